Background: an optimization exercise with open tools, aiming at small area, a short achievable clock period and few clock cycles. Do not read the settings as production practice.
Only simulation tests tie the RTL to the original design; equivalence was not proved.
Runs are listed by start time; runs that overlapped did not see each other's results, and the first one shown may already differ from the original design.
Not every run is shown, and edits may drop behaviour that the tests do not exercise.
Power figures rest on the tool's default switching activity, not on a simulated workload.

==> run.sh <==
#!/bin/bash
# synth_recipe.tcl (not shown) runs the flow's synth.tcl, then flattens the netlist and writes it again
# the make line also repeats each setting of config.mk as NAME=value (left out here)
make -C /OpenROAD-flow-scripts/flow DESIGN_CONFIG=/design/flow/config.mk WORK_HOME=/design/flow/orfs CLKGATE_MAP_FILE= SYNTH_SCRIPT=/design/flow/synth_recipe.tcl finish
==> config.mk <==
export PLATFORM = sky130hd
export DESIGN_NAME = JAM
export DESIGN_NICKNAME = JAM
export VERILOG_FILES = /design/flow/design.v
export SDC_FILE = /design/flow/constraint.sdc
export NUM_CORES = 4
export LEC_CHECK = 0
export CAP_MARGIN = 20
export CORE_MARGIN = 2
export CORE_UTILIZATION = 40
export SLEW_MARGIN = 20
==> constraint.sdc <==
create_clock -name core_clock -period 7.0 [get_ports {CLK}]
set_input_delay 1.4000 -clock core_clock [delete_from_list [all_inputs] [get_ports {CLK}]]
set_output_delay 1.4000 -clock core_clock [all_outputs]
set_load 0.01 [all_outputs]
==> design.v <==
module JAM (
input CLK,
input RST,
output reg [2:0] W,
output reg [2:0] J,
input [6:0] Cost,
output reg [3:0] MatchCount,
output reg [9:0] MinCost,
output reg Valid );
reg [ 2:0] ns, cs;
reg [ 2:0] i;			 
reg [ 2:0] w_j [0:7];
reg [15:0] cnt;			 
reg [ 9:0] acc;			 
reg        cost_done, next_done, change1_done, change2_done;
reg        acc_en;
reg [ 2:0] compare;
reg [ 2:0] n, m, index;            
parameter IDLE   = 3'b000;
parameter COST   = 3'b001;
parameter COMP   = 3'b010;
parameter NEXT   = 3'b011;
parameter CHANGE1 = 3'b100;
parameter CHANGE2 = 3'b101;
parameter DONE   = 3'b110;
always@(posedge CLK)begin
	if(RST)
		cs <= IDLE;
	else
		cs <= ns;
end
always@(*)begin
		case(cs)
			IDLE:begin
			         ns = COST;
			     end
			COST:begin
			     	if (cost_done) ns = COMP;
				    else ns = COST;
			     end
			COMP:begin
			         if(cnt == 16'd40319)
			             ns = DONE;
			         else
			             ns = NEXT;
			     end
			NEXT:begin
			     	if (next_done) ns = CHANGE1;
				    else ns = NEXT;
			     end
			CHANGE1:begin
			     	if (change1_done) ns = CHANGE2;
				    else ns = CHANGE1;
			       end			     
			CHANGE2:begin
			     	if (change2_done)begin 
			     	       ns = IDLE;
			     	end
				    else ns = CHANGE2;
			       end
			DONE:begin
			         ns = DONE;
			     end
			default: ns = IDLE;
		endcase
end
always@(*)begin
	if(RST)
		W = 3'd0;
	else if(cs == COST)
		W = i;
	else
		W = 3'd0;
end
always@(*)begin
	if(RST) 
		J = 3'd0;
	else if(cs == COST)
		J = w_j[i];
	else
		J = 3'd0;
end
always@(posedge CLK)begin
	if(RST)
		i <= 3'd0;
	else if(cs == COST)
		i <= i + 3'd1;
	else
		i <= 3'd0;
end
always@(posedge CLK)begin
	if(RST)
		acc <= 10'd0;
	else if(cs == COST && acc_en)
		acc <= Cost + acc;
	else if(ns == NEXT || cs == CHANGE1)
		acc <= acc;
	else 
		acc <= 10'd0;
end
always@(posedge CLK)begin
    if(RST)
        cost_done <= 0;
    else if(i == 3'd7)
        cost_done <= 1;
    else
        cost_done <= 0;
end     
always@(posedge CLK)begin
    if(RST)
        acc_en <= 0;
    else if(cs == COST)begin
        if(ns == COMP)
            acc_en <= 0;
        else
            acc_en <= 1;
    end
    else
        acc_en <= 0;
end       
always@(posedge CLK)begin
	if(RST)
		MinCost <= 10'd0;
	else if(cs == COMP)begin
	    if(cnt == 0)
	        MinCost <= acc;
	    else
		    if(MinCost > acc)
                MinCost <= acc;
		    else
		        MinCost <= MinCost;
	end
	else
	    MinCost <= MinCost;	
end
always@(posedge CLK)begin
	if(RST)
		MatchCount <= 4'd0;
	else if(cs == COMP)begin
		if(cnt == 0)
			MatchCount <= 4'd1;
		else if(MinCost == acc)
			MatchCount <= MatchCount + 4'd1;
		else if(MinCost > acc)
			MatchCount <= 4'd1;
	   else
	        MatchCount <= MatchCount;
	end
	else
		MatchCount <= MatchCount;
end
always@(posedge CLK)begin
	if(RST)
		cnt <= 16'd0;
	else if(cs == CHANGE2 && ns == IDLE)
		if(cnt < 16'd40320)
			cnt <= cnt + 16'd1;
		else
			cnt <= 16'd0;
	else
		cnt <= cnt;
end
always@(posedge CLK)begin
    if(RST)
        n <= 3'd0;
    else if(cs == NEXT)begin
        if(w_j[n-1] < w_j[n])
            n <= n;
        else
            n <= n - 3'd1;    
    end
    else if(cs == CHANGE1 || cs == CHANGE2)
        n <= n;
    else
        n <= 3'd7;    
end
always@(posedge CLK)begin
    if(RST)
        next_done <= 0;
    else if(cs == NEXT)
        if(w_j[n-1] < w_j[n])
            next_done <= 1;
        else
            next_done <= 0;
    else
        next_done <= 0;    
end
always@(posedge CLK)begin
    if(RST)
        m <= 3'd0;
    else if(cs == CHANGE1)begin
        if((m + n) == 7)
            m <= m;
        else
            m <= m + 3'd1;
    end
    else
        m <= 3'd0;
end
always@(posedge CLK)begin
    if(RST)
        compare <= 3'd0;
    else if(cs == CHANGE1)begin
        if((w_j[n+m] - w_j[n-1]) > 0)
            if((w_j[n+m] - w_j[n-1]) > compare)
                if(compare == 3'd0)
                    compare <= (w_j[n+m] - w_j[n-1]);
                else
                    compare <= compare;
            else
                compare <= (w_j[n+m] - w_j[n-1]);
        else
            compare <= compare;               
    end
    else
        compare <= 3'd0;        
end
always@(posedge CLK)begin
    if(RST)
        index <= 3'd0;
    else if(cs == CHANGE1)begin
        if((w_j[n+m] - w_j[n-1]) > compare)
            index <= index;
        else
            index <= m;
    end
    else if(cs == CHANGE2)begin
        index <= index;
    end
    else
        index <= 3'd0;   
end
always@(posedge CLK)begin
    if(RST)
        change1_done <= 0;
    else if(cs == CHANGE1)begin
        if((m+n)==7)
            change1_done <= 1;
        else     
            change1_done <= 0;  
    end
    else
        change1_done <= 0; 
end
reg [ 2:0] c_last, c;
always@(posedge CLK)begin
    if(RST)
        c_last <= 3'd0;
    else if(cs == CHANGE1 && ns == CHANGE2) begin
       case(n)
        3'd0: c_last <= 3'd4;
        3'd1: c_last <= 3'd4;
        3'd2: c_last <= 3'd3;
        3'd3: c_last <= 3'd3;
        3'd4: c_last <= 3'd2;
        3'd5: c_last <= 3'd2;
        3'd6: c_last <= 3'd0;
        3'd7: c_last <= 3'd0;
        default: c_last <= 3'd0;
       endcase 
    end
    else
        c_last <= c_last;
end
always@(posedge CLK)begin
    if(RST)
        c <= 3'd0;
    else if(cs == CHANGE2)
        if(c < c_last)
            c <= c + 3'd1;
        else
            c <= 3'd0;
    else
        c <= 3'd0;
end
always@(*)begin
    if(RST)
        change2_done = 0;
    else if(cs == CHANGE2)begin
        if(c_last == 0)
            change2_done = 1;
        else begin
            if(c == c_last -1)
                change2_done = 1;
            else
                change2_done = 0;
        end
    end
    else
        change2_done = 0;
end
always@(posedge CLK)begin
	if(RST)begin
		w_j[0] <= 3'd0;
		w_j[1] <= 3'd1;
		w_j[2] <= 3'd2;
		w_j[3] <= 3'd3;
		w_j[4] <= 3'd4;
		w_j[5] <= 3'd5;
		w_j[6] <= 3'd6;
		w_j[7] <= 3'd7;
	end
	else if(cs == CHANGE1 && ns == CHANGE2)begin
        w_j[n-1] <= w_j[n+index];
        w_j[n+index] <= w_j[n-1];
	end
	else if(cs == CHANGE2 )begin
	    w_j[n+c] <= w_j[7-c];
	    w_j[7-c] <= w_j[n+c];
	end
	else begin
		w_j[0] <= w_j[0];
		w_j[1] <= w_j[1];
		w_j[2] <= w_j[2];
		w_j[3] <= w_j[3];
		w_j[4] <= w_j[4];
		w_j[5] <= w_j[5];
		w_j[6] <= w_j[6];
		w_j[7] <= w_j[7];	
	end
end
always@(posedge CLK)begin
    if(RST)
        Valid <= 0;
    else if(cs == DONE)
        Valid <= 1;
    else
        Valid <= 0;
end
endmodule
==> results of run 1 <==
==> per-layer routing <==
| metal | vias to the layer above | GRT usage [%] | share of wire (%) |
|---|---|---|---|
| met1 | 2672 | 25.6 | 42 |
| li1 | 2608 | - | - |
| met5 | - | 0 | 0 |
| met3 | 38 | 2.99 | 6.8 |
| met2 | 214 | 32.5 | 48 |
| met4 | 0 | 7.99 | 2.6 |
==> where the power goes <==
group | switching [mW] | internal, mW
clock network | 0.225 | 0.314
logic | 0.0947 | 0.0738
registers | 0.0161 | 0.573
total | 0.336 | 0.961
==> logic make-up after synthesis <==
group	Yosys count	share of synthesized area, %
flops	96	31.4
simple gates	235	17.6
compound gates	130	13.6
buf+inv	76	4.60
mux	77	19.1
fa+ha+maj	50	9.64
xor+xnor	29	4.09
==> worst max path at each step <==
stage / depth (start not counted) / endpoint / from / slack [ns]
after floorplan: 16 / compare[2] / n[0] / 3.15
after global placement: 6 / J[2] / RST / 2.16
after detailed placement: 6 / J[2] / RST / 2.05
after CTS: 6 / J[2] / RST / 2.05
after global routing: 6 / J[2] / RST / 1.94
final: 6 / J[2] / RST / 2.03
==> worst max-delay path, cell delays in order <==
cell	delay (ns)
buf_2	0.10
buf_4	0.25
inv_1	0.69
nand2_1	0.31
nor2_1	0.20
clkdlybuf4s50_1	0.57
==> flip-flops by register name (all words and copies together) (netlist names), 3 cells and up, named ones only <==
register / cells
MatchCount: 4
MinCost: 10
acc: 10
c: 3
c_last: 3
cnt: 16
compare: 3
cs: 3
i: 3
index: 3
m: 3
n: 3
w_j: 24
==> area by class of cell <==
cell class              instances  share of cell area [%]
clock buffers                  11                    3.06
well taps                     220                    3.62
flip-flops and latches         96                    28.4
repair buffers                 31                    3.95
multi-input cells             521                    57.9
clock inverters                 5                    1.05
inverters                      40                    1.97
==> cells in the final DEF, fill, tap and decap left out, drive strengths merged, types with 11 or more instances in the layout <==
cell type / synthesis / routed
clkbuf: 23 / 11
dfxtp: 72 / 72
a21oi: 35 / 35
nand2: 53 / 53
edfxtp: 24 / 24
clkdlybuf4s50: 0 / 28
nor2: 68 / 68
nand3: 15 / 15
mux2i: 25 / 25
inv: 40 / 41
mux4: 42 / 42
nor3: 20 / 20
ha: 45 / 45
o21ai: 19 / 19
xnor2: 18 / 18
o211ai: 15 / 15
==> summary.txt, run 1 <==
core area 0.0167 mm²; antenna cell count 0; Finished Layout Cells between 900 and 1000; Total GRT Usage 19.6%; Hold EP MinCost[0]; Slew Limit Fails 0; gate count of the mapped netlist 693; reg-to-reg startpoint n[0]; CTS root buffer clkbuf_16; Post-synth EDFFs 24; vias 5532; leading post-synthesis cells by cell area dfxtp_1 (21%), mux4_2 (13%), edfxtp_1 (10%), ha_1 (8.2%), nor2_1 (3.7%); sequential fraction of the synthesis area 31.4%; CP max FO 39; Starting Density 41.2%; worst setup margin 2.03 ns; Port Buffer Count 29; WHS 0.487 ns; r2r endpoint compare[2]; synth warn 1; Max-Cap Viols 0; Die X-Extent 135 µm; fmax 201 MHz; pin count of the biggest net entering global routing 40; measured slew at the worst slew-check pin ~1.1 ns; DR pass1 iterations 5; top-area cell type share of the netlist area approximately a fifth; Synthesized Nets 752; FFs w/ async S/R, synth 0%; peak supply drop approximately 0.088 mV; Layout Skew about 0.0084 ns; status timing/DRC/antenna clean; I/O pin count 30; Setup crit end kind output pin; CTS max path bufs 2; Row Count 47; FF+latch area around 0.0022 mm²; pwr/cell area 170 mW/mm²; wire length of the first global-routing pass ~28 mm; top-count cell post-synth dfxtp_1; vias in the first global route 5463; worst setup path category input port to output pin; period utilization between 70 and 80%; final setup TNS 0 ns; Nets 758; CP Launch Type input port; Worst-path clk slew 0.06 ns; critical path required time 5.60 ns; minimum clock period 4.97 ns; post-synthesis sequential element count 96; Reg2Reg Depth 15; Num CTS Buffers 9; dpl ws 2.05 ns; Die ar. approximately 0.018 mm²; final instance area 0.00761 mm²; fin util 45.6%; fillcell total between 1500 and 2000; layout cells sized above 1 12.4%; top cells by count, synth dfxtp_1 (72), nor2_1 (67), nand2_1 (53), ha_1 (45), mux4_2 (41); Hold WC Path Type register to register; postcts setup bufs 0; total power 1.30 mW; final setup violation count 0; Synth Cell Area 0.00688 mm²; area grow syn2layout 10.6%; Post-CTS Resized 0; vias per cell between 5 and 6; H-tree levels 3; wire length per cell 18.9 µm; Final Routed Wirelength 17.4 mm; Worst Hold Path Cells 2; clk sink count 96; unrepaired setup endpoints after global routing no; Hold Vio Cnt, Final 0; Multi-input gate area 0.00441 mm²; Main synth FF type dfxtp_1; Die Height roughly 140 µm; Reg2Reg Setup Slack between 2 and 2.5 ns; number of antenna violations at the first check in global routing 0; max_slew headroom roughly 29%; count of cell types in the netlist 68; CTS tree yes; dpl hpwl 12.9 mm; Residual DRC 0; Skew-Pair Late Insertion Delay between 0.3 and 0.4 ns; RePlAce Congestion 0.930; area post-placement 0.00730 mm²; Synth area leader dfxtp_1; grt total ovfl 0; Crit path arrival time ~3.6 ns; Initial DRC Count 385; hold path startpoint MinCost[0]; Inst Count DP 908; Synth Area per Inst 9.93 µm²; Lkg Pwr 2.72 nW; Post-DRT Antenna Nets 0; hold buffers post-CTS 0
Testbench counts, summed over its fixed seeds: cycles 12,781,548.
==> run 2, diff against run 1 <==
==> design.v (replaced) <==
module JAM (
input CLK,
input RST,
output reg [2:0] W,
output reg [2:0] J,
input [6:0] Cost,
output reg [3:0] MatchCount,
output reg [9:0] MinCost,
output reg Valid );
localparam ST_HUNG  = 3'd0;
localparam ST_TIGHT = 3'd1;
localparam ST_RED   = 3'd2;
localparam ST_RYS   = 3'd3;
localparam ST_DONE  = 3'd4;
localparam [8:0] INF = 9'h1ff;
reg [2:0]  st;
reg [2:0]  row;           
reg        root;          
reg [2:0]  j0;            
reg [63:0] nvf;           
reg [71:0] mvf;           
reg [23:0] wayf;          
reg [7:0]  wset;          
reg [23:0] pf;            
reg [7:0]  matched, used, pend;
reg [6:0]  Dprev;         
reg [8:0]  best;          
reg [2:0]  j1;
reg [7:0]  K;             
reg        decide;
reg        isact;
reg [2:0]  iss;
reg [5:0]  tcnt;          
reg        vA, kA, lA; reg [2:0] cA;
reg        vB, kB, lB; reg [2:0] cB;
reg        vC, kC, lC; reg [2:0] cC; reg [6:0] Cr;
reg        vD, lD;     reg [2:0] cD; reg [8:0] keyD;
reg        vE, lE;     reg [2:0] cE; reg [8:0] nmE;
reg        aact;
reg [2:0]  jj;
reg [2:0]  arow;
reg [63:0] T;
reg [8:0]  tm;
reg [7:0]  tmask;
reg [2:0]  trow;
reg [7:0]  Rr, Rc;
reg [7:0]  S;
reg        vF, lF, sF; reg [31:0] F;
reg        vP, lP, sP; reg [3:0] P;
integer k;
function [3:0] pc8;
  input [7:0] x;
  pc8 = x[0] + x[1] + x[2] + x[3] + x[4] + x[5] + x[6] + x[7];
endfunction
function [3:0] mul4;
  input [3:0] a, b;
  mul4 = a * b;
endfunction
function oneh;
  input [7:0] x;
  oneh = (x != 8'd0) && ((x & (x - 8'd1)) == 8'd0);
endfunction
wire        hiss   = (st == ST_HUNG) && isact;
wire [2:0]  hcol   = (root ? 3'd0 : j0) + iss;
wire        tiss   = (st == ST_TIGHT) && isact;
wire        dec_cont = decide && matched[j1];
wire        dec_end  = decide && !matched[j1];
reg         issue_now;
reg  [2:0]  icol;
reg  [2:0]  irow;
reg         ifirstk;      
reg         ilast;
always @(*) begin
  issue_now = 1'b0; icol = 3'd0; irow = row; ifirstk = 1'b0; ilast = 1'b0;
  if (dec_cont) begin
    issue_now = 1'b1; icol = j1; irow = pf[j1*3 +: 3]; ifirstk = 1'b1;
  end else if (dec_end) begin
    issue_now = 1'b1; icol = 3'd0; irow = (row == 3'd7) ? 3'd0 : row + 3'd1;
  end else if (hiss) begin
    issue_now = 1'b1; icol = hcol; irow = root ? row : pf[j0*3 +: 3]; ilast = (iss == 3'd7);
  end else if (tiss) begin
    issue_now = 1'b1; icol = tcnt[2:0]; irow = tcnt[5:3]; ilast = (tcnt == 6'd63);
  end
end
wire [7:0] pend_e = dec_end ? used : pend;
wire [6:0] Dp_e   = dec_end ? best[6:0] : Dprev;
wire [7:0] nv_i   = nvf[icol*8 +: 8];
wire [7:0] nv_iadd = ifirstk ? -{1'b0, best[6:0]} : {1'b0, Dp_e};
wire [7:0] nv_inew = nv_i + nv_iadd;
wire       nv_iwe  = issue_now && (ifirstk || pend_e[icol]);
wire [7:0] nv_c   = nvf[cC*8 +: 8];
wire [9:0] keyC   = {3'd0, Cr} + {{2{nv_c[7]}}, nv_c} + {{2{K[7]}}, K};
wire [7:0] Kc     = -({1'b0, Cr} + nv_c);
wire [8:0] mv_d   = mvf[cD*9 +: 9];
wire       lt_d   = keyD < mv_d;
wire       upd_d  = vD && (st == ST_HUNG) && !used[cD];
wire       take_d = root || lt_d;
wire [8:0] nm_d   = take_d ? keyD : mv_d;
wire [7:0] oh_d   = 8'd1 << cD;
reg  [7:0] tmask_n;
always @(*) begin
  if (cD == 3'd0 || keyD < tm) tmask_n = oh_d;
  else if (keyD == tm)         tmask_n = tmask | oh_d;
  else                         tmask_n = tmask;
end
reg [7:0] fr, fc, rsel, csel, colm;
reg [7:0] mr;
integer r, c;
always @(*) begin
  fr = 8'd0; fc = 8'd0; rsel = 8'd0; csel = 8'd0;
  for (r = 0; r < 8; r = r + 1) begin
    mr = T[r*8 +: 8] & Rc;
    if (Rr[r] && oneh(mr)) begin
      fr[r] = 1'b1;
      csel = csel | mr;
    end
  end
  for (c = 0; c < 8; c = c + 1) begin
    for (r = 0; r < 8; r = r + 1) colm[r] = T[r*8 + c];
    colm = colm & Rr;
    if (Rc[c] && oneh(colm)) begin
      fc[c] = 1'b1;
      rsel = rsel | colm;
    end
  end
end
wire red_done = (fr == 8'd0) && (fc == 8'd0);
wire [7:0] S_next = ((S | ~Rc) + 8'd1) & Rc;
reg  [31:0] fac;
always @(*) begin
  for (r = 0; r < 8; r = r + 1)
    fac[r*4 +: 4] = Rr[r] ? pc8(T[r*8 +: 8] & S) : 4'd1;
end
wire [3:0] p01 = mul4(F[3:0],   F[7:4]);
wire [3:0] p23 = mul4(F[11:8],  F[15:12]);
wire [3:0] p45 = mul4(F[19:16], F[23:20]);
wire [3:0] p67 = mul4(F[27:24], F[31:28]);
wire [3:0] prod = mul4(mul4(p01, p23), mul4(p45, p67));
always @(posedge CLK) begin
  if (RST) begin
    st <= ST_HUNG;
    row <= 3'd0; root <= 1'b1; j0 <= 3'd0;
    nvf <= 64'd0; wset <= 8'd0; matched <= 8'd0; used <= 8'd0; pend <= 8'd0;
    Dprev <= 7'd0; best <= INF; K <= 8'd0; decide <= 1'b0;
    W <= 3'd0; J <= 3'd0;
    vA <= 1'b1; kA <= 1'b0; lA <= 1'b0; cA <= 3'd0;
    isact <= 1'b1; iss <= 3'd1;
    vB <= 1'b0; vC <= 1'b0; vD <= 1'b0; vE <= 1'b0;
    lB <= 1'b0; lC <= 1'b0; lD <= 1'b0; lE <= 1'b0;
    aact <= 1'b0;
    vF <= 1'b0; vP <= 1'b0;
    MinCost <= 10'd0; MatchCount <= 4'd0; Valid <= 1'b0;
  end else begin
    vA <= issue_now; kA <= ifirstk; lA <= ilast; cA <= icol;
    if (issue_now) begin
      W <= irow; J <= icol;
    end
    if (nv_iwe) nvf[icol*8 +: 8] <= nv_inew;
    if (issue_now && !ifirstk) pend[icol] <= 1'b0;
    if (hiss) begin
      iss <= iss + 3'd1;
      if (iss == 3'd7) isact <= 1'b0;
    end
    if (tiss) begin
      tcnt <= tcnt + 6'd1;
      if (tcnt == 6'd63) isact <= 1'b0;
    end
    vB <= vA; kB <= kA; lB <= lA; cB <= cA;
    vC <= vB; kC <= kB; lC <= lB; cC <= cB; Cr <= Cost;
    vD <= vC && !kC; lD <= lC; cD <= cC; keyD <= keyC[8:0];
    if (vC && kC) K <= Kc;
    vE <= upd_d; lE <= lD && (st == ST_HUNG); cE <= cD; nmE <= nm_d;
    if (upd_d && take_d) begin
      mvf[cD*9 +: 9] <= keyD;
      if (!root) begin
        wayf[cD*3 +: 3] <= j0;
        wset[cD] <= 1'b1;
      end
    end
    if (vE && nmE < best) begin
      best <= nmE; j1 <= cE;
    end
    decide <= lE;
    if (dec_cont) begin
      j0 <= j1; root <= 1'b0; used[j1] <= 1'b1;
      iss <= 3'd1; isact <= 1'b1; best <= INF;
      if (root) wset <= 8'd0;
    end
    if (dec_end) begin
      MinCost <= MinCost + {3'd0, best[6:0]};
      pend <= used; pend[0] <= 1'b0;
      Dprev <= best[6:0]; used <= 8'd0;
      if (root) wset <= 8'd0;
      best <= INF; K <= 8'd0; root <= 1'b1;
      iss <= 3'd1; isact <= 1'b1;
      if (row == 3'd7) begin
        st <= ST_TIGHT; tcnt <= 6'd1; trow <= 3'd0;
      end else begin
        row <= row + 3'd1;
        aact <= 1'b1; jj <= j1; arow <= row;
      end
    end
    if (aact) begin
      matched[jj] <= 1'b1;
      if (wset[jj]) begin
        pf[jj*3 +: 3] <= pf[wayf[jj*3 +: 3]*3 +: 3];
        jj <= wayf[jj*3 +: 3];
      end else begin
        pf[jj*3 +: 3] <= arow;
        aact <= 1'b0;
      end
    end
    if (st == ST_TIGHT && vD) begin
      tm <= (cD == 3'd0 || keyD < tm) ? keyD : tm;
      tmask <= tmask_n;
      if (cD == 3'd7) begin
        T[trow*8 +: 8] <= tmask_n;
        trow <= trow + 3'd1;
        if (trow == 3'd7) begin
          st <= ST_RED; Rr <= 8'hff; Rc <= 8'hff;
        end
      end
    end
    if (st == ST_RED) begin
      Rr <= Rr & ~fr & ~rsel;
      Rc <= Rc & ~fc & ~csel;
      if (red_done) begin
        st <= ST_RYS; S <= 8'd0; MatchCount <= 4'd0;
      end
    end
    vF <= 1'b0;
    if (st == ST_RYS) begin
      vF <= 1'b1; F <= fac; sF <= (^S) ^ (^Rc); lF <= (S_next == 8'd0);
      S <= S_next;
      if (S_next == 8'd0) st <= ST_DONE;
    end
    vP <= vF; lP <= lF; sP <= sF; P <= prod;
    if (vP) begin
      MatchCount <= sP ? MatchCount - P : MatchCount + P;
      if (lP) Valid <= 1'b1;
    end
  end
end
endmodule
==> run 2 against run 1 <==
Net effect: count of clock-buffer cells in the layout rose by 71; non-clock buffer count rose by 49; fmax fell by 2.5%; register-to-register slack got worse by 0.48 ns; still clean; critical endpoint is now nvf[15].
==> summary.txt, run 2 <==
post-synthesis sequential element count 495 (+420%); CTS max path bufs 3 (+1); Post-CTS Resized 0 (unchanged); vias 24100 (+340%); Top reg by flops mvf; max_slew headroom 28.4% (-0.23 points); area grow syn2layout 10.7%; Die Height 279 µm (+110%); synth warn 1 (unchanged); flip-flop count of the largest register after layout 72 (+200%); Num CTS Buffers 56 (+47); fillcell total 7039 (+340%); postcts setup bufs 0 (unchanged); Seq pwr share 45.4% (about the same); Hold WC Path Type register to register; final setup violation count 0 (unchanged); CP max FO 36 (-7.7%); Reg2Reg Setup Slack 1.91 ns (-0.48 ns); Synth Cell Area 0.0302 mm² (+340%); Internal 5.27 mW (+450%); CP Launch Type register; Residual DRC 0 (unchanged); minimum clock period 5.09 ns (+0.127 ns); Reg2Reg Depth 22 (+7); Row Count 100 (+110%); Skew-Pair Late Insertion Delay 0.64 ns (+0.28 ns); top-area cell type share of the netlist area 32.1% (+11 points); Synth Area per Inst 9.87 µm² (-0.57%); core area 0.0746 mm² (+350%); Main synth FF type edfxtp_1; most common cell after layout, fill and taps aside nand2_1; count of cell types in the netlist 90 (+32%); dpl hpwl 64.5 mm (+400%); Sw Share 26.2% (+0.34 points); number of antenna violations at the first check in global routing 0 (unchanged); Setup crit end kind register; Post-DRT Antenna Nets 0 (unchanged); vias in the first global route 23500 (+330%); pin count of the biggest net entering global routing 68 (+70%); I/O pin count 30 (unchanged); Starting Density 40.4% (-0.77 points); Die X-Extent 279 µm (+110%); Clock power frac 43.7% (+2.2 points); Max-Cap Viols 0 (unchanged); most frequent cells in the layout nand2_1 (547), edfxtp_1 (322), dfxtp_1 (173), o21ai_0 (166), ha_1 (155); layout cells sized above 1 8.97% (-3.4 points); unrepaired setup endpoints after global routing no; Worst-path clk slew 0.06 ns (about the same); grt total ovfl 0 (unchanged); period utilization 72.8% (+1.8 points); sequential fraction of the synthesis area 43.6% (+12 points); Final Routed Wirelength 93.0 mm (+430%); clk sink count 495 (+420%); Hold EP cB[0]; leading post-synthesis cells by cell area edfxtp_1 (32%), dfxtp_1 (11%), nand2_1 (6.8%), ha_1 (6.4%), mux4_2 (4.2%); combinational power share 10.9% (-2.1 points); Post-synth EDFFs 322 (+1200%); critical path required time 7.50 ns (+1.90 ns); Worst Hold Path Cells 0 (-2); antenna cell count 0 (unchanged); top cells by count, synth nand2_1 (547), edfxtp_1 (322), dfxtp_1 (173), o21ai_0 (167), ha_1 (155); measured slew at the worst slew-check pin 1.06 ns (-0.00291 ns); CTS tree yes; Hold Vio Cnt, Final 0 (unchanged); H-tree levels 2 (-1); gate count of the mapped netlist 3054 (+340%); vias per cell 5.96 (-0.44%); peak supply drop 0.209 mV (+140%); fmax 196 MHz (-2.5%); RePlAce Congestion 0.989 (+6.3%); r2r endpoint nvf[15]; Lkg Pwr 12.8 nW (+370%); DR pass1 iterations 7 (+2); wire length of the first global-routing pass 141 mm (+410%); Total GRT Usage 23.4% (+3.8 points); CTS root buffer clkbuf_16; status timing/DRC/antenna clean; FFs w/ async S/R, synth 0% (unchanged); Die ar. 0.0776 mm² (+320%); final setup TNS 0 ns (unchanged); Initial DRC Count 2644 (+590%); biggest regs mvf: 72 flops, T: 64 flops, nvf: 64 flops; Sw Pwr 1.87 mW (+460%); Layout Skew 0.0328 ns (+0.0244 ns); Synth area leader edfxtp_1; hold buffers post-CTS 0 (unchanged); Port Buffer Count 29 (unchanged); reg-to-reg startpoint root; wire length per cell 23.0 µm (+22%); hold path startpoint cA[0]; Slew Limit Fails 0 (unchanged); Crit path arrival time 5.59 ns (+2.02 ns); top-count cell post-synth nand2_1; pwr/cell area 214 mW/mm² (+26%); Synthesized Nets 3263 (+330%); worst setup path category register to register; Nets 3238 (+330%); WHS 0.403 ns (-0.0846 ns)
run 2: power groups by stage:
stage / sequential [mW] / clock, mW / combinational [mW]
after floorplan: 3.25 / 0 / 0.548
after CTS: 3.25 / 3.18 / 0.769
after global routing: 3.25 / 3.29 / 0.853
after global placement: 3.30 / 0 / 0.750
final: 3.25 / 3.12 / 0.779
after detailed placement: 3.31 / 0 / 0.766
run 2: final cells by class:
class                           instances  area [µm²]  share of cell area [%]
Multi-Input combinational cell       2241       15900                    47.5
Sequential cell                       495       13100                    39.3
Clock buffer                           82        1620                    4.86
Tap cell                              969        1210                    3.63
Timing Repair Buffer                   80         671                    2.01
Inverter                              155         582                    1.74
Clock inverter                         24         315                   0.944
run 2: cells by family after synthesis:
logic type,count (synthesis),synth area share [%]
AO/OA/AOI/OAI,684,15.1
multiplexers,152,7.56
adder cells (fa/ha/maj),204,9.55
buffers and inverters,318,4.05
XOR/XNOR,140,4.11
flip-flops,495,43.6
AND/OR/NAND/NOR,1061,16.1
run 2: per-layer routing:
metal | track usage [%] | vias up | routed length (µm)
li1 | - | 11000 | -
met1 | 31.2 | 11800 | 38900
met2 | 38.7 | 1099 | 43700
met3 | 3.64 | 217 | 7420
met4 | 8.29 | 0 | 3040
met5 | 0 | - | 0
run 2: stage by stage:
step                      instance area, µm²  power [mW]  std cells  setup WS (ns)  utilization (%)
after floorplan                        30200        3.80       3054          0.930                -
after global placement                 31400        4.05       3935           1.96             42.1
after detailed placement               31400        4.07       3936           1.92             42.1
after CTS                              33400        7.19       4042           1.92             44.7
after global routing                   33400        7.40       4046           1.47             44.8
final                                  33400        7.14       4046           1.91             44.8
run 2: worst max-delay path by stage:
stage           from  cells after the start  slack (ns)       to
6_report        root                     22        1.91  nvf[15]
5_1_grt         root                     22        1.47  nvf[15]
4_1_cts         root                     22        1.92  nvf[15]
3_5_place_dp    root                     22        1.92  nvf[15]
3_3_place_gp   j0[0]                     23        1.96  nvf[15]
2_1_floorplan    RST                      4        0.93   mvf[0]
run 2: worst max-delay path: stages, from the launching register on:
cell and delay [ns]:
dfxtp_1 0.57, nor2b_1 0.10, ha_1 0.20, fa_1 0.49
mux2i_1 0.10, or3_1 0.41, o21a_1 0.15, inv_2 0.49
nand2_1 0.11, nand3_1 0.09, o21ai_0 0.10, o21a_1 0.23
inv_1 0.06, ha_1 0.22, a21oi_1 0.16, inv_1 0.07
nand2_1 0.06, a21oi_1 0.08, o41ai_1 0.33, xor2_1 0.14
and3_1 0.19, o21ai_1 0.41, o21ai_0 0.17
Testbench counts for the RTL of run 2, summed over its fixed seeds: cycles 5,746.
==> run 3, diff against run 2 <==
==> design.v (replaced) <==
module JAM (
input CLK,
input RST,
output reg [2:0] W,
output reg [2:0] J,
input [6:0] Cost,
output reg [3:0] MatchCount,
output reg [9:0] MinCost,
output reg Valid );
localparam ST_HUNG  = 3'd0;
localparam ST_TIGHT = 3'd1;
localparam ST_RED   = 3'd2;
localparam ST_RYS   = 3'd3;
localparam ST_DONE  = 3'd4;
localparam [8:0] INF = 9'h1ff;
reg [2:0]  st;
reg [2:0]  row;           
reg        root;          
reg [2:0]  j0;            
reg [63:0] nvf;           
reg [71:0] mvf;           
reg [23:0] wayf;          
reg [7:0]  wset;          
reg [23:0] pf;            
reg [7:0]  matched, used, pend;
reg [6:0]  Dprev;         
reg [6:0]  D;             
reg [8:0]  best;          
reg [2:0]  j1;
reg [7:0]  Kr;            
reg        decide;
reg        isact;
reg [2:0]  iss;
reg [5:0]  tcnt;          
reg        vA, kA, lA; reg [2:0] cA;
reg        vB, kB, lB; reg [2:0] cB;
reg        vC, kC, lC; reg [2:0] cC; reg [6:0] Cr; reg [7:0] nvC; reg pC;
reg        vD, lD;     reg [2:0] cD; reg [8:0] keyD; reg [8:0] mvD;
reg        aact;
reg [2:0]  jj;
reg [2:0]  arow;
reg [7:0]  tmask;
reg [2:0]  trow;
reg [7:0]  Rr, Rc;
reg [7:0]  S;
reg        vP, lP, sP; reg [15:0] P;
function [3:0] pc8;
  input [7:0] x;
  pc8 = x[0] + x[1] + x[2] + x[3] + x[4] + x[5] + x[6] + x[7];
endfunction
function [3:0] mul4;
  input [3:0] a, b;
  mul4 = a * b;
endfunction
function oneh;
  input [7:0] x;
  oneh = (x != 8'd0) && ((x & (x - 8'd1)) == 8'd0);
endfunction
wire [63:0] T = {mvf[70:63], mvf[61:54], mvf[52:45], mvf[43:36],
                 mvf[34:27], mvf[25:18], mvf[16:9],  mvf[7:0]};
wire        hung     = (st == ST_HUNG);
wire        tight    = (st == ST_TIGHT);
wire        dec_cont = decide && matched[j1];
wire        dec_end  = decide && !matched[j1];
wire        hiss     = hung && isact;
wire        tiss     = tight && isact;
reg         issue_now;
reg  [2:0]  icol, irow;
reg         ik, il;
always @(*) begin
  issue_now = 1'b0; icol = 3'd0; irow = row; ik = 1'b0; il = 1'b0;
  if (dec_cont) begin
    issue_now = 1'b1; icol = j1; irow = pf[j1*3 +: 3]; ik = 1'b1;
  end else if (dec_end) begin
    issue_now = 1'b1; icol = 3'd0; irow = (row == 3'd7) ? 3'd0 : row + 3'd1;
  end else if (hiss) begin
    issue_now = 1'b1; icol = (root ? 3'd0 : j0) + iss;
    irow = root ? row : pf[j0*3 +: 3]; il = (iss == 3'd7);
  end else if (tiss) begin
    issue_now = 1'b1; icol = tcnt[2:0]; irow = tcnt[5:3]; il = (tcnt == 6'd63);
  end
end
wire       padd   = (root || tight) && pC;      
wire [7:0] pval   = padd ? {1'b0, Dprev} : 8'd0;
wire       ksub   = !root && !tight;            
wire [7:0] Z      = kC ? {1'b0, D} : (ksub ? Kr : pval);
wire [7:0] Zx     = ksub ? ~Z : Z;
wire [9:0] keyC   = {3'd0, Cr} + {{2{nvC[7]}}, nvC} + {{2{Zx[7]}}, Zx} + {9'd0, ksub};
wire [7:0] nvwb   = nvC + (kC ? -{1'b0, D} : pval);
wire       nvwe   = vC && (kC || padd);
wire       lt_km  = keyD < mvD;
wire       take   = root || lt_km;
wire [8:0] nm     = take ? keyD : mvD;
wire       upd    = vD && hung && !used[cD];
wire       nlt    = nm < best;
wire [7:0] oh_d   = 8'd1 << cD;
wire       tfirst = (cD == 3'd0) || (keyD < best);
wire [7:0] tmask_n = tfirst ? oh_d : ((keyD == best) ? (tmask | oh_d) : tmask);
reg [7:0] fr, fc, rsel, csel, colm, mr;
integer r, c;
always @(*) begin
  fr = 8'd0; fc = 8'd0; rsel = 8'd0; csel = 8'd0;
  for (r = 0; r < 8; r = r + 1) begin
    mr = T[r*8 +: 8] & Rc;
    if (Rr[r] && oneh(mr)) begin
      fr[r] = 1'b1;
      csel = csel | mr;
    end
  end
  for (c = 0; c < 8; c = c + 1) begin
    for (r = 0; r < 8; r = r + 1) colm[r] = T[r*8 + c];
    colm = colm & Rr;
    if (Rc[c] && oneh(colm)) begin
      fc[c] = 1'b1;
      rsel = rsel | colm;
    end
  end
end
wire red_done = (fr == 8'd0) && (fc == 8'd0);
wire [7:0] S_next = ((S | ~Rc) + 8'd1) & Rc;
reg  [31:0] fac;
always @(*) begin
  for (r = 0; r < 8; r = r + 1)
    fac[r*4 +: 4] = Rr[r] ? pc8(T[r*8 +: 8] & S) : 4'd1;
end
wire [15:0] fp = {mul4(fac[31:28], fac[27:24]), mul4(fac[23:20], fac[19:16]),
                  mul4(fac[15:12], fac[11:8]),  mul4(fac[7:4],   fac[3:0])};
wire [3:0]  prod = mul4(mul4(P[15:12], P[11:8]), mul4(P[7:4], P[3:0]));
always @(posedge CLK) begin
  if (RST) begin
    st <= ST_HUNG;
    row <= 3'd0; root <= 1'b1; j0 <= 3'd0;
    nvf <= 64'd0; wset <= 8'd0; matched <= 8'd0; used <= 8'd0; pend <= 8'd0;
    Dprev <= 7'd0; D <= 7'd0; best <= INF; decide <= 1'b0;
    W <= 3'd0; J <= 3'd0;
    vA <= 1'b1; kA <= 1'b0; lA <= 1'b0; cA <= 3'd0;
    isact <= 1'b1; iss <= 3'd1;
    vB <= 1'b0; vC <= 1'b0; vD <= 1'b0;
    lB <= 1'b0; lC <= 1'b0; lD <= 1'b0;
    aact <= 1'b0;
    vP <= 1'b0;
    MinCost <= 10'd0; MatchCount <= 4'd0; Valid <= 1'b0;
  end else begin
    vA <= issue_now; kA <= ik; lA <= il; cA <= icol;
    if (issue_now) begin
      W <= irow; J <= icol;
    end
    if (hiss) begin
      iss <= iss + 3'd1;
      if (iss == 3'd7) isact <= 1'b0;
    end
    if (tiss) begin
      tcnt <= tcnt + 6'd1;
      if (tcnt == 6'd63) isact <= 1'b0;
    end
    vB <= vA; kB <= kA; lB <= lA; cB <= cA;
    vC <= vB; kC <= kB; lC <= lB; cC <= cB;
    Cr <= Cost; nvC <= nvf[cB*8 +: 8]; pC <= pend[cB];
    vD <= vC && !kC; lD <= lC; cD <= cC; keyD <= keyC[8:0];
    mvD <= mvf[cC*9 +: 9];
    if (vC && kC) Kr <= keyC[7:0];
    if (nvwe) nvf[cC*8 +: 8] <= nvwb;
    if (vC && padd) pend[cC] <= 1'b0;
    if (upd) begin
      if (take) mvf[cD*9 +: 9] <= keyD;
      if (take && !root) begin
        wayf[cD*3 +: 3] <= j0;
        wset[cD] <= 1'b1;
      end
      if (nlt) begin
        best <= nm; j1 <= cD;
      end
    end
    decide <= lD && hung;
    if (dec_cont) begin
      j0 <= j1; root <= 1'b0; used[j1] <= 1'b1; D <= best[6:0];
      iss <= 3'd1; isact <= 1'b1; best <= INF;
      if (root) wset <= 8'd0;
    end
    if (dec_end) begin
      MinCost <= MinCost + {3'd0, best[6:0]};
      pend <= used; Dprev <= best[6:0]; used <= 8'd0; D <= 7'd0;
      if (root) wset <= 8'd0;
      best <= INF; root <= 1'b1;
      iss <= 3'd1; isact <= 1'b1;
      if (row == 3'd7) begin
        st <= ST_TIGHT; tcnt <= 6'd1; trow <= 3'd0;
      end else begin
        row <= row + 3'd1;
        aact <= 1'b1; jj <= j1; arow <= row;
      end
    end
    if (aact) begin
      matched[jj] <= 1'b1;
      if (wset[jj]) begin
        pf[jj*3 +: 3] <= pf[wayf[jj*3 +: 3]*3 +: 3];
        jj <= wayf[jj*3 +: 3];
      end else begin
        pf[jj*3 +: 3] <= arow;
        aact <= 1'b0;
      end
    end
    if (tight && vD) begin
      if (tfirst) best <= keyD;
      tmask <= tmask_n;
      if (cD == 3'd7) begin
        mvf[trow*9 +: 9] <= {1'b0, tmask_n};
        trow <= trow + 3'd1;
        if (trow == 3'd7) begin
          st <= ST_RED; Rr <= 8'hff; Rc <= 8'hff;
        end
      end
    end
    if (st == ST_RED) begin
      Rr <= Rr & ~fr & ~rsel;
      Rc <= Rc & ~fc & ~csel;
      if (red_done) begin
        st <= ST_RYS; S <= 8'd0; MatchCount <= 4'd0;
      end
    end
    vP <= 1'b0;
    if (st == ST_RYS) begin
      vP <= 1'b1; P <= fp; sP <= (^S) ^ (^Rc); lP <= (S_next == 8'd0);
      S <= S_next;
      if (S_next == 8'd0) st <= ST_DONE;
    end
    if (vP) begin
      MatchCount <= sP ? MatchCount - prod : MatchCount + prod;
      if (lP) Valid <= 1'b1;
    end
  end
end
endmodule
==> run 3 against run 2 <==
Net effect: still clean on timing, DRC and antenna; synthesized cell count is 7.6% lower; critical path depth down 6; power fell by 9.3%; register-to-register slack worse by 0.08 ns; flip-flop and latch count is 85 lower; first-iteration DRC count down 14%; clock skew grew 0.022 ns; worst hold slack about the same; critical path type unchanged; largest power group unchanged; highest routed layer is now met5.
==> summary.txt, run 3 <==
wire length of the first global-routing pass 135 mm (-4.3%); slowest stage delay, CP 0.75 ns (+0.18 ns); CP max FO 12 (-67%); Initial DRC Count 2283 (-14%); vias in the first global route 22300 (-4.9%); area grow syn2layout 10.2%; Crit path max-delay family simple AND/OR/NAND/NOR gates; Crit path arrival time 5.70 ns (+0.11 ns); Buf+Inv Stages, Crit Path 2 (-1); hold buffers post-CTS 0 (unchanged); CTS tree yes; gate count of the mapped netlist 2823 (-7.6%); H-tree levels 2 (unchanged); pin count of the biggest net entering global routing 98 (+44%); DR pass1 iterations 8 (+1); antenna cell count 0 (unchanged); minimum clock period 5.18 ns (+0.0828 ns); Layout Skew 0.0550 ns (+0.0223 ns); most frequent cells in the layout nand2_1 (399), edfxtp_1 (241), nor2_1 (202), dfxtp_1 (169), inv_1 (146); leading post-synthesis cells by cell area edfxtp_1 (27%), dfxtp_1 (13%), ha_1 (6.3%), nand2_1 (5.5%), mux4_2 (4.9%); Die X-Extent 264 µm (-5.2%); period utilization 73.9% (+1.2 points); Post-synth EDFFs 241 (-25%); Residual DRC 0 (unchanged); Hold Vio Cnt, Final 0 (unchanged); top-count cell post-synth nand2_1; critical-path cell list or3b_2, nand2_1, inv_1, nor3_1, a22o_1, ha_1, inv_1, fa_1, nor2b_1, o21ai_0, a21boi_0, o21ai_0, nor3b_1, nor3_1, a32oi_1, nor2_1; most common cell after layout, fill and taps aside nand2_1; measured slew at the worst slew-check pin 1.27 ns (+0.208 ns); Slew Limit Fails 0 (unchanged); fmax 193 MHz (-1.6%); unrepaired setup endpoints after global routing no; Max-Cap Viols 0 (unchanged); vias 22700 (-6.0%); top cells by count, synth nand2_1 (399), edfxtp_1 (241), nor2_1 (202), dfxtp_1 (169), clkbuf_1 (163); Die Height 264 µm (-5.2%); number of antenna violations at the first check in global routing 1 (+1); fillcell total 6372 (-9.5%); Top reg by flops mvf; peak supply drop 0.197 mV (-6.0%); Reg2Reg Setup Slack 1.82 ns (-0.08 ns); dpl hpwl 62.3 mm (-3.5%); top-area cell type share of the netlist area 26.8% (-5.3 points); clk sink count 410 (-17%); postcts setup bufs 0 (unchanged); vias per cell 6.16 (+3.4%); Post-CTS Resized 0 (unchanged); Lkg Pwr 11.7 nW (-9.1%); Nets 2956 (-8.7%); Worst-path clk slew 0.06 ns (about the same); Synth Cell Area 0.0270 mm² (-10%); count of cell types in the netlist 79 (-12%); RePlAce Congestion 0.955 (-3.4%); Synth area leader edfxtp_1; critical path required time 7.53 ns (+0.03 ns); Final Routed Wirelength 89.3 mm (-4.0%); pwr/cell area 218 mW/mm² (+1.7%); post-synthesis sequential element count 410 (-17%); wire length per cell 24.3 µm (+5.6%); Starting Density 40.3% (-0.10 points); Setup crit end kind register; Main synth FF type edfxtp_1; I/O pin count 30 (unchanged); core area 0.0670 mm² (-10%); WHS 0.403 ns (+0.000129 ns); FFs w/ async S/R, synth 0% (unchanged); Hold WC Path Type register to register; Total GRT Usage 25.0% (+1.6 points); sequential fraction of the synthesis area 39.3% (-4.3 points); Synthesized Nets 3012 (-7.7%); worst setup path category register to register; Row Count 95 (-5.0%); Die ar. 0.0697 mm² (-10%); final setup TNS 0 ns (unchanged); max_slew headroom 15.2% (-13 points); flip-flop count of the largest register after layout 72 (unchanged); Port Buffer Count 29 (unchanged); grt total ovfl 0 (unchanged); total power 6.48 mW (-9.3%); synth warn 1 (unchanged); Skew-Pair Late Insertion Delay 0.62 ns (-0.02 ns); status timing/DRC/antenna clean; slowest stage cell on the critical path nor3_1; biggest regs mvf: 72 flops, nvf: 64 flops; final setup violation count 0 (unchanged); Synth Area per Inst 9.58 µm² (-3.0%); Post-DRT Antenna Nets 0 (unchanged); layout cells sized above 1 8.48% (-0.48 points); CP Launch Type register; CTS root buffer clkbuf_16; CTS max path bufs 3 (unchanged); Num CTS Buffers 48 (-14%)
## run 3: cell families (layout without fill, tap and decap cells)
group	Yosys count	after routing	synth area share, %
AND/OR/NAND/NOR	947	947	16.2
multiplexers	203	203	10.4
flip-flops	410	410	39.3
XOR/XNOR	123	123	3.98
AO/OA/AOI/OAI	617	617	15.7
adder cells (fa/ha/maj)	182	182	9.63
buffers and inverters	341	323	4.87
## run 3: final timing paths
kind,endpoint,startpoint,depth (start not counted)
setup reg to reg,nvf[30],st[0],16
hold reg to reg,cB[0],cA[0],0
hold / removal,cB[0],cA[0],0
setup / recovery,nvf[30],st[0],16
## run 3: area by class of cell
| cell class | instances | area [µm²] | share of cell area [%] |
|---|---|---|---|
| clock inverters | 29 | 407 | 1.36 |
| flip-flops and latches | 410 | 10600 | 35.6 |
| inverters | 149 | 564 | 1.89 |
| repair buffers | 86 | 711 | 2.39 |
| clock buffers | 59 | 1250 | 4.20 |
| well taps | 873 | 1090 | 3.67 |
| multi-input cells | 2072 | 15100 | 50.8 |
## run 3: metal layers
metal | part of all wire, % | wire length, µm | track usage, %
met1 | 42 | 37200 | 32.4
met2 | 46 | 41400 | 40.9
met3 | 7.7 | 6850 | 4.25
met4 | 4.3 | 3870 | 11.3
met5 | 0.018 | 16 | 0
## run 3: report_power, final
| group | internal [mW] | switching (mW) |
|---|---|---|
| combinational | 0.411 | 0.601 |
| clock | 1.58 | 1.09 |
| sequential | 2.65 | 0.147 |
| total | 4.64 | 1.84 |
## run 3: through the flow
step	cells	setup slack [ns]	utilization, %	instance area, µm²
after floorplan	2823	0.930	-	27000
after global placement	3586	1.93	41.9	28100
after detailed placement	3590	1.86	42.0	28100
after CTS	3678	1.84	44.4	29800
after global routing	3678	1.41	44.4	29800
final	3678	1.82	44.4	29800
Testbench counts for the RTL of run 3, summed over its fixed seeds: cycles 5,392.
==> run 4, diff against run 3 <==
==> design.v (replaced) <==
module JAM (
input CLK,
input RST,
output reg [2:0] W,
output reg [2:0] J,
input [6:0] Cost,
output reg [3:0] MatchCount,
output reg [9:0] MinCost,
output reg Valid );
localparam ST_HUNG  = 3'd0;
localparam ST_TIGHT = 3'd1;
localparam ST_RED   = 3'd2;
localparam ST_RYS   = 3'd3;
localparam ST_DONE  = 3'd4;
localparam [8:0] INF = 9'h1ff;
reg [2:0]  st;
reg [2:0]  row;           
reg        root;          
reg [2:0]  j0;            
reg [63:0] nvf;           
reg [71:0] mvf;           
reg [23:0] wayf;          
reg [7:0]  wset;          
reg [23:0] pf;            
reg [7:0]  matched, used, pend;
reg [6:0]  Dprev;         
reg [6:0]  D;             
reg [8:0]  best;          
reg [2:0]  j1;
reg [7:0]  Kr;            
reg        isact;
reg [2:0]  iss;
reg [5:0]  tcnt;          
reg        vA, kA, lA; reg [2:0] cA;
reg        vB, kB, lB; reg [2:0] cB;
reg        vC, kC, lC; reg [2:0] cC; reg [6:0] Cr; reg [7:0] YC;
reg        vD, lD;     reg [2:0] cD; reg [8:0] keyD; reg [8:0] mvD;
reg        aact;
reg [2:0]  jj;
reg [2:0]  arow;
reg [7:0]  tmask;
reg [2:0]  trow;
reg [7:0]  Rr, Rc;
reg [7:0]  S;
reg        vF, lF, sF; reg [31:0] F;
reg        vQ, lQ, sQ; reg [7:0]  Q;
function [3:0] pc8;
  input [7:0] x;
  pc8 = x[0] + x[1] + x[2] + x[3] + x[4] + x[5] + x[6] + x[7];
endfunction
function [3:0] mul4;
  input [3:0] a, b;
  mul4 = a * b;
endfunction
function any4;
  input [3:0] x;
  any4 = |x;
endfunction
function two4;
  input [3:0] x;
  two4 = (x[0] & x[1]) | (x[2] & x[3]) | ((x[0] | x[1]) & (x[2] | x[3]));
endfunction
function oneh;
  input [7:0] x;
  oneh = (any4(x[3:0]) ^ any4(x[7:4])) & ~two4(x[3:0]) & ~two4(x[7:4]);
endfunction
wire [63:0] T = {mvf[70:63], mvf[61:54], mvf[52:45], mvf[43:36],
                 mvf[34:27], mvf[25:18], mvf[16:9],  mvf[7:0]};
wire        hung  = (st == ST_HUNG);
wire        tight = (st == ST_TIGHT);
wire       lt_km  = keyD < mvD;
wire       lt_kb  = keyD < best;
wire       lt_mb  = mvD < best;
wire       take   = root || lt_km;
wire [8:0] nm     = take ? keyD : mvD;
wire       upd    = vD && hung && !used[cD];
wire       nlt    = upd && (take ? lt_kb : lt_mb);
wire       dec    = vD && lD && hung;
wire [8:0] bestf  = nlt ? nm : best;
wire [2:0] j1f    = nlt ? cD : j1;
wire       mf     = nlt ? matched[cD] : matched[j1];
wire [2:0] pj1f   = nlt ? pf[cD*3 +: 3] : pf[j1*3 +: 3];
wire       dec_cont = dec && mf;
wire       dec_end  = dec && !mf;
wire [7:0] oh_d   = 8'd1 << cD;
wire       tfirst = (cD == 3'd0) || lt_kb;
wire [7:0] tmask_n = tfirst ? oh_d : ((keyD == best) ? (tmask | oh_d) : tmask);
wire        hiss = hung && isact;
wire        tiss = tight && isact;
reg         issue_now;
reg  [2:0]  icol, irow;
reg         ik, il;
always @(*) begin
  issue_now = 1'b0; icol = 3'd0; irow = row; ik = 1'b0; il = 1'b0;
  if (dec_cont) begin
    issue_now = 1'b1; icol = j1f; irow = pj1f; ik = 1'b1;
  end else if (dec_end) begin
    issue_now = 1'b1; icol = 3'd0; irow = (row == 3'd7) ? 3'd0 : row + 3'd1;
  end else if (hiss) begin
    issue_now = root || (iss != 3'd0);
    icol = (root ? 3'd0 : j0) + iss;
    irow = root ? row : pf[j0*3 +: 3]; il = (iss == 3'd7);
  end else if (tiss) begin
    issue_now = 1'b1; icol = tcnt[2:0]; irow = tcnt[5:3]; il = (tcnt == 6'd63);
  end
end
wire [7:0] nvB    = nvf[cB*8 +: 8];
wire       padd   = (root || tight) && pend[cB];
wire       bsub   = kB || (!root && !tight);
wire [7:0] Zx     = kB ? ~{1'b0, D} : (bsub ? ~Kr : (padd ? {1'b0, Dprev} : 8'd0));
wire [7:0] Y      = nvB + Zx + {7'd0, bsub};
wire       nvwe   = vB && (kB || padd);
wire [9:0] keyC   = {3'd0, Cr} + {{2{YC[7]}}, YC};
reg [7:0] fr, fc, rsel, csel, colm, mr;
integer r, c;
always @(*) begin
  fr = 8'd0; fc = 8'd0; rsel = 8'd0; csel = 8'd0;
  for (r = 0; r < 8; r = r + 1) begin
    mr = T[r*8 +: 8] & Rc;
    if (Rr[r] && oneh(mr)) begin
      fr[r] = 1'b1;
      csel = csel | mr;
    end
  end
  for (c = 0; c < 8; c = c + 1) begin
    for (r = 0; r < 8; r = r + 1) colm[r] = T[r*8 + c];
    colm = colm & Rr;
    if (Rc[c] && oneh(colm)) begin
      fc[c] = 1'b1;
      rsel = rsel | colm;
    end
  end
end
wire red_done = (fr == 8'd0) && (fc == 8'd0);
wire [7:0] S_next = ((S | ~Rc) + 8'd1) & Rc;
reg  [31:0] fac;
always @(*) begin
  for (r = 0; r < 8; r = r + 1)
    fac[r*4 +: 4] = Rr[r] ? pc8(T[r*8 +: 8] & S) : 4'd1;
end
wire [3:0] q0 = mul4(mul4(F[3:0],   F[7:4]),   mul4(F[11:8],  F[15:12]));
wire [3:0] q1 = mul4(mul4(F[19:16], F[23:20]), mul4(F[27:24], F[31:28]));
wire [3:0] prod = mul4(Q[3:0], Q[7:4]);
always @(posedge CLK) begin
  if (RST) begin
    st <= ST_HUNG;
    row <= 3'd0; root <= 1'b1; j0 <= 3'd0;
    nvf <= 64'd0; wset <= 8'd0; matched <= 8'd0; used <= 8'd0; pend <= 8'd0;
    Dprev <= 7'd0; D <= 7'd0; best <= INF;
    W <= 3'd0; J <= 3'd0;
    vA <= 1'b1; kA <= 1'b0; lA <= 1'b0; cA <= 3'd0;
    isact <= 1'b1; iss <= 3'd1;
    vB <= 1'b0; vC <= 1'b0; vD <= 1'b0;
    lB <= 1'b0; lC <= 1'b0; lD <= 1'b0;
    aact <= 1'b0;
    vF <= 1'b0; vQ <= 1'b0;
    MinCost <= 10'd0; MatchCount <= 4'd0; Valid <= 1'b0;
  end else begin
    vA <= issue_now; kA <= ik; lA <= il; cA <= icol;
    if (issue_now) begin
      W <= irow; J <= icol;
    end
    if (hiss) begin
      iss <= iss + 3'd1;
      if (iss == 3'd7) isact <= 1'b0;
    end
    if (tiss) begin
      tcnt <= tcnt + 6'd1;
      if (tcnt == 6'd63) isact <= 1'b0;
    end
    vB <= vA; kB <= kA; lB <= lA; cB <= cA;
    vC <= vB; kC <= kB; lC <= lB; cC <= cB; Cr <= Cost; YC <= Y;
    if (nvwe) nvf[cB*8 +: 8] <= Y;
    if (vB && padd) pend[cB] <= 1'b0;
    vD <= vC && !kC; lD <= lC; cD <= cC; keyD <= keyC[8:0];
    mvD <= mvf[cC*9 +: 9];
    if (vC && kC) Kr <= keyC[7:0];
    if (upd) begin
      if (take) mvf[cD*9 +: 9] <= keyD;
      if (take && !root) begin
        wayf[cD*3 +: 3] <= j0;
        wset[cD] <= 1'b1;
      end
      if (nlt) begin
        best <= nm; j1 <= cD;
      end
    end
    if (dec_cont) begin
      j0 <= j1f; root <= 1'b0; used[j1f] <= 1'b1; D <= bestf[6:0];
      iss <= 3'd0; isact <= 1'b1; best <= INF;
      if (root) wset <= 8'd0;
    end
    if (dec_end) begin
      MinCost <= MinCost + {3'd0, bestf[6:0]};
      pend <= used; Dprev <= bestf[6:0]; used <= 8'd0; D <= 7'd0;
      if (root) wset <= 8'd0;
      best <= INF; root <= 1'b1;
      iss <= 3'd1; isact <= 1'b1;
      if (row == 3'd7) begin
        st <= ST_TIGHT; tcnt <= 6'd1; trow <= 3'd0;
      end else begin
        row <= row + 3'd1;
        aact <= 1'b1; jj <= j1f; arow <= row;
      end
    end
    if (aact) begin
      matched[jj] <= 1'b1;
      if (wset[jj]) begin
        pf[jj*3 +: 3] <= pf[wayf[jj*3 +: 3]*3 +: 3];
        jj <= wayf[jj*3 +: 3];
      end else begin
        pf[jj*3 +: 3] <= arow;
        aact <= 1'b0;
      end
    end
    if (tight && vD) begin
      if (tfirst) best <= keyD;
      tmask <= tmask_n;
      if (cD == 3'd7) begin
        mvf[trow*9 +: 9] <= {1'b0, tmask_n};
        trow <= trow + 3'd1;
        if (trow == 3'd7) begin
          st <= ST_RED; Rr <= 8'hff; Rc <= 8'hff;
        end
      end
    end
    if (st == ST_RED) begin
      Rr <= Rr & ~fr & ~rsel;
      Rc <= Rc & ~fc & ~csel;
      if (red_done) begin
        st <= ST_RYS; S <= 8'd0; MatchCount <= 4'd0;
      end
    end
    vF <= 1'b0;
    if (st == ST_RYS) begin
      vF <= 1'b1; F <= fac; sF <= (^S) ^ (^Rc); lF <= (S_next == 8'd0);
      S <= S_next;
      if (S_next == 8'd0) st <= ST_DONE;
    end
    vQ <= vF; lQ <= lF; sQ <= sF; Q <= {q1, q0};
    if (vQ) begin
      MatchCount <= sQ ? MatchCount - prod : MatchCount + prod;
      if (lQ) Valid <= 1'b1;
    end
  end
end
endmodule
==> run 4 against run 3 <==
Net effect: clock skew grew 0.0067 ns; global-route usage grew 0.92 points; final area grew 0.91%; clock power grew 4%; via count shrank 0.19%; flip-flop and latch count grew 25; critical path depth is the same.
==> summary.txt, run 4 <==
slowest stage delay, CP 0.91 ns (+0.16 ns); synth warn 1 (unchanged); Multi-input gate area 0.0149 mm² (-1.9%); combinational power share 11.1% (-4.5 points); Max-Cap Viols 0 (unchanged); unrepaired setup endpoints after global routing no; Port Buffer Count 29 (unchanged); flip-flop count of the largest register after layout 72 (unchanged); Post-synth EDFFs 266 (+10%); Post-DRT Antenna Nets 0 (unchanged); status timing/DRC/antenna clean; Seq pwr share 46.1% (+3.0 points); gate count of the mapped netlist 2793 (-1.1%); Hold Vio Cnt, Final 0 (unchanged); critical path required time 7.56 ns (+0.03 ns); Synthesized Nets 2974 (-1.3%); Residual DRC 0 (unchanged); hold buffers post-CTS 0 (unchanged); vias 22600 (-0.19%); CTS root buffer clkbuf_16; CTS tree yes; Synth Area in Adders 8.99% (-0.64 points); wire length on met3 8.78 mm (+28%); Lkg Pwr 11.5 nW (-1.5%); RePlAce Congestion 1.04 (+8.6%); top cells by count, synth nand2_1 (369), edfxtp_1 (266), nor2_1 (230), dfxtp_1 (169), a22oi_1 (158); slowest stage cell on the critical path nor3b_1; Die Height 265 µm (+0.54%); biggest regs mvf: 72 flops, nvf: 64 flops, F: 32 flops; post-synthesis sequential element count 435 (+6.1%); Synth Area per Inst 9.79 µm² (+2.2%); max_slew headroom 25.2% (+10 points); Layout Skew 0.0617 ns (+0.00666 ns); Crit path arrival time 5.98 ns (+0.28 ns); minimum clock period 5.42 ns (+0.244 ns); Sw Pwr 1.75 mW (-4.9%); main combinational cell family by area after synthesis compound AO/OA/AOI/OAI gates; fin util 44.6% (+0.17 points); Internal 4.73 mW (+1.8%); top-count cell post-synth nand2_1; fmax 184 MHz (-4.5%); FFs w/ async S/R, synth 0% (unchanged); period utilization 77.4% (+3.5 points); wire length per cell 25.3 µm (+4.3%); Synth area leader edfxtp_1; Setup crit end kind register; met1 WL 37.4 mm (+0.56%); WHS 0.405 ns (+0.00199 ns); fillcell total 6321 (-0.80%); Nets 2899 (-1.9%); pwr/cell area 215 mW/mm² (-0.97%); CTS max path bufs 3 (unchanged); highest routed layer met5; count of cell types in the netlist 82 (+3.8%); Total GRT Usage 25.9% (+0.92 points); DR pass1 iterations 7 (-1); critical-path cell list nor3b_1, nor2_1, a21oi_1, a211oi_1, a21oi_1, ha_1, nor2b_1, o21ai_0, a21boi_0, o21ai_0, a21boi_0, o21a_1, or3_1, a211oi_1, a22oi_1, nor2_1; Starting Density 40.6% (+0.23 points); Hold WC Path Type register to register; vias in the first global route 22500 (+0.60%); area grow syn2layout 9.99%; most common cell after layout, fill and taps aside nand2_1; Initial DRC Count 3142 (+38%); leading post-synthesis cells by cell area edfxtp_1 (29%), dfxtp_1 (12%), ha_1 (6.1%), nand2_1 (5.1%), a22oi_1 (4.3%); Main synth FF type edfxtp_1; Post-CTS Resized 0 (unchanged); pin count of the biggest net entering global routing 80 (-18%); Row Count 95 (unchanged); final setup TNS 0 ns (unchanged); clk sink count 435 (+6.1%); worst setup path category register to register; Die ar. 0.0704 mm² (+1.1%); grt total ovfl 0 (unchanged); FF+latch area 0.0114 mm² (+7.1%); core area 0.0674 mm² (+0.53%); Post-Synth XOR/XNOR Area 3.91% (-0.075 points); top-area cell type share of the netlist area 29.2% (+2.5 points); Met2 Wirelength 42.0 mm (+1.5%); wire length of the first global-routing pass 140 mm (+3.6%); mux contribution to synthesized area 9.25% (-1.2 points); Worst-path clk slew 0.06 ns (about the same); I/O pin count 30 (unchanged); Top reg by flops mvf; dpl hpwl 64.0 mm (+2.8%); Die X-Extent 265 µm (+0.54%); measured slew at the worst slew-check pin 1.12 ns (-0.151 ns); peak supply drop 0.222 mV (+13%); layout cells sized above 1 9.35% (+0.87 points); sequential fraction of the synthesis area 41.6% (+2.3 points); CP max FO 10 (-2); final setup violation count 0 (unchanged); Num CTS Buffers 50 (+4.2%); Synth Cell Area 0.0273 mm² (+1.1%); number of antenna violations at the first check in global routing 2 (+1); H-tree levels 2 (unchanged); Final Routed Wirelength 92.0 mm (+3.0%); Sw Share 27.0% (-1.4 points); Slew Limit Fails 0 (unchanged); most frequent cells in the layout nand2_1 (369), edfxtp_1 (266), nor2_1 (229), dfxtp_1 (169), a22oi_1 (158); Compound-Gate Fraction of Synth Area 16.2% (+0.52 points); vias per cell 6.23 (+1.1%); postcts setup bufs 0 (unchanged); CP Launch Type register; Skew-Pair Late Insertion Delay 0.62 ns (about the same); simple-gate share of the synthesized area 15.7% (-0.46 points); Clock power frac 42.8% (+1.5 points)
## run 4: cell count changes in the layout (fill, tap and decap cells not counted), sizes merged, moves of 21 or more
cell / before / now
nor2: 202 / 231
a211oi: 11 / 32
mux2: 24 / 58
a32oi: 36 / 6
mux2i: 119 / 70
o22ai: 18 / 70
inv: 152 / 129
a21oi: 120 / 149
a22oi: 118 / 158
buf: 58 / 32
nand2: 399 / 369
o21ai: 118 / 53
edfxtp: 241 / 266
## run 4: per-layer routing
layer | vias to the layer above | global-route usage, %
met5 | - | 0
met4 | 2 | 10.2
met3 | 278 | 4.77
met2 | 1275 | 41.7
met1 | 11000 | 34.6
li1 | 10000 | -
## run 4: cell families after synthesis
kind of cell	count (synthesis)
AND/OR/NAND/NOR	931
AO/OA/AOI/OAI	637
flip-flops	435
buffers and inverters	314
multiplexers	180
adder cells (fa/ha/maj)	174
XOR/XNOR	122
## run 4: final timing paths
path	start	end	slack, ns	cells after the start
min reg2reg	cA[2]	cB[2]	0.40	0
max	st[0]	nvf[31]	1.58	16
min	cA[2]	cB[2]	0.40	0
max reg2reg	st[0]	nvf[31]	1.58	16
## run 4: power by group through the flow
stage / Combinational, mW / Sequential, mW / Clock [mW]
3_5_place_dp: 0.705 / 3.03 / 0
3_3_place_gp: 0.693 / 3.03 / 0
4_1_cts: 0.710 / 2.97 / 2.82
2_1_floorplan: 0.570 / 2.90 / 0
5_1_grt: 0.795 / 2.98 / 2.92
6_report: 0.718 / 2.98 / 2.78
## run 4: final cells by class
cell class                      instances  share of cell area (%)
Tap cell                              873                    3.63
Clock inverter                         29                    1.17
Timing Repair Buffer                   60                    1.73
Antenna cell                            1                 0.00832
Inverter                              127                    1.61
Sequential cell                       435                    37.8
Multi-Input combinational cell       2044                    49.4
Clock buffer                           63                    4.59
## run 4: critical path: cells and delay by family (launching register included)
kind / cells / cell delay, ns
fa+ha+maj: 1 / 0.28
flops: 1 / 0.38
compound gates: 10 / 3.08
simple gates: 5 / 1.61
## run 4: metrics by stage
step / cell area (µm²) / setup slack [ns] / power, mW / cells
after global routing: 30100 / 1.10 / 6.70 / 3631
final: 30100 / 1.58 / 6.48 / 3632
after detailed placement: 28300 / 1.80 / 3.73 / 3539
after floorplan: 27300 / 0.798 / 3.47 / 2793
after global placement: 28300 / 1.91 / 3.72 / 3539
after CTS: 30000 / 1.76 / 6.51 / 3631
Testbench counts for the RTL of run 4, summed over its fixed seeds: cycles 5,266.
==> run 5, diff against run 4 <==
--- a/design.v
+++ b/design.v
@@ -12,20 +12,20 @@
 localparam ST_RED   = 3'd2;
 localparam ST_RYS   = 3'd3;
 localparam ST_DONE  = 3'd4;
-localparam [8:0] INF = 9'h1ff;
+localparam [7:0] INF = 8'hff;
 reg [2:0]  st;
 reg [2:0]  row;           
 reg        root;          
 reg [2:0]  j0;            
 reg [63:0] nvf;           
-reg [71:0] mvf;           
+reg [63:0] mvf;           
 reg [23:0] wayf;          
 reg [7:0]  wset;          
 reg [23:0] pf;            
 reg [7:0]  matched, used, pend;
 reg [6:0]  Dprev;         
 reg [6:0]  D;             
-reg [8:0]  best;          
+reg [7:0]  best;          
 reg [2:0]  j1;
 reg [7:0]  Kr;            
 reg        isact;
@@ -34,7 +34,7 @@
 reg        vA, kA, lA; reg [2:0] cA;
 reg        vB, kB, lB; reg [2:0] cB;
 reg        vC, kC, lC; reg [2:0] cC; reg [6:0] Cr; reg [7:0] YC;
-reg        vD, lD;     reg [2:0] cD; reg [8:0] keyD; reg [8:0] mvD;
+reg        vD, lD;     reg [2:0] cD; reg [7:0] keyD; reg [7:0] mvD;
 reg        aact;
 reg [2:0]  jj;
 reg [2:0]  arow;
@@ -64,19 +64,18 @@
   input [7:0] x;
   oneh = (any4(x[3:0]) ^ any4(x[7:4])) & ~two4(x[3:0]) & ~two4(x[7:4]);
 endfunction
-wire [63:0] T = {mvf[70:63], mvf[61:54], mvf[52:45], mvf[43:36],
-                 mvf[34:27], mvf[25:18], mvf[16:9],  mvf[7:0]};
+wire [63:0] T = mvf;
 wire        hung  = (st == ST_HUNG);
 wire        tight = (st == ST_TIGHT);
 wire       lt_km  = keyD < mvD;
 wire       lt_kb  = keyD < best;
 wire       lt_mb  = mvD < best;
 wire       take   = root || lt_km;
-wire [8:0] nm     = take ? keyD : mvD;
+wire [7:0] nm     = take ? keyD : mvD;
 wire       upd    = vD && hung && !used[cD];
 wire       nlt    = upd && (take ? lt_kb : lt_mb);
 wire       dec    = vD && lD && hung;
-wire [8:0] bestf  = nlt ? nm : best;
+wire [7:0] bestf  = nlt ? nm : best;
 wire [2:0] j1f    = nlt ? cD : j1;
 wire       mf     = nlt ? matched[cD] : matched[j1];
 wire [2:0] pj1f   = nlt ? pf[cD*3 +: 3] : pf[j1*3 +: 3];
@@ -172,11 +171,11 @@
     vC <= vB; kC <= kB; lC <= lB; cC <= cB; Cr <= Cost; YC <= Y;
     if (nvwe) nvf[cB*8 +: 8] <= Y;
     if (vB && padd) pend[cB] <= 1'b0;
-    vD <= vC && !kC; lD <= lC; cD <= cC; keyD <= keyC[8:0];
-    mvD <= mvf[cC*9 +: 9];
+    vD <= vC && !kC; lD <= lC; cD <= cC; keyD <= keyC[8] ? 8'hff : keyC[7:0];
+    mvD <= mvf[cC*8 +: 8];
     if (vC && kC) Kr <= keyC[7:0];
     if (upd) begin
-      if (take) mvf[cD*9 +: 9] <= keyD;
+      if (take) mvf[cD*8 +: 8] <= keyD;
       if (take && !root) begin
         wayf[cD*3 +: 3] <= j0;
         wset[cD] <= 1'b1;
@@ -217,7 +216,7 @@
       if (tfirst) best <= keyD;
       tmask <= tmask_n;
       if (cD == 3'd7) begin
-        mvf[trow*9 +: 9] <= {1'b0, tmask_n};
+        mvf[trow*8 +: 8] <= tmask_n;
         trow <= trow + 3'd1;
         if (trow == 3'd7) begin
           st <= ST_RED; Rr <= 8'hff; Rc <= 8'hff;
==> run 5 against run 4 <==
Net effect: global-route usage fell by 0.21 points; clock skew decreased by 0.0060 ns; largest power group unchanged; die area fell by 1.2%; via count up 0.53%; combinational power increased by 6.7%; critical path depth is 5 lower; setup slack better by 0.015 ns; flip-flop and latch count decreased by 11; clock power decreased by 7.2%; synthesized area shrank 1.2%; core utilization shrank 0.31 points; sequential power shrank 3%.
==> summary.txt, run 5 <==
status timing/DRC/antenna clean; vias in the first global route 22800 (+1.3%); final instance area 0.0297 mm² (-1.2%); critical-path cell list mux4_2, nand2_1, nand4_1, a221o_1, nor2_1, inv_1, o211ai_2, a211o_1, buf_4, o221ai_1, a21oi_1; FF+latch area 0.0111 mm² (-2.8%); I/O pin count 30 (unchanged); Hold WC Path Type register to register; Multi-input gate area 0.0147 mm² (-1.0%); Hold Vio Cnt, Final 0 (unchanged); vias per cell 6.23 (about the same); vias 22700 (+0.53%); CTS max path bufs 3 (unchanged); grt total ovfl 0 (unchanged); main combinational cell family by area after synthesis compound AO/OA/AOI/OAI gates; Post-Synth XOR/XNOR Area 3.79% (-0.12 points); Die X-Extent 264 µm (-0.58%); slowest stage cell on the critical path nor2_1; CP Launch Type register; Inst Count DP 3555 (+0.45%); Port Buffer Count 29 (unchanged); max_slew headroom 25.7% (+0.48 points); mux contribution to synthesized area 7.53% (-1.7 points); most frequent cells in the layout nand2_1 (334), edfxtp_1 (256), nor2_1 (186), a22oi_1 (181), dfxtp_1 (168); final setup TNS 0 ns (unchanged); dpl ws 1.77 ns (-0.0272 ns); postcts setup bufs 0 (unchanged); Final Routed Wirelength 91.3 mm (-0.71%); leading post-synthesis cells by cell area edfxtp_1 (28%), dfxtp_1 (12%), ha_1 (6.3%), a22oi_1 (5.0%), nand2_1 (4.6%); Synth Area per Inst 9.64 µm² (-1.5%); period utilization 77.2% (-0.22 points); Row Count 95 (unchanged); Slew Limit Fails 0 (unchanged); Post-CTS Resized 0 (unchanged); slowest stage delay, CP 0.77 ns (-0.14 ns); fillcell total 6362 (+0.65%); Synth Area in Adders 9.35% (+0.36 points); worst setup margin 1.60 ns (+0.0154 ns); top cells by count, synth nand2_1 (334), edfxtp_1 (256), nor2_1 (187), a22oi_1 (181), clkbuf_1 (173); CTS root buffer clkbuf_16; Post-synth EDFFs 256 (-3.8%); count of cell types in the netlist 78 (-4.9%); Post-DRT Antenna Nets 0 (unchanged); CTS tree yes; measured slew at the worst slew-check pin 1.10 ns (-0.0174 ns); worst setup path category register to register; Nets 2919 (+0.69%); biggest regs mvf: 64 flops, nvf: 64 flops, F: 32 flops; top-area cell type share of the netlist area 28.5% (-0.77 points); Worst-path clk slew 0.06 ns (about the same); Num CTS Buffers 48 (-4.0%); core area 0.0670 mm² (-0.53%); DR pass1 iterations 8 (+1); layout cells sized above 1 8.61% (-0.74 points); pin count of the biggest net entering global routing 85 (+6.3%); dpl hpwl 64.3 mm (+0.42%); Starting Density 40.3% (-0.26 points); clk sink count 424 (-2.5%); number of antenna violations at the first check in global routing 2 (unchanged); wire length per cell 25.0 µm (-1.2%); CP max FO 17 (+7); sequential fraction of the synthesis area 40.9% (-0.69 points); Die Height 264 µm (-0.58%); Synthesized Nets 2986 (+0.40%); simple-gate share of the synthesized area 16.2% (+0.45 points); fmax 185 MHz (+0.29%); Main synth FF type edfxtp_1; peak supply drop 0.227 mV (+2.2%); Residual DRC 0 (unchanged); area grow syn2layout 9.93% (about the same); most common cell after layout, fill and taps aside nand2_1; Skew-Pair Late Insertion Delay 0.62 ns (about the same); final setup violation count 0 (unchanged); Finished Layout Cells 3650 (+0.50%); Die ar. 0.0696 mm² (-1.2%); Synth Cell Area 0.0270 mm² (-1.2%); FFs w/ async S/R, synth 0% (unchanged); Layout Skew 0.0557 ns (-0.00603 ns); top-count cell post-synth nand2_1; H-tree levels 2 (unchanged); Lkg Pwr 11.2 nW (-2.5%); synth warn 1 (unchanged); pwr/cell area 210 mW/mm² (-2.6%); Crit path arrival time 5.95 ns (-0.03 ns); wire length of the first global-routing pass 139 mm (-1.1%); Setup crit end kind register; Compound-Gate Fraction of Synth Area 17.5% (+1.3 points); Total GRT Usage 25.7% (-0.21 points); critical path required time 7.54 ns (-0.02 ns); gate count of the mapped netlist 2802 (+0.32%); hold buffers post-CTS 0 (unchanged); area post-placement 0.0280 mm² (-0.93%); Initial DRC Count 2827 (-10%); RePlAce Congestion 0.990 (-4.5%); unrepaired setup endpoints after global routing no; Max-Cap Viols 0 (unchanged); Synth area leader edfxtp_1; minimum clock period 5.40 ns (-0.0154 ns); post-synthesis sequential element count 424 (-2.5%)
-- run 5: cell count changes after synthesis, moves of 11 or more --
| cell | previous run | this run |
|---|---|---|
| nor2b_1 | 25 | 36 |
| o21ai_0 | 45 | 64 |
| a21oi_1 | 147 | 136 |
| clkbuf_1 | 156 | 173 |
| nor2_1 | 230 | 187 |
| mux2i_1 | 69 | 58 |
| mux2_2 | 58 | 29 |
| a22oi_1 | 158 | 181 |
| nand3_1 | 52 | 90 |
| nor3_1 | 22 | 43 |
| nand2_1 | 369 | 334 |
| nor3b_1 | 16 | 5 |
| inv_1 | 123 | 145 |
-- run 5: worst max-delay path, delay by kind of cell (launching register included) --
| kind | cells | cell delay, ns |
|---|---|---|
| AND/OR/NAND/NOR | 3 | 1.28 |
| AO/OA/AOI/OAI | 5 | 1.94 |
| flip-flops | 1 | 0.70 |
| buffers and inverters | 2 | 0.83 |
| multiplexers | 1 | 0.58 |
-- run 5: area by class of cell --
cell class | count | share of cell area (%)
tap | 873 | 3.68
sequential | 424 | 37.2
inverter | 148 | 1.89
multi-input combinational | 2034 | 49.5
timing repair buffer | 79 | 2.22
clock inverter | 14 | 0.598
antenna | 2 | 0.0169
clock buffer | 76 | 4.85
-- run 5: stage by stage --
step | power (mW) | utilization (%) | hold WS [ns]
after floorplan | 3.40 | - | 0.386
after global placement | 3.66 | 41.8 | 0.388
after detailed placement | 3.68 | 41.8 | 0.391
after CTS | 6.26 | 44.3 | 0.394
after global routing | 6.45 | 44.3 | 0.408
final | 6.23 | 44.3 | 0.397
-- run 5: logic make-up after synthesis --
family | Yosys count
and+or+nand+nor | 922
AOI/OAI and AO/OA | 678
DFF | 424
buffers and inverters | 344
adders and majority gates | 180
muxes | 137
xor gates and xnor gates | 117
-- run 5: final timing paths --
kind,from,endpoint,slack [ns],cells after the start
hold / removal,kA,kB,0.40,0
setup / recovery,cD[0],pend[4],1.60,11
hold reg to reg,kA,kB,0.40,0
setup reg to reg,cD[0],pend[4],1.60,11
-- run 5: layer usage --
layer	up-vias	part of all wire, %	track usage [%]
li1	10200	-	-
met1	11200	39	31.6
met2	1102	47	43.0
met3	300	8.4	5.07
met4	2	5.4	12.9
met5	-	0.021	0
-- run 5: report_power, final --
group          leakage, nW  total [mW]  internal, mW  switching, mW
Sequential            3.76        2.89          2.73          0.161
Clock                0.790        2.58          1.50           1.08
Combinational         6.65       0.766         0.298          0.468
Total                 11.2        6.23          4.52           1.71
Testbench counts for the RTL of run 5, summed over its fixed seeds: cycles 5,266.
==> run 6, diff against run 5 <==
--- a/config.mk
+++ b/config.mk
@@ -5,7 +5,9 @@
 export SDC_FILE = /design/flow/constraint.sdc
 export NUM_CORES = 4
 export LEC_CHECK = 0
+export ABC_CLOCK_PERIOD_IN_PS = 3000
 export CAP_MARGIN = 20
 export CORE_MARGIN = 2
 export CORE_UTILIZATION = 40
+export SETUP_SLACK_MARGIN = 4.0
 export SLEW_MARGIN = 20
==> run 6 against run 5 <==
Net effect: non-clock buffer count grew 340; sequential share of layout area shrank 6.2 points; largest cell class unchanged; worst hold slack better by 0.0054 ns; still clean on timing, DRC and antenna; core utilization grew 9.0 points.
==> summary.txt, run 6 <==
grt total ovfl 0 (unchanged); Reg2Reg Depth 17 (+6); Slew Limit Fails 0 (unchanged); DR pass1 iterations 8 (unchanged); Die ar. 0.0696 mm² (unchanged); H-tree levels 2 (unchanged); mux contribution to synthesized area 7.53% (unchanged); Nets 3261 (+12%); total power 6.91 mW (+11%); clk sink count 424 (unchanged); Residual DRC 0 (unchanged); CTS root buffer clkbuf_16; simple-gate share of the synthesized area 16.2% (unchanged); worst setup margin 3.10 ns (+1.51 ns); wire length per cell 26.4 µm (+5.4%); Die X-Extent 264 µm (unchanged); Max-Cap Viols 0 (unchanged); dpl hpwl 64.8 mm (+0.71%); gate count of the mapped netlist 2802 (unchanged); Crit path arrival time 4.42 ns (-1.53 ns); vias in the first global route 24400 (+7.4%); main combinational cell family by area after synthesis compound AO/OA/AOI/OAI gates; CP max FO 7 (-10); core area 0.0670 mm² (unchanged); FFs w/ async S/R, synth 0% (unchanged); RePlAce Congestion 0.957 (-3.4%); vias 24900 (+9.7%); Synthesized Nets 2986 (unchanged); CP Launch Type register; Final Routed Wirelength 105 mm (+15%); top-area cell type share of the netlist area 28.5% (unchanged); Setup crit end kind register; Total GRT Usage 28.7% (+3.0 points); CTS max path bufs 3 (unchanged); Hold Vio Cnt, Final 0 (unchanged); Post-synth EDFFs 256 (unchanged); Lkg Pwr 13.6 nW (+21%); hold buffers post-CTS 0 (unchanged); critical path required time 7.52 ns (-0.02 ns); fmax 256 MHz (+39%); final setup violation count 0 (unchanged); Skew-Pair Late Insertion Delay 0.61 ns (about the same); Hold WC Path Type register to register; count of cell types in the netlist 78 (unchanged); pwr/cell area 193 mW/mm² (-7.8%); Layout Skew 0.0180 ns (-0.0377 ns); Port Buffer Count 29 (unchanged); final instance area 0.0357 mm² (+20%); vias per cell 6.25 (+0.29%); synth warn 1 (unchanged); top cells by count, synth nand2_1 (334), edfxtp_1 (256), nor2_1 (187), a22oi_1 (181), clkbuf_1 (173); Compound-Gate Fraction of Synth Area 17.5% (unchanged); peak supply drop 0.173 mV (-24%); Initial DRC Count 3127 (+11%); dpl ws 2.05 ns (+0.280 ns); measured slew at the worst slew-check pin 1.05 ns (-0.0582 ns); top-count cell post-synth nand2_1; Synth area leader edfxtp_1; I/O pin count 30 (unchanged); layout cells sized above 1 32.1% (+23 points); most common cell after layout, fill and taps aside nand2_1; Synth Area per Inst 9.64 µm² (unchanged); worst setup path category register to register; Worst Hold Path Cells 0 (unchanged); number of antenna violations at the first check in global routing 3 (+1); Row Count 95 (unchanged); max_slew headroom 30.3% (+4.6 points); period utilization 55.7% (-22 points); final setup TNS 0 ns (unchanged); unrepaired setup endpoints after global routing yes; Synth Area in Adders 9.35% (unchanged); pin count of the biggest net entering global routing 102 (+20%); Main synth FF type edfxtp_1; Post-Synth XOR/XNOR Area 3.79% (unchanged); status timing/DRC/antenna clean; area grow syn2layout 32.2%; Die Height 264 µm (unchanged); area post-placement 0.0283 mm² (+0.90%); CTS tree yes; Synth Cell Area 0.0270 mm² (unchanged); sequential fraction of the synthesis area 40.9% (unchanged); fin util 53.3% (+9.0 points); post-synthesis sequential element count 424 (unchanged); minimum clock period 3.90 ns (-1.51 ns); Worst-path clk slew 0.06 ns (about the same); wire length of the first global-routing pass 153 mm (+10%); biggest regs mvf: 64 flops, nvf: 64 flops, F: 32 flops; most frequent cells in the layout nand2_1 (307), buf_4 (286), edfxtp_1 (256), dfxtp_1 (162), nor2_1 (154); leading post-synthesis cells by cell area edfxtp_1 (28%), dfxtp_1 (12%), ha_1 (6.3%), a22oi_1 (5.0%), nand2_1 (4.6%); Num CTS Buffers 48 (unchanged); Starting Density 40.3% (unchanged); Post-DRT Antenna Nets 0 (unchanged)
## run 6: layout make-up
type,instances,area [µm²]
antenna,3,7.51
clock buffer,67,1430
clock inverter,23,388
fill,5835,31300
inverter,148,594
multi-input combinational,2036,17100
sequential,424,11100
tap,873,1090
timing repair buffer,419,3980
## run 6: worst max-delay path, cell delays in order (launching register included)
cell	delay (ns)
edfxtp_1	0.43
buf_12	0.16
mux4_2	0.34
nand2_2	0.07
a21oi_4	0.32
a211oi_2	0.12
a21oi_2	0.23
ha_1	0.28
nor2b_1	0.16
o21ai_2	0.19
a21boi_2	0.10
o21ai_2	0.21
a21boi_2	0.09
o21a_1	0.20
or3_4	0.36
a21boi_4	0.29
o21ai_1	0.12
a21oi_1	0.15
## run 6: timing repair
action                     CTS  global route
resized for setup          293           268
gates cloned                 7             6
setup endpoints to repair  351           334
setup buffers              256            86
pin swaps                   87           140
## run 6: per-layer routing
metal / vias up / routed length, µm / GRT usage [%] / part of all wire [%]
met5: - / 16 / 0 / 0.015
met4: 2 / 6190 / 14.1 / 5.9
met3: 399 / 10100 / 6.98 / 9.6
met2: 1363 / 49700 / 47.0 / 47
met1: 12300 / 39400 / 35.4 / 37
li1: 10900 / - / - / -
## run 6: path summary, 6_finish.rpt
kind / startpoint / endpoint / slack (ns)
hold reg to reg: cA[1] / cB[1] / 0.40
setup / recovery: cB[0] / nvf[63] / 3.10
hold / removal: cA[1] / cB[1] / 0.40
setup reg to reg: cB[0] / nvf[63] / 3.10
## run 6: cells by family after synthesis
family	count (synthesis)
and+or+nand+nor	922
AOI/OAI and AO/OA	678
DFF	424
buffers and inverters	344
adders and majority gates	180
muxes	137
xor gates and xnor gates	117
## run 6: power breakdown
part	switching [mW]	total, mW	internal, mW
combinational	0.682	1.18	0.499
sequential	0.101	2.83	2.73
clock	1.13	2.90	1.77
## run 6: per-stage QoR
| stage | std cells | hold slack (ns) |
|---|---|---|
| after global placement | 3543 | 0.394 |
| after floorplan | 2802 | 0.386 |
| after CTS | 3898 | 0.404 |
| after global routing | 3990 | 0.412 |
| after detailed placement | 3545 | 0.389 |
| final | 3993 | 0.403 |
==> run 7, diff against run 6 <==
--- a/design.v
+++ b/design.v
@@ -22,17 +22,21 @@
 reg [23:0] wayf;          
 reg [7:0]  wset;          
 reg [23:0] pf;            
-reg [7:0]  matched, used, pend;
+reg [7:0]  matched;
+reg [7:0]  used;          
 reg [6:0]  Dprev;         
 reg [6:0]  D;             
 reg [7:0]  best;          
 reg [2:0]  j1;
 reg [7:0]  Kr;            
+reg        post, mfr;
+reg [2:0]  j1r;
+reg [6:0]  bestr;
 reg        isact;
 reg [2:0]  iss;
 reg [5:0]  tcnt;          
-reg        vA, kA, lA; reg [2:0] cA;
-reg        vB, kB, lB; reg [2:0] cB;
+reg        vA, kA, lA, mA; reg [2:0] cA;
+reg        vB, kB, lB, mB, pB; reg [2:0] cB; reg [7:0] nvB;
 reg        vC, kC, lC; reg [2:0] cC; reg [6:0] Cr; reg [7:0] YC;
 reg        vD, lD;     reg [2:0] cD; reg [7:0] keyD; reg [7:0] mvD;
 reg        aact;
@@ -81,32 +85,34 @@
 wire [2:0] pj1f   = nlt ? pf[cD*3 +: 3] : pf[j1*3 +: 3];
 wire       dec_cont = dec && mf;
 wire       dec_end  = dec && !mf;
+wire       nrow7  = (row == 3'd7);
 wire [7:0] oh_d   = 8'd1 << cD;
 wire       tfirst = (cD == 3'd0) || lt_kb;
 wire [7:0] tmask_n = tfirst ? oh_d : ((keyD == best) ? (tmask | oh_d) : tmask);
-wire        hiss = hung && isact;
+wire        hiss = hung && isact && !post;
 wire        tiss = tight && isact;
 reg         issue_now;
 reg  [2:0]  icol, irow;
-reg         ik, il;
+reg         ik, il, im;
 always @(*) begin
-  issue_now = 1'b0; icol = 3'd0; irow = row; ik = 1'b0; il = 1'b0;
+  issue_now = 1'b0; icol = 3'd0; irow = row; ik = 1'b0; il = 1'b0; im = 1'b1;
   if (dec_cont) begin
-    issue_now = 1'b1; icol = j1f; irow = pj1f; ik = 1'b1;
+    issue_now = 1'b1; icol = j1f; irow = pj1f; ik = 1'b1; im = 1'b0;
   end else if (dec_end) begin
-    issue_now = 1'b1; icol = 3'd0; irow = (row == 3'd7) ? 3'd0 : row + 3'd1;
+    issue_now = 1'b1; icol = 3'd0; irow = nrow7 ? 3'd0 : row + 3'd1;
+  end else if (post) begin
+    issue_now = !mfr; icol = 3'd1; irow = nrow7 ? 3'd0 : row + 3'd1;
   end else if (hiss) begin
-    issue_now = root || (iss != 3'd0);
+    issue_now = 1'b1;
     icol = (root ? 3'd0 : j0) + iss;
-    irow = root ? row : pf[j0*3 +: 3]; il = (iss == 3'd7);
+    irow = root ? row : pf[j0*3 +: 3]; il = (iss == 3'd7); im = root;
   end else if (tiss) begin
     issue_now = 1'b1; icol = tcnt[2:0]; irow = tcnt[5:3]; il = (tcnt == 6'd63);
   end
 end
-wire [7:0] nvB    = nvf[cB*8 +: 8];
-wire       padd   = (root || tight) && pend[cB];
-wire       bsub   = kB || (!root && !tight);
-wire [7:0] Zx     = kB ? ~{1'b0, D} : (bsub ? ~Kr : (padd ? {1'b0, Dprev} : 8'd0));
+wire       padd   = mB && pB;
+wire       bsub   = !mB;
+wire [7:0] Zx     = kB ? ~{1'b0, D} : (bsub ? ~Kr : (pB ? {1'b0, Dprev} : 8'd0));
 wire [7:0] Y      = nvB + Zx + {7'd0, bsub};
 wire       nvwe   = vB && (kB || padd);
 wire [9:0] keyC   = {3'd0, Cr} + {{2{YC[7]}}, YC};
@@ -144,10 +150,11 @@
   if (RST) begin
     st <= ST_HUNG;
     row <= 3'd0; root <= 1'b1; j0 <= 3'd0;
-    nvf <= 64'd0; wset <= 8'd0; matched <= 8'd0; used <= 8'd0; pend <= 8'd0;
+    nvf <= 64'd0; wset <= 8'd0; matched <= 8'd0; used <= 8'd0;
     Dprev <= 7'd0; D <= 7'd0; best <= INF;
+    post <= 1'b0;
     W <= 3'd0; J <= 3'd0;
-    vA <= 1'b1; kA <= 1'b0; lA <= 1'b0; cA <= 3'd0;
+    vA <= 1'b1; kA <= 1'b0; lA <= 1'b0; cA <= 3'd0; mA <= 1'b1;
     isact <= 1'b1; iss <= 3'd1;
     vB <= 1'b0; vC <= 1'b0; vD <= 1'b0;
     lB <= 1'b0; lC <= 1'b0; lD <= 1'b0;
@@ -155,7 +162,7 @@
     vF <= 1'b0; vQ <= 1'b0;
     MinCost <= 10'd0; MatchCount <= 4'd0; Valid <= 1'b0;
   end else begin
-    vA <= issue_now; kA <= ik; lA <= il; cA <= icol;
+    vA <= issue_now; kA <= ik; lA <= il; cA <= icol; mA <= im;
     if (issue_now) begin
       W <= irow; J <= icol;
     end
@@ -167,10 +174,11 @@
       tcnt <= tcnt + 6'd1;
       if (tcnt == 6'd63) isact <= 1'b0;
     end
-    vB <= vA; kB <= kA; lB <= lA; cB <= cA;
+    vB <= vA; kB <= kA; lB <= lA; cB <= cA; mB <= mA;
+    nvB <= nvf[cA*8 +: 8]; pB <= used[cA];
     vC <= vB; kC <= kB; lC <= lB; cC <= cB; Cr <= Cost; YC <= Y;
     if (nvwe) nvf[cB*8 +: 8] <= Y;
-    if (vB && padd) pend[cB] <= 1'b0;
+    if (vB && padd) used[cB] <= 1'b0;
     vD <= vC && !kC; lD <= lC; cD <= cC; keyD <= keyC[8] ? 8'hff : keyC[7:0];
     mvD <= mvf[cC*8 +: 8];
     if (vC && kC) Kr <= keyC[7:0];
@@ -184,22 +192,28 @@
         best <= nm; j1 <= cD;
       end
     end
-    if (dec_cont) begin
-      j0 <= j1f; root <= 1'b0; used[j1f] <= 1'b1; D <= bestf[6:0];
-      iss <= 3'd0; isact <= 1'b1; best <= INF;
+    post <= dec;
+    if (dec) begin
+      mfr <= mf; j1r <= j1f; bestr <= bestf[6:0];
+      isact <= 1'b0;
+    end
+    if (post) begin
+      best <= INF;
       if (root) wset <= 8'd0;
-    end
-    if (dec_end) begin
-      MinCost <= MinCost + {3'd0, bestf[6:0]};
-      pend <= used; Dprev <= bestf[6:0]; used <= 8'd0; D <= 7'd0;
-      if (root) wset <= 8'd0;
-      best <= INF; root <= 1'b1;
-      iss <= 3'd1; isact <= 1'b1;
-      if (row == 3'd7) begin
-        st <= ST_TIGHT; tcnt <= 6'd1; trow <= 3'd0;
+      isact <= 1'b1;
+      if (mfr) begin
+        j0 <= j1r; root <= 1'b0; used[j1r] <= 1'b1; D <= bestr;
+        iss <= 3'd1;
       end else begin
-        row <= row + 3'd1;
-        aact <= 1'b1; jj <= j1f; arow <= row;
+        MinCost <= MinCost + {3'd0, bestr};
+        Dprev <= bestr; D <= 7'd0; root <= 1'b1;
+        iss <= 3'd2;
+        if (nrow7) begin
+          st <= ST_TIGHT; tcnt <= 6'd2; trow <= 3'd0;
+        end else begin
+          row <= row + 3'd1;
+          aact <= 1'b1; jj <= j1r; arow <= row;
+        end
       end
     end
     if (aact) begin
--- a/config.mk
+++ b/config.mk
@@ -5,7 +5,6 @@
 export SDC_FILE = /design/flow/constraint.sdc
 export NUM_CORES = 4
 export LEC_CHECK = 0
-export ABC_CLOCK_PERIOD_IN_PS = 3000
 export CAP_MARGIN = 20
 export CORE_MARGIN = 2
 export CORE_UTILIZATION = 40
==> run 7 against run 6 <==
Net effect: still clean; synthesized area up 1.1%; fmax up 9.9%; setup slack better by 0.35 ns; register-to-register slack better by 0.35 ns; flip-flop and latch count up 15; sequential share of layout area up 2.4 points; wire length down 3.9%; worst hold slack better by 0.015 ns; critical path type unchanged; largest cell class unchanged.
==> summary.txt, run 7 <==
status timing/DRC/antenna clean; area grow syn2layout 26.8%; slowest stage cell on the critical path mux4_2; area post-placement 0.0283 mm² (+0.17%); gate count of the mapped netlist 2773 (-1.0%); Synth area leader edfxtp_1; most frequent cells in the layout nand2_1 (324), edfxtp_1 (277), buf_4 (276), nor2_1 (192), dfxtp_1 (161); vias per cell 6.32 (+1.2%); critical path required time 7.55 ns (+0.03 ns); sequential fraction of the synthesis area 42.3% (+1.4 points); Hold Vio Cnt, Final 0 (unchanged); Crit path arrival time 4.10 ns (-0.32 ns); Die ar. 0.0704 mm² (+1.1%); period utilization 50.7% (-5.0 points); CTS max path bufs 3 (unchanged); minimum clock period 3.55 ns (-0.351 ns); Residual DRC 0 (unchanged); fmax 282 MHz (+9.9%); leading post-synthesis cells by cell area edfxtp_1 (30%), dfxtp_1 (12%), ha_1 (6.1%), a22oi_1 (4.7%), nand2_1 (4.6%); top-count cell post-synth nand2_1; Total GRT Usage 27.6% (-1.1 points); H-tree levels 2 (unchanged); Hold WC Path Type register to register; Buf+Inv Stages, Crit Path 3 (+2); reg-to-reg startpoint keyD[2]; RePlAce Congestion 1.02 (+6.5%); synth warn 1 (unchanged); pwr/cell area 196 mW/mm² (+1.4%); wire length of the first global-routing pass 149 mm (-2.7%); Setup crit end kind register; peak supply drop 0.217 mV (+25%); max_slew headroom 27.2% (-3.1 points); Synth Area per Inst 9.85 µm² (+2.2%); measured slew at the worst slew-check pin 1.09 ns (+0.0464 ns); most common cell after layout, fill and taps aside nand2_1; core area 0.0674 mm² (+0.53%); FFs w/ async S/R, synth 0% (unchanged); clk sink count 439 (+3.5%); Skew-Pair Late Insertion Delay 0.63 ns (+0.02 ns); Row Count 95 (unchanged); slowest stage delay, CP 0.49 ns (+0.06 ns); number of antenna violations at the first check in global routing 5 (+2); Max-Cap Viols 0 (unchanged); dpl hpwl 62.2 mm (-3.9%); biggest regs mvf: 64 flops, nvf: 64 flops, F: 32 flops; hold path startpoint lF; critical-path cell list buf_4, buf_4, ha_1, o211ai_1, a21oi_2, or3_4, a21oi_4, mux2i_4, clkinv_4, mux2i_1, mux4_2, mux2i_1, o21a_1; fillcell total 5924 (+1.5%); I/O pin count 30 (unchanged); CTS root buffer clkbuf_16; CP Launch Type register; Main synth FF type edfxtp_1; Crit path max-delay family multiplexers; wire length per cell 25.8 µm (-2.3%); Starting Density 40.5% (+0.23 points); CP max FO 11 (+4); Lkg Pwr 13.2 nW (-2.3%); Slew Limit Fails 0 (unchanged); Synth Cell Area 0.0273 mm² (+1.1%); Initial DRC Count 3044 (-2.7%); count of cell types in the netlist 83 (+6.4%); Die X-Extent 265 µm (+0.54%); final instance area 0.0346 mm² (-3.0%); Nets 3187 (-2.3%); final setup violation count 0 (unchanged); vias 24800 (-0.47%); worst setup path category register to register; Die Height 265 µm (+0.54%); layout cells sized above 1 28.9% (-3.2 points); unrepaired setup endpoints after global routing yes; final setup TNS 0 ns (unchanged); CP startpoint keyD[2]; grt total ovfl 0 (unchanged); Layout Skew 0.0445 ns (+0.0265 ns); Num CTS Buffers 51 (+6.3%); Port Buffer Count 29 (unchanged); pin count of the biggest net entering global routing 104 (+2.0%); top cells by count, synth nand2_1 (334), edfxtp_1 (277), nor2_1 (213), clkbuf_1 (178), a22oi_1 (172); top-area cell type share of the netlist area 30.5% (+2.0 points); Final Routed Wirelength 101 mm (-3.9%); Post-synth EDFFs 277 (+8.2%); CTS tree yes; Worst-path clk slew 0.06 ns (about the same); DR pass1 iterations 14 (+6); hold buffers post-CTS 0 (unchanged); post-synthesis sequential element count 439 (+3.5%); Post-DRT Antenna Nets 0 (unchanged); vias in the first global route 24100 (-1.5%); Synthesized Nets 2953 (-1.1%)
==> run 7: final cells by class <==
cell class              count  area (µm²)  area share [%]
multi-input cells        2019       16600            47.8
clock buffers              66        1390            4.02
repair inverters            1        16.3          0.0470
diodes                      3        7.51          0.0217
flip-flops and latches    439       11600            33.4
inverters                 126         495            1.43
clock inverters            30         294           0.849
well taps                 873        1090            3.15
repair buffers            369        3210            9.26
==> run 7: worst paths after layout <==
check	endpoint	slack, ns	cells past startpoint
worst max-delay path	W[1]	3.45	13
worst max register to register	W[1]	3.45	13
worst min register to register	lQ	0.42	0
worst min-delay path	lQ	0.42	0
==> run 7: metrics by stage <==
| stage | setup slack [ns] | hold WS [ns] | cells | power [mW] | util (%) |
|---|---|---|---|---|---|
| detailed placement | 2.56 | 0.407 | 3505 | 3.82 | 42.1 |
| CTS | 3.44 | 0.420 | 3813 | 6.67 | 48.4 |
| global placement | 2.68 | 0.411 | 3505 | 3.80 | 42.1 |
| global route | 3.36 | 0.438 | 3923 | 7.01 | 51.4 |
| finish | 3.45 | 0.418 | 3926 | 6.79 | 51.4 |
| floorplan | 3.78 | 0.386 | 2773 | 3.54 | - |
==> run 7: worst register-to-register path, stage by stage (launching register included) <==
cell and delay (ns):
edfxtp_1 0.44, buf_4 0.16, buf_4 0.20, ha_1 0.33
o211ai_1 0.15, a21oi_2 0.12, or3_4 0.42, a21oi_4 0.23
mux2i_4 0.36, clkinv_4 0.15, mux2i_1 0.16, mux4_2 0.49
mux2i_1 0.15, o21a_1 0.13
==> run 7: layer usage <==
| metal | GRT usage, % | vias to the layer above | part of all wire, % |
|---|---|---|---|
| li1 | - | 10700 | - |
| met1 | 34.2 | 12100 | 38 |
| met2 | 44.1 | 1559 | 45 |
| met3 | 7.48 | 467 | 11 |
| met4 | 14.7 | 4 | 6.2 |
| met5 | 0 | - | 0.030 |
==> run 7: cell families (layout without fill, tap and decap cells) <==
family | Yosys count | in the layout | synth area share (%)
muxes | 146 | 146 | 7.96
xor gates and xnor gates | 118 | 119 | 3.78
other | 0 | 3 | 0
and+or+nand+nor | 951 | 956 | 16.7
adders and majority gates | 173 | 173 | 8.95
AOI/OAI and AO/OA | 624 | 625 | 15.8
buffers and inverters | 322 | 592 | 4.48
DFF | 439 | 439 | 42.3
==> run 7: repair_timing <==
| item | in CTS | in global routing |
|---|---|---|
| resized for setup | 221 | 246 |
| endpoints found under the setup margin | 302 | 232 |
| setup buffers | 207 | 105 |
| pin swaps | 59 | 130 |
| gates cloned | 5 | 4 |
==> run 7: report_power, final <==
part | switching (mW) | leakage (nW) | internal [mW] | total, mW
logic | 0.668 | 8.51 | 0.480 | 1.15
clock network | 1.17 | 0.824 | 1.53 | 2.70
registers | 0.107 | 3.92 | 2.84 | 2.95
total | 1.95 | 13.2 | 4.85 | 6.79
Testbench counts for the RTL of run 7, summed over its fixed seeds: cycles 5,266.
==> run 8, diff against run 7 <==
--- a/config.mk
+++ b/config.mk
@@ -8,5 +8,5 @@
 export CAP_MARGIN = 20
 export CORE_MARGIN = 2
 export CORE_UTILIZATION = 40
-export SETUP_SLACK_MARGIN = 4.0
+export SETUP_SLACK_MARGIN = 3.3
 export SLEW_MARGIN = 20
==> run 8 against run 7 <==
Net effect: clock power is essentially flat; critical path depth shrank 3; wire length shrank 4.2%; power shrank 3.2%; final cell count shrank 4.6%; largest cell class unchanged; largest power group unchanged.
==> summary.txt, run 8 <==
dpl hpwl 63.7 mm (+2.3%); Total GRT Usage 26.7% (-0.95 points); Hold Vio Cnt, Final 0 (unchanged); biggest regs mvf: 64 flops, nvf: 64 flops, F: 32 flops; Synth Cell Area 0.0273 mm² (unchanged); minimum clock period 3.66 ns (+0.108 ns); Synthesized Nets 2953 (unchanged); Crit path arrival time 4.03 ns (-0.07 ns); vias per cell 6.35 (+0.34%); Max-Cap Viols 0 (unchanged); Synth Area per Inst 9.85 µm² (unchanged); most common cell after layout, fill and taps aside nand2_1; CTS max path bufs 3 (unchanged); Final Routed Wirelength 96.9 mm (-4.2%); Hold WC Path Type register to register; Die X-Extent 265 µm (unchanged); Residual DRC 0 (unchanged); post-synthesis sequential element count 439 (unchanged); final setup TNS 0 ns (unchanged); CTS root buffer clkbuf_16; wire length of the first global-routing pass 143 mm (-3.7%); Port Buffer Count 29 (unchanged); Inst Count DP 3511 (+0.17%); Finished Layout Cells 3747 (-4.6%); Die ar. 0.0704 mm² (unchanged); Post-DRT Antenna Nets 0 (unchanged); fillcell total 6197 (+4.6%); grt total ovfl 0 (unchanged); Multi-input gate area 0.0149 mm² (-9.9%); FF+latch area 0.0116 mm² (about the same); count of cell types in the netlist 83 (unchanged); pwr/cell area 209 mW/mm² (+6.7%); Worst-path clk slew 0.06 ns (about the same); DR pass1 iterations 14 (unchanged); measured slew at the worst slew-check pin 1.11 ns (+0.0178 ns); Main synth FF type edfxtp_1; I/O pin count 30 (unchanged); area grow syn2layout 15.0%; gate count of the mapped netlist 2773 (unchanged); Slew Limit Fails 0 (unchanged); pin count of the biggest net entering global routing 91 (-13%); top cells by count, synth nand2_1 (334), edfxtp_1 (277), nor2_1 (213), clkbuf_1 (178), a22oi_1 (172); Row Count 95 (unchanged); fmax 274 MHz (-3.0%); Synth area leader edfxtp_1; Initial DRC Count 3008 (-1.2%); number of antenna violations at the first check in global routing 3 (-2); CP Launch Type register; most frequent cells in the layout nand2_1 (334), edfxtp_1 (277), nor2_1 (208), a22oi_1 (166), dfxtp_1 (162); FFs w/ async S/R, synth 0% (unchanged); period utilization 52.2% (+1.5 points); Num CTS Buffers 50 (-2.0%); layout cells sized above 1 14.9% (-14 points); Nets 3012 (-5.5%); Lkg Pwr 12.0 nW (-9.8%); Skew-Pair Late Insertion Delay 0.64 ns (about the same); peak supply drop 0.237 mV (+9.2%); vias in the first global route 23000 (-4.3%); sequential fraction of the synthesis area 42.3% (unchanged); synth warn 1 (unchanged); Post-synth EDFFs 277 (unchanged); H-tree levels 2 (unchanged); core area 0.0674 mm² (unchanged); final setup violation count 0 (unchanged); top-count cell post-synth nand2_1; wire length per cell 25.9 µm (+0.34%); vias 23800 (-4.2%); worst setup path category register to register; CP max FO 5 (-6); Layout Skew 0.0512 ns (+0.00667 ns); leading post-synthesis cells by cell area edfxtp_1 (30%), dfxtp_1 (12%), ha_1 (6.1%), a22oi_1 (4.7%), nand2_1 (4.6%); CTS tree yes; antenna cell count 0 (-3); top-area cell type share of the netlist area 30.5% (unchanged); Starting Density 40.5% (unchanged); unrepaired setup endpoints after global routing yes; Setup crit end kind register; critical path required time 7.37 ns (-0.18 ns); status timing/DRC/antenna clean; Die Height 265 µm (unchanged); RePlAce Congestion 1.01 (-1.3%); max_slew headroom 25.9% (-1.3 points); clk sink count 439 (unchanged)
## run 8: kinds of logic (layout without fill, tap and decap cells)
| family | Yosys count | count (layout) | share of synthesized area, % |
|---|---|---|---|
| buffers and inverters | 322 | 422 | 4.48 |
| muxes | 146 | 146 | 7.96 |
| DFF | 439 | 439 | 42.3 |
| AOI/OAI and AO/OA | 624 | 625 | 15.8 |
| xor gates and xnor gates | 118 | 118 | 3.78 |
| and+or+nand+nor | 951 | 951 | 16.7 |
| adders and majority gates | 173 | 173 | 8.95 |
## run 8: final timing paths
path | cells after the start | slack [ns] | startpoint | end
worst max register to register | 10 | 3.34 | mvf[32] | F[18]
worst max-delay path | 10 | 3.34 | mvf[32] | F[18]
worst min register to register | 0 | 0.42 | kA | kB
worst min-delay path | 0 | 0.42 | kA | kB
## run 8: layout make-up
cell class	instances	share of cell area (%)
clock buffer	62	4.29
clock inverter	32	1.08
inverter	126	1.54
multi-input combinational	2013	47.5
sequential	439	36.8
tap	873	3.48
timing repair buffer	201	5.23
timing repair inverter	1	0.0279
## run 8: power breakdown
part | switching [mW] | internal, mW | total, mW
registers | 0.140 | 2.84 | 2.98
clock network | 1.18 | 1.51 | 2.69
logic | 0.545 | 0.364 | 0.909
total | 1.87 | 4.71 | 6.58
## run 8: what timing repair did
item / in CTS / in global routing
hold buffers: 0 / 0
setup endpoints to repair: 140 / 116
cloned: 1 / 1
pin swaps: 4 / 22
buffers inserted: 40 / 98
resized for setup: 29 / 34
## run 8: per-stage QoR
step	instance area [µm²]	util (%)	setup slack (ns)	power [mW]	hold slack, ns
after CTS	30400	45.1	3.21	6.53	0.415
after floorplan	27300	-	3.37	3.52	0.386
after global routing	31400	46.6	3.19	6.79	0.417
after detailed placement	28200	41.9	2.31	3.81	0.400
final	31400	46.6	3.34	6.58	0.419
after global placement	28200	41.9	2.44	3.80	0.400
## run 8: metal layers
layer | up-vias | wire (µm) | track usage [%]
met5 | - | 24 | 0
met4 | 4 | 5600 | 13.3
met3 | 379 | 9120 | 5.65
met2 | 1450 | 45000 | 44.1
met1 | 11600 | 37200 | 33.1
li1 | 10300 | - | -
## run 8: critical path, stage by stage (launching register included)
cell,delay [ns]
edfxtp_1,0.54
and2_1,0.26
fa_1,0.55
inv_1,0.06
fa_1,0.51
fa_1,0.55
inv_1,0.04
ha_1,0.21
fa_1,0.40
xor2_1,0.16
and2_1,0.17
==> run 9, diff against run 8 <==
--- a/design.v
+++ b/design.v
@@ -25,7 +25,6 @@
 reg [7:0]  matched;
 reg [7:0]  used;          
 reg [6:0]  Dprev;         
-reg [6:0]  D;             
 reg [7:0]  best;          
 reg [2:0]  j1;
 reg [7:0]  Kr;            
@@ -36,8 +35,7 @@
 reg [2:0]  iss;
 reg [5:0]  tcnt;          
 reg        vA, kA, lA, mA; reg [2:0] cA;
-reg        vB, kB, lB, mB, pB; reg [2:0] cB; reg [7:0] nvB;
-reg        vC, kC, lC; reg [2:0] cC; reg [6:0] Cr; reg [7:0] YC;
+reg        vB, kB, lB; reg [2:0] cB; reg [7:0] YB;
 reg        vD, lD;     reg [2:0] cD; reg [7:0] keyD; reg [7:0] mvD;
 reg        aact;
 reg [2:0]  jj;
@@ -110,12 +108,15 @@
     issue_now = 1'b1; icol = tcnt[2:0]; irow = tcnt[5:3]; il = (tcnt == 6'd63);
   end
 end
-wire       padd   = mB && pB;
-wire       bsub   = !mB;
-wire [7:0] Zx     = kB ? ~{1'b0, D} : (bsub ? ~Kr : (pB ? {1'b0, Dprev} : 8'd0));
-wire [7:0] Y      = nvB + Zx + {7'd0, bsub};
-wire       nvwe   = vB && (kB || padd);
-wire [9:0] keyC   = {3'd0, Cr} + {{2{YC[7]}}, YC};
+wire [7:0] nvA    = nvf[cA*8 +: 8];
+wire       pA     = used[cA];
+wire       padd   = mA && pA;
+wire       asub   = !mA;
+wire [6:0] Dp     = post ? bestr : Dprev;
+wire [7:0] Zx     = kA ? ~{1'b0, bestr} : (asub ? ~Kr : (pA ? {1'b0, Dp} : 8'd0));
+wire [7:0] Y      = nvA + Zx + {7'd0, asub};
+wire       nvwe   = vA && (kA || padd);
+wire [9:0] keyB   = {3'd0, Cost} + {{2{YB[7]}}, YB};
 reg [7:0] fr, fc, rsel, csel, colm, mr;
 integer r, c;
 always @(*) begin
@@ -151,13 +152,13 @@
     st <= ST_HUNG;
     row <= 3'd0; root <= 1'b1; j0 <= 3'd0;
     nvf <= 64'd0; wset <= 8'd0; matched <= 8'd0; used <= 8'd0;
-    Dprev <= 7'd0; D <= 7'd0; best <= INF;
+    Dprev <= 7'd0; best <= INF;
     post <= 1'b0;
     W <= 3'd0; J <= 3'd0;
     vA <= 1'b1; kA <= 1'b0; lA <= 1'b0; cA <= 3'd0; mA <= 1'b1;
     isact <= 1'b1; iss <= 3'd1;
-    vB <= 1'b0; vC <= 1'b0; vD <= 1'b0;
-    lB <= 1'b0; lC <= 1'b0; lD <= 1'b0;
+    vB <= 1'b0; vD <= 1'b0;
+    lB <= 1'b0; lD <= 1'b0;
     aact <= 1'b0;
     vF <= 1'b0; vQ <= 1'b0;
     MinCost <= 10'd0; MatchCount <= 4'd0; Valid <= 1'b0;
@@ -174,14 +175,12 @@
       tcnt <= tcnt + 6'd1;
       if (tcnt == 6'd63) isact <= 1'b0;
     end
-    vB <= vA; kB <= kA; lB <= lA; cB <= cA; mB <= mA;
-    nvB <= nvf[cA*8 +: 8]; pB <= used[cA];
-    vC <= vB; kC <= kB; lC <= lB; cC <= cB; Cr <= Cost; YC <= Y;
-    if (nvwe) nvf[cB*8 +: 8] <= Y;
-    if (vB && padd) used[cB] <= 1'b0;
-    vD <= vC && !kC; lD <= lC; cD <= cC; keyD <= keyC[8] ? 8'hff : keyC[7:0];
-    mvD <= mvf[cC*8 +: 8];
-    if (vC && kC) Kr <= keyC[7:0];
+    vB <= vA; kB <= kA; lB <= lA; cB <= cA; YB <= Y;
+    if (nvwe) nvf[cA*8 +: 8] <= Y;
+    if (vA && padd) used[cA] <= 1'b0;
+    vD <= vB && !kB; lD <= lB; cD <= cB; keyD <= keyB[8] ? 8'hff : keyB[7:0];
+    mvD <= mvf[cB*8 +: 8];
+    if (vB && kB) Kr <= keyB[7:0];
     if (upd) begin
       if (take) mvf[cD*8 +: 8] <= keyD;
       if (take && !root) begin
@@ -202,11 +201,11 @@
       if (root) wset <= 8'd0;
       isact <= 1'b1;
       if (mfr) begin
-        j0 <= j1r; root <= 1'b0; used[j1r] <= 1'b1; D <= bestr;
+        j0 <= j1r; root <= 1'b0; used[j1r] <= 1'b1;
         iss <= 3'd1;
       end else begin
         MinCost <= MinCost + {3'd0, bestr};
-        Dprev <= bestr; D <= 7'd0; root <= 1'b1;
+        Dprev <= bestr; root <= 1'b1;
         iss <= 3'd2;
         if (nrow7) begin
           st <= ST_TIGHT; tcnt <= 6'd2; trow <= 3'd0;
==> run 9 against run 8 <==
Net effect: core utilization grew 0.27 points; non-clock buffer count decreased by 4; final area decreased by 3.5%; first-iteration DRC count up 2.3%; critical endpoint is now W[2]; clock power is 7% lower; still clean; largest cell class unchanged; clock skew decreased by 0.012 ns; global-route usage increased by 0.53 points; synthesized cell count shrank 2.8%; via count fell by 3.3%.
==> summary.txt, run 9 <==
status timing/DRC/antenna clean; count of cell types in the netlist 74 (-11%); fmax 272 MHz (-0.50%); Finished Layout Cells 3662 (-2.3%); Num CTS Buffers 48 (-4.0%); hold buffers post-CTS 0 (unchanged); critical path required time 7.49 ns (+0.12 ns); pwr/cell area 203 mW/mm² (-3.1%); max_slew headroom 23.2% (-2.7 points); post-synthesis sequential element count 409 (-6.8%); Main synth FF type edfxtp_1; fillcell total 6037 (-2.6%); peak supply drop 0.225 mV (-5.2%); FFs w/ async S/R, synth 0% (unchanged); vias in the first global route 22500 (-2.1%); Synth Cell Area 0.0263 mm² (-3.9%); Post-DRT Antenna Nets 0 (unchanged); Synthesized Nets 2875 (-2.6%); Starting Density 40.6% (+0.047 points); Synth Area per Inst 9.74 µm² (-1.1%); gate count of the mapped netlist 2694 (-2.8%); vias 23000 (-3.3%); core area 0.0647 mm² (-4.0%); area grow syn2layout 15.5%; I/O pin count 30 (unchanged); sequential fraction of the synthesis area 41.0% (-1.4 points); biggest regs mvf: 64 flops, nvf: 64 flops, F: 32 flops; final setup TNS 0 ns (unchanged); measured slew at the worst slew-check pin 1.14 ns (+0.0312 ns); worst setup path category register to register; layout cells sized above 1 15.0% (+0.036 points); Inst Count DP 3451 (-1.7%); Crit path arrival time 4.17 ns (+0.14 ns); Slew Limit Fails 0 (unchanged); Hold WC Path Type register to register; dpl ws 2.29 ns (-0.0161 ns); pin count of the biggest net entering global routing 96 (+5.5%); worst setup margin 3.33 ns (-0.0185 ns); Setup crit end kind register; Initial DRC Count 3078 (+2.3%); minimum clock period 3.67 ns (+0.0185 ns); top-count cell post-synth nand2_1; Total GRT Usage 27.2% (+0.53 points); leading post-synthesis cells by cell area edfxtp_1 (29%), dfxtp_1 (12%), ha_1 (6.4%), nand2_1 (5.0%), a22oi_1 (4.7%); period utilization 52.5% (+0.26 points); Row Count 93 (-2.1%); final setup violation count 0 (unchanged); Nets 2951 (-2.0%); Layout Skew 0.0395 ns (-0.0117 ns); most common cell after layout, fill and taps aside nand2_1; Die Height 260 µm (-1.9%); Worst-path clk slew 0.07 ns (about the same); top-area cell type share of the netlist area 29.3% (-1.2 points); dpl hpwl 63.5 mm (-0.23%); antenna cell count 0 (unchanged); RePlAce Congestion 0.993 (-1.3%); Residual DRC 0 (unchanged); number of antenna violations at the first check in global routing 4 (+1); clk sink count 409 (-6.8%); Synth area leader edfxtp_1; wire length of the first global-routing pass 140 mm (-1.9%); unrepaired setup endpoints after global routing yes; vias per cell 6.28 (-1.0%); CP max FO 4 (-1); CTS tree yes; Post-synth EDFFs 256 (-7.6%); most frequent cells in the layout nand2_1 (346), edfxtp_1 (256), nor2_1 (210), buf_4 (156), a22oi_1 (152); Hold Vio Cnt, Final 0 (unchanged); CP Launch Type register; Die ar. 0.0677 mm² (-3.8%); Port Buffer Count 29 (unchanged); Max-Cap Viols 0 (unchanged); Skew-Pair Late Insertion Delay 0.61 ns (-0.03 ns); Final Routed Wirelength 94.1 mm (-2.9%); DR pass1 iterations 6 (-8); top cells by count, synth nand2_1 (350), edfxtp_1 (256), nor2_1 (213), a22oi_1 (163), dfxtp_1 (153); grt total ovfl 0 (unchanged); CTS root buffer clkbuf_16; H-tree levels 2 (unchanged); Die X-Extent 260 µm (-1.9%); CTS max path bufs 3 (unchanged); wire length per cell 25.7 µm (-0.68%); synth warn 1 (unchanged); Lkg Pwr 11.5 nW (-3.9%)
-- run 9: cell types whose count changed in the layout (fill, tap and decap cells not counted), sizes merged, moves of 10 or more --
cell,previous run,this run
o21ai,66,48
a32oi,13,31
nor3b,5,18
nand3,83,60
nand2,334,350
mux2,46,24
edfxtp,277,256
a21oi,127,109
nand2b,28,38
o22ai,66,83
and2,104,88
-- run 9: where the power goes --
group | switching [mW] | total (mW) | internal (mW)
Combinational | 0.526 | 0.885 | 0.360
Sequential | 0.135 | 2.77 | 2.63
Clock | 1.08 | 2.50 | 1.42
Total | 1.74 | 6.15 | 4.41
-- run 9: layout make-up --
cell class | instances | area [µm²] | share of cell area (%)
Clock buffer | 62 | 1370 | 4.51
Clock inverter | 25 | 185 | 0.611
Sequential cell | 409 | 10800 | 35.5
Inverter | 125 | 487 | 1.61
Timing Repair Buffer | 197 | 1670 | 5.51
Multi-Input combinational cell | 1989 | 14800 | 48.8
Tap cell | 855 | 1070 | 3.53
-- run 9: what timing repair did --
action / in CTS / in global routing
endpoints found under the setup margin: 159 / 121
buffers inserted: 54 / 69
gates resized for setup: 51 / 43
pin swaps: 8 / 23
cloned: 1 / 0
-- run 9: through the flow --
step	util, %	cell area (µm²)	power [mW]	hold slack [ns]
final	46.9	30300	6.15	0.421
after global routing	46.9	30300	6.35	0.442
after CTS	45.7	29600	6.11	0.424
after detailed placement	42.3	27400	3.58	0.414
after global placement	42.2	27300	3.56	0.418
after floorplan	-	26300	3.29	0.400
-- run 9: cells by family after synthesis --
family | share of synthesized area [%]
simple gates | 17.0
fa+ha+maj | 9.40
flops | 41.0
buf+inv | 4.26
compound gates | 16.7
xor+xnor | 3.94
mux | 7.75
-- run 9: metal layers --
layer / global-route usage (%) / vias to the layer above / wire length, µm
met1: 34.8 / 11200 / 36800
li1: - / 10100 / -
met4: 12.2 / 6 / 4870
met5: 0 / - / 35
met3: 5.73 / 334 / 9150
met2: 44.3 / 1344 / 43300
-- run 9: final timing paths --
path	from	end	slack, ns	depth (start not counted)
max	keyD[3]	W[2]	3.33	12
min	sF	sQ	0.42	0
max reg2reg	keyD[3]	W[2]	3.33	12
min reg2reg	sF	sQ	0.42	0
-- run 9: critical path: stages (launching register included) --
cell and delay [ns]:
edfxtp_1 0.53, ha_1 0.34, o21a_1 0.13, o21bai_1 0.08, o32ai_2 0.40, mux2_4 0.37, nor2_8 0.16, mux2i_4 0.31
buf_6 0.15, mux4_2 0.49, mux2_2 0.28, nor4_2 0.26, nor3_1 0.06
Testbench counts for the RTL of run 9, summed over its fixed seeds: cycles 4,912.
==> run 10, diff against run 9 <==
--- a/config.mk
+++ b/config.mk
@@ -8,5 +8,5 @@
 export CAP_MARGIN = 20
 export CORE_MARGIN = 2
 export CORE_UTILIZATION = 40
-export SETUP_SLACK_MARGIN = 3.3
+export SETUP_SLACK_MARGIN = 3.0
 export SLEW_MARGIN = 20
==> run 10 against run 9 <==
Net effect: still clean on timing, DRC and antenna; wire length decreased by 1.3%; synthesized area unchanged; clock skew increased by 0.0048 ns; sequential power about the same; final area decreased by 2.7%; largest cell class unchanged.
==> summary.txt, run 10 <==
Hold EP lQ; wire length of the first global-routing pass 139 mm (-1.2%); final setup violation count 0 (unchanged); Reg2Reg Depth 9 (-3); leading post-synthesis cells by cell area edfxtp_1 (29%), dfxtp_1 (12%), ha_1 (6.4%), nand2_1 (5.0%), a22oi_1 (4.7%); H-tree levels 2 (unchanged); CTS max path bufs 3 (unchanged); Port Buffer Count 29 (unchanged); CTS root buffer clkbuf_16; Synth area leader edfxtp_1; Slew Limit Fails 0 (unchanged); measured slew at the worst slew-check pin 1.08 ns (-0.0596 ns); most frequent cells in the layout nand2_1 (349), edfxtp_1 (256), nor2_1 (211), a22oi_1 (160), dfxtp_1 (152); top-count cell post-synth nand2_1; pwr/cell area 209 mW/mm² (+2.7%); top-area cell type share of the netlist area 29.3% (unchanged); CP Launch Type register; Initial DRC Count 2849 (-7.4%); number of antenna violations at the first check in global routing 0 (-4); FFs w/ async S/R, synth 0% (unchanged); Final Routed Wirelength 92.9 mm (-1.3%); max_slew headroom 27.3% (+4.1 points); slowest stage cell on the critical path edfxtp_1; Post-synth EDFFs 256 (unchanged); gate count of the mapped netlist 2694 (unchanged); CP most frequent cell o31ai_1; dpl hpwl 63.9 mm (+0.58%); Buf+Inv Stages, Crit Path 2 (+1); biggest regs mvf: 64 flops, nvf: 64 flops, F: 32 flops; pin count of the biggest net entering global routing 94 (-2.1%); count of cell types in the netlist 74 (unchanged); hold path startpoint lF; Lkg Pwr 11.1 nW (-3.8%); r2r endpoint mvf[5]; sequential fraction of the synthesis area 41.0% (unchanged); post-synthesis sequential element count 409 (unchanged); Worst Hold Path Cells 0 (unchanged); Nets 2868 (-2.8%); Synth Area per Inst 9.74 µm² (unchanged); CTS tree yes; unrepaired setup endpoints after global routing yes; wire length per cell 25.9 µm (+0.90%); CP max FO 12 (+8); grt total ovfl 0 (unchanged); Hold WC Path Type register to register; vias 22600 (-1.6%); hold buffers post-CTS 0 (unchanged); Die Height 260 µm (unchanged); Worst-path clk slew 0.06 ns (about the same); final setup TNS 0 ns (unchanged); clk sink count 409 (unchanged); Post-DRT Antenna Nets 0 (unchanged); Hold Vio Cnt, Final 0 (unchanged); Die ar. 0.0677 mm² (unchanged); peak supply drop 0.174 mV (-23%); Starting Density 40.6% (unchanged); Skew-Pair Late Insertion Delay 0.62 ns (about the same); Layout Skew 0.0442 ns (+0.00478 ns); Die X-Extent 260 µm (unchanged); worst setup path category register to register; core area 0.0647 mm² (unchanged); Total GRT Usage 26.9% (-0.35 points); layout cells sized above 1 11.0% (-3.9 points); status timing/DRC/antenna clean; Reg2Reg Setup Slack 3.07 ns (-0.25 ns); minimum clock period 3.93 ns (+0.252 ns); WHS 0.427 ns (+0.00600 ns); Crit path arrival time 4.24 ns (+0.07 ns); most common cell after layout, fill and taps aside nand2_1; Synthesized Nets 2875 (unchanged); Row Count 93 (unchanged); DR pass1 iterations 8 (+2); Num CTS Buffers 49 (+2.1%); reg-to-reg startpoint keyD[0]; slowest stage delay, CP 0.76 ns (+0.23 ns); period utilization 56.1% (+3.6 points); top cells by count, synth nand2_1 (350), edfxtp_1 (256), nor2_1 (213), a22oi_1 (163), dfxtp_1 (153); vias in the first global route 22400 (-0.69%); Main synth FF type edfxtp_1; Setup crit end kind register; RePlAce Congestion 1.01 (+2.1%); Max-Cap Viols 0 (unchanged); critical path required time 7.31 ns (-0.18 ns); antenna cell count 0 (unchanged); I/O pin count 30 (unchanged); vias per cell 6.32 (+0.62%); Crit path max-delay family compound AO/OA/AOI/OAI gates; area grow syn2layout 12.4%; fmax 255 MHz (-6.4%); synth warn 1 (unchanged); critical-path cell list inv_1, ha_1, o221a_2, o31ai_1, and2_1, o31ai_1, a32oi_1, buf_2, o22ai_1; Residual DRC 0 (unchanged); Synth Cell Area 0.0263 mm² (unchanged)
## run 10: cell counts after synthesis
Identical to the previous run, type by type.
## run 10: where the power goes
group          leakage (nW)  switching (mW)  internal (mW)
Sequential             3.64           0.159           2.63
Combinational          6.64           0.485          0.331
Clock                 0.775            1.08           1.46
## run 10: logic make-up (layout without fill, tap and decap cells)
family / count (synthesis) / in the layout / synth area share [%]
muxes: 132 / 132 / 7.75
xor gates and xnor gates: 118 / 118 / 3.94
buffers and inverters: 296 / 329 / 4.26
and+or+nand+nor: 945 / 945 / 17.0
adders and majority gates: 175 / 175 / 9.40
DFF: 409 / 409 / 41.0
AOI/OAI and AO/OA: 619 / 619 / 16.7
## run 10: area by class of cell
class	count	area (µm²)
clock buffer	69	1380
clock inverter	22	210
fill	6167	35200
inverter	125	482
multi-input combinational	1989	14600
sequential	409	10800
tap	855	1070
timing repair buffer	113	987
## run 10: timing repair
action,in CTS,in global routing
setup endpoints to repair,115,100
resized for setup,27,18
pin swaps,1,5
cloned,1,0
buffers inserted,24,22
## run 10: how the worst max path moves through the flow
stage / cells past startpoint / to / startpoint / slack [ns]
floorplan: 17 / nvf[15] / cA[0] / 3.03
global placement: 9 / mvf[33] / cD[0] / 2.50
detailed placement: 9 / mvf[34] / cD[0] / 2.37
CTS: 11 / mA / cD[0] / 3.00
global route: 9 / mvf[34] / cD[0] / 2.92
finish: 9 / mvf[5] / keyD[0] / 3.07
## run 10: metrics by stage
stage	instance area [µm²]	power (mW)	setup WS, ns	cells	utilization [%]
finish	29500	6.15	3.07	3582	45.6
global route	29500	6.34	2.92	3582	45.6
CTS	29200	6.14	3.00	3560	45.2
detailed placement	27300	3.57	2.37	3444	42.2
global placement	27300	3.56	2.50	3441	42.1
floorplan	26300	3.29	3.03	2694	-
## run 10: routing by layer
metal | track usage (%) | share of wire [%]
met5 | 0 | 0
met4 | 13.0 | 5.1
met1 | 33.7 | 39
met2 | 44.5 | 47
met3 | 5.13 | 8.6
==> run 11, diff against run 10 <==
--- a/design.v
+++ b/design.v
@@ -117,10 +117,10 @@
 wire [7:0] Y      = nvA + Zx + {7'd0, asub};
 wire       nvwe   = vA && (kA || padd);
 wire [9:0] keyB   = {3'd0, Cost} + {{2{YB[7]}}, YB};
-reg [7:0] fr, fc, rsel, csel, colm, mr;
-integer r, c;
+reg [7:0] fr, csel, mr;
+integer r;
 always @(*) begin
-  fr = 8'd0; fc = 8'd0; rsel = 8'd0; csel = 8'd0;
+  fr = 8'd0; csel = 8'd0;
   for (r = 0; r < 8; r = r + 1) begin
     mr = T[r*8 +: 8] & Rc;
     if (Rr[r] && oneh(mr)) begin
@@ -128,16 +128,8 @@
       csel = csel | mr;
     end
   end
-  for (c = 0; c < 8; c = c + 1) begin
-    for (r = 0; r < 8; r = r + 1) colm[r] = T[r*8 + c];
-    colm = colm & Rr;
-    if (Rc[c] && oneh(colm)) begin
-      fc[c] = 1'b1;
-      rsel = rsel | colm;
-    end
-  end
-end
-wire red_done = (fr == 8'd0) && (fc == 8'd0);
+end
+wire red_done = (fr == 8'd0);
 wire [7:0] S_next = ((S | ~Rc) + 8'd1) & Rc;
 reg  [31:0] fac;
 always @(*) begin
@@ -237,8 +229,8 @@
       end
     end
     if (st == ST_RED) begin
-      Rr <= Rr & ~fr & ~rsel;
-      Rc <= Rc & ~fc & ~csel;
+      Rr <= Rr & ~fr;
+      Rc <= Rc & ~csel;
       if (red_done) begin
         st <= ST_RYS; S <= 8'd0; MatchCount <= 4'd0;
       end
--- a/config.mk
+++ b/config.mk
@@ -8,5 +8,5 @@
 export CAP_MARGIN = 20
 export CORE_MARGIN = 2
 export CORE_UTILIZATION = 40
-export SETUP_SLACK_MARGIN = 3.0
+export SETUP_SLACK_MARGIN = 3.3
 export SLEW_MARGIN = 20
==> run 11 against run 10 <==
Net effect: synthesized area shrank 5.2%; power is 1.0% lower; largest cell class unchanged; combinational power decreased by 2.9%; fmax up 6.8%; clock skew is 0.0096 ns lower.
==> summary.txt, run 11 <==
Die Height 253 µm (-2.6%); WHS 0.421 ns (-0.00642 ns); Nets 2748 (-4.2%); core area 0.0616 mm² (-4.8%); Synthesized Nets 2664 (-7.3%); gate count of the mapped netlist 2478 (-8.0%); post-synthesis sequential element count 409 (unchanged); Slew Limit Fails 0 (unchanged); Row Count 91 (-2.2%); period utilization 52.5% (-3.6 points); Starting Density 40.4% (-0.17 points); Synth area leader edfxtp_1; CTS tree yes; CTS max path bufs 3 (unchanged); synth warn 1 (unchanged); Max-Cap Viols 0 (unchanged); reg-to-reg startpoint keyD[1]; grt total ovfl 0 (unchanged); antenna cell count 0 (unchanged); CP most frequent cell a21o_4; count of cell types in the netlist 77 (+4.1%); Die ar. 0.0642 mm² (-5.1%); biggest regs mvf: 64 flops, nvf: 64 flops, F: 32 flops; status timing/DRC/antenna clean; leading post-synthesis cells by cell area edfxtp_1 (31%), dfxtp_1 (12%), ha_1 (7.0%), nand2_1 (4.9%), mux4_2 (4.5%); Setup crit end kind register; CP max FO 18 (+6); Buf+Inv Stages, Crit Path 2 (unchanged); Skew-Pair Late Insertion Delay 0.62 ns (about the same); Reg2Reg Setup Slack 3.32 ns (+0.25 ns); Lkg Pwr 10.9 nW (-1.3%); wire length of the first global-routing pass 121 mm (-13%); I/O pin count 30 (unchanged); final setup violation count 0 (unchanged); critical-path cell list buf_6, ha_1, a2111oi_4, o41ai_4, a21o_4, a21o_4, a21oi_4, inv_6, a221o_1, and2_1, or3_4, a211o_1; clk sink count 409 (unchanged); final setup TNS 0 ns (unchanged); Hold WC Path Type register to register; unrepaired setup endpoints after global routing yes; Hold Vio Cnt, Final 0 (unchanged); Levels on crit path 12 (+3); hold buffers post-CTS 0 (unchanged); Total GRT Usage 24.6% (-2.2 points); Synth Area per Inst 10.0 µm² (+3.1%); top-count cell post-synth nand2_1; H-tree levels 2 (unchanged); worst setup path category register to register; Port Buffer Count 29 (unchanged); slowest stage cell on the critical path edfxtp_1; r2r endpoint W[1]; layout cells sized above 1 13.9% (+2.8 points); Reg2Reg Depth 12 (+3); CP Launch Type register; FFs w/ async S/R, synth 0% (unchanged); fmax 272 MHz (+6.8%); dpl hpwl 55.1 mm (-14%); Crit path arrival time 4.18 ns (-0.06 ns); hold path startpoint sF; slowest stage delay, CP 0.50 ns (-0.26 ns); vias in the first global route 20400 (-8.8%); top cells by count, synth nand2_1 (326), edfxtp_1 (256), nor2_1 (207), dfxtp_1 (153), a22oi_1 (147); Final Routed Wirelength 80.0 mm (-14%); area grow syn2layout 15.7%; pin count of the biggest net entering global routing 105 (+12%); Num CTS Buffers 48 (-2.0%); RePlAce Congestion 0.922 (-9.0%); Synth Cell Area 0.0249 mm² (-5.2%); Worst Hold Path Cells 0 (unchanged); Hold EP sQ; measured slew at the worst slew-check pin 1.22 ns (+0.142 ns); Initial DRC Count 2035 (-29%); Layout Skew 0.0347 ns (-0.00955 ns); minimum clock period 3.68 ns (-0.250 ns); number of antenna violations at the first check in global routing 0 (unchanged); wire length per cell 23.3 µm (-10%); most common cell after layout, fill and taps aside nand2_1; pwr/cell area 212 mW/mm² (+1.4%); Crit path max-delay family compound AO/OA/AOI/OAI gates; area post-placement 0.0260 mm² (-4.7%); DR pass1 iterations 8 (unchanged); Worst-path clk slew 0.06 ns (about the same); peak supply drop 0.199 mV (+14%); vias 20400 (-10%); Post-DRT Antenna Nets 0 (unchanged); most frequent cells in the layout nand2_1 (324), edfxtp_1 (256), nor2_1 (201), dfxtp_1 (150), ha_1 (138); Residual DRC 0 (unchanged); vias per cell 5.93 (-6.2%); Post-synth EDFFs 256 (unchanged); CTS root buffer clkbuf_16; final instance area 0.0288 mm² (-2.4%); top-area cell type share of the netlist area 30.9% (+1.6 points); max_slew headroom 17.3% (-10 points); sequential fraction of the synthesis area 43.2% (+2.2 points); Main synth FF type edfxtp_1; Die X-Extent 253 µm (-2.6%); critical path required time 7.51 ns (+0.20 ns)
run 11: cell count changes after synthesis, sizes merged, moves of 13 or more:
cell    change
mux2i      -21
clkbuf     -63
mux2       +13
a32oi      -17
a22o       -19
and3       -13
nand4      -24
nand2      -23
o21ai      +21
a22oi      -16
run 11: cell families (layout without fill, tap and decap cells):
family                   count (synthesis)  count (layout)  synth area share [%]
AND/OR/NAND/NOR                        874             874                  16.4
AO/OA/AOI/OAI                          546             548                  15.1
flip-flops                             409             409                  43.2
buffers and inverters                  240             359                  3.75
adder cells (fa/ha/maj)                179             179                  10.1
multiplexers                           120             120                  7.58
XOR/XNOR                               110             111                  3.87
run 11: cell type report:
| class | count | area, µm² |
|---|---|---|
| fill | 5734 | 32800 |
| multi-input combinational | 1832 | 13600 |
| sequential | 409 | 10800 |
| clock buffer | 65 | 1340 |
| timing repair buffer | 143 | 1290 |
| tap | 837 | 1050 |
| inverter | 128 | 492 |
| clock inverter | 23 | 245 |
run 11: worst register-to-register path, stage by stage, from the launching register on:
cell       delay (ns)
edfxtp_1         0.50
buf_6            0.18
ha_1             0.32
a2111oi_4        0.36
o41ai_4          0.14
a21o_4           0.27
a21o_4           0.26
a21oi_4          0.19
inv_6            0.10
a221o_1          0.40
and2_1           0.18
or3_4            0.42
a211o_1          0.26
run 11: worst max-delay path by stage:
stage	slack [ns]	to	start
2_1_floorplan	3.33	wayf[0]	RST
3_5_place_dp	2.52	W[0]	keyD[6]
3_3_place_gp	2.58	W[1]	keyD[6]
5_1_grt	3.22	W[0]	keyD[1]
6_report	3.32	W[1]	keyD[1]
4_1_cts	3.19	W[1]	keyD[6]
run 11: where the power goes:
| group | switching, mW | leakage (nW) | internal (mW) | total (mW) |
|---|---|---|---|---|
| registers | 0.123 | 3.65 | 2.64 | 2.76 |
| logic | 0.459 | 6.50 | 0.332 | 0.792 |
| clock network | 1.08 | 0.759 | 1.46 | 2.54 |
| total | 1.66 | 10.9 | 4.43 | 6.09 |
run 11: per-stage QoR:
step	utilization [%]	instances	setup slack (ns)	total power, mW
after floorplan	-	2478	3.33	3.26
after global placement	42.2	3257	2.58	3.49
after detailed placement	42.2	3257	2.52	3.50
after CTS	45.5	3377	3.19	6.06
after global routing	46.7	3437	3.22	6.30
final	46.7	3437	3.32	6.09
run 11: timing repair:
item                                   in CTS  in global routing
gates resized for setup                    38                 45
gates cloned                                2                  2
setup endpoints to repair                 143                116
pin swaps                                   4                 19
setup buffers                              30                 56
endpoints found under the hold margin       0                  0
run 11: layer usage:
metal	wire [µm]	global-route usage (%)	vias up	share of wire [%]
met3	5280	3.75	255	6.6
met2	38700	42.4	842	48
met5	0	0	-	0
met1	32100	30.6	10000	40
li1	-	-	9237	-
met4	3810	10.9	0	4.8
Testbench counts for the RTL of run 11, summed over its fixed seeds: cycles 4,976.
==> run 12, diff against run 11 <==
--- a/design.v
+++ b/design.v
@@ -42,10 +42,9 @@
 reg [2:0]  arow;
 reg [7:0]  tmask;
 reg [2:0]  trow;
-reg [7:0]  Rr, Rc;
-reg [7:0]  S;
-reg        vF, lF, sF; reg [31:0] F;
-reg        vQ, lQ, sQ; reg [7:0]  Q;
+reg        vF, lF, sF;
+reg        vQ, lQ, sQ;
+reg [2:0]  i0r;           
 function [3:0] pc8;
   input [7:0] x;
   pc8 = x[0] + x[1] + x[2] + x[3] + x[4] + x[5] + x[6] + x[7];
@@ -67,6 +66,12 @@
   oneh = (any4(x[3:0]) ^ any4(x[7:4])) & ~two4(x[3:0]) & ~two4(x[7:4]);
 endfunction
 wire [63:0] T = mvf;
+wire [7:0]  S  = wayf[7:0];
+wire [7:0]  Rr = wayf[15:8];
+wire [7:0]  Rc = wayf[23:16];
+wire [31:0] F  = {nvf[59:56], nvf[51:48], nvf[43:40], nvf[35:32],
+                  nvf[27:24], nvf[19:16], nvf[11:8],  nvf[3:0]};
+wire [7:0]  Q  = {nvf[15:12], nvf[7:4]};
 wire        hung  = (st == ST_HUNG);
 wire        tight = (st == ST_TIGHT);
 wire       lt_km  = keyD < mvD;
@@ -103,7 +108,7 @@
   end else if (hiss) begin
     issue_now = 1'b1;
     icol = (root ? 3'd0 : j0) + iss;
-    irow = root ? row : pf[j0*3 +: 3]; il = (iss == 3'd7); im = root;
+    irow = root ? row : i0r; il = (iss == 3'd7); im = root;
   end else if (tiss) begin
     issue_now = 1'b1; icol = tcnt[2:0]; irow = tcnt[5:3]; il = (tcnt == 6'd63);
   end
@@ -185,7 +190,7 @@
     end
     post <= dec;
     if (dec) begin
-      mfr <= mf; j1r <= j1f; bestr <= bestf[6:0];
+      mfr <= mf; j1r <= j1f; bestr <= bestf[6:0]; i0r <= pj1f;
       isact <= 1'b0;
     end
     if (post) begin
@@ -224,24 +229,28 @@
         mvf[trow*8 +: 8] <= tmask_n;
         trow <= trow + 3'd1;
         if (trow == 3'd7) begin
-          st <= ST_RED; Rr <= 8'hff; Rc <= 8'hff;
+          st <= ST_RED; wayf[23:8] <= 16'hffff;
         end
       end
     end
     if (st == ST_RED) begin
-      Rr <= Rr & ~fr;
-      Rc <= Rc & ~csel;
+      wayf[15:8]  <= Rr & ~fr;
+      wayf[23:16] <= Rc & ~csel;
       if (red_done) begin
-        st <= ST_RYS; S <= 8'd0; MatchCount <= 4'd0;
+        st <= ST_RYS; wayf[7:0] <= 8'd0; MatchCount <= 4'd0;
       end
     end
     vF <= 1'b0;
     if (st == ST_RYS) begin
-      vF <= 1'b1; F <= fac; sF <= (^S) ^ (^Rc); lF <= (S_next == 8'd0);
-      S <= S_next;
+      vF <= 1'b1; sF <= (^S) ^ (^Rc); lF <= (S_next == 8'd0);
+      for (r = 0; r < 8; r = r + 1) nvf[r*8 +: 4] <= fac[r*4 +: 4];
+      wayf[7:0] <= S_next;
       if (S_next == 8'd0) st <= ST_DONE;
     end
-    vQ <= vF; lQ <= lF; sQ <= sF; Q <= {q1, q0};
+    vQ <= vF; lQ <= lF; sQ <= sF;
+    if (vF) begin
+      nvf[7:4] <= q0; nvf[15:12] <= q1;
+    end
     if (vQ) begin
       MatchCount <= sQ ? MatchCount - prod : MatchCount + prod;
       if (lQ) Valid <= 1'b1;
==> run 12 against run 11 <==
Net effect: setup slack got worse by 0.028 ns; wire length up 4.0%; first-iteration DRC count rose by 29%; largest power group unchanged; flip-flop and latch count is 61 lower; global-route usage rose by 2.2 points; synthesized cell count decreased by 2.1%; worst hold slack improved by 0.016 ns; combinational power is 19% higher; still clean; final cell count down 5.5%; synthesized area down 6.0%; critical path depth did not move.
==> summary.txt, run 12 <==
wire length of the first global-routing pass 123 mm (+1.8%); final setup TNS 0 ns (unchanged); max_slew headroom 25.9% (+8.6 points); Reg2Reg Setup Slack 3.29 ns (-0.03 ns); top-count cell post-synth nand2_1; Sw Pwr 1.63 mW (-2.0%); CTS root buffer clkbuf_16; Row Count 88 (-3.3%); Worst-path clk slew 0.07 ns (about the same); antenna cell count 0 (unchanged); r2r endpoint nvf[26]; CP max FO 8 (-10); Post-Synth XOR/XNOR Area 4.15% (+0.28 points); peak supply drop 0.174 mV (-12%); most common cell after layout, fill and taps aside nand2_1; Layout Skew 0.0320 ns (-0.00267 ns); vias per cell 6.32 (+6.6%); layout cells sized above 1 12.8% (-1.1 points); fmax 270 MHz (-0.77%); Synthesized Nets 2605 (-2.2%); Sw Share 30.1% (+2.8 points); Num CTS Buffers 41 (-15%); pwr/cell area 205 mW/mm² (-3.3%); Reg2Reg Depth 12 (unchanged); area grow syn2layout 13.0%; sequential fraction of the synthesis area 38.1% (-5.1 points); simple-gate share of the synthesized area 16.4% (+0.021 points); Hold EP vD; Main synth FF type edfxtp_1; pin count of the biggest net entering global routing 80 (-24%); dpl hpwl 59.1 mm (+7.3%); FFs w/ async S/R, synth 0% (unchanged); total power 5.41 mW (-11%); Die ar. 0.0604 mm² (-5.9%); final setup violation count 0 (unchanged); most frequent cells in the layout nand2_1 (275), edfxtp_1 (195), nor2_1 (168), dfxtp_1 (148), ha_1 (133); Slew Limit Fails 0 (unchanged); Crit path arrival time 4.13 ns (-0.05 ns); CTS tree yes; Synth Area in Adders 10.4% (+0.28 points); top cells by count, synth nand2_1 (279), edfxtp_1 (195), nor2_1 (169), dfxtp_1 (153), ha_1 (133); vias 20500 (+0.74%); Die Height 246 µm (-3.0%); minimum clock period 3.71 ns (+0.0284 ns); vias in the first global route 19400 (-4.8%); H-tree levels 2 (unchanged); Nets 2629 (-4.3%); fillcell total 5411 (-5.6%); critical path required time 7.43 ns (-0.08 ns); Die X-Extent 246 µm (-3.0%); gate count of the mapped netlist 2425 (-2.1%); Internal 3.78 mW (-15%); count of cell types in the netlist 83 (+7.8%); CP Launch Type register; top-area cell type share of the netlist area 25.0% (-5.9 points); FF+latch area 0.00893 mm² (-17%); Max-Cap Viols 0 (unchanged); mux contribution to synthesized area 9.66% (+2.1 points); biggest regs mvf: 64 flops, nvf: 64 flops; hold buffers post-CTS 0 (unchanged); Port Buffer Count 29 (unchanged); main combinational cell family by area after synthesis compound AO/OA/AOI/OAI gates; CTS max path bufs 3 (unchanged); Total GRT Usage 26.8% (+2.2 points); Hold WC Path Type register to register; clk sink count 348 (-15%); grt total ovfl 0 (unchanged); Worst Hold Path Cells 1 (+1); post-synthesis sequential element count 348 (-15%); Final Routed Wirelength 83.2 mm (+4.0%); DR pass1 iterations 14 (+6); Post-DRT Antenna Nets 0 (unchanged); Multi-input gate area 0.0139 mm² (+2.3%); Synth Cell Area 0.0234 mm² (-6.0%); Hold Vio Cnt, Final 0 (unchanged); Initial DRC Count 2627 (+29%); Synth area leader edfxtp_1; Seq pwr share 44.3% (-1.0 points); combinational power share 17.4% (+4.4 points); number of antenna violations at the first check in global routing 2 (+2); Lkg Pwr 10.4 nW (-4.7%); I/O pin count 30 (unchanged); Compound-Gate Fraction of Synth Area 17.2% (+2.1 points); Residual DRC 0 (unchanged); Post-synth EDFFs 195 (-24%); Synth Area per Inst 9.65 µm² (-3.9%); Setup crit end kind register; Starting Density 40.5% (+0.077 points); reg-to-reg startpoint wayf[1]; Skew-Pair Late Insertion Delay 0.59 ns (-0.03 ns); RePlAce Congestion 1.02 (+11%); wire length per cell 25.6 µm (+10%); period utilization 52.9% (+0.41 points); measured slew at the worst slew-check pin 1.10 ns (-0.122 ns); unrepaired setup endpoints after global routing yes; worst setup path category register to register; hold path startpoint kB; synth warn 1 (unchanged); core area 0.0578 mm² (-6.2%); Clock power frac 38.3% (-3.4 points); leading post-synthesis cells by cell area edfxtp_1 (25%), dfxtp_1 (13%), ha_1 (7.1%), nand2_1 (4.5%), mux4_2 (4.3%); status timing/DRC/antenna clean
## run 12: cell types whose count changed in the layout (fill, tap and decap cells not counted), moves of 14 or more
cell      previous run  this run
edfxtp_1           256       195
nand2b_1            35        19
a22oi_1            137        81
a32oi_1             12        31
nand2_1            324       275
nor2_1             201       168
a21oi_1             99       124
a31oi_1              8        22
buf_4              103        71
mux2i_1             29        85
## run 12: power groups by stage
stage / sequential, mW / clock [mW] / combinational [mW]
6_report: 2.40 / 2.07 / 0.939
5_1_grt: 2.40 / 2.17 / 1.02
4_1_cts: 2.39 / 2.10 / 0.887
3_5_place_dp: 2.45 / 0 / 0.846
3_3_place_gp: 2.45 / 0 / 0.829
2_1_floorplan: 2.34 / 0 / 0.648
## run 12: final cells by class
cell class | count | area share [%]
Timing Repair Buffer | 107 | 3.48
Inverter | 119 | 1.71
Clock inverter | 10 | 0.289
Clock buffer | 66 | 4.47
Multi-Input combinational cell | 1832 | 52.7
Tap cell | 765 | 3.62
Sequential cell | 348 | 33.8
## run 12: worst max-delay path, cell delays in order, from the launching register on
cell and delay [ns]:
edfxtp_1 0.57, buf_4 0.22, and2_4 0.15, fa_1 0.49, inv_1 0.05, fa_1 0.50
fa_1 0.54, inv_1 0.04, ha_1 0.22, fa_2 0.37, xnor2_2 0.19, a2bb2oi_2 0.15
a21oi_1 0.07
## run 12: metrics by stage
step	hold slack (ns)	utilization, %	cell area [µm²]	worst slack [ns]	cells
2_1_floorplan	0.400	-	23400	3.31	2425
3_3_place_gp	0.419	42.2	24400	2.60	3117
3_5_place_dp	0.426	42.2	24400	2.49	3119
4_1_cts	0.434	44.9	25900	3.26	3216
5_1_grt	0.452	45.7	26400	3.15	3247
6_report	0.437	45.7	26400	3.29	3247
## run 12: worst max-delay path by stage
stage / endpoint / slack [ns] / from
floorplan: nvf[14] / 3.31 / cA[0]
global placement: nvf[14] / 2.60 / cA[0]
detailed placement: nvf[15] / 2.49 / cA[1]
CTS: cA[1] / 3.26 / keyD[2]
global route: nvf[14] / 3.15 / cA[0]
finish: nvf[26] / 3.29 / wayf[1]
## run 12: timing repair
action | 4_1_cts | 5_1_grt
gates cloned | 0 | 2
endpoints found under the setup margin | 129 | 99
resized for setup | 21 | 58
pin swaps | 5 | 22
buffers inserted | 21 | 28
## run 12: per-layer routing
metal	track usage, %	part of all wire, %	up-vias
li1	-	-	9064
met1	36.3	40	9940
met2	40.9	44	1244
met3	6.02	11	276
met4	11.7	5.1	2
met5	0	0.014	-
## run 12: logic make-up (layout without fill, tap and decap cells)
logic type,after synthesis,after routing
adders and majority gates,172,172
xor gates and xnor gates,111,112
DFF,348,348
AOI/OAI and AO/OA,582,582
and+or+nand+nor,800,801
buffers and inverters,247,302
muxes,165,165
Testbench counts for the RTL of run 12, summed over its fixed seeds: cycles 4,976.
==> run 13, diff against run 12 <==
--- a/config.mk
+++ b/config.mk
@@ -5,6 +5,7 @@
 export SDC_FILE = /design/flow/constraint.sdc
 export NUM_CORES = 4
 export LEC_CHECK = 0
+export ABC_AREA = 1
 export CAP_MARGIN = 20
 export CORE_MARGIN = 2
 export CORE_UTILIZATION = 40
==> run 13 against run 12 <==
Net effect: fmax down 0.31%; register-to-register slack about the same; die area up 6.0%; count of clock-buffer cells in the layout down 12; flip-flop and latch count unchanged; synthesized area up 6.1%; clock skew down 0.0069 ns; non-clock buffer count down 9; largest cell class unchanged.
==> summary.txt, run 13 <==
status timing/DRC/antenna clean; CTS root buffer clkbuf_16; measured slew at the worst slew-check pin 1.07 ns (-0.0296 ns); Layout Skew 0.0251 ns (-0.00688 ns); Hold Vio Cnt, Final 0 (unchanged); wire length of the first global-routing pass 141 mm (+15%); leading post-synthesis cells by cell area edfxtp_1 (24%), dfxtp_1 (12%), nand2_1 (11%), ha_1 (6.7%), inv_1 (6.5%); Post-synth EDFFs 195 (unchanged); pwr/cell area 220 mW/mm² (+7.3%); fillcell total 6252 (+16%); top cells by count, synth nand2_1 (715), inv_1 (431), nor2_1 (320), o21ai_0 (305), edfxtp_1 (195); Row Count 91 (+3.4%); period utilization 53.1% (+0.16 points); fin util 45.6% (-0.17 points); most common cell after layout, fill and taps aside nand2_1; I/O pin count 30 (unchanged); Reg2Reg Setup Slack 3.28 ns (about the same); Num CTS Buffers 43 (+4.9%); CTS max path bufs 3 (unchanged); Lkg Pwr 11.9 nW (+15%); pin count of the biggest net entering global routing 77 (-3.8%); Synth area leader edfxtp_1; critical path required time 7.49 ns (+0.06 ns); Reg2Reg Depth 15 (+3); Hold WC Path Type register to register; final setup violation count 0 (unchanged); vias 24400 (+19%); Post-DRT Antenna Nets 0 (unchanged); synth warn 1 (unchanged); Initial DRC Count 3374 (+28%); biggest regs mvf: 64 flops, nvf: 64 flops; Residual DRC 0 (unchanged); r2r endpoint nvf[50]; fmax 269 MHz (-0.31%); layout cells sized above 1 8.60% (-4.2 points); unrepaired setup endpoints after global routing yes; number of antenna violations at the first check in global routing 3 (+1); grt total ovfl 0 (unchanged); Synth Cell Area 0.0248 mm² (+6.1%); gate count of the mapped netlist 3340 (+38%); Worst Hold Path Cells 2 (+1); Max-Cap Viols 0 (unchanged); top-area cell type share of the netlist area 23.6% (-1.4 points); Starting Density 40.4% (-0.12 points); worst setup path category register to register; wire length per cell 22.7 µm (-11%); H-tree levels 2 (unchanged); most frequent cells in the layout nand2_1 (711), inv_1 (427), nor2_1 (303), o21ai_0 (295), edfxtp_1 (195); RePlAce Congestion 1.02 (-0.56%); CP Launch Type register; Synthesized Nets 3520 (+35%); hold path startpoint lB; peak supply drop 0.146 mV (-16%); Die ar. 0.0640 mm² (+6.0%); vias in the first global route 22300 (+15%); FFs w/ async S/R, synth 0% (unchanged); Die X-Extent 253 µm (+2.9%); count of cell types in the netlist 66 (-20%); antenna cell count 0 (unchanged); Slew Limit Fails 0 (unchanged); Worst-path clk slew 0.06 ns (about the same); clk sink count 348 (unchanged); Skew-Pair Late Insertion Delay 0.60 ns (about the same); reg-to-reg startpoint wayf[0]; CTS tree yes; Synth Area per Inst 7.43 µm² (-23%); max_slew headroom 28.1% (+2.2 points); vias per cell 5.82 (-7.9%); Port Buffer Count 29 (unchanged); post-synthesis sequential element count 348 (unchanged); Crit path arrival time 4.20 ns (+0.07 ns); minimum clock period 3.72 ns (+0.0114 ns); area grow syn2layout 12.9% (about the same); final setup TNS 0 ns (unchanged); Hold EP lD; Die Height 253 µm (+2.9%); sequential fraction of the synthesis area 35.9% (-2.2 points); Nets 3542 (+35%); core area 0.0615 mm² (+6.4%); Main synth FF type edfxtp_1; dpl hpwl 69.9 mm (+18%); Final Routed Wirelength 95.1 mm (+14%); Setup crit end kind register; Total GRT Usage 29.1% (+2.3 points); CP max FO 6 (-2); top-count cell post-synth nand2_1; DR pass1 iterations 7 (-7)
-- run 13: changes by cell type after synthesis, sizes merged, moves of 70 or more --
cell	previous run	this run
nand3	68	166
mux2i	86	0
a22oi	90	20
o21ai	72	324
and2	87	1
inv	117	450
nand2	279	733
nor2	169	333
-- run 13: cell type report --
class                           count  area (µm²)  area share [%]
Inverter                          460        1790            6.40
Tap cell                          790         988            3.53
Clock inverter                     25         259           0.924
Timing Repair inverter              3        27.5          0.0982
Sequential cell                   348        8930            31.9
Timing Repair Buffer               98         926            3.30
Multi-Input combinational cell   2408       13900            49.7
Clock buffer                       54        1160            4.13
-- run 13: worst max-delay path by stage --
stage          depth (start not counted)     from      end
2_1_floorplan                         15  wayf[0]  nvf[50]
5_1_grt                               15  wayf[0]  nvf[50]
6_report                              15  wayf[0]  nvf[50]
3_5_place_dp                          13    cA[1]  nvf[33]
4_1_cts                               15  wayf[0]   nvf[2]
3_3_place_gp                          13    cA[1]  nvf[25]
-- run 13: critical path, cell delays in order (launching register included) --
cell and delay, ns:
edfxtp_1 0.42, buf_12 0.17, nand2_1 0.06, inv_1 0.05, fa_1 0.52, inv_1 0.05
fa_1 0.52, fa_1 0.58, inv_1 0.05, ha_1 0.22, fa_1 0.38, xor2_1 0.17
nand2_1 0.10, o31ai_1 0.10, o21ai_0 0.16, inv_1 0.05
-- run 13: through the flow --
step | hold slack [ns] | std cells | area (µm²) | total power, mW | setup WS [ns]
finish | 0.404 | 4186 | 28000 | 6.15 | 3.28
global placement | 0.392 | 4057 | 25700 | 3.73 | 2.07
detailed placement | 0.401 | 4057 | 25700 | 3.73 | 2.04
global route | 0.408 | 4186 | 28000 | 6.40 | 3.16
floorplan | 0.388 | 3340 | 24800 | 3.27 | 3.49
CTS | 0.405 | 4159 | 27500 | 6.05 | 3.30
-- run 13: logic make-up (layout without fill, tap and decap cells) --
logic type               Yosys count  after routing  share of synthesized area (%)
flip-flops                       348            348                           35.9
buffers and inverters            584            640                           9.28
XOR/XNOR                          88             88                           3.11
AND/OR/NAND/NOR                 1350           1350                           22.9
adder cells (fa/ha/maj)          171            171                           9.77
AO/OA/AOI/OAI                    799            799                           19.0
-- run 13: power breakdown --
| group | internal, mW | switching, mW | total (mW) |
|---|---|---|---|
| clock network | 1.33 | 0.955 | 2.28 |
| registers | 2.28 | 0.160 | 2.44 |
| logic | 0.438 | 0.993 | 1.43 |
| total | 4.04 | 2.11 | 6.15 |
-- run 13: timing repair --
item / in CTS / in global routing
gates resized for setup: 26 / 93
hold buffers: 0 / 0
gates cloned: 3 / 2
pin swaps: 5 / 30
buffers inserted: 20 / 25
hold endpoints to repair: 0 / 0
setup endpoints to repair: 95 / 112
-- run 13: routing by layer --
layer | vias up | GRT usage (%) | part of all wire [%]
met5 | - | 0 | 0.027
met4 | 4 | 11.8 | 4.2
met3 | 233 | 4.36 | 9.4
met2 | 1374 | 44.9 | 44
met1 | 11300 | 40.7 | 43
li1 | 11400 | - | -
==> run 14, diff against run 13 <==
--- a/design.v
+++ b/design.v
@@ -16,7 +16,6 @@
 reg [2:0]  st;
 reg [2:0]  row;           
 reg        root;          
-reg [2:0]  j0;            
 reg [63:0] nvf;           
 reg [63:0] mvf;           
 reg [23:0] wayf;          
@@ -24,22 +23,19 @@
 reg [23:0] pf;            
 reg [7:0]  matched;
 reg [7:0]  used;          
-reg [6:0]  Dprev;         
 reg [7:0]  best;          
 reg [2:0]  j1;
 reg [7:0]  Kr;            
 reg        post, mfr;
-reg [2:0]  j1r;
-reg [6:0]  bestr;
+reg [2:0]  j1r;           
+reg [6:0]  bestr;         
 reg        isact;
-reg [2:0]  iss;
 reg [5:0]  tcnt;          
 reg        vA, kA, lA, mA; reg [2:0] cA;
 reg        vB, kB, lB; reg [2:0] cB; reg [7:0] YB;
 reg        vD, lD;     reg [2:0] cD; reg [7:0] keyD; reg [7:0] mvD;
 reg        aact;
 reg [2:0]  jj;
-reg [2:0]  arow;
 reg [7:0]  tmask;
 reg [2:0]  trow;
 reg        vF, lF, sF;
@@ -107,8 +103,8 @@
     issue_now = !mfr; icol = 3'd1; irow = nrow7 ? 3'd0 : row + 3'd1;
   end else if (hiss) begin
     issue_now = 1'b1;
-    icol = (root ? 3'd0 : j0) + iss;
-    irow = root ? row : i0r; il = (iss == 3'd7); im = root;
+    icol = (root ? 3'd0 : j1r) + tcnt[2:0];
+    irow = root ? row : i0r; il = (tcnt[2:0] == 3'd7); im = root;
   end else if (tiss) begin
     issue_now = 1'b1; icol = tcnt[2:0]; irow = tcnt[5:3]; il = (tcnt == 6'd63);
   end
@@ -117,8 +113,7 @@
 wire       pA     = used[cA];
 wire       padd   = mA && pA;
 wire       asub   = !mA;
-wire [6:0] Dp     = post ? bestr : Dprev;
-wire [7:0] Zx     = kA ? ~{1'b0, bestr} : (asub ? ~Kr : (pA ? {1'b0, Dp} : 8'd0));
+wire [7:0] Zx     = kA ? ~{1'b0, bestr} : (asub ? ~Kr : (pA ? {1'b0, bestr} : 8'd0));
 wire [7:0] Y      = nvA + Zx + {7'd0, asub};
 wire       nvwe   = vA && (kA || padd);
 wire [9:0] keyB   = {3'd0, Cost} + {{2{YB[7]}}, YB};
@@ -147,13 +142,13 @@
 always @(posedge CLK) begin
   if (RST) begin
     st <= ST_HUNG;
-    row <= 3'd0; root <= 1'b1; j0 <= 3'd0;
+    row <= 3'd0; root <= 1'b1;
     nvf <= 64'd0; wset <= 8'd0; matched <= 8'd0; used <= 8'd0;
-    Dprev <= 7'd0; best <= INF;
+    best <= INF;
     post <= 1'b0;
     W <= 3'd0; J <= 3'd0;
     vA <= 1'b1; kA <= 1'b0; lA <= 1'b0; cA <= 3'd0; mA <= 1'b1;
-    isact <= 1'b1; iss <= 3'd1;
+    isact <= 1'b1; tcnt <= 6'd1;
     vB <= 1'b0; vD <= 1'b0;
     lB <= 1'b0; lD <= 1'b0;
     aact <= 1'b0;
@@ -164,14 +159,8 @@
     if (issue_now) begin
       W <= irow; J <= icol;
     end
-    if (hiss) begin
-      iss <= iss + 3'd1;
-      if (iss == 3'd7) isact <= 1'b0;
-    end
-    if (tiss) begin
-      tcnt <= tcnt + 6'd1;
-      if (tcnt == 6'd63) isact <= 1'b0;
-    end
+    if (hiss || tiss) tcnt <= tcnt + 6'd1;
+    if ((hiss && tcnt[2:0] == 3'd7) || (tiss && tcnt == 6'd63)) isact <= 1'b0;
     vB <= vA; kB <= kA; lB <= lA; cB <= cA; YB <= Y;
     if (nvwe) nvf[cA*8 +: 8] <= Y;
     if (vA && padd) used[cA] <= 1'b0;
@@ -181,7 +170,7 @@
     if (upd) begin
       if (take) mvf[cD*8 +: 8] <= keyD;
       if (take && !root) begin
-        wayf[cD*3 +: 3] <= j0;
+        wayf[cD*3 +: 3] <= j1r;
         wset[cD] <= 1'b1;
       end
       if (nlt) begin
@@ -198,17 +187,17 @@
       if (root) wset <= 8'd0;
       isact <= 1'b1;
       if (mfr) begin
-        j0 <= j1r; root <= 1'b0; used[j1r] <= 1'b1;
-        iss <= 3'd1;
+        root <= 1'b0; used[j1r] <= 1'b1;
+        tcnt <= 6'd1;
       end else begin
         MinCost <= MinCost + {3'd0, bestr};
-        Dprev <= bestr; root <= 1'b1;
-        iss <= 3'd2;
+        root <= 1'b1;
+        tcnt <= 6'd2;
         if (nrow7) begin
-          st <= ST_TIGHT; tcnt <= 6'd2; trow <= 3'd0;
+          st <= ST_TIGHT; trow <= 3'd0;
         end else begin
           row <= row + 3'd1;
-          aact <= 1'b1; jj <= j1r; arow <= row;
+          aact <= 1'b1; jj <= j1r;
         end
       end
     end
@@ -218,7 +207,7 @@
         pf[jj*3 +: 3] <= pf[wayf[jj*3 +: 3]*3 +: 3];
         jj <= wayf[jj*3 +: 3];
       end else begin
-        pf[jj*3 +: 3] <= arow;
+        pf[jj*3 +: 3] <= row - 3'd1;
         aact <= 1'b0;
       end
     end
--- a/config.mk
+++ b/config.mk
@@ -5,7 +5,6 @@
 export SDC_FILE = /design/flow/constraint.sdc
 export NUM_CORES = 4
 export LEC_CHECK = 0
-export ABC_AREA = 1
 export CAP_MARGIN = 20
 export CORE_MARGIN = 2
 export CORE_UTILIZATION = 40
==> run 14 against run 13 <==
Net effect: flip-flop and latch count shrank 16; via count decreased by 19%; non-clock buffer count increased by 24; worst hold slack improved by 0.014 ns; clock power is 13% lower; power is 15% lower; critical path depth fell by 4; combinational power is 34% lower; sequential power down 6%; count of clock-buffer cells in the layout rose by 1; synthesized area down 8.5%; synthesized cell count fell by 29%.
==> summary.txt, run 14 <==
fmax 274 MHz (+2.0%); layout cells sized above 1 12.5% (+3.9 points); Main synth FF type edfxtp_1; status timing/DRC/antenna clean; Initial DRC Count 2262 (-33%); Synth Cell Area 0.0227 mm² (-8.5%); peak supply drop 0.155 mV (+6.0%); antenna cell count 0 (unchanged); final setup violation count 0 (unchanged); biggest regs mvf: 64 flops, nvf: 64 flops; sequential fraction of the synthesis area 37.5% (+1.5 points); Die X-Extent 242 µm (-4.3%); fin util 45.7% (+0.16 points); Synth Area per Inst 9.60 µm² (+29%); period utilization 52.0% (-1.0 points); critical-path cell list buf_4, inv_1, nor2_2, and3_1, a31oi_1, o2111ai_1, nor2_1, or4_1, or4_4, nand2_1, o22ai_1; area grow syn2layout 13.3%; number of antenna violations at the first check in global routing 2 (-1); CP Launch Type register; Starting Density 40.4% (about the same); I/O pin count 30 (unchanged); Nets 2585 (-27%); Setup crit end kind register; Crit path arrival time 3.93 ns (-0.27 ns); Buf+Inv Stages, Crit Path 2 (-3); most frequent cells in the layout nand2_1 (273), edfxtp_1 (186), nor2_1 (173), dfxtp_1 (144), ha_1 (134); Lkg Pwr 10.2 nW (-14%); RePlAce Congestion 0.951 (-6.5%); vias in the first global route 19000 (-15%); Final Routed Wirelength 78.1 mm (-18%); Num CTS Buffers 40 (-7.0%); fillcell total 5346 (-14%); Total GRT Usage 25.9% (-3.2 points); Row Count 87 (-4.4%); Sw Pwr 1.59 mW (-25%); synth warn 1 (unchanged); post-synthesis sequential element count 332 (-4.6%); worst setup path category register to register; main combinational cell family by area after synthesis compound AO/OA/AOI/OAI gates; max_slew headroom 32.3% (+4.2 points); CP max FO 14 (+8); Skew-Pair Late Insertion Delay 0.58 ns (-0.02 ns); dpl hpwl 55.8 mm (-20%); top cells by count, synth nand2_1 (274), edfxtp_1 (186), nor2_1 (175), dfxtp_1 (146), ha_1 (134); Residual DRC 0 (unchanged); Worst-path clk slew 0.06 ns (about the same); FF+latch area 0.00851 mm² (-4.7%); Sw Share 30.4% (-3.9 points); final setup TNS 0 ns (unchanged); clk sink count 332 (-4.6%); grt total ovfl 0 (unchanged); pwr/cell area 203 mW/mm² (-7.5%); Internal 3.64 mW (-10%); Layout Skew 0.0268 ns (+0.00161 ns); Synth area leader edfxtp_1; minimum clock period 3.64 ns (-0.0733 ns); Seq pwr share 43.8% (+4.2 points); vias per cell 6.16 (+5.9%); mux contribution to synthesized area 8.83% (+8.8 points); Hold WC Path Type register to register; H-tree levels 2 (unchanged); Synth Area in Adders 10.8% (+1.0 points); Port Buffer Count 29 (unchanged); Max-Cap Viols 0 (unchanged); CTS root buffer clkbuf_16; Crit path max-delay family simple AND/OR/NAND/NOR gates; Inst Count DP 3046 (-25%); core area 0.0563 mm² (-8.5%); measured slew at the worst slew-check pin 1.02 ns (-0.0560 ns); critical path required time 7.29 ns (-0.20 ns); simple-gate share of the synthesized area 16.6% (-6.3 points); wire length per cell 24.5 µm (+7.7%); top-count cell post-synth nand2_1; unrepaired setup endpoints after global routing yes; FFs w/ async S/R, synth 0% (unchanged); slowest stage cell on the critical path or4_4; CTS tree yes; Post-DRT Antenna Nets 0 (unchanged); top-area cell type share of the netlist area 24.6% (+1.0 points); most common cell after layout, fill and taps aside nand2_1; Die ar. 0.0587 mm² (-8.4%); combinational power share 18.2% (-5.1 points); Synthesized Nets 2547 (-28%); CTS max path bufs 3 (unchanged); count of cell types in the netlist 90 (+36%); DR pass1 iterations 6 (-1); Slew Limit Fails 0 (unchanged); Clock power frac 38.0% (+0.9 points); Die Height 242 µm (-4.3%); gate count of the mapped netlist 2366 (-29%); Hold Vio Cnt, Final 0 (unchanged); Finished Layout Cells 3191 (-24%); slowest stage delay, CP 0.58 ns (about the same); Post-Synth XOR/XNOR Area 4.24% (+1.1 points); wire length of the first global-routing pass 117 mm (-17%); pin count of the biggest net entering global routing 87 (+13%); Post-synth EDFFs 186 (-4.6%); leading post-synthesis cells by cell area edfxtp_1 (25%), dfxtp_1 (13%), ha_1 (7.4%), nand2_1 (4.5%), mux4_2 (4.3%); Compound-Gate Fraction of Synth Area 17.6% (-1.3 points); Multi-input gate area 0.0135 mm² (-3.3%); vias 19700 (-19%)
run 14: cell count changes after synthesis, sizes merged, moves of 96 or more:
| cell | previous run | this run |
|---|---|---|
| a21oi | 191 | 95 |
| nand3 | 166 | 53 |
| nor2 | 333 | 177 |
| inv | 450 | 127 |
| o21ai | 324 | 79 |
| nand2 | 733 | 276 |
run 14: per-layer routing:
layer  vias up  global-route usage [%]  routed length, µm
met3       222                    4.59               6400
met1      9613                    34.7              32900
li1       8806                       -                  -
met4         0                    12.3               3810
met5         -                       0                  0
met2      1024                    40.5              35000
run 14: final timing paths:
kind	end	from	slack, ns	depth (start not counted)
worst min-delay path	sQ	sF	0.42	0
worst min register to register	sQ	sF	0.42	0
worst max register to register	wayf[3]	wayf[20]	3.36	11
worst max-delay path	wayf[3]	wayf[20]	3.36	11
run 14: through the flow:
stage                     hold slack [ns]  power (mW)  worst slack (ns)  instance area, µm²
final                               0.418        5.23              3.36               25700
after global routing                0.429        5.42              3.12               25700
after CTS                           0.420        5.20              3.28               25300
after detailed placement            0.406        3.18              1.79               23600
after global placement              0.404        3.16              1.96               23600
after floorplan                     0.400        2.88              3.31               22700
run 14: final cells by class:
type,instances,share of cell area (%)
clock buffers,55,4.15
well taps,756,3.67
clock inverters,18,0.535
inverters,128,1.91
repair buffers,122,4.27
multi-input cells,1780,52.4
flip-flops and latches,332,33.1
run 14: cell families after synthesis:
| kind of cell | after synthesis |
|---|---|
| XOR/XNOR | 110 |
| AND/OR/NAND/NOR | 779 |
| flip-flops | 332 |
| adder cells (fa/ha/maj) | 173 |
| multiplexers | 142 |
| buffers and inverters | 255 |
| AO/OA/AOI/OAI | 575 |
run 14: power groups by stage:
| stage | combinational, mW | clock, mW | sequential, mW |
|---|---|---|---|
| global placement | 0.819 | 0 | 2.34 |
| CTS | 0.894 | 2.02 | 2.29 |
| finish | 0.949 | 1.99 | 2.29 |
| detailed placement | 0.835 | 0 | 2.34 |
| global route | 1.03 | 2.10 | 2.29 |
| floorplan | 0.645 | 0 | 2.24 |
run 14: repair_timing:
action / 4_1_cts / 5_1_grt
buffers inserted: 41 / 28
hold buffers: 0 / 0
pin swaps: 3 / 23
endpoints found under the setup margin: 164 / 110
gates cloned: 1 / 1
gates resized for setup: 36 / 33
Testbench counts for the RTL of run 14, summed over its fixed seeds: cycles 4,976.
==> run 15, diff against run 14 <==
--- a/config.mk
+++ b/config.mk
@@ -8,5 +8,6 @@
 export CAP_MARGIN = 20
 export CORE_MARGIN = 2
 export CORE_UTILIZATION = 40
+export CTS_BUF_LIST = sky130_fd_sc_hd__clkbuf_4 sky130_fd_sc_hd__clkbuf_8
 export SETUP_SLACK_MARGIN = 3.3
 export SLEW_MARGIN = 20
==> run 15 against run 14 <==
Net effect: final area is 1.1% higher; clock skew up 0.057 ns; final cell count is 1.3% higher; fmax fell by 1.6%; critical path type unchanged.
==> summary.txt, run 15 <==
area post-placement 0.0236 mm² (unchanged); RePlAce Congestion 0.951 (unchanged); leading post-synthesis cells by cell area edfxtp_1 (25%), dfxtp_1 (13%), ha_1 (7.4%), nand2_1 (4.5%), mux4_2 (4.3%); total power 5.44 mW (+4.1%); minimum clock period 3.70 ns (+0.0608 ns); Crit path max-delay family simple AND/OR/NAND/NOR gates; Synth area leader edfxtp_1; fin util 46.2% (+0.50 points); Clock power frac 40.3% (+2.3 points); worst setup margin 3.30 ns (-0.0608 ns); vias per cell 6.13 (-0.54%); Synthesized Nets 2547 (unchanged); CTS tree yes; top-area cell type share of the netlist area 24.6% (unchanged); period utilization 52.9% (+0.87 points); slowest stage cell on the critical path a221oi_1; Skew-Pair Late Insertion Delay 0.73 ns (+0.15 ns); hold buffers post-CTS 0 (unchanged); Residual DRC 0 (unchanged); sequential fraction of the synthesis area 37.5% (unchanged); status timing/DRC/antenna clean; Post-DRT Antenna Nets 0 (unchanged); CP Launch Type register; combinational power share 17.6% (-0.6 points); measured slew at the worst slew-check pin 1.04 ns (+0.0272 ns); Port Buffer Count 29 (unchanged); wire length per cell 24.4 µm (-0.38%); biggest regs mvf: 64 flops, nvf: 64 flops; Finished Layout Cells 3232 (+1.3%); Post-synth EDFFs 186 (unchanged); Seq pwr share 42.1% (-1.7 points); WHS 0.429 ns (+0.0107 ns); pwr/cell area 209 mW/mm² (+3.0%); FFs w/ async S/R, synth 0% (unchanged); most frequent cells in the layout nand2_1 (272), edfxtp_1 (186), nor2_1 (172), dfxtp_1 (144), ha_1 (133); Num CTS Buffers 60 (+50%); Buf+Inv Stages, Crit Path 1 (-1); Starting Density 40.4% (unchanged); most common cell after layout, fill and taps aside nand2_1; Layout Skew 0.0840 ns (+0.0572 ns); top cells by count, synth nand2_1 (274), edfxtp_1 (186), nor2_1 (175), dfxtp_1 (146), ha_1 (134); Main synth FF type edfxtp_1; Die X-Extent 242 µm (unchanged); Internal 3.82 mW (+5.0%); vias in the first global route 19200 (+0.96%); wire length of the first global-routing pass 118 mm (+0.48%); peak supply drop 0.148 mV (-4.6%); Initial DRC Count 2210 (-2.3%); max_slew headroom 30.5% (-1.8 points); Slew Limit Fails 0 (unchanged); Row Count 87 (unchanged); number of antenna violations at the first check in global routing 2 (unchanged); Worst-path clk slew 0.07 ns (about the same); Crit path arrival time 4.13 ns (+0.20 ns); Die Height 242 µm (unchanged); Hold Vio Cnt, Final 0 (unchanged); gate count of the mapped netlist 2366 (unchanged); Sw Pwr 1.62 mW (+2.0%); layout cells sized above 1 14.8% (+2.3 points); critical-path cell list inv_1, mux4_2, nand2_4, or3_1, nor2_1, nand2_1, a221oi_1, o22ai_1; Hold WC Path Type register to register; Total GRT Usage 26.0% (+0.076 points); count of cell types in the netlist 90 (unchanged); slowest stage delay, CP 0.72 ns (+0.14 ns); critical path required time 7.42 ns (+0.13 ns); synth warn 1 (unchanged); Final Routed Wirelength 78.8 mm (+0.90%); vias 19800 (+0.74%); area grow syn2layout 14.6%; core area 0.0563 mm² (unchanged); dpl hpwl 55.8 mm (unchanged); Die ar. 0.0587 mm² (unchanged); Setup crit end kind register; worst setup path category register to register; Synth Cell Area 0.0227 mm² (unchanged); dpl ws 1.79 ns (unchanged); pin count of the biggest net entering global routing 87 (unchanged); CTS root buffer clkbuf_8; CP max FO 8 (-6); Max-Cap Viols 0 (unchanged); Synth Area per Inst 9.60 µm² (unchanged); grt total ovfl 0 (unchanged); unrepaired setup endpoints after global routing yes; Nets 2607 (+0.85%); H-tree levels 2 (unchanged); I/O pin count 30 (unchanged); Inst Count DP 3046 (unchanged); top-count cell post-synth nand2_1; clk sink count 332 (unchanged); Sw Share 29.8% (-0.62 points); final instance area 0.0260 mm² (+1.1%); Lkg Pwr 10.4 nW (+1.9%); final setup violation count 0 (unchanged); CTS max path bufs 3 (unchanged); DR pass1 iterations 6 (unchanged); post-synthesis sequential element count 332 (unchanged); final setup TNS 0 ns (unchanged); fmax 270 MHz (-1.6%)
run 15: worst register-to-register path, cell delays in order, from the launching register on:
cell      delay, ns
edfxtp_1       0.66
inv_1          0.31
mux4_2         0.34
nand2_4        0.17
or3_1          0.57
nor2_1         0.26
nand2_1        0.17
a221oi_1       0.72
o22ai_1        0.20
run 15: power by group through the flow:
stage	Clock, mW	Combinational (mW)	Sequential, mW
2_1_floorplan	0	0.645	2.24
3_3_place_gp	0	0.819	2.34
3_5_place_dp	0	0.835	2.34
4_1_cts	2.22	0.893	2.29
5_1_grt	2.30	1.04	2.29
6_report	2.19	0.960	2.29
run 15: cell families after synthesis:
family                     synth area share, %
and+or+nand+nor                           16.6
AOI/OAI and AO/OA                         17.6
DFF                                       37.5
buffers and inverters                     4.41
adders and majority gates                 10.8
muxes                                     8.83
xor gates and xnor gates                  4.24
run 15: per-layer routing:
layer	share of wire (%)	routed length (µm)	GRT usage, %	up-vias
met5	0	0	0	-
met4	5.1	3990	12.7	0
met3	8.9	7010	4.50	234
met2	45	35300	40.9	1117
met1	41	32500	34.6	9611
li1	-	-	-	8848
run 15: area by class of cell:
class,instances,area (µm²)
Antenna cell,1,2.50
Clock inverter,24,332
Fill cell,5329,30300
Timing Repair Buffer,124,1130
Clock buffer,87,1080
Tap cell,756,946
Inverter,128,494
Sequential cell,332,8520
Multi-Input combinational cell,1780,13500
run 15: final timing paths:
kind | start | to | slack [ns] | depth (start not counted)
setup / recovery | cD[2] | wayf[17] | 3.30 | 8
hold / removal | lF | lQ | 0.43 | 0
setup reg to reg | cD[2] | wayf[17] | 3.30 | 8
hold reg to reg | lF | lQ | 0.43 | 0
run 15: what timing repair did:
item | CTS | global route
gates cloned | 1 | 1
pin swaps | 3 | 31
buffers inserted | 41 | 31
gates resized for setup | 33 | 55
endpoints found under the setup margin | 166 | 127
==> run 16, diff against run 15 <==
--- a/config.mk
+++ b/config.mk
@@ -7,7 +7,6 @@
 export LEC_CHECK = 0
 export CAP_MARGIN = 20
 export CORE_MARGIN = 2
-export CORE_UTILIZATION = 40
-export CTS_BUF_LIST = sky130_fd_sc_hd__clkbuf_4 sky130_fd_sc_hd__clkbuf_8
+export CORE_UTILIZATION = 55
 export SETUP_SLACK_MARGIN = 3.3
 export SLEW_MARGIN = 20
==> run 16 against run 15 <==
Net effect: worst hold slack lost 0.0043 ns; global-route usage increased by 11 points; core utilization rose by 16 points; first-iteration DRC count rose by 20%; fmax shrank 3.6%; clock power decreased by 8%; largest cell class unchanged; largest power group unchanged.
==> summary.txt, run 16 <==
sequential fraction of the synthesis area 37.5% (unchanged); Die X-Extent 207 µm (-14%); WHS 0.425 ns (-0.00432 ns); Nets 2586 (-0.81%); unrepaired setup endpoints after global routing yes; CP most frequent cell o21ai_0; critical path required time 7.27 ns (-0.15 ns); Crit path arrival time 4.11 ns (-0.02 ns); CTS root buffer clkbuf_16; synth warn 1 (unchanged); critical-path cell list ha_1, nand4_1, a21oi_2, or2_2, and2_1, o21ai_0, and2_0, a22oi_1, o21ai_0; top-area cell type share of the netlist area 24.6% (unchanged); Starting Density 55.6% (+15 points); Clock power frac 38.2% (-2.1 points); worst setup path category register to register; number of antenna violations at the first check in global routing 2 (unchanged); core area 0.0408 mm² (-27%); hold path startpoint lF; Buf+Inv Stages, Crit Path 0 (-1); Initial DRC Count 2645 (+20%); layout cells sized above 1 13.6% (-1.2 points); measured slew at the worst slew-check pin 1.25 ns (+0.205 ns); status timing/DRC/antenna clean; worst setup margin 3.16 ns (-0.137 ns); Row Count 74 (-15%); gate count of the mapped netlist 2366 (unchanged); dpl ws 2.18 ns (+0.392 ns); Synth area leader edfxtp_1; dpl hpwl 56.9 mm (+2.0%); Worst-path clk slew 0.06 ns (about the same); Main synth FF type edfxtp_1; final setup violation count 0 (unchanged); CP max FO 9 (+1); leading post-synthesis cells by cell area edfxtp_1 (25%), dfxtp_1 (13%), ha_1 (7.4%), nand2_1 (4.5%), mux4_2 (4.3%); combinational power share 18.3% (+0.7 points); minimum clock period 3.84 ns (+0.137 ns); Lkg Pwr 10.2 nW (-1.8%); clk sink count 332 (unchanged); Internal 3.68 mW (-3.8%); most common cell after layout, fill and taps aside nand2_1; Hold Vio Cnt, Final 0 (unchanged); slowest stage cell on the critical path a22oi_1; CP Launch Type register; slowest stage delay, CP 0.77 ns (+0.05 ns); H-tree levels 2 (unchanged); Reg2Reg Depth 9 (+1); total power 5.28 mW (-3.0%); Sw Share 30.3% (+0.55 points); peak supply drop 0.216 mV (+46%); Num CTS Buffers 39 (-35%); Residual DRC 0 (unchanged); I/O pin count 30 (unchanged); Skew-Pair Late Insertion Delay 0.57 ns (-0.16 ns); Seq pwr share 43.5% (+1.4 points); Layout Skew 0.0235 ns (-0.0605 ns); pwr/cell area 207 mW/mm² (-1.0%); Die Height 207 µm (-14%); Final Routed Wirelength 80.9 mm (+2.6%); Total GRT Usage 36.8% (+11 points); Worst Hold Path Cells 0 (unchanged); period utilization 54.9% (+2.0 points); Crit path max-delay family compound AO/OA/AOI/OAI gates; CTS max path bufs 3 (unchanged); fmax 260 MHz (-3.6%); top-count cell post-synth nand2_1; RePlAce Congestion 1.07 (+13%); pin count of the biggest net entering global routing 64 (-26%); Sw Pwr 1.60 mW (-1.2%); Slew Limit Fails 0 (unchanged); vias in the first global route 19000 (-0.78%); wire length per cell 27.3 µm (+12%); Die ar. 0.0429 mm² (-27%); CTS tree yes; Synthesized Nets 2547 (unchanged); most frequent cells in the layout nand2_1 (273), edfxtp_1 (186), nor2_1 (170), dfxtp_1 (142), ha_1 (133); Post-synth EDFFs 186 (unchanged); fillcell total 3468 (-35%); Hold WC Path Type register to register; Synth Area per Inst 9.60 µm² (unchanged); reg-to-reg startpoint keyD[6]; grt total ovfl 0 (unchanged); Max-Cap Viols 0 (unchanged); FFs w/ async S/R, synth 0% (unchanged); Setup crit end kind register; final setup TNS 0 ns (unchanged); max_slew headroom 16.8% (-14 points); DR pass1 iterations 6 (unchanged); Synth Cell Area 0.0227 mm² (unchanged); post-synthesis sequential element count 332 (unchanged); Post-DRT Antenna Nets 0 (unchanged); area grow syn2layout 12.3%; Port Buffer Count 29 (unchanged); wire length of the first global-routing pass 120 mm (+2.3%); Reg2Reg Setup Slack 3.16 ns (-0.14 ns); hold buffers post-CTS 0 (unchanged); vias 20000 (+0.87%); r2r endpoint mvf[5]; count of cell types in the netlist 90 (unchanged); biggest regs mvf: 64 flops, nvf: 64 flops; vias per cell 6.74 (+9.9%); Hold EP lQ; top cells by count, synth nand2_1 (274), edfxtp_1 (186), nor2_1 (175), dfxtp_1 (146), ha_1 (134)
run 16: cell counts after synthesis:
Identical to the previous run, type by type.
run 16: what timing repair did:
item,CTS,global route
resized for setup,33,55
gates cloned,1,0
pin swaps,5,22
setup endpoints to repair,137,136
buffers inserted,26,43
run 16: how the worst max path moves through the flow:
stage | from | to | slack, ns | cells after the start
2_1_floorplan | cA[0] | nvf[15] | 3.31 | 16
3_3_place_gp | cA[1] | nvf[15] | 2.23 | 18
3_5_place_dp | cA[1] | nvf[15] | 2.18 | 18
4_1_cts | cA[0] | nvf[14] | 3.30 | 19
5_1_grt | keyD[6] | mvf[7] | 3.12 | 9
6_report | keyD[6] | mvf[5] | 3.16 | 9
run 16: layout make-up:
type	count	area [µm²]	area share [%]
antenna	1	2.50	0.00981
timing repair buffer	125	1110	4.37
multi-input combinational	1779	13500	52.9
inverter	128	492	1.93
clock inverter	16	110	0.432
tap	532	666	2.61
clock buffer	54	1110	4.35
sequential	332	8520	33.4
run 16: cells by family (layout without fill, tap and decap cells):
kind of cell	Yosys count	after routing	share of synthesized area (%)
and+or+nand+nor	779	779	16.6
AOI/OAI and AO/OA	575	575	17.6
DFF	332	332	37.5
buffers and inverters	255	323	4.41
adders and majority gates	173	173	10.8
muxes	142	142	8.83
xor gates and xnor gates	110	110	4.24
other	0	1	0
run 16: per-stage QoR:
| step | utilization, % | area [µm²] | cells |
|---|---|---|---|
| after floorplan | - | 22700 | 2366 |
| after global placement | 57.2 | 23300 | 2825 |
| after detailed placement | 57.2 | 23400 | 2825 |
| after CTS | 61.0 | 24900 | 2922 |
| after global routing | 62.5 | 25500 | 2966 |
| final | 62.5 | 25500 | 2967 |
run 16: power by group through the flow:
stage	Clock (mW)	Combinational, mW	Sequential [mW]
after detailed placement	0	0.838	2.35
after CTS	2.03	0.883	2.30
after global placement	0	0.820	2.35
after floorplan	0	0.645	2.24
after global routing	2.10	1.04	2.30
final	2.02	0.965	2.30
run 16: metal layers:
metal  part of all wire (%)  track usage [%]  vias up  routed length [µm]
li1                       -                -     8788                   -
met1                     39             49.0     9682               31900
met2                     44             56.1     1239               36000
met3                     11             9.34      272                8910
met4                    5.0             18.1        2                4050
met5                  0.021                0        -                  17
==> run 17, diff against run 16 <==
--- a/design.v
+++ b/design.v
@@ -31,8 +31,9 @@
 reg [6:0]  bestr;         
 reg        isact;
 reg [5:0]  tcnt;          
-reg        vA, kA, lA, mA; reg [2:0] cA;
-reg        vB, kB, lB; reg [2:0] cB; reg [7:0] YB;
+reg [7:0]  M;             
+reg        vA, kA, lA, mA, fA; reg [2:0] cA;
+reg        vB, kB, lB, fB; reg [2:0] cB; reg [8:0] YB;
 reg        vD, lD;     reg [2:0] cD; reg [7:0] keyD; reg [7:0] mvD;
 reg        aact;
 reg [2:0]  jj;
@@ -56,6 +57,19 @@
 function two4;
   input [3:0] x;
   two4 = (x[0] & x[1]) | (x[2] & x[3]) | ((x[0] | x[1]) & (x[2] | x[3]));
+endfunction
+function [2:0] ctz8;
+  input [7:0] x;
+  casez (x)
+    8'b???????1: ctz8 = 3'd0;
+    8'b??????10: ctz8 = 3'd1;
+    8'b?????100: ctz8 = 3'd2;
+    8'b????1000: ctz8 = 3'd3;
+    8'b???10000: ctz8 = 3'd4;
+    8'b??100000: ctz8 = 3'd5;
+    8'b?1000000: ctz8 = 3'd6;
+    default:     ctz8 = 3'd7;
+  endcase
 endfunction
 function oneh;
   input [7:0] x;
@@ -89,22 +103,28 @@
 wire       tfirst = (cD == 3'd0) || lt_kb;
 wire [7:0] tmask_n = tfirst ? oh_d : ((keyD == best) ? (tmask | oh_d) : tmask);
 wire        hiss = hung && isact && !post;
+wire [7:0]  Minit = ~used & ~(8'd1 << j1r);
 wire        tiss = tight && isact;
 reg         issue_now;
 reg  [2:0]  icol, irow;
-reg         ik, il, im;
+reg         ik, il, im, ifw;
 always @(*) begin
-  issue_now = 1'b0; icol = 3'd0; irow = row; ik = 1'b0; il = 1'b0; im = 1'b1;
+  issue_now = 1'b0; icol = 3'd0; irow = row; ik = 1'b0; il = 1'b0; im = 1'b1; ifw = 1'b0;
   if (dec_cont) begin
     issue_now = 1'b1; icol = j1f; irow = pj1f; ik = 1'b1; im = 1'b0;
   end else if (dec_end) begin
     issue_now = 1'b1; icol = 3'd0; irow = nrow7 ? 3'd0 : row + 3'd1;
   end else if (post) begin
-    issue_now = !mfr; icol = 3'd1; irow = nrow7 ? 3'd0 : row + 3'd1;
+    issue_now = 1'b1;
+    if (mfr) begin
+      icol = ctz8(Minit); irow = i0r; im = 1'b0; ifw = 1'b1; il = oneh(Minit);
+    end else begin
+      icol = 3'd1; irow = nrow7 ? 3'd0 : row + 3'd1;
+    end
   end else if (hiss) begin
     issue_now = 1'b1;
-    icol = (root ? 3'd0 : j1r) + tcnt[2:0];
-    irow = root ? row : i0r; il = (tcnt[2:0] == 3'd7); im = root;
+    icol = ctz8(M);
+    irow = root ? row : i0r; il = oneh(M); im = root;
   end else if (tiss) begin
     issue_now = 1'b1; icol = tcnt[2:0]; irow = tcnt[5:3]; il = (tcnt == 6'd63);
   end
@@ -112,11 +132,12 @@
 wire [7:0] nvA    = nvf[cA*8 +: 8];
 wire       pA     = used[cA];
 wire       padd   = mA && pA;
-wire       asub   = !mA;
-wire [7:0] Zx     = kA ? ~{1'b0, bestr} : (asub ? ~Kr : (pA ? {1'b0, bestr} : 8'd0));
-wire [7:0] Y      = nvA + Zx + {7'd0, asub};
+wire       asub   = !mA && !fA;
+wire [8:0] Zx     = kA ? ~{2'b0, bestr} : (fA ? 9'd0 : (asub ? ~{Kr[7], Kr} : (pA ? {2'b0, bestr} : 9'd0)));
+wire [8:0] Y      = {nvA[7], nvA} + Zx + {8'd0, asub};
 wire       nvwe   = vA && (kA || padd);
-wire [9:0] keyB   = {3'd0, Cost} + {{2{YB[7]}}, YB};
+wire [7:0] KB     = fB ? ~Kr : 8'd0;
+wire [9:0] keyB   = {3'd0, Cost} + {YB[8], YB} + {{2{KB[7]}}, KB} + {9'd0, fB};
 reg [7:0] fr, csel, mr;
 integer r;
 always @(*) begin
@@ -134,7 +155,7 @@
 reg  [31:0] fac;
 always @(*) begin
   for (r = 0; r < 8; r = r + 1)
-    fac[r*4 +: 4] = Rr[r] ? pc8(T[r*8 +: 8] & S) : 4'd1;
+    fac[r*4 +: 4] = pc8(T[r*8 +: 8] & S) | {3'd0, ~Rr[r]};   
 end
 wire [3:0] q0 = mul4(mul4(F[3:0],   F[7:4]),   mul4(F[11:8],  F[15:12]));
 wire [3:0] q1 = mul4(mul4(F[19:16], F[23:20]), mul4(F[27:24], F[31:28]));
@@ -147,22 +168,23 @@
     best <= INF;
     post <= 1'b0;
     W <= 3'd0; J <= 3'd0;
-    vA <= 1'b1; kA <= 1'b0; lA <= 1'b0; cA <= 3'd0; mA <= 1'b1;
-    isact <= 1'b1; tcnt <= 6'd1;
+    vA <= 1'b1; kA <= 1'b0; lA <= 1'b0; cA <= 3'd0; mA <= 1'b1; fA <= 1'b0;
+    isact <= 1'b1; M <= 8'hfe;
     vB <= 1'b0; vD <= 1'b0;
     lB <= 1'b0; lD <= 1'b0;
     aact <= 1'b0;
     vF <= 1'b0; vQ <= 1'b0;
     MinCost <= 10'd0; MatchCount <= 4'd0; Valid <= 1'b0;
   end else begin
-    vA <= issue_now; kA <= ik; lA <= il; cA <= icol; mA <= im;
+    vA <= issue_now; kA <= ik; lA <= il; cA <= icol; mA <= im; fA <= ifw;
     if (issue_now) begin
       W <= irow; J <= icol;
     end
-    if (hiss || tiss) tcnt <= tcnt + 6'd1;
-    if ((hiss && tcnt[2:0] == 3'd7) || (tiss && tcnt == 6'd63)) isact <= 1'b0;
-    vB <= vA; kB <= kA; lB <= lA; cB <= cA; YB <= Y;
-    if (nvwe) nvf[cA*8 +: 8] <= Y;
+    if (hiss) M <= M & ~(8'd1 << icol);
+    if (tiss) tcnt <= tcnt + 6'd1;
+    if ((hiss && il) || (tiss && tcnt == 6'd63)) isact <= 1'b0;
+    vB <= vA; kB <= kA; lB <= lA; cB <= cA; fB <= fA; YB <= Y;
+    if (nvwe) nvf[cA*8 +: 8] <= Y[7:0];
     if (vA && padd) used[cA] <= 1'b0;
     vD <= vB && !kB; lD <= lB; cD <= cB; keyD <= keyB[8] ? 8'hff : keyB[7:0];
     mvD <= mvf[cB*8 +: 8];
@@ -185,14 +207,14 @@
     if (post) begin
       best <= INF;
       if (root) wset <= 8'd0;
-      isact <= 1'b1;
+      isact <= !(mfr && il);
       if (mfr) begin
         root <= 1'b0; used[j1r] <= 1'b1;
-        tcnt <= 6'd1;
+        M <= Minit & ~(8'd1 << icol);
       end else begin
         MinCost <= MinCost + {3'd0, bestr};
         root <= 1'b1;
-        tcnt <= 6'd2;
+        tcnt <= 6'd2; M <= 8'hfc;
         if (nrow7) begin
           st <= ST_TIGHT; trow <= 3'd0;
         end else begin
--- a/config.mk
+++ b/config.mk
@@ -7,6 +7,6 @@
 export LEC_CHECK = 0
 export CAP_MARGIN = 20
 export CORE_MARGIN = 2
-export CORE_UTILIZATION = 55
+export CORE_UTILIZATION = 40
 export SETUP_SLACK_MARGIN = 3.3
 export SLEW_MARGIN = 20
==> run 17 against run 16 <==
Net effect: worst hold slack improved by 0.011 ns; die area up 42%; critical path depth grew 9; via count grew 5.6%; clock skew shrank 0.0064 ns; fmax is 2.8% higher; non-clock buffer count rose by 50; synthesized cell count increased by 4.2%; largest power group unchanged.
==> summary.txt, run 17 <==
Synth area leader edfxtp_1; Initial DRC Count 2801 (+5.9%); synth warn 1 (unchanged); count of cell types in the netlist 80 (-11%); Starting Density 40.6% (-15 points); clk sink count 343 (+3.3%); unrepaired setup endpoints after global routing yes; top-count cell post-synth nand2_1; most frequent cells in the layout nand2_1 (262), edfxtp_1 (194), nor2_1 (167), dfxtp_1 (148), ha_1 (133); FF+latch area 0.00881 mm² (+3.5%); sequential fraction of the synthesis area 37.4% (about the same); Buf+Inv Stages, Crit Path 6 (+6); fillcell total 5432 (+57%); hold path startpoint kB; vias in the first global route 20300 (+6.8%); top-area cell type share of the netlist area 24.8% (+0.17 points); Hold Vio Cnt, Final 0 (unchanged); Die Height 247 µm (+19%); DR pass1 iterations 10 (+4); period utilization 53.4% (-1.5 points); RePlAce Congestion 0.982 (-8.3%); area grow syn2layout 17.2%; status timing/DRC/antenna clean; most common cell after layout, fill and taps aside nand2_1; fmax 268 MHz (+2.8%); wire length per cell 24.9 µm (-8.5%); Row Count 88 (+19%); Crit path arrival time 4.20 ns (+0.09 ns); reg-to-reg startpoint keyD[2]; H-tree levels 2 (unchanged); Crit path max-delay family compound AO/OA/AOI/OAI gates; vias per cell 6.29 (-6.6%); CTS tree yes; critical path required time 7.47 ns (+0.20 ns); core area 0.0579 mm² (+42%); Main synth FF type edfxtp_1; slowest stage cell on the critical path edfxtp_1; fin util 47.6% (-15 points); Lkg Pwr 10.8 nW (+6.2%); dpl ws 2.42 ns (+0.237 ns); minimum clock period 3.74 ns (-0.103 ns); gate count of the mapped netlist 2466 (+4.2%); Die X-Extent 247 µm (+19%); Num CTS Buffers 42 (+7.7%); Multi-input gate area 0.0143 mm² (+5.9%); peak supply drop 0.147 mV (-32%); max_slew headroom 31.1% (+14 points); grt total ovfl 0 (unchanged); Reg2Reg Setup Slack 3.26 ns (+0.10 ns); CP max FO 8 (-1); I/O pin count 30 (unchanged); Synth Cell Area 0.0235 mm² (+3.6%); final setup violation count 0 (unchanged); layout cells sized above 1 15.6% (+2.0 points); area post-placement 0.0245 mm² (+4.9%); Setup crit end kind register; Nets 2753 (+6.5%); Worst-path clk slew 0.06 ns (about the same); Slew Limit Fails 0 (unchanged); Layout Skew 0.0171 ns (-0.00635 ns); biggest regs mvf: 64 flops, nvf: 64 flops; wire length of the first global-routing pass 125 mm (+3.7%); Total GRT Usage 27.0% (-9.8 points); CTS root buffer clkbuf_16; worst setup path category register to register; Final Routed Wirelength 83.7 mm (+3.5%); vias 21100 (+5.6%); final instance area 0.0276 mm² (+8.1%); Post-synth EDFFs 194 (+4.3%); Synthesized Nets 2663 (+4.6%); pin count of the biggest net entering global routing 85 (+33%); CP most frequent cell buf_12; leading post-synthesis cells by cell area edfxtp_1 (25%), dfxtp_1 (13%), ha_1 (7.7%), nand2_1 (4.2%), mux4_2 (4.2%); worst setup margin 3.26 ns (+0.103 ns); top cells by count, synth nand2_1 (265), edfxtp_1 (194), nor2_1 (172), dfxtp_1 (149), ha_1 (144); Residual DRC 0 (unchanged); CTS max path bufs 3 (unchanged); Post-DRT Antenna Nets 0 (unchanged); Port Buffer Count 29 (unchanged); CP Launch Type register; Synth Area per Inst 9.54 µm² (-0.61%); Skew-Pair Late Insertion Delay 0.59 ns (+0.02 ns); dpl hpwl 58.3 mm (+2.5%); CP startpoint keyD[2]; pwr/cell area 207 mW/mm² (about the same); total power 5.71 mW (+8.1%); critical-path cell list buf_12, buf_12, ha_4, nand3_1, o221a_2, o31ai_4, mux2i_4, buf_12, buf_6, nand3_2, and2_4, a211oi_4, buf_4, a211oi_4, inv_2, a31oi_4, nand3b_1, a221o_1; number of antenna violations at the first check in global routing 1 (-1); post-synthesis sequential element count 343 (+3.3%); Max-Cap Viols 0 (unchanged); FFs w/ async S/R, synth 0% (unchanged); Hold WC Path Type register to register; slowest stage delay, CP 0.41 ns (-0.36 ns); measured slew at the worst slew-check pin 1.03 ns (-0.222 ns); final setup TNS 0 ns (unchanged); Die ar. 0.0608 mm² (+42%)
==> run 17: report_power, final <==
part	total, mW	internal [mW]	switching, mW
combinational	1.10	0.472	0.630
sequential	2.35	2.22	0.129
clock	2.26	1.33	0.929
total	5.71	4.02	1.69
==> run 17: logic make-up after synthesis <==
| logic type | Yosys count | share of synthesized area [%] |
|---|---|---|
| DFF | 343 | 37.4 |
| muxes | 109 | 7.12 |
| buffers and inverters | 265 | 4.30 |
| AOI/OAI and AO/OA | 649 | 19.3 |
| and+or+nand+nor | 801 | 16.3 |
| xor gates and xnor gates | 109 | 4.06 |
| adders and majority gates | 190 | 11.5 |
==> run 17: per-stage QoR <==
step / instances / hold WS (ns)
after detailed placement: 3155 / 0.422
after CTS: 3305 / 0.435
after global placement: 3154 / 0.423
after global routing: 3354 / 0.456
final: 3355 / 0.436
after floorplan: 2466 / 0.400
==> run 17: worst paths after layout <==
check,to,depth (start not counted)
setup / recovery,M[5],18
hold / removal,vD,1
setup reg to reg,M[5],18
hold reg to reg,vD,1
==> run 17: cell type report <==
type	count	share of cell area, %
Sequential cell	343	32.0
Multi-Input combinational cell	1858	51.8
Antenna cell	1	0.00908
Timing Repair Buffer	175	5.68
Clock buffer	58	4.40
Tap cell	765	3.47
Clock inverter	19	0.740
Inverter	136	1.91
==> run 17: per-layer routing <==
layer | global-route usage (%) | routed length, µm
met5 | 0 | 0
met4 | 13.2 | 4490
met3 | 5.08 | 7730
met2 | 42.0 | 37300
met1 | 36.0 | 34200
==> run 17: worst register-to-register path, cell delays in order (launching register included) <==
cell,delay (ns)
edfxtp_1,0.41
buf_12,0.17
buf_12,0.13
ha_4,0.26
nand3_1,0.10
o221a_2,0.30
o31ai_4,0.28
mux2i_4,0.12
buf_12,0.17
buf_6,0.11
nand3_2,0.08
and2_4,0.19
a211oi_4,0.06
buf_4,0.15
a211oi_4,0.24
inv_2,0.10
a31oi_4,0.33
nand3b_1,0.13
a221o_1,0.30
==> run 17: timing repair <==
item,4_1_cts,5_1_grt
setup endpoints to repair,195,151
hold buffers,0,0
resized for setup,46,90
gates cloned,1,0
buffers inserted,72,49
pin swaps,19,57
Testbench counts for the RTL of run 17, summed over its fixed seeds: cycles 4,485.
==> run 18, diff against run 17 <==
--- a/config.mk
+++ b/config.mk
@@ -8,5 +8,5 @@
 export CAP_MARGIN = 20
 export CORE_MARGIN = 2
 export CORE_UTILIZATION = 40
-export SETUP_SLACK_MARGIN = 3.3
+export SETUP_SLACK_MARGIN = 3.5
 export SLEW_MARGIN = 20
==> run 18 against run 17 <==
Net effect: flip-flop and latch count is the same; non-clock buffer count grew 1; fmax grew 0.47%; first-iteration DRC count shrank 0.61%; count of clock-buffer cells in the layout shrank 9; setup slack gained 0.018 ns; critical path depth shrank 3; synthesized area is the same; register-to-register slack gained 0.02 ns; clock skew grew 0.021 ns; synthesized cell count is the same; final area grew 0.99%; critical path type unchanged; critical endpoint is now M[6]; largest cell class unchanged.
==> summary.txt, run 18 <==
H-tree levels 2 (unchanged); period utilization 53.1% (-0.25 points); Starting Density 40.6% (unchanged); CP Launch Type register; max_slew headroom 20.1% (-11 points); Port Buffer Count 29 (unchanged); WHS 0.436 ns (-0.000377 ns); vias in the first global route 20700 (+1.8%); RePlAce Congestion 1.00 (+2.0%); DR pass1 iterations 9 (-1); final instance area 0.0278 mm² (+0.99%); final setup TNS 0 ns (unchanged); biggest regs mvf: 64 flops, nvf: 64 flops; vias per cell 6.33 (+0.57%); combinational power share 20.5% (+1.2 points); Total GRT Usage 27.4% (+0.43 points); Reg2Reg Setup Slack 3.28 ns (+0.02 ns); Internal 3.98 mW (-0.89%); CP Capture Point M[6]; I/O pin count 30 (unchanged); FFs w/ async S/R, synth 0% (unchanged); wire length per cell 25.5 µm (+2.0%); Nets 2754 (+0.036%); Hold WC Path Type register to register; count of cell types in the netlist 80 (unchanged); Synth area leader edfxtp_1; area post-placement 0.0245 mm² (+0.17%); CP startpoint keyD[1]; Clock power frac 38.5% (-1.1 points); Synth Area per Inst 9.54 µm² (unchanged); Setup crit end kind register; unrepaired setup endpoints after global routing yes; core area 0.0579 mm² (unchanged); minimum clock period 3.72 ns (-0.0176 ns); final setup violation count 0 (unchanged); Hold Vio Cnt, Final 0 (unchanged); CTS root buffer clkbuf_16; Num CTS Buffers 41 (-2.4%); most common cell after layout, fill and taps aside nand2_1; Reg2Reg Depth 15 (-3); top cells by count, synth nand2_1 (265), edfxtp_1 (194), nor2_1 (172), dfxtp_1 (149), ha_1 (144); measured slew at the worst slew-check pin 1.20 ns (+0.172 ns); Final Routed Wirelength 85.4 mm (+2.0%); Skew-Pair Late Insertion Delay 0.61 ns (+0.02 ns); Row Count 88 (unchanged); grt total ovfl 0 (unchanged); CTS max path bufs 3 (unchanged); Residual DRC 0 (unchanged); post-synthesis sequential element count 343 (unchanged); Crit path arrival time 4.20 ns (about the same); Lkg Pwr 10.9 nW (+0.23%); Main synth FF type edfxtp_1; gate count of the mapped netlist 2466 (unchanged); Max-Cap Viols 0 (unchanged); dpl hpwl 58.7 mm (+0.69%); number of antenna violations at the first check in global routing 1 (unchanged); Sw Pwr 1.72 mW (+1.9%); Synth Cell Area 0.0235 mm² (unchanged); pin count of the biggest net entering global routing 102 (+20%); Die Height 247 µm (unchanged); CTS tree yes; r2r endpoint M[6]; most frequent cells in the layout nand2_1 (253), edfxtp_1 (194), nor2_1 (160), dfxtp_1 (141), ha_1 (126); worst setup path category register to register; Sw Share 30.1% (+0.58 points); synth warn 1 (unchanged); clk sink count 343 (unchanged); Layout Skew 0.0380 ns (+0.0209 ns); leading post-synthesis cells by cell area edfxtp_1 (25%), dfxtp_1 (13%), ha_1 (7.7%), nand2_1 (4.2%), mux4_2 (4.2%); Post-synth EDFFs 194 (unchanged); Die ar. 0.0608 mm² (unchanged); status timing/DRC/antenna clean; CP max FO 12 (+4); Seq pwr share 41.0% (about the same); layout cells sized above 1 17.8% (+2.3 points); area grow syn2layout 18.4%; Synthesized Nets 2663 (unchanged); pwr/cell area 205 mW/mm² (-1.0%); Worst-path clk slew 0.06 ns (about the same); top-count cell post-synth nand2_1; Slew Limit Fails 0 (unchanged); sequential fraction of the synthesis area 37.4% (unchanged); Initial DRC Count 2784 (-0.61%); peak supply drop 0.188 mV (+27%); Post-DRT Antenna Nets 0 (unchanged); fmax 269 MHz (+0.47%); fin util 48.1% (+0.47 points); Die X-Extent 247 µm (unchanged); critical path required time 7.48 ns (about the same); reg-to-reg startpoint keyD[1]; vias 21200 (+0.57%); top-area cell type share of the netlist area 24.8% (unchanged); wire length of the first global-routing pass 127 mm (+1.4%)
-- run 18: cell counts after synthesis --
Identical to the previous run, type by type.
-- run 18: worst min path at each step --
stage | startpoint | end | slack (ns) | depth (start not counted)
finish | kB | vD | 0.44 | 1
global route | kB | vD | 0.46 | 1
CTS | kB | vD | 0.44 | 1
detailed placement | kB | vD | 0.43 | 1
global placement | kB | vD | 0.42 | 1
floorplan | lF | lQ | 0.40 | 0
-- run 18: logic make-up (layout without fill, tap and decap cells) --
family	after synthesis	count (layout)	synth area share (%)
DFF	343	343	37.4
other	0	1	0
adders and majority gates	190	190	11.5
xor gates and xnor gates	109	109	4.06
muxes	109	109	7.12
buffers and inverters	265	387	4.30
and+or+nand+nor	801	801	16.3
AOI/OAI and AO/OA	649	650	19.3
-- run 18: stage by stage --
| step | instances | setup slack (ns) | power, mW |
|---|---|---|---|
| floorplan | 2466 | 3.16 | 2.97 |
| global placement | 3157 | 2.43 | 3.26 |
| detailed placement | 3158 | 2.42 | 3.29 |
| CTS | 3319 | 3.32 | 5.58 |
| global route | 3354 | 3.21 | 5.89 |
| finish | 3355 | 3.28 | 5.70 |
-- run 18: critical path: stages (launching register included) --
cell and delay (ns):
edfxtp_1 0.40, buf_6 0.19, ha_4 0.26, a2111oi_4 0.45, o32ai_4 0.19, mux2_4 0.41, buf_4 0.16, o21ai_4 0.20
nand3_2 0.13, a211oi_4 0.26, buf_4 0.16, a211oi_4 0.04, inv_2 0.10, a31oi_4 0.13, nand3b_1 0.20, a221o_1 0.31
-- run 18: layout make-up --
type                            count  area, µm²
Antenna cell                        1       2.50
Clock buffer                       49       1060
Clock inverter                     26        280
Fill cell                        5400      30100
Inverter                          136        536
Multi-Input combinational cell   1859      14500
Sequential cell                   343       8830
Tap cell                          765        957
Timing Repair Buffer              176       1650
-- run 18: power groups by stage --
stage | Clock [mW] | Sequential [mW] | Combinational (mW)
final | 2.20 | 2.34 | 1.17
after global routing | 2.30 | 2.34 | 1.26
after CTS | 2.21 | 2.33 | 1.03
after detailed placement | 0 | 2.42 | 0.870
after global placement | 0 | 2.42 | 0.842
after floorplan | 0 | 2.31 | 0.662
-- run 18: routing by layer --
layer	global-route usage, %	wire length [µm]	vias up
met4	12.5	4330	0
met5	0	0	-
li1	-	-	9351
met1	36.5	34900	10400
met3	4.61	7570	266
met2	43.5	38600	1212
-- run 18: repair_timing --
item | 4_1_cts | 5_1_grt
setup endpoints to repair | 233 | 179
pin swaps | 36 | 84
buffers inserted | 84 | 35
cloned | 2 | 0
hold buffers | 0 | 0
resized for setup | 82 | 137
==> run 19, diff against run 18 <==
--- a/design.v
+++ b/design.v
@@ -31,9 +31,8 @@
 reg [6:0]  bestr;         
 reg        isact;
 reg [5:0]  tcnt;          
-reg [7:0]  M;             
-reg        vA, kA, lA, mA, fA; reg [2:0] cA;
-reg        vB, kB, lB, fB; reg [2:0] cB; reg [8:0] YB;
+reg        vA, kA, lA, mA; reg [2:0] cA;
+reg        vB, kB, lB; reg [2:0] cB; reg [8:0] YB;
 reg        vD, lD;     reg [2:0] cD; reg [7:0] keyD; reg [7:0] mvD;
 reg        aact;
 reg [2:0]  jj;
@@ -57,19 +56,6 @@
 function two4;
   input [3:0] x;
   two4 = (x[0] & x[1]) | (x[2] & x[3]) | ((x[0] | x[1]) & (x[2] | x[3]));
-endfunction
-function [2:0] ctz8;
-  input [7:0] x;
-  casez (x)
-    8'b???????1: ctz8 = 3'd0;
-    8'b??????10: ctz8 = 3'd1;
-    8'b?????100: ctz8 = 3'd2;
-    8'b????1000: ctz8 = 3'd3;
-    8'b???10000: ctz8 = 3'd4;
-    8'b??100000: ctz8 = 3'd5;
-    8'b?1000000: ctz8 = 3'd6;
-    default:     ctz8 = 3'd7;
-  endcase
 endfunction
 function oneh;
   input [7:0] x;
@@ -103,28 +89,22 @@
 wire       tfirst = (cD == 3'd0) || lt_kb;
 wire [7:0] tmask_n = tfirst ? oh_d : ((keyD == best) ? (tmask | oh_d) : tmask);
 wire        hiss = hung && isact && !post;
-wire [7:0]  Minit = ~used & ~(8'd1 << j1r);
 wire        tiss = tight && isact;
 reg         issue_now;
 reg  [2:0]  icol, irow;
-reg         ik, il, im, ifw;
+reg         ik, il, im;
 always @(*) begin
-  issue_now = 1'b0; icol = 3'd0; irow = row; ik = 1'b0; il = 1'b0; im = 1'b1; ifw = 1'b0;
+  issue_now = 1'b0; icol = 3'd0; irow = row; ik = 1'b0; il = 1'b0; im = 1'b1;
   if (dec_cont) begin
     issue_now = 1'b1; icol = j1f; irow = pj1f; ik = 1'b1; im = 1'b0;
   end else if (dec_end) begin
     issue_now = 1'b1; icol = 3'd0; irow = nrow7 ? 3'd0 : row + 3'd1;
   end else if (post) begin
-    issue_now = 1'b1;
-    if (mfr) begin
-      icol = ctz8(Minit); irow = i0r; im = 1'b0; ifw = 1'b1; il = oneh(Minit);
-    end else begin
-      icol = 3'd1; irow = nrow7 ? 3'd0 : row + 3'd1;
-    end
+    issue_now = !mfr; icol = 3'd1; irow = nrow7 ? 3'd0 : row + 3'd1;
   end else if (hiss) begin
     issue_now = 1'b1;
-    icol = ctz8(M);
-    irow = root ? row : i0r; il = oneh(M); im = root;
+    icol = (root ? 3'd0 : j1r) + tcnt[2:0];
+    irow = root ? row : i0r; il = (tcnt[2:0] == 3'd7); im = root;
   end else if (tiss) begin
     issue_now = 1'b1; icol = tcnt[2:0]; irow = tcnt[5:3]; il = (tcnt == 6'd63);
   end
@@ -132,12 +112,11 @@
 wire [7:0] nvA    = nvf[cA*8 +: 8];
 wire       pA     = used[cA];
 wire       padd   = mA && pA;
-wire       asub   = !mA && !fA;
-wire [8:0] Zx     = kA ? ~{2'b0, bestr} : (fA ? 9'd0 : (asub ? ~{Kr[7], Kr} : (pA ? {2'b0, bestr} : 9'd0)));
+wire       asub   = !mA;
+wire [8:0] Zx     = kA ? ~{2'b0, bestr} : (asub ? ~{Kr[7], Kr} : (pA ? {2'b0, bestr} : 9'd0));
 wire [8:0] Y      = {nvA[7], nvA} + Zx + {8'd0, asub};
 wire       nvwe   = vA && (kA || padd);
-wire [7:0] KB     = fB ? ~Kr : 8'd0;
-wire [9:0] keyB   = {3'd0, Cost} + {YB[8], YB} + {{2{KB[7]}}, KB} + {9'd0, fB};
+wire [9:0] keyB   = {3'd0, Cost} + {YB[8], YB};
 reg [7:0] fr, csel, mr;
 integer r;
 always @(*) begin
@@ -155,7 +134,7 @@
 reg  [31:0] fac;
 always @(*) begin
   for (r = 0; r < 8; r = r + 1)
-    fac[r*4 +: 4] = pc8(T[r*8 +: 8] & S) | {3'd0, ~Rr[r]};   
+    fac[r*4 +: 4] = Rr[r] ? pc8(T[r*8 +: 8] & S) : 4'd1;
 end
 wire [3:0] q0 = mul4(mul4(F[3:0],   F[7:4]),   mul4(F[11:8],  F[15:12]));
 wire [3:0] q1 = mul4(mul4(F[19:16], F[23:20]), mul4(F[27:24], F[31:28]));
@@ -168,22 +147,21 @@
     best <= INF;
     post <= 1'b0;
     W <= 3'd0; J <= 3'd0;
-    vA <= 1'b1; kA <= 1'b0; lA <= 1'b0; cA <= 3'd0; mA <= 1'b1; fA <= 1'b0;
-    isact <= 1'b1; M <= 8'hfe;
+    vA <= 1'b1; kA <= 1'b0; lA <= 1'b0; cA <= 3'd0; mA <= 1'b1;
+    isact <= 1'b1; tcnt <= 6'd1;
     vB <= 1'b0; vD <= 1'b0;
     lB <= 1'b0; lD <= 1'b0;
     aact <= 1'b0;
     vF <= 1'b0; vQ <= 1'b0;
     MinCost <= 10'd0; MatchCount <= 4'd0; Valid <= 1'b0;
   end else begin
-    vA <= issue_now; kA <= ik; lA <= il; cA <= icol; mA <= im; fA <= ifw;
+    vA <= issue_now; kA <= ik; lA <= il; cA <= icol; mA <= im;
     if (issue_now) begin
       W <= irow; J <= icol;
     end
-    if (hiss) M <= M & ~(8'd1 << icol);
-    if (tiss) tcnt <= tcnt + 6'd1;
-    if ((hiss && il) || (tiss && tcnt == 6'd63)) isact <= 1'b0;
-    vB <= vA; kB <= kA; lB <= lA; cB <= cA; fB <= fA; YB <= Y;
+    if (hiss || tiss) tcnt <= tcnt + 6'd1;
+    if ((hiss && tcnt[2:0] == 3'd7) || (tiss && tcnt == 6'd63)) isact <= 1'b0;
+    vB <= vA; kB <= kA; lB <= lA; cB <= cA; YB <= Y;
     if (nvwe) nvf[cA*8 +: 8] <= Y[7:0];
     if (vA && padd) used[cA] <= 1'b0;
     vD <= vB && !kB; lD <= lB; cD <= cB; keyD <= keyB[8] ? 8'hff : keyB[7:0];
@@ -207,14 +185,14 @@
     if (post) begin
       best <= INF;
       if (root) wset <= 8'd0;
-      isact <= !(mfr && il);
+      isact <= 1'b1;
       if (mfr) begin
         root <= 1'b0; used[j1r] <= 1'b1;
-        M <= Minit & ~(8'd1 << icol);
+        tcnt <= 6'd1;
       end else begin
         MinCost <= MinCost + {3'd0, bestr};
         root <= 1'b1;
-        tcnt <= 6'd2; M <= 8'hfc;
+        tcnt <= 6'd2;
         if (nrow7) begin
           st <= ST_TIGHT; trow <= 3'd0;
         end else begin
--- a/config.mk
+++ b/config.mk
@@ -8,5 +8,5 @@
 export CAP_MARGIN = 20
 export CORE_MARGIN = 2
 export CORE_UTILIZATION = 40
-export SETUP_SLACK_MARGIN = 3.5
+export SETUP_SLACK_MARGIN = 3.3
 export SLEW_MARGIN = 20
==> run 19 against run 18 <==
Net effect: setup slack better by 0.020 ns; wire length down 7.7%; power down 4.1%; fmax up 0.55%; sequential share of layout area up 1.3 points; non-clock buffer count down 62; combinational power down 18%; synthesized cell count down 3.9%; global-route usage down 1.3 points; die area down 3.7%; flip-flop and latch count down 10; largest cell class unchanged.
==> summary.txt, run 19 <==
status timing/DRC/antenna clean; slowest stage delay, CP 0.52 ns (+0.07 ns); Die ar. 0.0585 mm² (-3.7%); top-area cell type share of the netlist area 24.8% (+0.046 points); most frequent cells in the layout nand2_1 (274), nor2_1 (194), edfxtp_1 (187), dfxtp_1 (145), ha_1 (134); Synth Area per Inst 9.55 µm² (+0.15%); period utilization 52.8% (-0.29 points); WHS 0.428 ns (-0.00729 ns); combinational power share 17.6% (-2.9 points); slowest stage cell on the critical path mux4_2; hold buffers post-CTS 0 (unchanged); max_slew headroom 31.7% (+12 points); CP max FO 5 (-7); final setup TNS 0 ns (unchanged); antenna cell count 0 (-1); Post-synth EDFFs 187 (-3.6%); measured slew at the worst slew-check pin 1.01 ns (-0.184 ns); top cells by count, synth nand2_1 (276), nor2_1 (196), edfxtp_1 (187), dfxtp_1 (146), ha_1 (135); critical path required time 7.43 ns (-0.05 ns); Starting Density 40.3% (-0.32 points); vias in the first global route 19100 (-7.6%); Hold Vio Cnt, Final 0 (unchanged); Crit path max-delay family compound AO/OA/AOI/OAI gates; biggest regs mvf: 64 flops, nvf: 64 flops; number of antenna violations at the first check in global routing 0 (-1); fillcell total 5338 (-1.1%); Hold WC Path Type register to register; Synthesized Nets 2551 (-4.2%); final setup violation count 0 (unchanged); DR pass1 iterations 6 (-3); worst setup path category register to register; H-tree levels 2 (unchanged); RePlAce Congestion 0.959 (-4.2%); CTS root buffer clkbuf_16; Row Count 87 (-1.1%); Crit path arrival time 4.13 ns (-0.07 ns); wire length per cell 24.7 µm (-2.8%); Sw Share 29.8% (-0.34 points); peak supply drop 0.199 mV (+5.7%); fin util 46.1% (-2.0 points); Slew Limit Fails 0 (unchanged); Post-DRT Antenna Nets 0 (unchanged); sequential fraction of the synthesis area 37.7% (+0.28 points); worst setup margin 3.30 ns (+0.0205 ns); Nets 2584 (-6.2%); pwr/cell area 211 mW/mm² (+3.1%); Num CTS Buffers 40 (-2.4%); Sw Pwr 1.63 mW (-5.2%); Synth area leader edfxtp_1; Initial DRC Count 2382 (-14%); Die X-Extent 242 µm (-1.9%); Port Buffer Count 29 (unchanged); wire length of the first global-routing pass 119 mm (-6.3%); Clock power frac 40.6% (+2.1 points); gate count of the mapped netlist 2369 (-3.9%); Final Routed Wirelength 78.9 mm (-7.7%); Total GRT Usage 26.1% (-1.3 points); fmax 270 MHz (+0.55%); Synth Cell Area 0.0226 mm² (-3.8%); top-count cell post-synth nand2_1; pin count of the biggest net entering global routing 88 (-14%); layout cells sized above 1 12.9% (-5.0 points); most common cell after layout, fill and taps aside nand2_1; Lkg Pwr 10.2 nW (-6.5%); synth warn 1 (unchanged); Layout Skew 0.0305 ns (-0.00755 ns); CTS tree yes; vias per cell 6.22 (-1.7%); clk sink count 333 (-2.9%); Main synth FF type edfxtp_1; Internal 3.84 mW (-3.6%); unrepaired setup endpoints after global routing yes; leading post-synthesis cells by cell area edfxtp_1 (25%), dfxtp_1 (13%), ha_1 (7.5%), nand2_1 (4.6%), mux4_2 (4.3%); Buf+Inv Stages, Crit Path 3 (-1); critical-path cell list buf_12, buf_4, mux4_2, mux2i_1, fa_2, inv_2, fa_2, nand2_1, nand2_1, a21oi_2, o21bai_1, a21oi_2, xnor2_4, a22oi_2, nor2_1, a21oi_1, nor2_1; minimum clock period 3.70 ns (-0.0205 ns); CP Launch Type register; Setup crit end kind register; FFs w/ async S/R, synth 0% (unchanged); area grow syn2layout 14.4%; count of cell types in the netlist 91 (+14%); vias 19800 (-6.7%); core area 0.0562 mm² (-3.0%); I/O pin count 30 (unchanged); Max-Cap Viols 0 (unchanged); dpl ws 2.59 ns (+0.168 ns); Seq pwr share 41.8% (+0.8 points); dpl hpwl 56.8 mm (-3.2%); post-synthesis sequential element count 333 (-2.9%); total power 5.47 mW (-4.1%); Die Height 242 µm (-1.9%); CTS max path bufs 3 (unchanged); Skew-Pair Late Insertion Delay 0.60 ns (about the same); Worst-path clk slew 0.06 ns (about the same); Residual DRC 0 (unchanged); grt total ovfl 0 (unchanged)
## run 19: cell count changes after synthesis, sizes merged, moves of 18 or more
cell	previous run	this run
a21o	29	9
a21oi	134	102
and2	99	80
mux2i	42	60
nand3	83	54
nor2	172	196
## run 19: final cells by class
type | count | area (µm²) | area share (%)
Inverter | 124 | 487 | 1.88
Clock inverter | 16 | 219 | 0.845
Tap cell | 756 | 946 | 3.65
Sequential cell | 333 | 8540 | 33.0
Timing Repair Buffer | 114 | 1000 | 3.87
Clock buffer | 55 | 1170 | 4.52
Multi-Input combinational cell | 1789 | 13500 | 52.3
## run 19: worst paths after layout
check | startpoint | endpoint | slack, ns | cells after the start
hold reg to reg | kB | vD | 0.43 | 1
hold / removal | kB | vD | 0.43 | 1
setup / recovery | cA[0] | nvf[6] | 3.30 | 17
setup reg to reg | cA[0] | nvf[6] | 3.30 | 17
## run 19: logic make-up after synthesis
group	share of synthesized area (%)
fa+ha+maj	10.9
buf+inv	4.23
simple gates	16.8
compound gates	17.8
mux	8.16
flops	37.7
xor+xnor	4.33
## run 19: stage by stage
stage | cells | cell area, µm²
final | 3187 | 25900
after global routing | 3187 | 25900
after CTS | 3150 | 25400
after detailed placement | 3057 | 23600
after global placement | 3057 | 23600
after floorplan | 2369 | 22700
## run 19: repair_timing
| item | 4_1_cts | 5_1_grt |
|---|---|---|
| pin swaps | 6 | 41 |
| setup buffers | 21 | 37 |
| cloned | 1 | 0 |
| gates resized for setup | 34 | 59 |
| setup endpoints to repair | 156 | 120 |
| endpoints found under the hold margin | 0 | 0 |
## run 19: metal layers
| metal | share of wire (%) | global-route usage [%] |
|---|---|---|
| met1 | 42 | 35.9 |
| met2 | 44 | 40.5 |
| met3 | 9.9 | 4.89 |
| met4 | 4.4 | 10.3 |
| met5 | 0 | 0 |
## run 19: power by group through the flow
| stage | logic (mW) | registers [mW] | clock network (mW) |
|---|---|---|---|
| finish | 0.961 | 2.29 | 2.22 |
| global route | 1.04 | 2.29 | 2.33 |
| CTS | 0.896 | 2.29 | 2.25 |
| detailed placement | 0.857 | 2.33 | 0 |
| global placement | 0.836 | 2.33 | 0 |
| floorplan | 0.635 | 2.25 | 0 |
Testbench counts for the RTL of run 19, summed over its fixed seeds: cycles 4,976.
==> run 20, diff against run 19 <==
--- a/design.v
+++ b/design.v
@@ -31,8 +31,9 @@
 reg [6:0]  bestr;         
 reg        isact;
 reg [5:0]  tcnt;          
-reg        vA, kA, lA, mA; reg [2:0] cA;
-reg        vB, kB, lB; reg [2:0] cB; reg [8:0] YB;
+reg [7:0]  M;             
+reg        vA, kA, lA, mA, fA; reg [2:0] cA;
+reg        vB, kB, lB, fB; reg [2:0] cB; reg [8:0] YB;
 reg        vD, lD;     reg [2:0] cD; reg [7:0] keyD; reg [7:0] mvD;
 reg        aact;
 reg [2:0]  jj;
@@ -56,6 +57,19 @@
 function two4;
   input [3:0] x;
   two4 = (x[0] & x[1]) | (x[2] & x[3]) | ((x[0] | x[1]) & (x[2] | x[3]));
+endfunction
+function [2:0] ctz8;
+  input [7:0] x;
+  casez (x)
+    8'b???????1: ctz8 = 3'd0;
+    8'b??????10: ctz8 = 3'd1;
+    8'b?????100: ctz8 = 3'd2;
+    8'b????1000: ctz8 = 3'd3;
+    8'b???10000: ctz8 = 3'd4;
+    8'b??100000: ctz8 = 3'd5;
+    8'b?1000000: ctz8 = 3'd6;
+    default:     ctz8 = 3'd7;
+  endcase
 endfunction
 function oneh;
   input [7:0] x;
@@ -89,22 +103,28 @@
 wire       tfirst = (cD == 3'd0) || lt_kb;
 wire [7:0] tmask_n = tfirst ? oh_d : ((keyD == best) ? (tmask | oh_d) : tmask);
 wire        hiss = hung && isact && !post;
+wire [7:0]  Minit = ~used & ~(8'd1 << j1r);
 wire        tiss = tight && isact;
 reg         issue_now;
 reg  [2:0]  icol, irow;
-reg         ik, il, im;
+reg         ik, il, im, ifw;
 always @(*) begin
-  issue_now = 1'b0; icol = 3'd0; irow = row; ik = 1'b0; il = 1'b0; im = 1'b1;
+  issue_now = 1'b0; icol = 3'd0; irow = row; ik = 1'b0; il = 1'b0; im = 1'b1; ifw = 1'b0;
   if (dec_cont) begin
     issue_now = 1'b1; icol = j1f; irow = pj1f; ik = 1'b1; im = 1'b0;
   end else if (dec_end) begin
     issue_now = 1'b1; icol = 3'd0; irow = nrow7 ? 3'd0 : row + 3'd1;
   end else if (post) begin
-    issue_now = !mfr; icol = 3'd1; irow = nrow7 ? 3'd0 : row + 3'd1;
+    issue_now = 1'b1;
+    if (mfr) begin
+      icol = ctz8(Minit); irow = i0r; im = 1'b0; ifw = 1'b1; il = oneh(Minit);
+    end else begin
+      icol = 3'd1; irow = nrow7 ? 3'd0 : row + 3'd1;
+    end
   end else if (hiss) begin
     issue_now = 1'b1;
-    icol = (root ? 3'd0 : j1r) + tcnt[2:0];
-    irow = root ? row : i0r; il = (tcnt[2:0] == 3'd7); im = root;
+    icol = ctz8(M);
+    irow = root ? row : i0r; il = oneh(M); im = root;
   end else if (tiss) begin
     issue_now = 1'b1; icol = tcnt[2:0]; irow = tcnt[5:3]; il = (tcnt == 6'd63);
   end
@@ -112,11 +132,12 @@
 wire [7:0] nvA    = nvf[cA*8 +: 8];
 wire       pA     = used[cA];
 wire       padd   = mA && pA;
-wire       asub   = !mA;
-wire [8:0] Zx     = kA ? ~{2'b0, bestr} : (asub ? ~{Kr[7], Kr} : (pA ? {2'b0, bestr} : 9'd0));
+wire       asub   = !mA && !fA;
+wire [8:0] Zx     = kA ? ~{2'b0, bestr} : (fA ? 9'd0 : (asub ? ~{Kr[7], Kr} : (pA ? {2'b0, bestr} : 9'd0)));
 wire [8:0] Y      = {nvA[7], nvA} + Zx + {8'd0, asub};
 wire       nvwe   = vA && (kA || padd);
-wire [9:0] keyB   = {3'd0, Cost} + {YB[8], YB};
+wire [7:0] KB     = fB ? ~Kr : 8'd0;
+wire [9:0] keyB   = {3'd0, Cost} + {YB[8], YB} + {{2{KB[7]}}, KB} + {9'd0, fB};
 reg [7:0] fr, csel, mr;
 integer r;
 always @(*) begin
@@ -134,7 +155,7 @@
 reg  [31:0] fac;
 always @(*) begin
   for (r = 0; r < 8; r = r + 1)
-    fac[r*4 +: 4] = Rr[r] ? pc8(T[r*8 +: 8] & S) : 4'd1;
+    fac[r*4 +: 4] = pc8(T[r*8 +: 8] & S) | {3'd0, ~Rr[r]};   
 end
 wire [3:0] q0 = mul4(mul4(F[3:0],   F[7:4]),   mul4(F[11:8],  F[15:12]));
 wire [3:0] q1 = mul4(mul4(F[19:16], F[23:20]), mul4(F[27:24], F[31:28]));
@@ -147,21 +168,22 @@
     best <= INF;
     post <= 1'b0;
     W <= 3'd0; J <= 3'd0;
-    vA <= 1'b1; kA <= 1'b0; lA <= 1'b0; cA <= 3'd0; mA <= 1'b1;
-    isact <= 1'b1; tcnt <= 6'd1;
+    vA <= 1'b1; kA <= 1'b0; lA <= 1'b0; cA <= 3'd0; mA <= 1'b1; fA <= 1'b0;
+    isact <= 1'b1; M <= 8'hfe;
     vB <= 1'b0; vD <= 1'b0;
     lB <= 1'b0; lD <= 1'b0;
     aact <= 1'b0;
     vF <= 1'b0; vQ <= 1'b0;
     MinCost <= 10'd0; MatchCount <= 4'd0; Valid <= 1'b0;
   end else begin
-    vA <= issue_now; kA <= ik; lA <= il; cA <= icol; mA <= im;
+    vA <= issue_now; kA <= ik; lA <= il; cA <= icol; mA <= im; fA <= ifw;
     if (issue_now) begin
       W <= irow; J <= icol;
     end
-    if (hiss || tiss) tcnt <= tcnt + 6'd1;
-    if ((hiss && tcnt[2:0] == 3'd7) || (tiss && tcnt == 6'd63)) isact <= 1'b0;
-    vB <= vA; kB <= kA; lB <= lA; cB <= cA; YB <= Y;
+    if (hiss) M <= M & (M - 8'd1);         
+    if (tiss) tcnt <= tcnt + 6'd1;
+    if ((hiss && il) || (tiss && tcnt == 6'd63)) isact <= 1'b0;
+    vB <= vA; kB <= kA; lB <= lA; cB <= cA; fB <= fA; YB <= Y;
     if (nvwe) nvf[cA*8 +: 8] <= Y[7:0];
     if (vA && padd) used[cA] <= 1'b0;
     vD <= vB && !kB; lD <= lB; cD <= cB; keyD <= keyB[8] ? 8'hff : keyB[7:0];
@@ -185,14 +207,14 @@
     if (post) begin
       best <= INF;
       if (root) wset <= 8'd0;
-      isact <= 1'b1;
+      isact <= !(mfr && il);
       if (mfr) begin
         root <= 1'b0; used[j1r] <= 1'b1;
-        tcnt <= 6'd1;
+        M <= Minit & (Minit - 8'd1);
       end else begin
         MinCost <= MinCost + {3'd0, bestr};
         root <= 1'b1;
-        tcnt <= 6'd2;
+        tcnt <= 6'd2; M <= 8'hfc;
         if (nrow7) begin
           st <= ST_TIGHT; trow <= 3'd0;
         end else begin
==> run 20 against run 19 <==
Net effect: global-route usage grew 0.88 points; sequential power grew 2%; critical endpoint is now W[1]; clock skew shrank 0.00051 ns; synthesized cell count grew 3.2%; synthesized area grew 3.2%; die area grew 3.2%; flip-flop and latch count grew 9; final cell count grew 3.3%; first-iteration DRC count grew 6.9%; largest cell class unchanged; combinational power grew 5%; core utilization grew 0.30 points; clock power grew 2%.
==> summary.txt, run 20 <==
status timing/DRC/antenna clean; Initial DRC Count 2547 (+6.9%); critical path required time 7.50 ns (+0.07 ns); H-tree levels 2 (unchanged); Nets 2692 (+4.2%); post-synthesis sequential element count 342 (+2.7%); Skew-Pair Late Insertion Delay 0.59 ns (about the same); Main synth FF type edfxtp_1; top cells by count, synth nand2_1 (281), edfxtp_1 (194), nor2_1 (163), dfxtp_1 (148), ha_1 (143); Num CTS Buffers 41 (+2.5%); CTS tree yes; Port Buffer Count 29 (unchanged); final setup TNS 0 ns (unchanged); final setup violation count 0 (unchanged); Multi-input gate area 0.0139 mm² (+2.9%); Inst Count DP 3141 (+2.7%); Post-DRT Antenna Nets 0 (unchanged); pin count of the biggest net entering global routing 86 (-2.3%); Post-synth EDFFs 194 (+3.7%); dpl hpwl 59.4 mm (+4.5%); grt total ovfl 0 (unchanged); Synth Cell Area 0.0234 mm² (+3.2%); Hold EP sQ; Reg2Reg Depth 11 (-6); vias 20400 (+2.9%); area post-placement 0.0244 mm² (+3.1%); Die X-Extent 246 µm (+1.6%); sequential fraction of the synthesis area 37.6% (-0.11 points); measured slew at the worst slew-check pin 1.09 ns (+0.0757 ns); Lkg Pwr 10.5 nW (+3.3%); DR pass1 iterations 8 (+2); Max-Cap Viols 0 (unchanged); wire length per cell 25.1 µm (+1.6%); hold path startpoint sF; hold buffers post-CTS 0 (unchanged); FFs w/ async S/R, synth 0% (unchanged); Final Routed Wirelength 82.8 mm (+4.9%); Worst-path clk slew 0.06 ns (about the same); unrepaired setup endpoints after global routing yes; total power 5.61 mW (+2.7%); vias per cell 6.19 (-0.36%); FF+latch area 0.00880 mm² (+3.0%); Layout Skew 0.0299 ns (-0.000512 ns); Row Count 88 (+1.1%); Slew Limit Fails 0 (unchanged); Hold Vio Cnt, Final 0 (unchanged); number of antenna violations at the first check in global routing 2 (+2); Reg2Reg Setup Slack 3.28 ns (-0.02 ns); gate count of the mapped netlist 2445 (+3.2%); CP max FO 7 (+2); most frequent cells in the layout nand2_1 (273), edfxtp_1 (194), nor2_1 (160), dfxtp_1 (144), ha_1 (139); CTS root buffer clkbuf_16; Total GRT Usage 27.0% (+0.88 points); minimum clock period 3.72 ns (+0.0233 ns); wire length of the first global-routing pass 124 mm (+4.3%); biggest regs mvf: 64 flops, nvf: 64 flops; worst setup path category register to register; layout cells sized above 1 13.1% (+0.23 points); most common cell after layout, fill and taps aside nand2_1; Synthesized Nets 2641 (+3.5%); leading post-synthesis cells by cell area edfxtp_1 (25%), dfxtp_1 (13%), ha_1 (7.7%), mux4_2 (4.7%), nand2_1 (4.5%); r2r endpoint W[1]; Die ar. 0.0604 mm² (+3.2%); Die Height 246 µm (+1.6%); Worst Hold Path Cells 0 (-1); Synth Area per Inst 9.56 µm² (about the same); synth warn 1 (unchanged); core area 0.0577 mm² (+2.7%); max_slew headroom 27.3% (-4.4 points); clk sink count 342 (+2.7%); reg-to-reg startpoint keyD[1]; area grow syn2layout 14.6%; Synth area leader edfxtp_1; vias in the first global route 19600 (+2.6%); top-area cell type share of the netlist area 24.9% (+0.12 points); Crit path arrival time 4.22 ns (+0.09 ns); Setup crit end kind register; final instance area 0.0268 mm² (+3.4%); Hold WC Path Type register to register; I/O pin count 30 (unchanged); CTS max path bufs 3 (unchanged); Finished Layout Cells 3292 (+3.3%); count of cell types in the netlist 75 (-18%); Starting Density 40.5% (+0.20 points); peak supply drop 0.160 mV (-20%); fillcell total 5448 (+2.1%); Residual DRC 0 (unchanged); RePlAce Congestion 0.954 (-0.59%); fmax 269 MHz (-0.63%); top-count cell post-synth nand2_1; period utilization 53.2% (+0.33 points); CP Launch Type register; pwr/cell area 210 mW/mm² (-0.70%)
[run 20: cell count changes in the layout (fill, tap and decap cells not counted), sizes merged, moves of 13 or more]
cell	change
nor2	-33
mux2i	-29
a21oi	+27
a221oi	+19
inv	+19
buf	+17
and2	+16
a31oi	-13
nor3	+13
[run 20: cells by family after synthesis]
logic type                 Yosys count  synth area share [%]
DFF                                342                  37.6
buffers and inverters              267                  4.43
muxes                              109                  7.46
AOI/OAI and AO/OA                  622                  18.2
xor gates and xnor gates           106                  3.97
and+or+nand+nor                    809                  16.7
adders and majority gates          190                  11.6
[run 20: cell type report]
type	instances	share of cell area, %
diodes	1	0.00934
clock buffers	55	4.49
multi-input cells	1837	52.0
flip-flops and latches	342	32.8
inverters	143	2.04
well taps	765	3.57
repair buffers	131	4.24
clock inverters	18	0.785
[run 20: power breakdown]
part / switching [mW] / internal, mW / leakage [nW]
Combinational: 0.607 / 0.403 / 6.73
Sequential: 0.126 / 2.21 / 3.05
Clock: 0.910 / 1.36 / 0.704
[run 20: worst max-delay path by stage]
stage / from / endpoint / slack [ns]
after floorplan: Cost[0] / keyD[2] / 3.16
after global placement: Cost[0] / keyD[2] / 2.24
after detailed placement: Cost[0] / keyD[2] / 2.18
after CTS: cA[0] / nvf[63] / 3.30
after global routing: keyD[1] / mvf[7] / 3.08
final: keyD[1] / W[1] / 3.28
[run 20: critical path, cell delays in order, from the launching register on]
cell       delay [ns]
edfxtp_1         0.52
buf_4            0.20
ha_4             0.24
a2111oi_4        0.41
o32ai_2          0.13
and3_4           0.18
a211o_4          0.30
a21o_4           0.25
mux2_1           0.31
mux4_2           0.54
or3b_1           0.37
a31oi_1          0.16
[run 20: timing repair]
| item | 4_1_cts | 5_1_grt |
|---|---|---|
| setup endpoints to repair | 136 | 124 |
| pin swaps | 9 | 25 |
| setup buffers | 47 | 26 |
| resized for setup | 37 | 61 |
| gates cloned | 1 | 1 |
[run 20: stage by stage]
stage	setup slack, ns	hold slack [ns]	utilization (%)
global route	3.08	0.441	46.4
floorplan	3.16	0.400	-
detailed placement	2.18	0.411	42.2
global placement	2.24	0.403	42.2
finish	3.28	0.423	46.4
CTS	3.30	0.425	45.6
[run 20: layer usage]
metal | global-route usage, % | part of all wire [%]
met5 | 0 | 0
met4 | 11.7 | 4.6
met3 | 4.53 | 8.8
met2 | 42.2 | 45
met1 | 36.8 | 41
Testbench counts for the RTL of run 20, summed over its fixed seeds: cycles 4,485.
==> run 21, diff against run 20 <==
--- a/design.v
+++ b/design.v
@@ -32,7 +32,7 @@
 reg        isact;
 reg [5:0]  tcnt;          
 reg [7:0]  M;             
-reg        vA, kA, lA, mA, fA; reg [2:0] cA;
+reg        vA, kA, lA, mA, fA, sA; reg [2:0] cA;
 reg        vB, kB, lB, fB; reg [2:0] cB; reg [8:0] YB;
 reg        vD, lD;     reg [2:0] cD; reg [7:0] keyD; reg [7:0] mvD;
 reg        aact;
@@ -105,22 +105,25 @@
 wire        hiss = hung && isact && !post;
 wire [7:0]  Minit = ~used & ~(8'd1 << j1r);
 wire        tiss = tight && isact;
+wire        spec = hung && vB && lB && !nrow7;
 reg         issue_now;
 reg  [2:0]  icol, irow;
-reg         ik, il, im, ifw;
+reg         ik, il, im, ifw, isp;
 always @(*) begin
-  issue_now = 1'b0; icol = 3'd0; irow = row; ik = 1'b0; il = 1'b0; im = 1'b1; ifw = 1'b0;
+  issue_now = 1'b0; icol = 3'd0; irow = row; ik = 1'b0; il = 1'b0; im = 1'b1; ifw = 1'b0; isp = 1'b0;
   if (dec_cont) begin
     issue_now = 1'b1; icol = j1f; irow = pj1f; ik = 1'b1; im = 1'b0;
   end else if (dec_end) begin
-    issue_now = 1'b1; icol = 3'd0; irow = nrow7 ? 3'd0 : row + 3'd1;
+    issue_now = 1'b1; icol = nrow7 ? 3'd0 : ctz8(M); irow = nrow7 ? 3'd0 : row + 3'd1;
   end else if (post) begin
     issue_now = 1'b1;
     if (mfr) begin
       icol = ctz8(Minit); irow = i0r; im = 1'b0; ifw = 1'b1; il = oneh(Minit);
     end else begin
-      icol = 3'd1; irow = nrow7 ? 3'd0 : row + 3'd1;
-    end
+      icol = nrow7 ? 3'd1 : ctz8(M); irow = nrow7 ? 3'd0 : row + 3'd1;
+    end
+  end else if (spec) begin
+    issue_now = 1'b1; icol = ctz8(~used); irow = row + 3'd1; isp = 1'b1;
   end else if (hiss) begin
     issue_now = 1'b1;
     icol = ctz8(M);
@@ -168,7 +171,7 @@
     best <= INF;
     post <= 1'b0;
     W <= 3'd0; J <= 3'd0;
-    vA <= 1'b1; kA <= 1'b0; lA <= 1'b0; cA <= 3'd0; mA <= 1'b1; fA <= 1'b0;
+    vA <= 1'b1; kA <= 1'b0; lA <= 1'b0; cA <= 3'd0; mA <= 1'b1; fA <= 1'b0; sA <= 1'b0;
     isact <= 1'b1; M <= 8'hfe;
     vB <= 1'b0; vD <= 1'b0;
     lB <= 1'b0; lD <= 1'b0;
@@ -176,14 +179,16 @@
     vF <= 1'b0; vQ <= 1'b0;
     MinCost <= 10'd0; MatchCount <= 4'd0; Valid <= 1'b0;
   end else begin
-    vA <= issue_now; kA <= ik; lA <= il; cA <= icol; mA <= im; fA <= ifw;
+    vA <= issue_now; kA <= ik; lA <= il; cA <= icol; mA <= im; fA <= ifw; sA <= isp;
     if (issue_now) begin
       W <= irow; J <= icol;
     end
     if (hiss) M <= M & (M - 8'd1);         
+    if (spec) M <= ~(8'd1 << icol);
+    if (dec_end && !nrow7) M <= M & (M - 8'd1);
     if (tiss) tcnt <= tcnt + 6'd1;
     if ((hiss && il) || (tiss && tcnt == 6'd63)) isact <= 1'b0;
-    vB <= vA; kB <= kA; lB <= lA; cB <= cA; fB <= fA; YB <= Y;
+    vB <= vA && !(sA && dec_cont); kB <= kA; lB <= lA; cB <= cA; fB <= fA; YB <= Y;
     if (nvwe) nvf[cA*8 +: 8] <= Y[7:0];
     if (vA && padd) used[cA] <= 1'b0;
     vD <= vB && !kB; lD <= lB; cD <= cB; keyD <= keyB[8] ? 8'hff : keyB[7:0];
@@ -214,7 +219,7 @@
       end else begin
         MinCost <= MinCost + {3'd0, bestr};
         root <= 1'b1;
-        tcnt <= 6'd2; M <= 8'hfc;
+        tcnt <= 6'd2; M <= M & (M - 8'd1);
         if (nrow7) begin
           st <= ST_TIGHT; trow <= 3'd0;
         end else begin
==> run 21 against run 20 <==
Net effect: non-clock buffer count grew 19; critical endpoint is now M[6]; synthesized area grew 3.7%; first-iteration DRC count shrank 12%; still clean; sequential power is essentially flat; via count grew 5.9%; setup slack lost 0.056 ns; register-to-register slack lost 0.06 ns.
==> summary.txt, run 21 <==
status timing/DRC/antenna clean; grt total ovfl 0 (unchanged); Buf+Inv Stages, Crit Path 2 (+1); main combinational cell family by area after synthesis compound AO/OA/AOI/OAI gates; Crit path arrival time 4.23 ns (about the same); Worst-path clk slew 0.06 ns (about the same); Compound-Gate Fraction of Synth Area 19.1% (+0.90 points); Num CTS Buffers 41 (unchanged); unrepaired setup endpoints after global routing yes; measured slew at the worst slew-check pin 1.04 ns (-0.0523 ns); most common cell after layout, fill and taps aside nand2_1; post-synthesis sequential element count 344 (+0.58%); Row Count 90 (+2.3%); top cells by count, synth nand2_1 (346), edfxtp_1 (194), nor2_1 (165), dfxtp_1 (150), ha_1 (139); gate count of the mapped netlist 2576 (+5.4%); core area 0.0601 mm² (+4.2%); Layout Skew 0.0482 ns (+0.0182 ns); synth warn 1 (unchanged); wire length per cell 25.4 µm (+0.96%); Synth Cell Area 0.0242 mm² (+3.7%); Die X-Extent 250 µm (+1.8%); pwr/cell area 198 mW/mm² (-5.3%); Main synth FF type edfxtp_1; CTS tree yes; worst setup margin 3.22 ns (-0.0556 ns); vias per cell 6.26 (+1.1%); Die Height 250 µm (+1.8%); layout cells sized above 1 14.7% (+1.6 points); Synth Area in Adders 10.9% (-0.70 points); CP Launch Type register; Skew-Pair Late Insertion Delay 0.61 ns (+0.02 ns); Post-Synth XOR/XNOR Area 3.98% (about the same); hold buffers post-CTS 0 (unchanged); dpl hpwl 62.2 mm (+4.7%); most frequent cells in the layout nand2_1 (344), edfxtp_1 (194), nor2_1 (156), dfxtp_1 (142), inv_1 (134); H-tree levels 2 (unchanged); peak supply drop 0.170 mV (+6.7%); final setup TNS 0 ns (unchanged); antenna cell count 0 (-1); vias in the first global route 20800 (+6.1%); Die ar. 0.0626 mm² (+3.6%); slowest stage cell on the critical path edfxtp_1; minimum clock period 3.78 ns (+0.0556 ns); Post-DRT Antenna Nets 0 (unchanged); Slew Limit Fails 0 (unchanged); top-count cell post-synth nand2_1; Initial DRC Count 2233 (-12%); Final Routed Wirelength 87.6 mm (+5.8%); worst setup path category register to register; Max-Cap Viols 0 (unchanged); DR pass1 iterations 6 (-2); Crit path max-delay family compound AO/OA/AOI/OAI gates; FFs w/ async S/R, synth 0% (unchanged); top-area cell type share of the netlist area 24.0% (-0.89 points); Synth area leader edfxtp_1; wire length of the first global-routing pass 130 mm (+5.2%); final setup violation count 0 (unchanged); mux contribution to synthesized area 8.10% (+0.64 points); leading post-synthesis cells by cell area edfxtp_1 (24%), dfxtp_1 (12%), ha_1 (7.2%), nand2_1 (5.4%), mux4_2 (4.1%); vias 21600 (+5.9%); Starting Density 40.3% (-0.21 points); pin count of the biggest net entering global routing 95 (+10%); biggest regs mvf: 64 flops, nvf: 64 flops; Lkg Pwr 10.8 nW (+3.4%); Port Buffer Count 29 (unchanged); period utilization 54.0% (+0.79 points); Synthesized Nets 2768 (+4.8%); fmax 265 MHz (-1.5%); CTS max path bufs 3 (unchanged); dpl ws 2.21 ns (+0.0305 ns); Setup crit end kind register; area grow syn2layout 15.1%; critical-path cell list ha_1, nand3_2, o221a_1, o31ai_4, a21o_1, a21o_4, mux2_4, o21bai_4, o211ai_4, nor3_4, buf_6, buf_6, or3_1, a31oi_1, a31oi_1; simple-gate share of the synthesized area 17.1% (+0.35 points); sequential fraction of the synthesis area 36.4% (-1.2 points); Post-synth EDFFs 194 (unchanged); Nets 2828 (+5.1%); number of antenna violations at the first check in global routing 0 (-2); RePlAce Congestion 0.979 (+2.7%); Synth Area per Inst 9.41 µm² (-1.6%); Total GRT Usage 27.2% (+0.18 points); I/O pin count 30 (unchanged); Residual DRC 0 (unchanged); Hold WC Path Type register to register; CP max FO 6 (-1); critical path required time 7.45 ns (-0.05 ns); clk sink count 344 (+0.58%); max_slew headroom 30.6% (+3.3 points); count of cell types in the netlist 96 (+28%); slowest stage delay, CP 0.51 ns (-0.03 ns); CTS root buffer clkbuf_16; Hold Vio Cnt, Final 0 (unchanged)
==> run 21: cell count changes in the layout (fill, tap and decap cells not counted), sizes merged, moves of 12 or more <==
cell,change
and3,-14
a22o,+20
buf,+20
o21ai,+33
a211oi,+12
mux2i,+26
a222oi,-12
o22ai,-28
nand2,+65
a22oi,-28
==> run 21: routing by layer <==
metal	track usage, %	part of all wire [%]	vias up
met5	0.232	0	-
met4	11.3	4.4	0
met3	5.18	9.6	246
met2	43.0	45	1206
met1	36.4	41	10500
li1	-	-	9604
==> run 21: per-stage QoR <==
stage / instances / hold slack [ns] / instance area, µm² / utilization (%) / total power, mW
floorplan: 2576 / 0.400 / 24300 / - / 2.96
global placement: 3280 / 0.422 / 25200 / 41.9 / 3.27
detailed placement: 3281 / 0.436 / 25200 / 41.9 / 3.28
CTS: 3404 / 0.450 / 27100 / 45.1 / 5.46
global route: 3450 / 0.469 / 27900 / 46.4 / 5.72
finish: 3450 / 0.451 / 27900 / 46.4 / 5.53
==> run 21: final cells by class <==
class                   instances  area, µm²
well taps                     782        978
clock inverters                15        173
multi-input cells            1958      15000
flip-flops and latches        344       8840
repair buffers                150       1250
inverters                     141        541
fillers                      5713      32300
clock buffers                  60       1120
==> run 21: final timing paths <==
kind	from	endpoint	slack [ns]	cells after the start
setup reg to reg	keyD[1]	M[6]	3.22	15
setup / recovery	keyD[1]	M[6]	3.22	15
hold / removal	kB	vD	0.45	1
hold reg to reg	kB	vD	0.45	1
==> run 21: what timing repair did <==
item | CTS | global route
gates cloned | 0 | 1
gates resized for setup | 54 | 83
setup buffers | 48 | 43
pin swaps | 24 | 37
setup endpoints to repair | 192 | 125
==> run 21: power by group <==
group / leakage (nW) / switching, mW / internal, mW / total [mW]
Sequential: 3.07 / 0.134 / 2.22 / 2.35
Combinational: 7.16 / 0.618 / 0.432 / 1.05
Clock: 0.622 / 0.936 / 1.19 / 2.13
==> run 21: cells by family after synthesis <==
kind of cell,Yosys count
multiplexers,136
buffers and inverters,275
adder cells (fa/ha/maj),184
flip-flops,344
XOR/XNOR,110
AND/OR/NAND/NOR,871
AO/OA/AOI/OAI,656
Testbench counts for the RTL of run 21, summed over its fixed seeds: cycles 4,359.
==> run 22, diff against run 21 <==
--- a/config.mk
+++ b/config.mk
@@ -8,5 +8,7 @@
 export CAP_MARGIN = 20
 export CORE_MARGIN = 2
 export CORE_UTILIZATION = 40
+export CTS_CLUSTER_DIAMETER = 100
+export CTS_CLUSTER_SIZE = 20
 export SETUP_SLACK_MARGIN = 3.3
 export SLEW_MARGIN = 20
==> run 22 against run 21 <==
Net effect: still clean on timing, DRC and antenna; setup slack improved by 0.022 ns; first-iteration DRC count rose by 13%; non-clock buffer count rose by 1; worst hold slack improved by 0.0018 ns; power fell by 11%; wire length fell by 0.93%; register-to-register slack improved by 0.02 ns; flip-flop and latch count did not move; largest cell class unchanged; highest routed layer unchanged.
==> summary.txt, run 22 <==
vias in the first global route 20600 (-1.2%); Nets 2811 (-0.60%); area post-placement 0.0252 mm² (unchanged); post-synthesis sequential element count 344 (unchanged); critical-path cell list ha_4, nand4_1, o31ai_4, nand3_2, a21o_4, mux2_4, o21bai_4, o211ai_4, mux2_4, o21a_4, nor4b_4, o41ai_2; Post-DRT Antenna Nets 0 (unchanged); CP max FO 6 (unchanged); slowest stage cell on the critical path edfxtp_1; slowest stage delay, CP 0.53 ns (+0.02 ns); Reg2Reg Depth 12 (-3); grt total ovfl 0 (unchanged); Port Buffer Count 29 (unchanged); minimum clock period 3.76 ns (-0.0221 ns); Slew Limit Fails 0 (unchanged); Synth Area per Inst 9.41 µm² (unchanged); Main synth FF type edfxtp_1; CP startpoint keyD[5]; Synth Cell Area 0.0242 mm² (unchanged); pwr/cell area 180 mW/mm² (-9.4%); CP Capture Point M[1]; Multi-input gate area 0.0149 mm² (-0.22%); area grow syn2layout 13.0%; Total GRT Usage 26.7% (-0.44 points); final instance area 0.0274 mm² (-1.8%); peak supply drop 0.177 mV (+4.1%); FFs w/ async S/R, synth 0% (unchanged); vias per cell 6.27 (+0.12%); antenna cell count 0 (unchanged); I/O pin count 30 (unchanged); Reg2Reg Setup Slack 3.24 ns (+0.02 ns); FF+latch area 0.00884 mm² (about the same); wire length of the first global-routing pass 129 mm (-0.94%); critical path required time 7.47 ns (+0.02 ns); RePlAce Congestion 0.979 (unchanged); synth warn 1 (unchanged); Die ar. 0.0626 mm² (unchanged); CP most frequent cell mux2_4; r2r endpoint M[1]; Worst Hold Path Cells 1 (unchanged); fmax 266 MHz (+0.59%); period utilization 53.7% (-0.32 points); gate count of the mapped netlist 2576 (unchanged); most common cell after layout, fill and taps aside nand2_1; sequential fraction of the synthesis area 36.4% (unchanged); Crit path arrival time 4.23 ns (about the same); Max-Cap Viols 0 (unchanged); Synth area leader edfxtp_1; hold buffers post-CTS 0 (unchanged); wire length on met3 8.10 mm (-4.0%); DR pass1 iterations 6 (unchanged); final setup TNS 0 ns (unchanged); reg-to-reg startpoint keyD[5]; fin util 45.5% (-0.86 points); count of cell types in the netlist 96 (unchanged); measured slew at the worst slew-check pin 1.02 ns (-0.0217 ns); top-area cell type share of the netlist area 24.0% (unchanged); Initial DRC Count 2513 (+13%); met1 WL 35.7 mm (+0.11%); Row Count 90 (unchanged); Inst Count DP 3281 (unchanged); Num CTS Buffers 24 (-41%); Die X-Extent 250 µm (unchanged); Lkg Pwr 10.6 nW (-2.1%); final setup violation count 0 (unchanged); CTS tree yes; Die Height 250 µm (unchanged); clk sink count 344 (unchanged); Final Routed Wirelength 86.7 mm (-0.93%); pin count of the biggest net entering global routing 95 (unchanged); Setup crit end kind register; worst setup margin 3.24 ns (+0.0221 ns); unrepaired setup endpoints after global routing yes; Starting Density 40.3% (unchanged); dpl ws 2.21 ns (unchanged); Hold WC Path Type register to register; top cells by count, synth nand2_1 (346), edfxtp_1 (194), nor2_1 (165), dfxtp_1 (150), ha_1 (139); Met2 Wirelength 39.2 mm (-0.96%); Hold Vio Cnt, Final 0 (unchanged); dpl hpwl 62.2 mm (unchanged); layout cells sized above 1 14.1% (-0.51 points); top-count cell post-synth nand2_1; max_slew headroom 32.0% (+1.5 points); most frequent cells in the layout nand2_1 (343), edfxtp_1 (194), nor2_1 (160), dfxtp_1 (141), inv_1 (134); fillcell total 5752 (+0.68%); Post-synth EDFFs 194 (unchanged); Finished Layout Cells 3419 (-0.90%); Skew-Pair Late Insertion Delay 0.58 ns (-0.03 ns); CP Launch Type register; CTS max path bufs 3 (unchanged); wire length per cell 25.4 µm (about the same); biggest regs mvf: 64 flops, nvf: 64 flops; CTS root buffer clkbuf_16; core area 0.0601 mm² (unchanged); H-tree levels 1 (-1); status timing/DRC/antenna clean; number of antenna violations at the first check in global routing 0 (unchanged); Synthesized Nets 2768 (unchanged); worst setup path category register to register; Layout Skew 0.0326 ns (-0.0156 ns); Worst-path clk slew 0.09 ns (+0.03 ns); Residual DRC 0 (unchanged); vias 21400 (-0.78%); highest routed layer met4; leading post-synthesis cells by cell area edfxtp_1 (24%), dfxtp_1 (12%), ha_1 (7.2%), nand2_1 (5.4%), mux4_2 (4.1%)
==> run 22: cell counts after synthesis <==
Identical to the previous run, type by type.
==> run 22: per-layer routing <==
metal  vias up  track usage [%]
li1       9558                -
met1     10500             36.4
met2      1148             42.5
met3       216             4.48
met4         0             10.2
met5         -                0
==> run 22: worst max-delay path, delay by kind of cell, from the launching register on <==
family / cells / cell delay [ns]
and+or+nand+nor: 3 / 0.62
muxes: 2 / 0.69
adders and majority gates: 1 / 0.33
DFF: 1 / 0.53
AOI/OAI and AO/OA: 6 / 1.47
==> run 22: cell families (layout without fill, tap and decap cells) <==
logic type      after synthesis  after routing  share of synthesized area, %
compound gates              656            656                          19.1
xor+xnor                    110            110                          3.98
fa+ha+maj                   184            184                          10.9
buf+inv                     275            336                          4.42
flops                       344            344                          36.4
mux                         136            136                          8.10
simple gates                871            871                          17.1
==> run 22: per-stage QoR <==
stage	power [mW]	hold slack, ns
after floorplan	2.96	0.400
after global placement	3.27	0.422
after detailed placement	3.28	0.436
after CTS	4.85	0.447
after global routing	5.09	0.471
final	4.92	0.452
==> run 22: layout make-up <==
cell class,count,area share (%)
Clock inverter,9,0.366
Inverter,141,1.98
Sequential cell,344,32.3
Timing Repair Buffer,151,4.69
Multi-Input combinational cell,1957,54.6
Tap cell,782,3.58
Clock buffer,35,2.46
==> run 22: report_power, final <==
group | switching (mW) | leakage [nW] | internal [mW]
Clock | 0.818 | 0.378 | 0.700
Sequential | 0.134 | 3.07 | 2.22
Combinational | 0.617 | 7.17 | 0.437
Total | 1.57 | 10.6 | 3.35
==> run 22: what timing repair did <==
item | CTS | global route
gates cloned | 0 | 1
gates resized for setup | 53 | 89
setup buffers | 55 | 36
pin swaps | 21 | 46
endpoints found under the setup margin | 192 | 130
==> run 22: how the worst min path moves through the flow <==
stage | startpoint | endpoint | slack (ns)
after global routing | kB | vD | 0.47
final | kB | vD | 0.45
after global placement | lA | lB | 0.42
after CTS | kB | vD | 0.45
after floorplan | lF | lQ | 0.40
after detailed placement | kB | vD | 0.44
==> run 23, diff against run 22 <==
==> design.v: back to that of run 20 <==
==> run 23 against run 22 <==
Net effect: first-iteration DRC count rose by 2.8%; power shrank 3.7%; worst hold slack worse by 0.020 ns; largest power group unchanged.
==> summary.txt, run 23 <==
area grow syn2layout 12.0%; combinational power share 21.5% (about the same); RePlAce Congestion 0.954 (-2.6%); clk sink count 342 (-0.58%); Clock power frac 29.3% (-1.5 points); Synth Area per Inst 9.56 µm² (+1.6%); reg-to-reg startpoint cD[1]; unrepaired setup endpoints after global routing yes; Seq pwr share 49.2% (+1.5 points); layout cells sized above 1 12.7% (-1.5 points); Num CTS Buffers 22 (-8.3%); vias in the first global route 19400 (-5.7%); Die ar. 0.0604 mm² (-3.5%); count of cell types in the netlist 75 (-22%); leading post-synthesis cells by cell area edfxtp_1 (25%), dfxtp_1 (13%), ha_1 (7.7%), mux4_2 (4.7%), nand2_1 (4.5%); Post-synth EDFFs 194 (unchanged); number of antenna violations at the first check in global routing 1 (+1); most frequent cells in the layout nand2_1 (274), edfxtp_1 (194), nor2_1 (160), dfxtp_1 (143), ha_1 (138); pwr/cell area 181 mW/mm² (+0.68%); CTS tree yes; CP startpoint cD[1]; wire length per cell 25.2 µm (-0.76%); max_slew headroom 20.0% (-12 points); Final Routed Wirelength 82.2 mm (-5.3%); Hold Vio Cnt, Final 0 (unchanged); main combinational cell family by area after synthesis compound AO/OA/AOI/OAI gates; pin count of the biggest net entering global routing 86 (-9.5%); Crit path arrival time 4.02 ns (-0.21 ns); Skew-Pair Late Insertion Delay 0.56 ns (-0.02 ns); simple-gate share of the synthesized area 16.7% (-0.35 points); Synth area leader edfxtp_1; Internal 3.25 mW (-3.0%); measured slew at the worst slew-check pin 1.20 ns (+0.183 ns); Post-Synth XOR/XNOR Area 3.97% (about the same); vias per cell 6.21 (-0.90%); Post-DRT Antenna Nets 0 (unchanged); CP Launch Type register; gate count of the mapped netlist 2445 (-5.1%); Starting Density 40.5% (+0.21 points); dpl hpwl 59.4 mm (-4.5%); Initial DRC Count 2584 (+2.8%); Compound-Gate Fraction of Synth Area 18.2% (-0.90 points); top-count cell post-synth nand2_1; total power 4.74 mW (-3.7%); Total GRT Usage 26.6% (-0.16 points); Synthesized Nets 2641 (-4.6%); Synth Cell Area 0.0234 mm² (-3.6%); CP max FO 9 (+3); top-area cell type share of the netlist area 24.9% (+0.89 points); mux contribution to synthesized area 7.46% (-0.64 points); Lkg Pwr 10.2 nW (-4.3%); critical path required time 7.25 ns (-0.22 ns); top cells by count, synth nand2_1 (281), edfxtp_1 (194), nor2_1 (163), dfxtp_1 (148), ha_1 (143); Port Buffer Count 29 (unchanged); CTS max path bufs 3 (unchanged); worst setup path category register to register; most common cell after layout, fill and taps aside nand2_1; Die X-Extent 246 µm (-1.8%); post-synthesis sequential element count 342 (-0.58%); Row Count 88 (-2.2%); final setup TNS 0 ns (unchanged); Setup crit end kind register; synth warn 1 (unchanged); Sw Share 31.4% (-0.51 points); Die Height 246 µm (-1.8%); H-tree levels 1 (unchanged); Synth Area in Adders 11.6% (+0.70 points); biggest regs mvf: 64 flops, nvf: 64 flops; sequential fraction of the synthesis area 37.6% (+1.2 points); Worst-path clk slew 0.09 ns (about the same); vias 20300 (-5.4%); period utilization 54.0% (+0.30 points); peak supply drop 0.165 mV (-7.0%); Slew Limit Fails 0 (unchanged); Residual DRC 0 (unchanged); final setup violation count 0 (unchanged); Sw Pwr 1.49 mW (-5.2%); core area 0.0577 mm² (-4.1%); wire length of the first global-routing pass 123 mm (-5.0%); Layout Skew 0.0238 ns (-0.00882 ns); DR pass1 iterations 6 (unchanged); status timing/DRC/antenna clean; FFs w/ async S/R, synth 0% (unchanged); fmax 265 MHz (-0.56%); grt total ovfl 0 (unchanged); Hold WC Path Type register to register; Main synth FF type edfxtp_1; CTS root buffer clkbuf_16; Max-Cap Viols 0 (unchanged); minimum clock period 3.78 ns (+0.0210 ns); hold path startpoint sF; Nets 2678 (-4.7%); I/O pin count 30 (unchanged)
run 23: changes by cell type in the layout (fill, tap and decap cells not counted), sizes merged, moves of 15 or more:
cell and change:
mux2i -26, o21ai -33, a22o -20, a22oi +28
buf -15, nand2 -65, o22ai +28
run 23: final timing paths:
kind | to | cells past startpoint | slack (ns)
setup / recovery | mvf[30] | 9 | 3.22
hold / removal | sQ | 0 | 0.43
setup reg to reg | mvf[30] | 9 | 3.22
hold reg to reg | sQ | 0 | 0.43
run 23: what timing repair did:
item	CTS	global route
gates cloned	1	1
hold buffers	0	0
setup endpoints to repair	135	135
gates resized for setup	36	88
pin swaps	11	30
setup buffers	48	30
run 23: stage by stage:
step                cell area, µm²  utilization, %  setup slack, ns  std cells  hold WS, ns
finish                       26200            45.4             3.22       3264        0.433
global route                 26200            45.4             3.06       3263        0.448
CTS                          25600            44.3             3.30       3230        0.432
detailed placement           24400            42.2             2.18       3141        0.411
global placement             24400            42.2             2.24       3140        0.403
floorplan                    23400               -             3.16       2445        0.400
run 23: cell families (layout without fill, tap and decap cells):
kind of cell / after synthesis / count (layout)
xor+xnor: 106 / 106
compound gates: 622 / 622
other cells: 0 / 1
flops: 342 / 342
mux: 109 / 109
simple gates: 809 / 809
buf+inv: 267 / 320
fa+ha+maj: 190 / 190
run 23: metal layers:
layer / vias to the layer above / global-route usage [%] / share of wire (%)
li1: 9110 / - / -
met1: 9926 / 36.9 / 42
met2: 1051 / 41.9 / 45
met3: 189 / 4.11 / 8.5
met4: 0 / 9.64 / 4.1
met5: - / 0 / 0
run 23: layout make-up:
class / instances / area, µm²
tap: 765 / 957
antenna: 1 / 2.50
timing repair buffer: 137 / 1200
multi-input combinational: 1836 / 14000
fill: 5508 / 31500
clock buffer: 35 / 631
inverter: 143 / 546
sequential: 342 / 8800
clock inverter: 5 / 46.3
run 23: power by group through the flow:
| stage | registers (mW) | clock network, mW | logic [mW] |
|---|---|---|---|
| after floorplan | 2.30 | 0 | 0.616 |
| after global placement | 2.41 | 0 | 0.818 |
| after detailed placement | 2.41 | 0 | 0.836 |
| after CTS | 2.33 | 1.40 | 0.930 |
| after global routing | 2.34 | 1.47 | 1.10 |
| final | 2.33 | 1.39 | 1.02 |
run 23: critical path, stage by stage, from the launching register on:
cell and delay (ns):
edfxtp_1 0.65, inv_1 0.16, ha_1 0.23, ha_1 0.28
clkinv_1 0.18, and2_1 0.33, o21ai_0 0.24, and2_0 0.25
a22oi_1 0.91, o22ai_1 0.23
Testbench counts for the RTL of run 23, summed over its fixed seeds: cycles 4,485.

==> re-timing with driven ports <==
The results above use ideal ports. As a check the final layouts listed here were re-extracted and re-timed, cells and wires unchanged.
Step 1, drivers: a clkbuf_16 drives CLK and a buf_2 each remaining input, both assumed.
Step 2 moves the port delays by t, midway between the first and last clock arrival at a register: inputs arrive t later, outputs are due t later. That takes back most of the time a late clock gives input paths.
Three values: ideal ports, drivers, drivers and shift; two values: the first two.
run	shift t [ns]	setup slack, ns	worst setup path after step 2	worst slew at a driven data input, ns
run 1	0.388	2.034 / 2.009 / 2.009	input to output	0.03
run 2	0.695	1.907 / 1.907 / 1.907	register to register	0.03
run 3	0.660	1.824 / 1.824 / 1.824	register to register	0.07
run 4	0.656	1.580 / 1.580 / 1.580	register to register	0.04
run 5	0.653	1.595 / 1.595 / 1.595	register to register	0.04
run 6	0.661	3.101 / 3.101 / 3.101	register to register	0.04
run 7	0.665	3.452 / 3.452 / 3.452	register to register	0.04
run 8	0.669	3.344 / 3.344 / 3.344	register to register	0.04
run 9	0.645	3.326 / 3.326 / 3.085	input to register	0.03
run 10	0.659	3.074 / 3.074 / 3.074	register to register	0.04
run 11	0.661	3.323 / 3.323 / 3.080	input to register	0.04
run 12	0.633	3.295 / 3.295 / 2.851	input to register	0.04
run 13	0.652	3.284 / 3.284 / 3.043	input to register	0.04
run 14	0.627	3.357 / 3.357 / 3.149	input to register	0.03
run 15	0.740	3.296 / 3.296 / 3.184	input to register	0.03
run 16	0.622	3.160 / 3.160 / 3.041	input to register	0.04
run 17	0.638	3.263 / 3.263 / 2.800	input to register	0.04
run 18	0.650	3.280 / 3.280 / 2.905	input to register	0.04
run 19	0.644	3.301 / 3.301 / 2.837	input to register	0.04
run 20	0.642	3.277 / 3.277 / 2.697	input to register	0.05
run 21	0.643	3.222 / 3.222 / 2.783	input to register	0.03
run 22	0.627	3.244 / 3.244 / 2.800	input to register	0.04
run 23	0.608	3.223 / 3.223 / 2.684	input to register	0.05
After both steps every run listed still meets setup and hold. For run 20, which loses most, drivers alone change the setup slack by 0.000 ns; drivers and shift together by -0.580 ns.
